Context: an optimization exercise on an open-source flow, tuned for a short achievable clock period and few clock cycles. The choices shown serve that exercise and are no tape-out recipe. RTL that was checked went through simulation tests only; none was proved equivalent to the original. The runs stand in the order in which they began. Some may have run side by side, so a run need not build on the results above it, and the first need not be the original design. Not every run is shown, and edits may drop behaviour that the tests do not exercise. The RTL of runs 3, 5 and 6 was laid out without a check of its function.

### design/flow/config.mk
export PLATFORM = sky130hd
export DESIGN_NAME = risc_cpu
export DESIGN_NICKNAME = risc_cpu
export VERILOG_FILES = /design/flow/design.v
export SDC_FILE = /design/flow/constraint.sdc
export NUM_CORES = 4
export LEC_CHECK = 0
export CAP_MARGIN = 20
export CORE_MARGIN = 2
export CORE_UTILIZATION = 40
export SLEW_MARGIN = 20
### design/flow/constraint.sdc
create_clock -name core_clock -period 5.0 [get_ports {clk}]
set_input_delay 1.0000 -clock core_clock [delete_from_list [all_inputs] [get_ports {clk}]]
set_output_delay 1.0000 -clock core_clock [all_outputs]
set_load 0.01 [all_outputs]
### design/flow/design.v
module register (
	input clk,     
	input rst,   
	input [7:0] data,
	input 		ena ,
	output reg [15:0] opc_iraddr
);
	reg state ;
	always @(posedge clk) begin : proc_opc_iraddr
		if(rst) begin
			opc_iraddr <= 16'b 0000_0000_0000_0000;
			state      <= 1'b0 ;
		end else if (ena) begin
			case (state)
				1'b0 : begin
					opc_iraddr[15:8] <= data ;
					state			 <= 1'b1 	 ;
				end
				1'b1 : begin
					opc_iraddr[7:0] <= data ;
					state			<= 1'b0 	;
				end
			endcase
		end else begin
			state <= 1'b0 ;
		end
	end
endmodule
module accum (
	input clk,     
	input rst,     
	input ena,
	input [7:0] data,
	output reg [7:0] accum
);
	always @(posedge clk) begin
		if(rst) begin
			accum <= 8'b0000_0000;
		end else if (ena) begin
			accum <= data;
		end
	end
endmodule
module alu (
	input [2:0] opcode  ,  
	input [7:0] data    ,  
	input [7:0] accum   ,  
	output reg [7:0] alu_out, 
	output zero
);
	parameter HLT = 3'b000 ;
	parameter SKZ = 3'b001 ;
	parameter ADD = 3'b010 ;
	parameter ANDD = 3'b011 ;
	parameter XORR = 3'b100 ;
	parameter LDA = 3'b101 ;
	parameter STO = 3'b110 ;
	parameter JMP = 3'b111 ;
	always @(*) begin
		casex(opcode)
			HLT : alu_out = accum ;
			SKZ : alu_out = accum ;
			ADD : alu_out = data + accum ;
			ANDD: alu_out = data & accum ;
			XORR: alu_out = data ^ accum ;
			LDA : alu_out = data ;
			STO : alu_out = accum;
			JMP : alu_out = accum;
			default : alu_out = accum ;
		endcase
	end
	assign zero = !accum ;
endmodule
module machin (
	input clk,     
	input rst,     
	input zero,    
	input [2:0] opcode,
	output reg fetch	,   
	output reg inc_pc 	,
	output reg load_acc ,
	output reg load_pc  ,
	output reg rd 	    ,
	output reg wr	    ,
	output reg load_ir  ,
	output reg datactl_ena,
	output reg halt	    
);
	parameter HLT = 3'b000 ;
	parameter SKZ = 3'b001 ;
	parameter ADD = 3'b010 ;
	parameter ANDD = 3'b011 ;
	parameter XORR = 3'b100 ;
	parameter LDA = 3'b101 ;
	parameter STO = 3'b110 ;
	parameter JMP = 3'b111 ;
	reg [2 : 0] state ;
	always @(posedge clk) begin
		if (rst) begin
			state <= 3'b000 ;
			fetch <= 1'b0 ;
			{inc_pc, load_acc, load_pc, rd} <= 4'b0000;
			{wr, load_ir, datactl_ena, halt} <= 4'b0000;
		end else if (!halt) begin
			fetch <= (state == 3'b111) || (state == 3'b000) || (state == 3'b001) || (state == 3'b010) ;
			ctl_cycle;
		end
	end
	task ctl_cycle;
		begin
			case(state)
				3'b000:  
					begin
						{inc_pc, load_acc, load_pc, rd} <= 4'b1001 ;
						{wr, load_ir, datactl_ena, halt} <= 4'b0100;
						state <= 3'b001 ;
					end
				3'b001:  
					begin
						{inc_pc, load_acc, load_pc, rd} <= 4'b0001 ;
						{wr, load_ir, datactl_ena, halt} <= 4'b0100;
						state <= 3'b010 ;
					end
				3'b010:  
					begin
						{inc_pc, load_acc, load_pc, rd} <= 4'b1000 ;
						{wr, load_ir, datactl_ena, halt} <= 4'b0000;
						state <= 3'b011 ;
					end
				3'b011:  
					begin
						if (opcode == HLT) begin
							{inc_pc, load_acc, load_pc, rd} <= 4'b0000 ;
							{wr, load_ir, datactl_ena, halt} <= 4'b0001;
						end else begin
							{inc_pc, load_acc, load_pc, rd} <= 4'b0000 ;
							{wr, load_ir, datactl_ena, halt} <= 4'b0000;
						end
						state <= 3'b100 ;
					end
				3'b100:  
					begin
						if (opcode == JMP) begin
							{inc_pc, load_acc, load_pc, rd} <= 4'b0010 ;
							{wr, load_ir, datactl_ena, halt} <= 4'b0000;
						end 
						else if (opcode == ADD || opcode == ANDD || opcode == XORR || opcode == LDA) begin
							{inc_pc, load_acc, load_pc, rd} <= 4'b0001 ;
							{wr, load_ir, datactl_ena, halt} <= 4'b0000;
						end
						else if (opcode == STO) begin
							{inc_pc, load_acc, load_pc, rd} <= 4'b0000 ;
							{wr, load_ir, datactl_ena, halt} <= 4'b0010;
						end
						else begin
							{inc_pc, load_acc, load_pc, rd} <= 4'b0000 ;
							{wr, load_ir, datactl_ena, halt} <= 4'b0000;
						end
						state <= 3'b101 ;
					end
				3'b101:  
					begin
						if (opcode == ADD || opcode == ANDD || opcode == XORR || opcode == LDA) begin
							{inc_pc, load_acc, load_pc, rd} <= 4'b0101 ;
							{wr, load_ir, datactl_ena, halt} <= 4'b0000;
						end
						else if (opcode == SKZ && zero == 1) begin
							{inc_pc, load_acc, load_pc, rd} <= 4'b1000 ;
							{wr, load_ir, datactl_ena, halt} <= 4'b0000;
						end
						else if (opcode == JMP) begin
							{inc_pc, load_acc, load_pc, rd} <= 4'b1010 ;
							{wr, load_ir, datactl_ena, halt} <= 4'b0000;
						end
						else if (opcode == STO) begin
							{inc_pc, load_acc, load_pc, rd} <= 4'b0000 ;
							{wr, load_ir, datactl_ena, halt} <= 4'b1010;
						end
						else begin
							{inc_pc, load_acc, load_pc, rd} <= 4'b0000 ;
							{wr, load_ir, datactl_ena, halt} <= 4'b0000;
						end
						state <= 3'b110 ;
					end
				3'b110 : 
					begin
						if (opcode == STO) begin
							{inc_pc, load_acc, load_pc, rd} <= 4'b0000 ;
							{wr, load_ir, datactl_ena, halt} <= 4'b0010;
						end else if (opcode == ADD || opcode == ANDD || opcode == XORR || opcode == LDA) begin
							{inc_pc, load_acc, load_pc, rd} <= 4'b0001 ;
							{wr, load_ir, datactl_ena, halt} <= 4'b0000;
						end else begin
							{inc_pc, load_acc, load_pc, rd} <= 4'b0000 ;
							{wr, load_ir, datactl_ena, halt} <= 4'b0000;
						end
						state <= 3'b111 ;
					end 
				3'b111 : 
					begin
						if (opcode == SKZ && zero == 1) begin
							{inc_pc, load_acc, load_pc, rd} <= 4'b1000 ;
							{wr, load_ir, datactl_ena, halt} <= 4'b0000;
						end else begin
							{inc_pc, load_acc, load_pc, rd} <= 4'b0000 ;
							{wr, load_ir, datactl_ena, halt} <= 4'b0000;
						end
						state <= 3'b000 ;
					end
				default: 
					begin
						{inc_pc, load_acc, load_pc, rd} <= 4'b0000 ;
						{wr, load_ir, datactl_ena, halt} <= 4'b0000;
						state <= 3'b000 ;
					end
			endcase
		end	
	endtask
endmodule
module datactl (
	input [7:0] in 		,  
	input 	 	data_ena,  
	output wire [7:0] data  
);
	assign data = (data_ena) ? in : 8'b0000_0000;
endmodule
module adr (
    	input fetch ,  
    	input [12:0] ir_addr ,
    	input [12:0] pc_addr ,
    	output wire [12:0] addr
    );
	assign addr = fetch ? pc_addr : ir_addr ;
endmodule    
module counter (
	input 	  		  clk    ,  
	input 	  		  rst    ,  
	input 	  		  inc    ,  
	input 	  [12:0]  ir_addr,  
	input 	  		  load	 ,  
	output reg [12:0] pc_addr   
);
	always @(posedge clk) begin
		if (rst) begin
			pc_addr <= 13'b0_0000_0000_0000 ;
		end
		else if (inc && load) begin
			pc_addr <= ir_addr ;
		end else if (inc) begin
			pc_addr <= pc_addr + 1'b1 ;
		end
	end
endmodule
module risc_cpu (
	input 				clk    , 
	input 				rst    , 
	output wire 		rd     ,
	output wire 		wr     ,
	output wire 		halt   ,
	output wire [12:0] 	addr   ,
	input  wire [7:0] 	data_in ,
	output wire [7:0] 	data_out
);
	wire [7:0] alu_out ;
	wire [7:0] accum   ;
	wire [2:0] opcode  ;
	wire [12:0] ir_addr;
	wire [12:0] pc_addr;
	wire zero ;
	wire fetch;
	wire inc_pc;
	wire load_acc;
	wire load_pc;
	wire load_ir;
	wire data_ena;
	register inst_register (
		.clk(clk), 
		.rst(rst), 
		.data(data_in), 
		.ena(load_ir), 
		.opc_iraddr({opcode, ir_addr})
		);
	accum inst_accum (
		.clk(clk), 
		.rst(rst), 
		.ena(load_acc), 
		.data(alu_out), 
		.accum(accum)
		);
	alu inst_alu (
		.opcode  (opcode),
		.data    (data_in),
		.accum   (accum),
		.alu_out (alu_out),
		.zero    (zero)
		);
	machin inst_machin (
		.clk         (clk),
		.rst         (rst),
		.zero        (zero),
		.opcode      (opcode),
		.fetch       (fetch),
		.inc_pc      (inc_pc),
		.load_acc    (load_acc),
		.load_pc     (load_pc),
		.rd          (rd),
		.wr          (wr),
		.load_ir     (load_ir),
		.datactl_ena (data_ena),
		.halt        (halt)
		);
	datactl inst_datactl (
		.in(alu_out), 
		.data_ena(data_ena), 
		.data(data_out)
		);
	adr inst_adr (
		.fetch(fetch), 
		.ir_addr(ir_addr), 
		.pc_addr(pc_addr), 
		.addr(addr)
		);
	counter inst_counter (
		.clk(clk), 
		.rst(rst), 
		.inc(inc_pc), 
		.ir_addr(ir_addr), 
		.load(load_pc), 
		.pc_addr(pc_addr)
		);
endmodule
### design/flow/run.sh
#!/bin/bash
# synth_recipe.tcl (not shown) runs the flow's synth.tcl, then flattens the netlist and writes it again
# the make line also repeats each setting of config.mk as NAME=value (left out here)
make -C /OpenROAD-flow-scripts/flow DESIGN_CONFIG=/design/flow/config.mk WORK_HOME=/design/flow/orfs CLKGATE_MAP_FILE= SYNTH_SCRIPT=/design/flow/synth_recipe.tcl finish
==> results.sh, run 1 <==
export IMPL_critical_path_most_common_cell="clkdlybuf4s50_1"
export IMPL_dpl_hpwl_um=6205
export IMPL_clock_sinks=50
export IMPL_insertion_delay_ns=0.31
export IMPL_ys_types=57
export IMPL_routedWlPerCell_um=16.31
export IMPL_cts_root_buf="clkbuf_8"
export IMPL_gr_total_overflow=0
export IMPL_grt_pass1_vias=2909
export IMPL_setup_viol=0
export IMPL_worstPathCellList="clkdlybuf4s50_1 -> ha_1 -> fa_1 -> a211oi_2 -> nor3_1 -> or2_2 -> nor3b_1 -> clkdlybuf4s50_1"
export IMPL_synth_most_common_cell="dfxtp_1"
export IMPL_path_depth=8
export IMPL_avgSynthCellArea_um2=7.779
export IMPL_timing_final_crit_share_pct=95.76
export IMPL_hold_class="reg -> reg"
export IMPL_cap_viol_max_count=0
export IMPL_synthCells=442
export IMPL_drtIter0Drc=141
export IMPL_fmax_mhz=208.9
export IMPL_grt_start_max_net_pins=54
export IMPL_worstHoldPathCells=2
export IMPL_nets=471
export IMPL_cpMaxStageDelayCell="clkdlybuf4s50_1"
export IMPL_ys_top_cells_by_area="dfxtp_1 (29%), a21oi_1 (6.4%), nand2_1 (5.2%), ha_1 (4.7%), mux2_2 (4.6%)"
export IMPL_numCtsBuffers=5
export IMPL_boundaryPins=34
export IMPL_std_cell_rows=33
export IMPL_antenna_found_initial=0
export IMPL_slew_headroom_pct=30.72
export IMPL_grt_usage_pct=19.08
export IMPL_critical_path_top_delay_family="buffers and inverters"
export IMPL_synth_edf_count=0
export IMPL_reg2reg_depth=4
export IMPL_critPathKind="in -> out"
export IMPL_first_pass_iters=7
export IMPL_slowest_delay_ns=0.58
export IMPL_hold_violations=0
export IMPL_num_vias=3247
export IMPL_grt_pass1_wl_um=15010
export IMPL_place_gp_congestion=0.8651
export IMPL_n_fill_cell=858
export IMPL_drive_gt1_share_pct=7.366
export IMPL_htreeDepth=2
export IMPL_synth_fp_nets=466
export IMPL_cp_start_kind="input pin"
export IMPL_ctsHoldBuffers=0
export IMPL_required_ns=4.00
export IMPL_grt_setup_unrepaired="no"
export IMPL_cts_tree="built"
export IMPL_ys_seq_elements=50
export IMPL_core_um2=8258
export IMPL_synth_async_sr_flop_share_pct=0
export IMPL_worstPathMaxFanout=5
export IMPL_cp_arrival_ns=3.79
export IMPL_crit_buf_inv=2
export IMPL_drtAntennaViolNets=0
export IMPL_cts_path_max_buffers=2
export IMPL_post_route_drc_count=0
export IMPL_period_needed_ns=4.788
export IMPL_die_y_um=96.72
export IMPL_synth_top_cell_area_share_pct=29.11
export IMPL_outcome="timing/DRC/antenna clean"
export IMPL_final_area_um2=3876
export IMPL_skew_ns=0.003667
export IMPL_fp_dieW_um=96.72
export IMPL_synth_largest_area_cell="dfxtp_1"
export IMPL_ys_seq_area_share_pct=29.11
export IMPL_tns_ns=0
export IMPL_routed_wl_um=9022
export IMPL_initial_utilization_pct=41.64
export IMPL_slew_violations=0
export IMPL_ys_warn_count=5
export IMPL_ys_flop_type="dfxtp_1"
export IMPL_endpoint_kind="output port"
export IMPL_diodes=0
export IMPL_fin_ws_ns=0.2122
export IMPL_pre_cts_ws_ns=0.1156
export IMPL_clk_pin_slew_ns=0.10
export IMPL_vias_per_cell=5.872
export IMPL_synth_common_cells="dfxtp_1 (50), nand2_1 (48), a21oi_1 (44)"
export IMPL_max_slew_worst_pin_slew_ns=1.038
export IMPL_placed_area_um2=3750
export IMPL_area_delta_synth_final_pct=12.74
export IMPL_port_buffer_count=33
export IMPL_die_area_um2=9354
export IMPL_syn_cell_area_um2=3438
-- path summary, 6_finish.rpt --
| kind | start | end | slack (ns) |
|---|---|---|---|
| setup / recovery | data_in[0] | data_out[4] | 0.21 |
| hold / removal | inst_register.opc_iraddr[12]$_SDFFE_PP0P_ | inst_register.opc_iraddr[12]$_SDFFE_PP0P_ | 0.48 |
| setup reg to reg | inst_register.opc_iraddr[13]$_SDFFE_PP0P_ | inst_accum.accum[4]$_SDFFE_PP0P_ | 2.75 |
| hold reg to reg | inst_register.opc_iraddr[12]$_SDFFE_PP0P_ | inst_register.opc_iraddr[12]$_SDFFE_PP0P_ | 0.48 |
-- stage by stage --
step	util, %	cells	hold WS, ns
floorplan	-	442	0.4417
global placement	45.41	545	0.4566
global route	46.94	553	0.5022
CTS	46.88	553	0.4809
finish	46.94	553	0.4760
detailed placement	45.41	545	0.4657
-- sequential cells by signal (all words and copies together) (netlist names) --
register                  count
inst_machin.fetch             1
inst_machin.datactl_ena       1
inst_machin.load_pc           1
inst_accum.accum              8
inst_machin.wr                1
inst_counter.pc_addr         13
inst_machin.load_acc          1
inst_machin.halt              1
inst_machin.load_ir           1
inst_machin.inc_pc            1
inst_register.opc_iraddr     16
inst_machin.rd                1
inst_machin.state             3
inst_register.state           1
-- tightest hold or removal path, delay by kind of cell, from the launching register on --
| family | cells | cell delay [ns] |
|---|---|---|
| and+or+nand+nor | 1 | 0.05 |
| DFF | 1 | 0.33 |
| AOI/OAI and AO/OA | 1 | 0.05 |
-- logic make-up (layout without fill, tap and decap cells) --
kind of cell    Yosys count  count (layout)  synth area share (%)
simple gates            163             163                 24.27
mux                      25              25                 7.788
compound gates          142             142                 27.37
fa+ha+maj                14              14                 5.313
flops                    50              50                 29.11
buf+inv                  46              52                 5.640
xor+xnor                  2               2                0.5096
-- routing by layer --
layer  up-vias  routed length [um]  track usage, %
met5         -                   0               0
met4         0                  75           3.684
met3         9                 399           3.974
met2        67                4184           30.02
met1      1519                4363           27.19
li1       1652                   -               -
-- layout by cell type (no fill, tap or decap), types with 3 or more instances in the layout --
master / count
o211ai_1: 7
a31oi_1: 4
a21o_1: 3
nand2b_1: 12
inv_1: 9
nor2_1: 22
nand2_1: 48
o21a_1: 3
or3_1: 6
nor2b_1: 8
nor3_1: 9
ha_1: 13
mux2_2: 14
a211oi_1: 15
o22ai_1: 3
o21ai_0: 26
nand3_1: 23
and3_1: 3
a22oi_1: 3
nor4_1: 6
a21boi_0: 3
a211o_1: 4
mux2i_1: 11
dfxtp_1: 50
a311oi_1: 4
nor3b_1: 8
nand4_1: 5
clkbuf_8: 6
nand3b_1: 4
a21oi_1: 44
clkdlybuf4s50_1: 32
-- area by class of cell --
cell class | instances | area, um^2 | area share, %
multi-input cells | 346 | 2248 | 58.01
repair buffers | 35 | 340.3 | 8.780
clock inverters | 2 | 38.79 | 1.001
well taps | 105 | 131.4 | 3.389
clock buffers | 6 | 82.58 | 2.130
flip-flops and latches | 50 | 1001 | 25.82
inverters | 9 | 33.78 | 0.8715
-- timing repair --
item                       in CTS  in global routing
setup buffers                   0                  0
setup endpoints to repair       0                  1
resized for setup               0                  1
Testbench counts, summed over its fixed seeds: cycles 64,424.
Power of run 1 is not shown: the default activity estimate is doubtful for this run.
==> run 2: changes to the inputs <==
==> design/flow/design.v (replaced) <==
module risc_cpu (
	input 				clk    ,
	input 				rst    ,
	output wire 		rd     ,
	output wire 		wr     ,
	output wire 		halt   ,
	output wire [12:0] 	addr   ,
	input  wire [7:0] 	data_in ,
	output wire [7:0] 	data_out
);
	localparam [2:0] HLT = 3'b000, SKZ = 3'b001, ADD = 3'b010, ANDD = 3'b011,
	                 XORR = 3'b100, LDA = 3'b101, STO = 3'b110, JMP = 3'b111;
	localparam [1:0] S_F0 = 2'd0, S_F1 = 2'd1, S_D = 2'd2, S_W = 2'd3;
	reg [1:0]  state;
	reg [12:0] addr_r;
	reg [12:0] pc_r;       
	reg [2:0]  op_r;
	reg [4:0]  hi_r;
	reg [7:0]  acc;
	reg        rd_r, wr_r, halt_r;
	reg [7:0]  dout_r;
	assign addr     = addr_r;
	assign rd       = rd_r;
	assign wr       = wr_r;
	assign halt     = halt_r;
	assign data_out = dout_r;
	wire [2:0]  op_in = data_in[7:5];
	wire        zero  = (acc == 8'd0);
	wire [12:0] target = {hi_r, data_in};
	reg [7:0] alu;
	always @(*) begin
		case (op_r)
			ADD:     alu = acc + data_in;
			ANDD:    alu = acc & data_in;
			XORR:    alu = acc ^ data_in;
			default: alu = data_in;      
		endcase
	end
	always @(posedge clk) begin
		if (rst) begin
			state  <= S_F0;
			addr_r <= 13'd0;
			pc_r   <= 13'd0;
			op_r   <= 3'd0;
			hi_r   <= 5'd0;
			acc    <= 8'd0;
			rd_r   <= 1'b1;
			wr_r   <= 1'b0;
			halt_r <= 1'b0;
			dout_r <= 8'd0;
		end else if (!halt_r) begin
			case (state)
				S_F0: begin
					op_r <= op_in;
					hi_r <= data_in[4:0];
					if (op_in == HLT) begin
						halt_r <= 1'b1;
						rd_r   <= 1'b0;
					end else if (op_in == SKZ) begin
						addr_r <= addr_r + (zero ? 13'd4 : 13'd2);
					end else begin
						addr_r <= addr_r + 13'd1;
						state  <= S_F1;
					end
				end
				S_F1: begin
					addr_r <= target;
					pc_r   <= addr_r + 13'd1;
					if (op_r == JMP) begin
						state <= S_F0;
					end else if (op_r == STO) begin
						state  <= S_W;
						rd_r   <= 1'b0;
						wr_r   <= 1'b1;
						dout_r <= acc;
					end else begin
						state <= S_D;
					end
				end
				S_D: begin
					acc    <= alu;
					addr_r <= pc_r;
					state  <= S_F0;
				end
				S_W: begin
					addr_r <= pc_r;
					rd_r   <= 1'b1;
					wr_r   <= 1'b0;
					dout_r <= 8'd0;
					state  <= S_F0;
				end
			endcase
		end
	end
endmodule
==> run 2 against run 1 <==
Compared with the run above: highest routed layer unchanged; sequential share of layout area grew 2.8 points; maximum frequency rose by 52%; still clean; worst hold slack worse by 0.0059 ns; synthesized cell count fell by 1.8%; register-to-register slack lost 0.40 ns; final cell count grew 1.1%; global-route usage grew 2.3 points.
==> results.sh, run 2 <==
export IMPL_outcome="timing/DRC/antenna clean"
export IMPL_hp_start="rd_r$_SDFFE_PP1P_"
export IMPL_cts_resized=0
export IMPL_max_slew_worst_pin_slew_ns=1.058
export IMPL_route_met2_wl_um=4363
export IMPL_grt_usage_pct=21.42
export IMPL_grt_start_max_net_pins=57
export IMPL_dpl_hpwl_um=6567
export IMPL_synth_async_sr_flop_share_pct=0
export IMPL_ys_types=61
export IMPL_ys_warn_count=1
export IMPL_r2r_end="addr_r[11]$_SDFFE_PP0P_"
export IMPL_slew_violations=0
export IMPL_tns_ns=0
export IMPL_cts_path_max_buffers=2
export IMPL_hold_violations=0
export IMPL_reg_top3="addr_r (13), pc_r (13)"
export IMPL_synth_common_cells="nor2_1 (69), dfxtp_1 (55), nand2_1 (41)"
export IMPL_synth_fp_nets=457
export IMPL_drive_gt1_share_pct=5.947
export IMPL_post_route_drc_count=0
export IMPL_routedWlPerCell_um=16.70
export IMPL_core_um2=8175
export IMPL_final_common_cell="nor2_1"
export IMPL_ys_flop_type="dfxtp_1"
export IMPL_routed_wl_um=9334
export IMPL_synth_largest_area_cell="dfxtp_1"
export IMPL_place_gp_congestion=0.9636
export IMPL_worstHoldPathCells=2
export IMPL_grt_pass1_vias=3023
export IMPL_hold_slack_ns=0.4701
export IMPL_required_ns=5.17
export IMPL_reg2reg_depth=9
export IMPL_holdPathEnd="rd_r$_SDFFE_PP1P_"
export IMPL_avgSynthCellArea_um2=7.755
export IMPL_cp_arrival_ns=3.31
export IMPL_timing_final_crit_share_pct=62.92
export IMPL_synth_most_common_cell="nor2_1"
export IMPL_cp_start_kind="input pin"
export IMPL_syn_cell_area_um2=3366
export IMPL_first_pass_iters=4
export IMPL_die_area_um2=9164
export IMPL_met1_length_um=4392
export IMPL_ys_seq_elements=55
export IMPL_grt_setup_unrepaired="no"
export IMPL_initial_utilization_pct=41.17
export IMPL_synth_edf_count=0
export IMPL_pre_cts_ws_ns=1.527
export IMPL_cts_tree="built"
export IMPL_fmax_mhz=317.9
export IMPL_slowest_delay_ns=0.68
export IMPL_area_delta_synth_final_pct=14.13
export IMPL_die_y_um=95.73
export IMPL_ctsHoldBuffers=0
export IMPL_cap_viol_max_count=0
export IMPL_ys_seq_area_share_pct=32.71
export IMPL_cts_root_buf="clkbuf_8"
export IMPL_period_needed_ns=3.146
export IMPL_gr_total_overflow=0
export IMPL_ys_top_cells_by_area="dfxtp_1 (33%), nor2_1 (7.7%), a211oi_1 (4.7%), nand2_1 (4.6%), a21oi_1 (4.5%)"
export IMPL_clock_sinks=55
export IMPL_worstPathCellList="clkdlybuf4s50_1 -> nor3b_2 -> mux2i_1 -> mux2_2 -> a21oi_1 -> nor3_1"
export IMPL_worstPathMaxFanout=8
export IMPL_fin_ws_ns=1.854
export IMPL_slew_headroom_pct=29.48
export IMPL_drtIter0Drc=159
export IMPL_critPathKind="in -> reg"
export IMPL_num_vias=3237
export IMPL_final_core_util_pct=46.99
export IMPL_diodes=0
export IMPL_timing_rr_start="acc[1]$_SDFFE_PP0P_"
export IMPL_cts_setup_buffers=0
export IMPL_hold_class="reg -> reg"
export IMPL_numCtsBuffers=5
export IMPL_cpMaxStageDelayCell="clkdlybuf4s50_1"
export IMPL_vias_per_cell=5.791
export IMPL_insertion_delay_ns=0.31
export IMPL_boundaryPins=34
export IMPL_synthCells=434
export IMPL_synth_top_cell_area_share_pct=32.71
export IMPL_skew_ns=0.01266
export IMPL_grt_pass1_wl_um=15430
export IMPL_setup_viol=0
export IMPL_nets=476
export IMPL_antenna_found_initial=0
export IMPL_rrSetupSlack_ns=2.35
export IMPL_clk_pin_slew_ns=0.11
export IMPL_endpoint_kind="flip-flop"
export IMPL_port_buffer_count=33
export IMPL_htreeDepth=2
export IMPL_std_cell_rows=33
export IMPL_routed_top_layer="met4"
export IMPL_fp_dieW_um=95.73
export IMPL_drtAntennaViolNets=0
export IMPL_wl_met3_um=506
export IMPL_final_cell_mix="nor2_1 (69), dfxtp_1 (55), nand2_1 (41), clkdlybuf4s50_1 (32), a21oi_1 (30)"
[run 2: cell type report]
class | count | area, um^2
tap | 105 | 131.4
timing repair buffer | 37 | 355.3
clock inverter | 2 | 12.51
fill | 833 | 4334
inverter | 12 | 45.04
multi-input combinational | 342 | 2123
clock buffer | 6 | 72.57
sequential | 55 | 1101
[run 2: worst max-delay path, delay by kind of cell]
kind                   cells  cell delay [ns]
multiplexers               2             1.03
buffers and inverters      1             0.68
AND/OR/NAND/NOR            2             0.46
AO/OA/AOI/OAI              1             0.14
[run 2: worst max-delay path by stage]
stage	start	endpoint	slack [ns]	cells past startpoint
final	data_in[5]	addr_r[4]$_SDFFE_PP0P_	1.85	6
after global routing	data_in[5]	addr_r[4]$_SDFFE_PP0P_	1.67	6
after CTS	data_in[5]	addr_r[4]$_SDFFE_PP0P_	1.88	6
after detailed placement	data_in[5]	addr_r[4]$_SDFFE_PP0P_	1.53	6
after global placement	data_in[5]	addr_r[4]$_SDFFE_PP0P_	1.62	6
after floorplan	data_in[0]	acc[6]$_SDFFE_PP0P_	2.46	7
[run 2: layer usage]
metal	vias up	GRT usage (%)
met3	4	4.150
met4	0	6.071
li1	1611	-
met1	1540	30.38
met2	82	33.10
met5	-	0
[run 2: cells by family after synthesis]
logic type                 Yosys count  synth area share, %
muxes                               13                3.903
xor gates and xnor gates            13                3.383
and+or+nand+nor                    171                24.31
DFF                                 55                32.71
buffers and inverters               37                4.201
AOI/OAI and AO/OA                  132                26.21
adders and majority gates           13                5.279
[run 2: stage by stage]
| stage | cell area, um^2 | cells |
|---|---|---|
| 2_1_floorplan | 3366 | 434 |
| 5_1_grt | 3841 | 559 |
| 3_5_place_dp | 3756 | 551 |
| 4_1_cts | 3841 | 559 |
| 6_report | 3841 | 559 |
| 3_3_place_gp | 3756 | 551 |
Testbench counts for the RTL of run 2, summed over its fixed seeds: cycles 21,235.
Power of run 2 is not shown: the default activity estimate is doubtful for this run.
==> run 3: changes to the inputs <==
==> design/flow/design.v (replaced) <==
module risc_cpu (
	input 				clk    ,
	input 				rst    ,
	output wire 		rd     ,
	output wire 		wr     ,
	output wire 		halt   ,
	output wire [12:0] 	addr   ,
	input  wire [7:0] 	data_in ,
	output wire [7:0] 	data_out
);
	localparam [2:0] HLT = 3'b000, SKZ = 3'b001, ADD = 3'b010, ANDD = 3'b011,
	                 XORR = 3'b100, LDA = 3'b101, STO = 3'b110, JMP = 3'b111;
	localparam [1:0] M_FETCH = 2'd0, M_F1 = 2'd1, M_DATA = 2'd2;
	localparam integer NIDX = 5;                
	localparam integer NENT = 1 << NIDX;
	localparam integer TAGW = 13 - NIDX;        
	reg [1:0]  mode;
	reg [12:0] addr_r;
	reg [12:0] pc;         
	reg [2:0]  cur_op;     
	reg [7:0]  b0_r;
	reg [7:0]  acc;
	reg        rd_r, wr_r, halt_r;
	reg [NENT-1:0] c_val;
	reg [TAGW-1:0] c_tag [0:NENT-1];
	reg [7:0]      c_b0  [0:NENT-1];
	reg [7:0]      c_b1  [0:NENT-1];
	assign addr     = addr_r;
	assign rd       = rd_r;
	assign wr       = wr_r;
	assign halt     = halt_r;
	assign data_out = wr_r ? acc : 8'd0;
	wire            zero   = (acc == 8'd0);
	wire [NIDX-1:0] idx    = pc[NIDX:1];
	wire [TAGW-1:0] tag    = {pc[12:NIDX+1], pc[0]};
	wire            hit    = c_val[idx] && (c_tag[idx] == tag);
	wire [7:0]      h_b0   = c_b0[idx];
	wire [7:0]      h_b1   = c_b1[idx];
	wire [2:0]      h_op   = h_b0[7:5];
	wire [12:0]     h_a    = {h_b0[4:0], h_b1};
	wire [2:0]      in_op  = data_in[7:5];
	wire [12:0]     f1_a   = {b0_r[4:0], data_in};
	wire [2:0]      f1_op  = b0_r[7:5];
	wire [12:0]     pc_1   = pc + 13'd1;
	wire [12:0]     pc_2   = pc + 13'd2;
	wire [12:0]     pc_skz = pc + (zero ? 13'd4 : 13'd2);
	wire            d_read = (mode == M_DATA) && !wr_r;    
	reg [7:0] alu;
	always @(*) begin
		case (cur_op)
			ADD:     alu = acc + data_in;
			ANDD:    alu = acc & data_in;
			XORR:    alu = acc ^ data_in;
			default: alu = data_in;      
		endcase
	end
	wire c_we = (mode == M_F1) || ((mode == M_FETCH) && (in_op == SKZ));
	wire [7:0] c_wb0 = (mode == M_F1) ? b0_r : data_in;
	integer i;
	always @(posedge clk) begin
		if (rst) begin
			c_val <= {NENT{1'b0}};
		end else if (c_we && !halt_r) begin
			c_val[idx] <= 1'b1;
		end
	end
	always @(posedge clk) begin
		if (c_we && !halt_r) begin
			c_tag[idx] <= tag;
			c_b0[idx]  <= c_wb0;
			c_b1[idx]  <= data_in;
		end
	end
	always @(posedge clk) begin
		if (rst) begin
			mode   <= M_FETCH;
			addr_r <= 13'd0;
			pc     <= 13'd0;
			cur_op <= 3'd0;
			b0_r   <= 8'd0;
			acc    <= 8'd0;
			rd_r   <= 1'b1;
			wr_r   <= 1'b0;
			halt_r <= 1'b0;
		end else if (!halt_r) begin
			if (d_read) acc <= alu;
			rd_r <= 1'b1;
			wr_r <= 1'b0;
			if ((mode != M_F1) && hit) begin
				case (h_op)
					HLT: begin
						halt_r <= 1'b1;
						rd_r   <= 1'b0;
					end
					SKZ: begin
						mode <= M_FETCH;
						if (d_read) begin
							addr_r <= pc;
						end else begin
							addr_r <= pc_skz;
							pc     <= pc_skz;
						end
					end
					JMP: begin
						mode   <= M_FETCH;
						addr_r <= h_a;
						pc     <= h_a;
					end
					default: begin
						mode   <= M_DATA;
						addr_r <= h_a;
						pc     <= pc_2;
						cur_op <= h_op;
						if (h_op == STO) begin
							rd_r <= 1'b0;
							wr_r <= 1'b1;
						end
					end
				endcase
			end else if (mode == M_DATA) begin
				mode   <= M_FETCH;
				addr_r <= pc;
			end else if (mode == M_FETCH) begin
				case (in_op)
					HLT: begin
						halt_r <= 1'b1;
						rd_r   <= 1'b0;
					end
					SKZ: begin
						addr_r <= pc_skz;
						pc     <= pc_skz;
					end
					default: begin
						mode   <= M_F1;
						b0_r   <= data_in;
						addr_r <= pc_1;
					end
				endcase
			end else begin
				if (f1_op == JMP) begin
					mode   <= M_FETCH;
					addr_r <= f1_a;
					pc     <= f1_a;
				end else begin
					mode   <= M_DATA;
					addr_r <= f1_a;
					pc     <= pc_2;
					cur_op <= f1_op;
					if (f1_op == STO) begin
						rd_r <= 1'b0;
						wr_r <= 1'b1;
					end
				end
			end
		end
	end
endmodule
--- a/design/flow/config.mk
+++ b/design/flow/config.mk
@@ -5,7 +5,10 @@
 export SDC_FILE = /design/flow/constraint.sdc
 export NUM_CORES = 4
 export LEC_CHECK = 0
+export ABC_CLOCK_PERIOD_IN_PS = 1500
 export CAP_MARGIN = 20
 export CORE_MARGIN = 2
 export CORE_UTILIZATION = 40
+export SETUP_SLACK_MARGIN = 3.5
 export SLEW_MARGIN = 20
+export TNS_END_PERCENT = 100
==> run 3 against run 2 <==
Compared with the run above: critical endpoint is now pc[4]$_SDFFE_PP0P_; first-iteration DRC count increased to 21 times the previous value; global-route usage increased by 6.0 points; largest cell class is now registers; highest routed layer is now met5; count of clock-buffer cells in the layout up 106; clock skew grew 0.019 ns; wire length grew to 15 times the previous value; synthesized area grew to 11 times the previous value.
==> results.sh, run 3 <==
export IMPL_synth_xor_xnor_area_share_pct=1.072
export IMPL_hold_slack_ns=0.4634
export IMPL_vias_per_cell=6.399
export IMPL_core_um2=88780
export IMPL_dpl_cell_count=3273
export IMPL_synth_edf_count=768
export IMPL_post_route_drc_count=0
export IMPL_grt_setup_unrepaired="yes"
export IMPL_cp_start_kind="flip-flop"
export IMPL_synth_common_cells="edfxtp_1 (768), mux4_2 (213), nor2_1 (151)"
export IMPL_ys_flop_type="edfxtp_1"
export IMPL_initial_utilization_pct=40.49
export IMPL_nets=2593
export IMPL_synth_fp_nets=2126
export IMPL_die_y_um=303.8
export IMPL_insertion_delay_ns=0.66
export IMPL_avgSynthCellArea_um2=17.13
export IMPL_synth_compound_area_share_pct=5.594
export IMPL_gr_total_overflow=0
export IMPL_period_needed_ns=3.566
export IMPL_synth_top_family_by_area="multiplexers"
export IMPL_num_vias=24350
export IMPL_clk_pin_slew_ns=0.06
export IMPL_hold_violations=0
export IMPL_grt_usage_pct=27.39
export IMPL_std_cell_rows=109
export IMPL_synth_top_cell_area_share_pct=64.16
export IMPL_setup_viol=0
export IMPL_synth_async_sr_flop_share_pct=0
export IMPL_numCtsBuffers=88
export IMPL_routed_wl_um=139200
export IMPL_die_area_um2=92280
export IMPL_synth_simple_area_share_pct=5.308
export IMPL_skew_ns=0.03130
export IMPL_ys_top_cells_by_area="edfxtp_1 (64%), mux4_2 (13%), dfxtp_1 (4.8%), mux2i_1 (2.0%), nor2_1 (1.6%)"
export IMPL_fin_cells=3805
export IMPL_synth_most_common_cell="edfxtp_1"
export IMPL_final_cell_mix="edfxtp_1 (768), mux4_2 (213), buf_4 (139), clkbuf_16 (123), buf_12 (116)"
export IMPL_place_gp_congestion=0.9322
export IMPL_port_buffer_count=33
export IMPL_grt_pass1_wl_um=177600
export IMPL_outcome="timing/DRC/antenna clean"
export IMPL_cts_tree="built"
export IMPL_grt_pass1_vias=22750
export IMPL_dpl_hpwl_um=61550
export IMPL_ys_seq_elements=855
export IMPL_slew_headroom_pct=40.75
export IMPL_cp_arrival_ns=4.04
export IMPL_critPathKind="reg -> reg"
export IMPL_cts_path_max_buffers=3
export IMPL_ctsHoldBuffers=0
export IMPL_drtAntennaViolNets=0
export IMPL_antenna_found_initial=4
export IMPL_ys_seq_area_share_pct=69.01
export IMPL_endpoint_kind="flip-flop"
export IMPL_tns_ns=0
export IMPL_grt_start_max_net_pins=70
export IMPL_worstPathMaxFanout=7
export IMPL_synthCells=2098
export IMPL_max_slew_worst_pin_slew_ns=0.8888
export IMPL_required_ns=5.48
export IMPL_syn_cell_area_um2=35940
export IMPL_synthMuxAreaShare_pct=16.30
export IMPL_drive_gt1_share_pct=43.33
export IMPL_cts_root_buf="clkbuf_16"
export IMPL_routedWlPerCell_um=36.58
export IMPL_first_pass_iters=7
export IMPL_drtIter0Drc=3339
export IMPL_synth_largest_area_cell="edfxtp_1"
export IMPL_fp_dieW_um=303.8
export IMPL_final_common_cell="edfxtp_1"
export IMPL_fmax_mhz=280.4
export IMPL_boundaryPins=34
export IMPL_clock_sinks=855
export IMPL_ys_types=71
export IMPL_slew_violations=0
export IMPL_cap_viol_max_count=0
export IMPL_timing_final_crit_share_pct=71.32
export IMPL_hold_class="reg -> reg"
export IMPL_htreeDepth=3
export IMPL_synthAdderAreaFrac_pct=0.6683
export IMPL_ys_warn_count=1
export IMPL_area_delta_synth_final_pct=37.14
export IMPL_reg_top3="c_b0 (256), c_b1 (256), c_tag (256)"
-- run 3: changes by cell type in the layout (fill, tap and decap cells not counted), sizes merged, moves of 34 or more --
| cell | change |
|---|---|
| a21oi | +58 |
| buf | +448 |
| clkbuf | +140 |
| clkinv | +36 |
| edfxtp | +768 |
| mux2 | +46 |
| mux2i | +61 |
| mux4 | +213 |
| nand2 | +46 |
| nor2 | +82 |
| o22ai | +34 |
-- run 3: routing by layer --
layer / GRT usage, % / vias up / part of all wire [%]
met5: 0 / - / 0.032
met4: 12.25 / 6 / 7.0
met3: 7.062 / 425 / 14
met2: 41.01 / 1835 / 43
met1: 37.86 / 12600 / 36
li1: - / 9488 / -
-- run 3: area by class of cell --
type                            count  area (um^2)
Fill cell                        6548        39490
Inverter                           14        63.81
Timing Repair Buffer              495         7779
Clock buffer                      112         2323
Sequential cell                   855        24880
Antenna cell                        2        5.005
Clock inverter                     51        457.9
Tap cell                         1165         1458
Multi-Input combinational cell   1111        12330
-- run 3: worst paths after layout --
path | cells past startpoint | startpoint | endpoint | slack [ns]
worst max register to register | 14 | flip-flop | pc[4]$_SDFFE_PP0P_ | 1.43
worst min-delay path | 2 | addr_r[1]$_SDFFE_PP0P_ | addr_r[1]$_SDFFE_PP0P_ | 0.46
worst min register to register | 2 | addr_r[1]$_SDFFE_PP0P_ | addr_r[1]$_SDFFE_PP0P_ | 0.46
worst max-delay path | 14 | flip-flop | pc[4]$_SDFFE_PP0P_ | 1.43
-- run 3: metrics by stage --
stage	util, %	cell area (um^2)	setup WS, ns
after detailed placement	43.61	38710	0.6076
final	55.52	49290	1.434
after floorplan	-	36780	1.939
after global routing	55.52	49290	1.377
after global placement	43.61	38710	0.5645
after CTS	52.88	46950	1.535
-- run 3: logic make-up after synthesis --
family | Yosys count
flip-flops | 855
AND/OR/NAND/NOR | 400
multiplexers | 315
AO/OA/AOI/OAI | 311
buffers and inverters | 155
XOR/XNOR | 44
adder cells (fa/ha/maj) | 18
-- run 3: what timing repair did --
| item | in CTS | in global routing |
|---|---|---|
| pin swaps | 76 | 51 |
| resized for setup | 619 | 144 |
| setup buffers | 176 | 73 |
| gates cloned | 75 | 43 |
| setup endpoints to repair | 1263 | 1165 |
-- run 3: worst max-delay path, cell delays in order, from the launching register on --
cell and delay, ns:
dfxtp_4 0.45, buf_12 0.15, buf_12 0.13, mux4_2 0.51, mux4_2 0.52, mux2i_4 0.18, buf_12 0.16, buf_4 0.15
nand2_8 0.08, a21oi_4 0.23, nor2_4 0.12, and3_4 0.23, buf_4 0.14, o221ai_2 0.22, a21oi_1 0.10
Power of run 3 is not shown: the default activity estimate is doubtful for this run.
==> run 4: changes to the inputs <==
==> design/flow/design.v (replaced) <==
module risc_cpu (
	input 				clk    ,
	input 				rst    ,
	output wire 		rd     ,
	output wire 		wr     ,
	output wire 		halt   ,
	output wire [12:0] 	addr   ,
	input  wire [7:0] 	data_in ,
	output wire [7:0] 	data_out
);
	localparam [2:0] HLT = 3'b000, SKZ = 3'b001, ADD = 3'b010, ANDD = 3'b011,
	                 XORR = 3'b100, LDA = 3'b101, STO = 3'b110, JMP = 3'b111;
	localparam [1:0] S_F0 = 2'd0, S_F1 = 2'd1, S_D = 2'd2, S_W = 2'd3;
	reg [1:0]  state;
	reg [12:0] addr_r;
	reg [12:0] pc_r;       
	reg [2:0]  op_r;
	reg [4:0]  hi_r;
	reg [7:0]  acc;
	reg        rd_r, wr_r, halt_r;
	reg [7:0]  dout_r;
	assign addr     = addr_r;
	assign rd       = rd_r;
	assign wr       = wr_r;
	assign halt     = halt_r;
	assign data_out = dout_r;
	wire [2:0]  op_in = data_in[7:5];
	wire        zero  = (acc == 8'd0);
	wire [12:0] target = {hi_r, data_in};
	reg [7:0] alu;
	always @(*) begin
		case (op_r)
			ADD:     alu = acc + data_in;
			ANDD:    alu = acc & data_in;
			XORR:    alu = acc ^ data_in;
			default: alu = data_in;      
		endcase
	end
	always @(posedge clk) begin
		if (rst) begin
			state  <= S_F0;
			addr_r <= 13'd0;
			pc_r   <= 13'd0;
			op_r   <= 3'd0;
			hi_r   <= 5'd0;
			acc    <= 8'd0;
			rd_r   <= 1'b1;
			wr_r   <= 1'b0;
			halt_r <= 1'b0;
			dout_r <= 8'd0;
		end else if (!halt_r) begin
			case (state)
				S_F0: begin
					op_r <= op_in;
					hi_r <= data_in[4:0];
					if (op_in == HLT) begin
						halt_r <= 1'b1;
						rd_r   <= 1'b0;
					end else if (op_in == SKZ) begin
						addr_r <= addr_r + (zero ? 13'd4 : 13'd2);
					end else begin
						addr_r <= addr_r + 13'd1;
						state  <= S_F1;
					end
				end
				S_F1: begin
					addr_r <= target;
					pc_r   <= addr_r + 13'd1;
					if (op_r == JMP) begin
						state <= S_F0;
					end else if (op_r == STO) begin
						state  <= S_W;
						rd_r   <= 1'b0;
						wr_r   <= 1'b1;
						dout_r <= acc;
					end else begin
						state <= S_D;
					end
				end
				S_D: begin
					acc    <= alu;
					addr_r <= pc_r;
					state  <= S_F0;
				end
				S_W: begin
					addr_r <= pc_r;
					rd_r   <= 1'b1;
					wr_r   <= 1'b0;
					dout_r <= 8'd0;
					state  <= S_F0;
				end
			endcase
		end
	end
endmodule
==> run 4 against run 3 <==
Compared with the run above: die area is 90% lower; synthesized area down 91%; worst hold slack improved by 0.0011 ns.
==> results.sh, run 4 <==
export IMPL_first_pass_iters=7
export IMPL_cp_arrival_ns=2.62
export IMPL_die_y_um=95.73
export IMPL_setup_viol=0
export IMPL_outcome="timing/DRC/antenna clean"
export IMPL_core_um2=8175
export IMPL_boundaryPins=34
export IMPL_dpl_hpwl_um=6764
export IMPL_tns_ns=0
export IMPL_reg_top3="addr_r (13), pc_r (13)"
export IMPL_final_core_util_pct=59.72
export IMPL_hold_violations=0
export IMPL_grt_usage_pct=26.19
export IMPL_insertion_delay_ns=0.31
export IMPL_timing_final_crit_share_pct=48.19
export IMPL_place_gp_congestion=0.8776
export IMPL_ys_warn_count=1
export IMPL_antenna_found_initial=0
export IMPL_avgSynthCellArea_um2=7.755
export IMPL_hold_class="reg -> reg"
export IMPL_die_area_um2=9164
export IMPL_ys_top_cells_by_area="dfxtp_1 (33%), nor2_1 (7.7%), a211oi_1 (4.7%), nand2_1 (4.6%), a21oi_1 (4.5%)"
export IMPL_syn_cell_area_um2=3366
export IMPL_diodes=0
export IMPL_routed_wl_um=11550
export IMPL_synth_edf_count=0
export IMPL_vias_per_cell=5.851
export IMPL_port_buffer_count=33
export IMPL_final_cell_mix="nor2_1 (62), buf_4 (39), nand2_1 (38), buf_6 (32), a21oi_1 (25)"
export IMPL_period_needed_ns=2.410
export IMPL_max_slew_worst_pin_slew_ns=0.5443
export IMPL_reg2reg_depth=7
export IMPL_synth_most_common_cell="nor2_1"
export IMPL_fp_dieW_um=95.73
export IMPL_worstPathMaxFanout=7
export IMPL_slew_headroom_pct=63.58
export IMPL_critPathKind="in -> reg"
export IMPL_numCtsBuffers=5
export IMPL_drtAntennaViolNets=0
export IMPL_grt_start_max_net_pins=57
export IMPL_fin_cells=610
export IMPL_num_vias=3569
export IMPL_synth_largest_area_cell="dfxtp_1"
export IMPL_post_route_drc_count=0
export IMPL_clk_pin_slew_ns=0.10
export IMPL_ys_seq_area_share_pct=32.71
export IMPL_grt_setup_unrepaired="yes"
export IMPL_clock_sinks=55
export IMPL_n_fill_cell=739
export IMPL_htreeDepth=2
export IMPL_final_common_cell="nor2_1"
export IMPL_cp_start_kind="input pin"
export IMPL_ys_seq_elements=55
export IMPL_synth_async_sr_flop_share_pct=0
export IMPL_grt_pass1_vias=3461
export IMPL_synth_common_cells="nor2_1 (69), dfxtp_1 (55), nand2_1 (41)"
export IMPL_initial_utilization_pct=41.17
export IMPL_ys_types=61
export IMPL_ys_flop_type="dfxtp_1"
export IMPL_grt_pass1_wl_um=18330
export IMPL_cts_tree="built"
export IMPL_synth_fp_nets=457
export IMPL_routedWlPerCell_um=18.93
export IMPL_ctsHoldBuffers=0
export IMPL_dpl_cell_count=550
export IMPL_drive_gt1_share_pct=39.01
export IMPL_skew_ns=0.005961
export IMPL_required_ns=5.21
export IMPL_cts_root_buf="clkbuf_8"
export IMPL_seq_area_um2=1187
export IMPL_cts_path_max_buffers=2
export IMPL_std_cell_rows=33
export IMPL_worstHoldPathCells=2
export IMPL_slew_violations=0
export IMPL_drtIter0Drc=191
export IMPL_gr_total_overflow=0
export IMPL_fmax_mhz=415.0
export IMPL_synth_top_cell_area_share_pct=32.71
export IMPL_nets=527
export IMPL_multi_input_area_um2=2535
export IMPL_area_delta_synth_final_pct=45.06
export IMPL_endpoint_kind="flip-flop"
export IMPL_synthCells=434
export IMPL_cap_viol_max_count=0
==> run 4: final cells by class <==
type / count / share of cell area, %
clock buffers: 6 / 1.691
clock inverters: 2 / 0.7176
inverters: 12 / 0.9226
multi-input cells: 344 / 51.92
flip-flops and latches: 55 / 24.32
well taps: 105 / 2.691
repair buffers: 86 / 17.73
==> run 4: path summary, 6_finish.rpt <==
check / from / endpoint / slack [ns]
setup / recovery: data_in[6] / addr_r[5]$_SDFFE_PP0P_ / 2.59
hold / removal: pc_r[1]$_SDFFE_PP0P_ / pc_r[1]$_SDFFE_PP0P_ / 0.46
setup reg to reg: acc[1]$_SDFFE_PP0P_ / addr_r[5]$_SDFFE_PP0P_ / 2.64
hold reg to reg: pc_r[1]$_SDFFE_PP0P_ / pc_r[1]$_SDFFE_PP0P_ / 0.46
==> run 4: cell families (layout without fill, tap and decap cells) <==
group,Yosys count,after routing,share of synthesized area (%)
AND/OR/NAND/NOR,171,173,24.31
adder cells (fa/ha/maj),13,13,5.279
AO/OA/AOI/OAI,132,132,26.21
multiplexers,13,13,3.903
XOR/XNOR,13,13,3.383
buffers and inverters,37,106,4.201
flip-flops,55,55,32.71
==> run 4: worst max-delay path, cell delays in order <==
cell and delay, ns:
buf_12 0.11, or3b_4 0.39, or3_4 0.43, and2_4 0.17, a2111o_1 0.40, o311a_1 0.12
==> run 4: through the flow <==
| stage | hold slack [ns] | setup WS, ns | instance area, um^2 |
|---|---|---|---|
| after floorplan | 0.4360 | 2.487 | 3581 |
| after global placement | 0.4423 | 1.694 | 3905 |
| after detailed placement | 0.4466 | 1.674 | 3905 |
| after CTS | 0.4649 | 2.640 | 4695 |
| after global routing | 0.4961 | 2.576 | 4882 |
| final | 0.4645 | 2.590 | 4882 |
==> run 4: timing repair <==
| item | in CTS | in global routing |
|---|---|---|
| pin swaps | 37 | 19 |
| setup buffers | 37 | 11 |
| gates cloned | 4 | 0 |
| resized for setup | 251 | 27 |
| endpoints found under the setup margin | 79 | 77 |
==> run 4: routing by layer <==
metal | vias to the layer above | GRT usage (%) | routed length, um
met2 | 96 | 48.43 | 5992
li1 | 1716 | - | -
met1 | 1733 | 30.93 | 4776
met3 | 24 | 3.837 | 479
met5 | - | 0 | 0
met4 | 0 | 8.333 | 298
Testbench counts for the RTL of run 4, summed over its fixed seeds: cycles 21,235.
Power of run 4 is not shown: the default activity estimate is doubtful for this run.
==> run 5: changes to the inputs <==
==> design/flow/design.v (replaced) <==
module risc_cpu (
	input 				clk    ,
	input 				rst    ,
	output wire 		rd     ,
	output wire 		wr     ,
	output wire 		halt   ,
	output wire [12:0] 	addr   ,
	input  wire [7:0] 	data_in ,
	output wire [7:0] 	data_out
);
	localparam [2:0] HLT = 3'b000, SKZ = 3'b001, ADD = 3'b010, ANDD = 3'b011,
	                 XORR = 3'b100, LDA = 3'b101, STO = 3'b110, JMP = 3'b111;
	reg        s_f0, s_f1, s_d, s_w;
	reg [12:0] addr_r;
	reg [12:0] pc_r;       
	reg [4:0]  hi_r;
	reg        o_add, o_and, o_xor, o_jmp, o_sto;
	reg [7:0]  acc;
	reg        rd_r, wr_r, halt_r;
	reg [7:0]  dout_r;
	assign addr     = addr_r;
	assign rd       = rd_r;
	assign wr       = wr_r;
	assign halt     = halt_r;
	assign data_out = dout_r;
	wire [2:0]  op_in  = data_in[7:5];
	wire        in_hlt = (op_in == HLT);
	wire        in_skz = (op_in == SKZ);
	wire        zero   = (acc == 8'd0);
	wire        run    = !halt_r;
	wire [12:0] addr_p1 = addr_r + 13'd1;
	wire [12:0] pc_skz  = addr_r + (zero ? 13'd4 : 13'd2);
	wire [12:0] base    = s_f0 ? addr_p1 : pc_r;
	wire        f0_skz  = s_f0 && in_skz;
	reg [12:0] addr_n;
	always @(*) begin
		addr_n = f0_skz ? pc_skz : base;
		if (s_f1) addr_n = {hi_r, data_in};
	end
	reg [7:0] alu;
	always @(*) begin
		if (o_add)      alu = acc + data_in;
		else if (o_and) alu = acc & data_in;
		else if (o_xor) alu = acc ^ data_in;
		else            alu = data_in;      
	end
	always @(posedge clk) begin
		if (rst) begin
			s_f0   <= 1'b1;
			s_f1   <= 1'b0;
			s_d    <= 1'b0;
			s_w    <= 1'b0;
			addr_r <= 13'd0;
			acc    <= 8'd0;
			rd_r   <= 1'b1;
			wr_r   <= 1'b0;
			halt_r <= 1'b0;
			dout_r <= 8'd0;
		end else begin
			addr_r <= addr_n;
			if (s_d) acc <= alu;
			if (run) begin
				s_f0   <= (s_f0 && (in_skz || in_hlt)) || s_d || s_w || (s_f1 && o_jmp);
				s_f1   <= s_f0 && !in_skz && !in_hlt;
				s_d    <= s_f1 && !o_jmp && !o_sto;
				s_w    <= s_f1 && o_sto;
				halt_r <= s_f0 && in_hlt;
				rd_r   <= !(s_f0 && in_hlt) && !(s_f1 && o_sto);
				wr_r   <= s_f1 && o_sto;
				dout_r <= (s_f1 && o_sto) ? acc : 8'd0;
			end
		end
	end
	always @(posedge clk) begin
		if (s_f0) begin
			hi_r  <= data_in[4:0];
			o_add <= (op_in == ADD);
			o_and <= (op_in == ANDD);
			o_xor <= (op_in == XORR);
			o_jmp <= (op_in == JMP);
			o_sto <= (op_in == STO);
		end
		if (s_f1) pc_r <= addr_p1;
	end
endmodule
--- a/design/flow/config.mk
+++ b/design/flow/config.mk
@@ -9,6 +9,6 @@
 export CAP_MARGIN = 20
 export CORE_MARGIN = 2
 export CORE_UTILIZATION = 40
-export SETUP_SLACK_MARGIN = 3.5
+export SETUP_SLACK_MARGIN = 3.3
 export SLEW_MARGIN = 20
 export TNS_END_PERCENT = 100
==> run 5 against run 4 <==
Compared with the run above: largest cell class unchanged; flip-flop and latch count increased by 3; clock skew increased by 0.0048 ns; worst hold slack improved by 0.027 ns; utilization increased by 1.7 points; still clean on timing, DRC and antenna; synthesized area decreased by 3.7%.
==> results.sh, run 5 <==
export IMPL_outcome="timing/DRC/antenna clean"
export IMPL_synth_fp_nets=366
export IMPL_drtIter0Drc=143
export IMPL_synthCells=343
export IMPL_antenna_found_initial=0
export IMPL_vias_per_cell=5.589
export IMPL_max_slew_worst_pin_slew_ns=0.5898
export IMPL_period_needed_ns=2.193
export IMPL_final_common_cell="buf_4"
export IMPL_cp_arrival_ns=2.41
export IMPL_seq_area_um2=1481
export IMPL_cts_root_buf="clkbuf_8"
export IMPL_timing_final_crit_share_pct=43.87
export IMPL_cp_start_kind="input pin"
export IMPL_avgSynthCellArea_um2=9.448
export IMPL_slew_violations=0
export IMPL_diodes=0
export IMPL_r2r_end="addr_r[4]$_SDFF_PP0_"
export IMPL_routed_top_layer="met4"
export IMPL_area_delta_synth_final_pct=47.95
export IMPL_synth_top_cell_area_share_pct=21.62
export IMPL_holdPathEnd="rd_r$_SDFFE_PP1N_"
export IMPL_worstHoldPathCells=2
export IMPL_cts_path_max_buffers=2
export IMPL_std_cell_rows=32
export IMPL_cap_viol_max_count=0
export IMPL_htreeDepth=3
export IMPL_boundaryPins=34
export IMPL_ctsHoldBuffers=0
export IMPL_worstPathMaxFanout=2
export IMPL_synth_common_cells="dfxtp_1 (35), nand2_1 (31), nor2_1 (25)"
export IMPL_insertion_delay_ns=0.34
export IMPL_hold_violations=0
export IMPL_dpl_cell_count=459
export IMPL_setup_viol=0
export IMPL_die_area_um2=8838
export IMPL_drive_gt1_share_pct=46.70
export IMPL_synth_largest_area_cell="dfxtp_1"
export IMPL_required_ns=5.22
export IMPL_reg2reg_depth=10
export IMPL_timing_rr_start="acc[0]$_SDFFE_PP0P_"
export IMPL_place_gp_congestion=0.7755
export IMPL_reg_top3="addr_r (13), pc_r (13)"
export IMPL_drtAntennaViolNets=0
export IMPL_nets=442
export IMPL_fin_cells=526
export IMPL_clock_sinks=58
export IMPL_initial_utilization_pct=41.51
export IMPL_post_route_drc_count=0
export IMPL_cts_tree="built"
export IMPL_core_um2=7807
export IMPL_num_vias=2940
export IMPL_grt_setup_unrepaired="yes"
export IMPL_tns_ns=0
export IMPL_routedWlPerCell_um=17.69
export IMPL_port_buffer_count=33
export IMPL_ys_seq_area_share_pct=42.93
export IMPL_hold_class="reg -> reg"
export IMPL_first_pass_iters=4
export IMPL_gr_total_overflow=0
export IMPL_grt_pass1_wl_um=15070
export IMPL_rrSetupSlack_ns=2.86
export IMPL_grt_pass1_vias=2866
export IMPL_syn_cell_area_um2=3241
export IMPL_skew_ns=0.01073
export IMPL_grt_start_max_net_pins=44
export IMPL_fp_dieW_um=94.01
export IMPL_final_cell_mix="buf_4 (45), buf_6 (33), nand2_1 (27), edfxtp_1 (23), nor2_1 (22)"
export IMPL_slew_headroom_pct=60.62
export IMPL_ys_top_cells_by_area="dfxtp_1 (22%), edfxtp_1 (21%), a221oi_1 (4.3%), ha_1 (4.2%), nand2_1 (3.6%)"
export IMPL_clk_pin_slew_ns=0.07
export IMPL_dpl_hpwl_um=5585
export IMPL_synth_most_common_cell="dfxtp_1"
export IMPL_hp_start="rd_r$_SDFFE_PP1N_"
export IMPL_ys_flop_type="dfxtp_1"
export IMPL_route_met2_wl_um=4595
export IMPL_routed_wl_um=9306
export IMPL_ys_types=55
export IMPL_ys_seq_elements=58
export IMPL_multi_input_area_um2=2027
export IMPL_endpoint_kind="flip-flop"
export IMPL_wl_met3_um=374
export IMPL_grt_usage_pct=22.62
export IMPL_ys_warn_count=1
export IMPL_n_fill_cell=660
export IMPL_die_y_um=94.01
export IMPL_critPathKind="in -> reg"
export IMPL_fmax_mhz=455.9
export IMPL_met1_length_um=4073
export IMPL_synth_edf_count=23
export IMPL_numCtsBuffers=9
export IMPL_synth_async_sr_flop_share_pct=0
[run 5: changes by cell type after synthesis, moves of 10 or more]
cell / change
nor2_1: -44
edfxtp_1: +23
dfxtp_1: -20
a211oi_1: -18
a221oi_1: +13
clkbuf_1: -12
o21ai_0: -12
inv_1: +11
nand2_1: -10
[run 5: area by class of cell]
type / count / share of cell area (%)
Clock buffer: 11 / 2.949
Multi-Input combinational cell: 239 / 42.28
Tap cell: 102 / 2.662
Clock inverter: 5 / 1.618
Inverter: 24 / 2.009
Sequential cell: 58 / 30.90
Timing Repair Buffer: 87 / 17.59
[run 5: worst max-delay path by stage]
stage,to,startpoint,slack (ns),cells past startpoint
finish,acc[6]$_SDFFE_PP0P_,data_in[0],2.81,9
CTS,acc[6]$_SDFFE_PP0P_,data_in[0],2.73,9
global route,acc[6]$_SDFFE_PP0P_,data_in[0],2.74,9
floorplan,acc[6]$_SDFFE_PP0P_,data_in[0],2.69,8
global placement,addr_r[4]$_SDFF_PP0_,data_in[7],1.79,6
detailed placement,addr_r[4]$_SDFF_PP0_,data_in[7],1.76,6
[run 5: metrics by stage]
stage	worst slack [ns]	hold slack, ns	instance area, um^2	util (%)
floorplan	2.687	0.4711	3379	-
global placement	1.791	0.4561	3745	47.96
detailed placement	1.764	0.4740	3745	47.96
CTS	2.729	0.4903	4563	58.45
global route	2.737	0.5345	4795	61.41
finish	2.807	0.4913	4795	61.41
[run 5: kinds of logic (layout without fill, tap and decap cells)]
group	Yosys count	in the layout	synth area share [%]
XOR/XNOR	22	22	6.178
multiplexers	12	12	3.745
adder cells (fa/ha/maj)	13	13	5.483
flip-flops	58	58	42.93
AND/OR/NAND/NOR	108	108	17.38
buffers and inverters	46	127	6.216
AO/OA/AOI/OAI	84	84	18.07
[run 5: per-layer routing]
layer | GRT usage (%) | up-vias
met5 | 0 | -
met2 | 36.61 | 71
met4 | 8.454 | 0
met3 | 5.457 | 14
li1 | - | 1408
met1 | 29.23 | 1447
[run 5: what timing repair did]
action                     4_1_cts  5_1_grt
setup endpoints to repair       65       50
buffers inserted                40       11
gates resized for setup        247       35
hold endpoints to repair         0        0
pin swaps                       36       25
[run 5: worst max-delay path, stage by stage]
cell and delay (ns):
buf_8 0.08, ha_4 0.13, inv_2 0.03, fa_2 0.33, and2b_1 0.23, o211ai_1 0.09
a21boi_1 0.17, mux2i_1 0.25, o41ai_2 0.08
Power of run 5 is not shown: the default activity estimate is doubtful for this run.
==> run 6: changes to the inputs <==
==> design/flow/config.mk (replaced) <==
export PLATFORM = sky130hd
export DESIGN_NAME = risc_cpu
export DESIGN_NICKNAME = risc_cpu
export VERILOG_FILES = /design/flow/design.v
export SDC_FILE = /design/flow/constraint.sdc
export NUM_CORES = 4
export LEC_CHECK = 0
export ABC_CLOCK_PERIOD_IN_PS = 1000
export CAP_MARGIN = 20
export CORE_MARGIN = 2
export CORE_UTILIZATION = 60
export SETUP_SLACK_MARGIN = 3.5
export SLEW_MARGIN = 20
export TNS_END_PERCENT = 100
==> run 6 against run 5 <==
Compared with the run above: sequential share of layout area is 0.17 points lower; still clean; highest routed layer unchanged; clock skew hardly changed; critical path depth is 1 lower; maximum frequency is 5.7% lower; via count is 18% higher.
==> results.sh, run 6 <==
export IMPL_outcome="timing/DRC/antenna clean"
export IMPL_antenna_found_initial=0
export IMPL_clock_sinks=58
export IMPL_ys_seq_area_share_pct=42.93
export IMPL_synthCells=343
export IMPL_port_buffer_count=33
export IMPL_ys_types=55
export IMPL_clk_pin_slew_ns=0.08
export IMPL_core_um2=5172
export IMPL_nets=448
export IMPL_setup_viol=0
export IMPL_std_cell_rows=26
export IMPL_diodes=0
export IMPL_initial_utilization_pct=62.65
export IMPL_ctsHoldBuffers=0
export IMPL_period_needed_ns=2.326
export IMPL_critPathKind="in -> reg"
export IMPL_worstPathMaxFanout=5
export IMPL_synth_top_cell_area_share_pct=21.62
export IMPL_gr_total_overflow=0
export IMPL_fin_cells=500
export IMPL_timing_final_crit_share_pct=46.53
export IMPL_reg_top3="addr_r (13), pc_r (13)"
export IMPL_first_pass_iters=6
export IMPL_hold_violations=0
export IMPL_final_common_cell="buf_4"
export IMPL_grt_pass1_vias=2932
export IMPL_endpoint="acc[6]$_SDFFE_PP0P_"
export IMPL_drtIter0Drc=583
export IMPL_die_y_um=77.49
export IMPL_tns_ns=0
export IMPL_place_gp_congestion=0.9107
export IMPL_dpl_hpwl_um=5252
export IMPL_cts_tree="built"
export IMPL_routed_wl_um=12590
export IMPL_drtAntennaViolNets=0
export IMPL_cap_viol_max_count=0
export IMPL_routedWlPerCell_um=25.17
export IMPL_avgSynthCellArea_um2=9.448
export IMPL_fmax_mhz=429.8
export IMPL_timing_rr_start="acc[4]$_SDFFE_PP0P_"
export IMPL_boundaryPins=34
export IMPL_cp_startpoint="data_in[1]"
export IMPL_grt_setup_unrepaired="yes"
export IMPL_synth_common_cells="dfxtp_1 (35), nand2_1 (31), nor2_1 (25)"
export IMPL_fp_dieW_um=77.49
export IMPL_synth_edf_count=23
export IMPL_syn_cell_area_um2=3241
export IMPL_slew_violations=0
export IMPL_ys_warn_count=1
export IMPL_post_route_drc_count=0
export IMPL_slew_headroom_pct=58.29
export IMPL_grt_usage_pct=32.15
export IMPL_hold_class="reg -> reg"
export IMPL_synth_async_sr_flop_share_pct=0
export IMPL_skew_ns=0.01090
export IMPL_reg2reg_depth=8
export IMPL_ys_top_cells_by_area="dfxtp_1 (22%), edfxtp_1 (21%), a221oi_1 (4.3%), ha_1 (4.2%), nand2_1 (3.6%)"
export IMPL_required_ns=5.23
export IMPL_numCtsBuffers=9
export IMPL_synth_most_common_cell="dfxtp_1"
export IMPL_max_slew_worst_pin_slew_ns=0.6256
export IMPL_endpoint_kind="flip-flop"
export IMPL_drive_gt1_share_pct=51.16
export IMPL_grt_start_max_net_pins=44
export IMPL_rrSetupSlack_ns=2.77
export IMPL_ys_flop_type="dfxtp_1"
export IMPL_area_delta_synth_final_pct=49.38
export IMPL_htreeDepth=3
export IMPL_r2r_end="addr_r[11]$_SDFF_PP0_"
export IMPL_num_vias=3480
export IMPL_synth_fp_nets=366
export IMPL_dpl_cell_count=426
export IMPL_cp_start_kind="input pin"
export IMPL_synth_largest_area_cell="dfxtp_1"
export IMPL_insertion_delay_ns=0.37
export IMPL_cts_path_max_buffers=2
export IMPL_vias_per_cell=6.960
export IMPL_die_area_um2=6005
export IMPL_cts_root_buf="clkbuf_8"
export IMPL_cp_arrival_ns=2.56
export IMPL_grt_pass1_wl_um=14900
export IMPL_hold_slack_ns=0.5184
export IMPL_final_cell_mix="buf_4 (55), buf_6 (30), nand2_1 (26), edfxtp_1 (23)"
export IMPL_ys_seq_elements=58
==> run 6: cell counts after synthesis <==
Identical to the previous run, type by type.
==> run 6: what timing repair did <==
action	in CTS	in global routing
pin swaps	32	39
setup endpoints to repair	68	58
gates resized for setup	236	65
setup buffers	38	20
==> run 6: how the worst min path moves through the flow <==
stage / endpoint / from / depth (start not counted)
2_1_floorplan: acc[0]$_SDFFE_PP0P_ / acc[0]$_SDFFE_PP0P_ / 2
3_3_place_gp: rd_r$_SDFFE_PP1N_ / rd_r$_SDFFE_PP1N_ / 2
3_5_place_dp: rd_r$_SDFFE_PP1N_ / rd_r$_SDFFE_PP1N_ / 2
4_1_cts: rd_r$_SDFFE_PP1N_ / rd_r$_SDFFE_PP1N_ / 2
5_1_grt: rd_r$_SDFFE_PP1N_ / rd_r$_SDFFE_PP1N_ / 2
6_report: rd_r$_SDFFE_PP1N_ / rd_r$_SDFFE_PP1N_ / 2
==> run 6: final cells by class <==
cell class | count | area [um^2]
Sequential cell | 58 | 1488
Multi-Input combinational cell | 239 | 2093
Fill cell | 150 | 331.6
Clock buffer | 13 | 191.4
Timing Repair Buffer | 93 | 870.8
Clock inverter | 3 | 16.27
Inverter | 24 | 93.84
Tap cell | 70 | 87.58
==> run 6: routing by layer <==
| layer | GRT usage [%] | wire length (um) |
|---|---|---|
| met1 | 43.29 | 4614 |
| met2 | 50.00 | 5849 |
| met3 | 8.256 | 1442 |
| met4 | 11.96 | 679 |
| met5 | 0 | 0 |
==> run 6: stage by stage <==
| step | area, um^2 | worst slack, ns | util [%] |
|---|---|---|---|
| after global placement | 3705 | 2.019 | 71.63 |
| final | 4841 | 2.674 | 93.59 |
| after global routing | 4841 | 2.602 | 93.59 |
| after floorplan | 3405 | 2.687 | - |
| after detailed placement | 3705 | 1.953 | 71.63 |
| after CTS | 4417 | 2.874 | 85.39 |
==> run 6: kinds of logic after synthesis <==
logic type | synth area share [%]
AO/OA/AOI/OAI | 18.07
XOR/XNOR | 6.178
adder cells (fa/ha/maj) | 5.483
buffers and inverters | 6.216
flip-flops | 42.93
multiplexers | 3.745
AND/OR/NAND/NOR | 17.38
==> run 6: worst max-delay path, cell delays in order <==
cell	delay [ns]
buf_4	0.13
inv_2	0.05
fa_2	0.38
and2b_2	0.26
o211ai_1	0.11
a21boi_1	0.21
mux2i_1	0.12
o41ai_1	0.30
Power of run 6 is not shown: the default activity estimate is doubtful for this run.
==> run 7: changes to the inputs <==
--- a/design/flow/design.v
+++ b/design/flow/design.v
@@ -11,11 +11,14 @@
 	localparam [2:0] HLT = 3'b000, SKZ = 3'b001, ADD = 3'b010, ANDD = 3'b011,
 	                 XORR = 3'b100, LDA = 3'b101, STO = 3'b110, JMP = 3'b111;
 	reg        s_f0, s_f1, s_d, s_w;
+	reg        s_p;        
 	reg [12:0] addr_r;
 	reg [12:0] pc_r;       
 	reg [4:0]  hi_r;
 	reg        o_add, o_and, o_xor, o_jmp, o_sto;
 	reg [7:0]  acc;
+	reg [7:0]  mdr;
+	reg        zflag;      
 	reg        rd_r, wr_r, halt_r;
 	reg [7:0]  dout_r;
 	assign addr     = addr_r;
@@ -26,10 +29,11 @@
 	wire [2:0]  op_in  = data_in[7:5];
 	wire        in_hlt = (op_in == HLT);
 	wire        in_skz = (op_in == SKZ);
-	wire        zero   = (acc == 8'd0);
 	wire        run    = !halt_r;
 	wire [12:0] addr_p1 = addr_r + 13'd1;
-	wire [12:0] pc_skz  = addr_r + (zero ? 13'd4 : 13'd2);
+	wire [12:0] addr_p2 = addr_r + 13'd2;
+	wire [12:0] addr_p4 = addr_r + 13'd4;
+	wire [12:0] pc_skz  = zflag ? addr_p4 : addr_p2;
 	wire [12:0] base    = s_f0 ? addr_p1 : pc_r;
 	wire        f0_skz  = s_f0 && in_skz;
 	reg [12:0] addr_n;
@@ -37,12 +41,17 @@
 		addr_n = f0_skz ? pc_skz : base;
 		if (s_f1) addr_n = {hi_r, data_in};
 	end
+	wire z_add = ((acc ^ data_in) == {acc[6:0] | data_in[6:0], 1'b0});
+	wire z_and = ((acc & data_in) == 8'd0);
+	wire z_xor = (acc == data_in);
+	wire z_lda = (data_in == 8'd0);
+	wire z_new = o_add ? z_add : o_and ? z_and : o_xor ? z_xor : z_lda;
 	reg [7:0] alu;
 	always @(*) begin
-		if (o_add)      alu = acc + data_in;
-		else if (o_and) alu = acc & data_in;
-		else if (o_xor) alu = acc ^ data_in;
-		else            alu = data_in;      
+		if (o_add)      alu = acc + mdr;
+		else if (o_and) alu = acc & mdr;
+		else if (o_xor) alu = acc ^ mdr;
+		else            alu = mdr;      
 	end
 	always @(posedge clk) begin
 		if (rst) begin
@@ -50,20 +59,24 @@
 			s_f1   <= 1'b0;
 			s_d    <= 1'b0;
 			s_w    <= 1'b0;
+			s_p    <= 1'b0;
 			addr_r <= 13'd0;
 			acc    <= 8'd0;
+			zflag  <= 1'b1;
 			rd_r   <= 1'b1;
 			wr_r   <= 1'b0;
 			halt_r <= 1'b0;
 			dout_r <= 8'd0;
 		end else begin
 			addr_r <= addr_n;
-			if (s_d) acc <= alu;
+			if (s_p) acc <= alu;
+			if (s_d) zflag <= z_new;
 			if (run) begin
 				s_f0   <= (s_f0 && (in_skz || in_hlt)) || s_d || s_w || (s_f1 && o_jmp);
 				s_f1   <= s_f0 && !in_skz && !in_hlt;
 				s_d    <= s_f1 && !o_jmp && !o_sto;
 				s_w    <= s_f1 && o_sto;
+				s_p    <= s_d;
 				halt_r <= s_f0 && in_hlt;
 				rd_r   <= !(s_f0 && in_hlt) && !(s_f1 && o_sto);
 				wr_r   <= s_f1 && o_sto;
@@ -81,5 +94,6 @@
 			o_sto <= (op_in == STO);
 		end
 		if (s_f1) pc_r <= addr_p1;
+		if (s_d)  mdr  <= data_in;
 	end
 endmodule
==> design/flow/config.mk (replaced) <==
export PLATFORM = sky130hd
export DESIGN_NAME = risc_cpu
export DESIGN_NICKNAME = risc_cpu
export VERILOG_FILES = /design/flow/design.v
export SDC_FILE = /design/flow/constraint.sdc
export NUM_CORES = 4
export LEC_CHECK = 0
export ABC_CLOCK_PERIOD_IN_PS = 1500
export CAP_MARGIN = 20
export CORE_MARGIN = 2
export CORE_UTILIZATION = 40
export SETUP_SLACK_MARGIN = 3.3
export SLEW_MARGIN = 20
export TNS_END_PERCENT = 100
==> run 7 against run 6 <==
Compared with the run above: die area rose by 76%; utilization fell by 36 points; wire length fell by 9.7%; maximum frequency rose by 17%; non-clock buffer count fell by 3; final area rose by 14%; global-route usage fell by 9.1 points; sequential share of layout area rose by 0.82 points; via count fell by 0.83%; critical path type unchanged.
==> results.sh, run 7 <==
export IMPL_numCtsBuffers=9
export IMPL_fin_cells=621
export IMPL_cp_arrival_ns=2.25
export IMPL_synth_largest_area_cell="edfxtp_1"
export IMPL_grt_usage_pct=23.01
export IMPL_synth_most_common_cell="dfxtp_1"
export IMPL_std_cell_rows=36
export IMPL_max_slew_worst_pin_slew_ns=0.6829
export IMPL_cts_root_buf="clkbuf_8"
export IMPL_core_um2=9639
export IMPL_drive_gt1_share_pct=39.34
export IMPL_critPathKind="in -> reg"
export IMPL_final_common_cell="buf_4"
export IMPL_period_needed_ns=1.986
export IMPL_insertion_delay_ns=0.35
export IMPL_final_cell_mix="buf_4 (52), nor2_1 (34), edfxtp_1 (31), buf_6 (29), nand2_1 (27)"
export IMPL_outcome="timing/DRC/antenna clean"
export IMPL_synth_common_cells="dfxtp_1 (37), nor2_1 (35), edfxtp_1 (31)"
export IMPL_synth_top_cell_area_share_pct=23.86
export IMPL_grt_start_max_net_pins=36
export IMPL_cts_tree="built"
export IMPL_synthCells=407
export IMPL_placed_area_um2=4400
export IMPL_first_pass_iters=4
export IMPL_skew_ns=0.01174
export IMPL_synth_fp_nets=445
export IMPL_fp_dieW_um=102.8
export IMPL_post_route_drc_count=0
export IMPL_hold_violations=0
export IMPL_area_delta_synth_final_pct=41.89
export IMPL_tns_ns=0
export IMPL_synth_async_sr_flop_share_pct=0
export IMPL_grt_setup_unrepaired="yes"
export IMPL_syn_cell_area_um2=3901
export IMPL_ys_flop_type="dfxtp_1"
export IMPL_boundaryPins=34
export IMPL_num_vias=3451
export IMPL_nets=521
export IMPL_clk_pin_slew_ns=0.09
export IMPL_port_buffer_count=33
export IMPL_die_area_um2=10560
export IMPL_diodes=0
export IMPL_cts_path_max_buffers=2
export IMPL_seq_area_um2=1747
export IMPL_fmax_mhz=503.6
export IMPL_timing_final_crit_share_pct=39.71
export IMPL_vias_per_cell=5.557
export IMPL_die_y_um=102.8
export IMPL_final_area_um2=5535
export IMPL_ys_seq_elements=68
export IMPL_dpl_hpwl_um=6934
export IMPL_cp_start_kind="input pin"
export IMPL_synth_edf_count=31
export IMPL_ys_top_cells_by_area="edfxtp_1 (24%), dfxtp_1 (19%), ha_1 (8.7%), xor2_1 (3.6%), nor2_1 (3.4%)"
export IMPL_slew_headroom_pct=54.41
export IMPL_n_fill_cell=849
export IMPL_grt_pass1_wl_um=18390
export IMPL_routedWlPerCell_um=18.30
export IMPL_slew_violations=0
export IMPL_gr_total_overflow=0
export IMPL_drtIter0Drc=168
export IMPL_hold_class="reg -> reg"
export IMPL_setup_viol=0
export IMPL_worstPathMaxFanout=7
export IMPL_clock_sinks=68
export IMPL_avgSynthCellArea_um2=9.585
export IMPL_dpl_cell_count=551
export IMPL_initial_utilization_pct=40.47
export IMPL_antenna_found_initial=0
export IMPL_ys_seq_area_share_pct=42.85
export IMPL_drtAntennaViolNets=0
export IMPL_reg_top3="addr_r (13), pc_r (13)"
export IMPL_cap_viol_max_count=0
export IMPL_required_ns=5.27
export IMPL_routed_wl_um=11370
export IMPL_multi_input_area_um2=2407
export IMPL_ys_warn_count=1
export IMPL_ys_types=51
export IMPL_htreeDepth=3
export IMPL_endpoint_kind="flip-flop"
export IMPL_grt_pass1_vias=3423
export IMPL_place_gp_congestion=0.8585
[run 7: worst paths after layout]
check	startpoint	endpoint	slack [ns]	depth (start not counted)
setup / recovery	data_in[7]	addr_r[12]$_SDFF_PP0_	3.01	6
setup reg to reg	mdr[0]$_DFFE_PP_	acc[4]$_SDFFE_PP0P_	3.10	8
hold / removal	rd_r$_SDFFE_PP1N_	rd_r$_SDFFE_PP1N_	0.48	2
hold reg to reg	rd_r$_SDFFE_PP1N_	rd_r$_SDFFE_PP1N_	0.48	2
[run 7: worst max-delay path, stage by stage]
cell	delay (ns)
buf_12	0.12
or3b_4	0.46
a221oi_4	0.29
a2111oi_4	0.06
xnor2_1	0.15
o31ai_2	0.17
[run 7: cell families after synthesis]
logic type      synth area share [%]
flops                          42.85
xor+xnor                       5.613
buf+inv                        5.164
compound gates                 18.38
fa+ha+maj                      9.172
mux                            3.079
simple gates                   15.75
[run 7: what timing repair did]
action | 4_1_cts | 5_1_grt
resized for setup | 267 | 21
pin swaps | 26 | 21
setup endpoints to repair | 61 | 49
cloned | 1 | 0
hold buffers | 0 | 0
buffers inserted | 40 | 13
[run 7: per-layer routing]
metal / share of wire, % / vias up / GRT usage, %
li1: - / 1643 / -
met1: 44 / 1682 / 29.89
met2: 48 / 90 / 37.00
met3: 4.7 / 36 / 4.136
met4: 3.9 / 0 / 11.44
met5: 0 / - / 0
[run 7: per-stage QoR]
stage	util (%)	hold WS, ns	setup WS, ns
after floorplan	-	0.4472	2.674
after global placement	45.65	0.4605	1.894
after detailed placement	45.65	0.4720	1.840
after CTS	55.21	0.4885	3.020
after global routing	57.42	0.5302	2.970
final	57.42	0.4847	3.014
[run 7: final cells by class]
class                   instances  share of cell area, %
clock inverters                 7                  1.469
multi-input cells             290                  43.49
clock buffers                   9                  2.238
well taps                     133                  3.006
inverters                      24                  2.012
repair buffers                 90                  16.23
flip-flops and latches         68                  31.56
Testbench counts for the RTL of run 7, summed over its fixed seeds: cycles 21,235.
Power of run 7 is not shown: the default activity estimate is doubtful for this run.
==> run 8: changes to the inputs <==
==> design/flow/design.v (replaced) <==
module risc_cpu (
	input 				clk    ,
	input 				rst    ,
	output wire 		rd     ,
	output wire 		wr     ,
	output wire 		halt   ,
	output wire [12:0] 	addr   ,
	input  wire [7:0] 	data_in ,
	output wire [7:0] 	data_out
);
	localparam [2:0] HLT = 3'b000, SKZ = 3'b001, ADD = 3'b010, ANDD = 3'b011,
	                 XORR = 3'b100, LDA = 3'b101, STO = 3'b110, JMP = 3'b111;
	localparam integer NIDX = 5;
	localparam integer NENT = 1 << NIDX;
	localparam integer TAGW = 13 - NIDX;        
	reg        m_fetch, m_f1, m_data;
	reg [12:0] addr_r;
	reg [12:0] pc;
	reg [NENT-1:0] q;                           
	reg        e_hit;
	reg [7:0]  e_b0, e_b1;
	reg        zflag;
	reg [7:0]  b0_r;
	reg        c_add, c_and, c_xor;             
	reg [7:0]  acc;
	reg        rd_r, wr_r, halt_r;
	reg [7:0]  dout_r;
	reg [NENT-1:0] c_val;
	reg [TAGW-1:0] c_tag [0:NENT-1];
	reg [7:0]      c_b0  [0:NENT-1];
	reg [7:0]      c_b1  [0:NENT-1];
	assign addr     = addr_r;
	assign rd       = rd_r;
	assign wr       = wr_r;
	assign halt     = halt_r;
	assign data_out = dout_r;
	function [TAGW-1:0] tag_of(input [12:0] a);
		tag_of = {a[12:NIDX+1], a[0]};
	endfunction
	function [NENT-1:0] onehot(input [NIDX-1:0] i);
		onehot = {{(NENT-1){1'b0}}, 1'b1} << i;
	endfunction
	function [NENT-1:0] rotl(input [NENT-1:0] v, input integer n);
		rotl = (v << n) | (v >> (NENT - n));
	endfunction
	function [16:0] lookup(input [NENT-1:0] sel, input [NENT-1:0] match);
		integer k;
		reg [15:0] d;
		reg v;
		begin
			d = 0; v = 0;
			for (k = 0; k < NENT; k = k + 1) begin
				if (sel[k]) begin
					d = d | {c_b0[k], c_b1[k]};
					v = v | match[k];
				end
			end
			lookup = {v, d};
		end
	endfunction
	wire        zero    = zflag;
	wire        d_read  = m_data && !wr_r;        
	wire [2:0]  e_op    = e_b0[7:5];
	wire [12:0] e_a     = {e_b0[4:0], e_b1};
	wire [2:0]  in_op   = data_in[7:5];
	wire [2:0]  f1_op   = b0_r[7:5];
	wire [12:0] f1_a    = {b0_r[4:0], data_in};
	reg  [12:0] pc_1, pc_2, pc_4;
	reg  [12-NIDX-1:0] tn_r;
	wire [NENT-1:0] q_2 = rotl(q, 1);
	wire [NENT-1:0] q_4 = rotl(q, 2);
	wire [NENT-1:0] q_j = onehot(e_a[NIDX:1]);
	wire [NENT-1:0] q_f = onehot(f1_a[NIDX:1]);
	wire [TAGW-1:0] t_cur = tag_of(pc);
	wire [TAGW-1:0] t_nxt = {tn_r, pc[0]};
	reg  [NENT-1:0] m_cur, m_nxt;
	integer k;
	always @(*) begin
		for (k = 0; k < NENT; k = k + 1) begin
			m_cur[k] = c_val[k] && (c_tag[k] == t_cur);
			m_nxt[k] = c_val[k] && (c_tag[k] == t_nxt);
		end
	end
	wire [NENT-1:0] m_2 = {m_cur[NENT-1:1], m_nxt[0]};
	wire [NENT-1:0] m_4 = {m_cur[NENT-1:2], m_nxt[1:0]};
	wire [16:0] r_2 = lookup(q_2, m_2);
	wire [16:0] r_4 = lookup(q_4, m_4);
	reg [7:0] alu;
	always @(*) begin
		if (c_add)      alu = acc + data_in;
		else if (c_and) alu = acc & data_in;
		else if (c_xor) alu = acc ^ data_in;
		else            alu = data_in;      
	end
	wire z_add = ((acc ^ data_in) == {acc[6:0] | data_in[6:0], 1'b0});
	wire z_and = ((acc & data_in) == 8'd0);
	wire z_xor = (acc == data_in);
	wire z_lda = (data_in == 8'd0);
	wire z_new = c_add ? z_add : c_and ? z_and : c_xor ? z_xor : z_lda;
	wire zero_now = d_read ? z_new : zflag;
	wire c_we = !halt_r && (m_f1 || (m_fetch && (in_op == SKZ)));
	reg            w_en;
	reg [NENT-1:0] w_sel;
	reg [TAGW-1:0] w_tag;
	reg [7:0]      w_b0, w_b1;
	always @(posedge clk) begin
		if (rst) w_en <= 1'b0;
		else     w_en <= c_we;
		w_sel <= q;
		w_tag <= tag_of(pc);
		w_b0  <= m_f1 ? b0_r : data_in;
		w_b1  <= data_in;
	end
	integer i;
	always @(posedge clk) begin
		for (i = 0; i < NENT; i = i + 1) begin
			if (rst) c_val[i] <= 1'b0;
			else if (w_en && w_sel[i]) c_val[i] <= 1'b1;
			if (w_en && w_sel[i]) begin
				c_tag[i] <= w_tag;
				c_b0[i]  <= w_b0;
				c_b1[i]  <= w_b1;
			end
		end
	end
	function [52+TAGW-2:0] derive(input [12:0] x);
		derive = {x, x + 13'd1, x + 13'd2, x + 13'd4, x[12:NIDX+1] + 1'b1};
	endfunction
	wire [52+TAGW-2:0] d_2 = derive(pc_2);
	wire [52+TAGW-2:0] d_4 = derive(pc_4);
	wire [52+TAGW-2:0] d_j = derive(e_a);
	wire [52+TAGW-2:0] d_f = derive(f1_a);
	task set_pc(input [52+TAGW-2:0] d);
		begin
			{pc, pc_1, pc_2, pc_4, tn_r} <= d;
		end
	endtask
	task go_next(input sel);
		begin
			if (sel) begin
				set_pc(d_4); q <= q_4; {e_hit, e_b0, e_b1} <= r_4;
			end else begin
				set_pc(d_2); q <= q_2; {e_hit, e_b0, e_b1} <= r_2;
			end
		end
	endtask
	task start_mem(input [2:0] op, input [12:0] a);
		begin
			m_fetch <= 1'b0;
			m_f1    <= 1'b0;
			m_data  <= 1'b1;
			addr_r  <= a;
			c_add   <= (op == ADD);
			c_and   <= (op == ANDD);
			c_xor   <= (op == XORR);
			if (op == STO) begin
				rd_r   <= 1'b0;
				wr_r   <= 1'b1;
				dout_r <= d_read ? alu : acc;
			end
		end
	endtask
	task to_fetch(input [12:0] a);
		begin
			m_fetch <= 1'b1;
			m_f1    <= 1'b0;
			m_data  <= 1'b0;
			addr_r  <= a;
		end
	endtask
	always @(posedge clk) begin
		if (rst) begin
			m_fetch <= 1'b1;
			m_f1    <= 1'b0;
			m_data  <= 1'b0;
			addr_r  <= 13'd0;
			set_pc(derive(13'd0));
			q       <= onehot(0);
			e_hit   <= 1'b0;
			zflag   <= 1'b1;
			acc     <= 8'd0;
			rd_r    <= 1'b1;
			wr_r    <= 1'b0;
			halt_r  <= 1'b0;
			dout_r  <= 8'd0;
		end else if (!halt_r) begin
			if (d_read) begin
				acc   <= alu;
				zflag <= z_new;
			end
			rd_r   <= 1'b1;
			wr_r   <= 1'b0;
			dout_r <= 8'd0;
			if (!m_f1 && e_hit) begin
				case (e_op)
					HLT: begin
						halt_r <= 1'b1;
						rd_r   <= 1'b0;
					end
					SKZ: begin
						to_fetch(zero_now ? pc_4 : pc_2);
						go_next(zero_now);
					end
					JMP: begin
						to_fetch(e_a);
						set_pc(d_j);
						q     <= q_j;
						e_hit <= 1'b0;
					end
					default: begin
						start_mem(e_op, e_a);
						go_next(1'b0);
					end
				endcase
			end else if (m_data) begin
				to_fetch(pc);                     
			end else if (m_fetch) begin
				case (in_op)
					HLT: begin
						halt_r <= 1'b1;
						rd_r   <= 1'b0;
					end
					SKZ: begin
						to_fetch(zero ? pc_4 : pc_2);
						go_next(zero);
					end
					default: begin
						m_fetch <= 1'b0;
						m_f1    <= 1'b1;
						b0_r    <= data_in;
						addr_r  <= pc_1;
					end
				endcase
			end else begin
				if (f1_op == JMP) begin
					to_fetch(f1_a);
					set_pc(d_f);
					q     <= q_f;
					e_hit <= 1'b0;
				end else begin
					start_mem(f1_op, f1_a);
					go_next(1'b0);
				end
			end
		end
	end
endmodule
--- a/design/flow/config.mk
+++ b/design/flow/config.mk
@@ -8,7 +8,7 @@
 export ABC_CLOCK_PERIOD_IN_PS = 1500
 export CAP_MARGIN = 20
 export CORE_MARGIN = 2
-export CORE_UTILIZATION = 40
-export SETUP_SLACK_MARGIN = 3.3
+export CORE_UTILIZATION = 25
+export SETUP_SLACK_MARGIN = 3.0
 export SLEW_MARGIN = 20
 export TNS_END_PERCENT = 100
==> run 8 against run 7 <==
Compared with the run above: worst setup slack worse by 0.90 ns; via count grew to 11 times the previous value; final cell count increased to 11 times the previous value; flip-flop and latch count is 944 higher; synthesized cell count grew to 9.6 times the previous value; clock skew grew 0.071 ns; non-clock buffer count increased by 315; critical path depth is 9 higher; critical path type unchanged; largest cell class is now registers; highest routed layer is now met5.
==> results.sh, run 8 <==
export IMPL_ctsHoldBuffers=0
export IMPL_worstHoldPathCells=2
export IMPL_hold_class="reg -> reg"
export IMPL_htreeDepth=3
export IMPL_nets=4125
export IMPL_synth_top_cell_area_share_pct=50.64
export IMPL_area_delta_synth_final_pct=25.35
export IMPL_critical_path_top_delay_family="buffers and inverters"
export IMPL_grt_usage_pct=20.09
export IMPL_grt_pass1_vias=37350
export IMPL_drtIter0Drc=5954
export IMPL_slew_headroom_pct=16.85
export IMPL_final_common_cell="edfxtp_1"
export IMPL_synth_largest_area_cell="edfxtp_1"
export IMPL_diodes=0
export IMPL_cts_tree="built"
export IMPL_slew_violations=0
export IMPL_placed_area_um2=51100
export IMPL_worstPathMaxFanout=4
export IMPL_fp_dieW_um=438.2
export IMPL_tns_ns=0
export IMPL_synthCells=3892
export IMPL_die_y_um=438.2
export IMPL_antenna_found_initial=7
export IMPL_fmax_mhz=346.6
export IMPL_reg2reg_depth=6
export IMPL_critPathKind="in -> reg"
export IMPL_skew_ns=0.08309
export IMPL_syn_cell_area_um2=47140
export IMPL_max_slew_worst_pin_slew_ns=1.247
export IMPL_clock_sinks=1012
export IMPL_synth_common_cells="edfxtp_1 (795), xnor2_1 (292), a22oi_1 (272)"
export IMPL_avgSynthCellArea_um2=12.11
export IMPL_reg_top3="c_b0 (256), c_b1 (256), c_tag (256)"
export IMPL_holdPathEnd="pc[3]$_SDFFE_PP0P_"
export IMPL_drtAntennaViolNets=0
export IMPL_ys_seq_area_share_pct=59.86
export IMPL_required_ns=5.64
export IMPL_dpl_hpwl_um=115100
export IMPL_num_vias=38990
export IMPL_hold_violations=0
export IMPL_rrSetupSlack_ns=2.19
export IMPL_worstPathCellList="buf_6 -> buf_12 -> ha_2 -> nor4_2 -> nand4b_1 -> o211ai_1 -> buf_4 -> o211ai_1 -> buf_4 -> buf_12 -> buf_6 -> buf_12 -> buf_4 -> o221ai_1 -> a32o_1"
export IMPL_insertion_delay_ns=0.77
export IMPL_n_fill_cell=18530
export IMPL_hp_start="pc[3]$_SDFFE_PP0P_"
export IMPL_std_cell_rows=159
export IMPL_post_route_drc_count=0
export IMPL_drive_gt1_share_pct=23.20
export IMPL_routedWlPerCell_um=30.45
export IMPL_ys_top_cells_by_area="edfxtp_1 (51%), dfxtp_1 (9.2%), xnor2_1 (5.4%), a22oi_1 (4.3%), a221oi_1 (3.2%)"
export IMPL_numCtsBuffers=106
export IMPL_cpMaxStageDelayCell="nor4_2"
export IMPL_cp_startpoint="data_in[3]"
export IMPL_timing_rr_start="e_b0[5]$_DFFE_PP_"
export IMPL_cts_path_max_buffers=3
export IMPL_grt_start_max_net_pins=51
export IMPL_boundaryPins=34
export IMPL_outcome="timing/DRC/antenna clean"
export IMPL_core_um2=187600
export IMPL_port_buffer_count=33
export IMPL_cap_viol_max_count=0
export IMPL_cts_root_buf="clkbuf_16"
export IMPL_ys_warn_count=4
export IMPL_ys_flop_type="edfxtp_1"
export IMPL_timing_final_crit_share_pct=57.71
export IMPL_place_gp_congestion=0.9643
export IMPL_synth_fp_nets=3947
export IMPL_cp_start_kind="input pin"
export IMPL_synth_edf_count=795
export IMPL_crit_buf_inv=8
export IMPL_r2r_end="q[4]$_SDFFE_PP0P_"
export IMPL_grt_setup_unrepaired="yes"
export IMPL_synth_most_common_cell="edfxtp_1"
export IMPL_ys_types=78
export IMPL_cp_arrival_ns=3.53
export IMPL_vias_per_cell=5.855
export IMPL_routed_wl_um=202800
export IMPL_clk_pin_slew_ns=0.06
export IMPL_final_area_um2=59090
export IMPL_first_pass_iters=10
export IMPL_die_area_um2=192100
export IMPL_setup_viol=0
export IMPL_final_cell_mix="edfxtp_1 (795), xnor2_1 (291), a22oi_1 (268), buf_4 (248), nand2_1 (189)"
export IMPL_period_needed_ns=2.886
export IMPL_gr_total_overflow=0
export IMPL_initial_utilization_pct=25.13
export IMPL_slowest_delay_ns=0.27
export IMPL_synth_async_sr_flop_share_pct=0
export IMPL_endpoint_kind="flip-flop"
export IMPL_ys_seq_elements=1012
export IMPL_grt_pass1_wl_um=281300
==> run 8: kinds of logic (layout without fill, tap and decap cells) <==
logic type / Yosys count / count (layout) / share of synthesized area, %
simple gates: 844 / 845 / 8.870
mux: 64 / 64 / 1.409
xor+xnor: 407 / 407 / 7.562
flops: 1012 / 1012 / 59.86
buf+inv: 378 / 649 / 3.214
fa+ha+maj: 45 / 45 / 1.210
compound gates: 1142 / 1142 / 17.88
==> run 8: worst max path at each step <==
stage | to | slack (ns) | depth (start not counted)
after CTS | pc_1[6]$_SDFFE_PP0P_ | 2.27 | 16
after global placement | pc_4[2]$_SDFFE_PP1P_ | 0.78 | 11
final | pc_4[5]$_SDFFE_PP0P_ | 2.11 | 15
after floorplan | e_b0[4]$_DFFE_PP_ | 1.71 | 12
after detailed placement | pc_4[2]$_SDFFE_PP1P_ | 0.74 | 11
after global routing | pc_1[6]$_SDFFE_PP0P_ | 2.10 | 14
==> run 8: stage by stage <==
| step | instances | util, % | hold slack, ns | worst slack (ns) |
|---|---|---|---|---|
| 6_report | 6659 | 31.50 | 0.4540 | 2.114 |
| 2_1_floorplan | 3892 | - | 0.3258 | 1.713 |
| 5_1_grt | 6659 | 31.50 | 0.4468 | 2.098 |
| 3_5_place_dp | 6237 | 27.24 | 0.4501 | 0.7370 |
| 4_1_cts | 6609 | 30.86 | 0.4336 | 2.270 |
| 3_3_place_gp | 6235 | 27.21 | 0.4399 | 0.7780 |
==> run 8: routing by layer <==
metal,wire length (um),track usage [%],up-vias
met3,27650,6.089,853
met1,76130,26.26,19280
li1,-,-,15620
met5,142,0,-
met2,84990,29.73,3224
met4,13850,10.57,10
==> run 8: layout make-up <==
class	instances	area, um^2	share of cell area, %
flip-flops and latches	1012	28370	48.02
multi-input cells	2503	19340	32.72
inverters	42	220.2	0.3727
clock buffers	154	3105	5.255
repair buffers	405	4378	7.409
clock inverters	48	555.5	0.9401
well taps	2495	3122	5.283
==> run 8: worst min-delay path: cells and delay by family (launching register included) <==
kind            cells  cell delay, ns
compound gates      1            0.05
flops               1            0.31
simple gates        1            0.05
==> run 8: timing repair <==
action / CTS / global route
buffers inserted: 154 / 45
gates cloned: 16 / 5
resized for setup: 531 / 118
pin swaps: 126 / 76
endpoints found under the setup margin: 961 / 262
Testbench counts for the RTL of run 8, summed over its fixed seeds: cycles 15,320.
Power of run 8 is not shown: the default activity estimate is doubtful for this run.
==> run 9: changes to the inputs <==
--- a/design/flow/design.v
+++ b/design/flow/design.v
@@ -65,14 +65,15 @@
 	wire [2:0]  in_op   = data_in[7:5];
 	wire [2:0]  f1_op   = b0_r[7:5];
 	wire [12:0] f1_a    = {b0_r[4:0], data_in};
-	reg  [12:0] pc_1, pc_2, pc_4;
-	reg  [12-NIDX-1:0] tn_r;
+	wire [12:0] pc_1    = pc + 13'd1;
+	wire [12:0] pc_2    = pc + 13'd2;
+	wire [12:0] pc_4    = pc + 13'd4;
 	wire [NENT-1:0] q_2 = rotl(q, 1);
 	wire [NENT-1:0] q_4 = rotl(q, 2);
 	wire [NENT-1:0] q_j = onehot(e_a[NIDX:1]);
 	wire [NENT-1:0] q_f = onehot(f1_a[NIDX:1]);
 	wire [TAGW-1:0] t_cur = tag_of(pc);
-	wire [TAGW-1:0] t_nxt = {tn_r, pc[0]};
+	wire [TAGW-1:0] t_nxt = {pc[12:NIDX+1] + 1'b1, pc[0]};
 	reg  [NENT-1:0] m_cur, m_nxt;
 	integer k;
 	always @(*) begin
@@ -97,7 +98,6 @@
 	wire z_xor = (acc == data_in);
 	wire z_lda = (data_in == 8'd0);
 	wire z_new = c_add ? z_add : c_and ? z_and : c_xor ? z_xor : z_lda;
-	wire zero_now = d_read ? z_new : zflag;
 	wire c_we = !halt_r && (m_f1 || (m_fetch && (in_op == SKZ)));
 	reg            w_en;
 	reg [NENT-1:0] w_sel;
@@ -123,24 +123,12 @@
 			end
 		end
 	end
-	function [52+TAGW-2:0] derive(input [12:0] x);
-		derive = {x, x + 13'd1, x + 13'd2, x + 13'd4, x[12:NIDX+1] + 1'b1};
-	endfunction
-	wire [52+TAGW-2:0] d_2 = derive(pc_2);
-	wire [52+TAGW-2:0] d_4 = derive(pc_4);
-	wire [52+TAGW-2:0] d_j = derive(e_a);
-	wire [52+TAGW-2:0] d_f = derive(f1_a);
-	task set_pc(input [52+TAGW-2:0] d);
-		begin
-			{pc, pc_1, pc_2, pc_4, tn_r} <= d;
-		end
-	endtask
 	task go_next(input sel);
 		begin
 			if (sel) begin
-				set_pc(d_4); q <= q_4; {e_hit, e_b0, e_b1} <= r_4;
+				pc <= pc_4; q <= q_4; {e_hit, e_b0, e_b1} <= r_4;
 			end else begin
-				set_pc(d_2); q <= q_2; {e_hit, e_b0, e_b1} <= r_2;
+				pc <= pc_2; q <= q_2; {e_hit, e_b0, e_b1} <= r_2;
 			end
 		end
 	endtask
@@ -174,7 +162,7 @@
 			m_f1    <= 1'b0;
 			m_data  <= 1'b0;
 			addr_r  <= 13'd0;
-			set_pc(derive(13'd0));
+			pc      <= 13'd0;
 			q       <= onehot(0);
 			e_hit   <= 1'b0;
 			zflag   <= 1'b1;
@@ -198,12 +186,16 @@
 						rd_r   <= 1'b0;
 					end
 					SKZ: begin
-						to_fetch(zero_now ? pc_4 : pc_2);
-						go_next(zero_now);
+						if (d_read) begin
+							to_fetch(pc);             
+						end else begin
+							to_fetch(zero ? pc_4 : pc_2);
+							go_next(zero);
+						end
 					end
 					JMP: begin
 						to_fetch(e_a);
-						set_pc(d_j);
+						pc    <= e_a;
 						q     <= q_j;
 						e_hit <= 1'b0;
 					end
@@ -234,7 +226,7 @@
 			end else begin
 				if (f1_op == JMP) begin
 					to_fetch(f1_a);
-					set_pc(d_f);
+					pc    <= f1_a;
 					q     <= q_f;
 					e_hit <= 1'b0;
 				end else begin
==> run 9 against run 8 <==
Compared with the run above: register-to-register slack better by 0.46 ns; synthesized cell count decreased by 18%; non-clock buffer count shrank 11; highest routed layer unchanged.
==> results.sh, run 9 <==
export IMPL_ys_top_cells_by_area="edfxtp_1 (57%), dfxtp_1 (8.2%), a22oi_1 (5.9%), xnor2_1 (3.5%), xor2_1 (2.9%)"
export IMPL_tns_ns=0
export IMPL_core_um2=166700
export IMPL_ys_warn_count=4
export IMPL_synth_edf_count=795
export IMPL_std_cell_rows=150
export IMPL_initial_utilization_pct=25.09
export IMPL_cp_start_kind="flip-flop"
export IMPL_skew_ns=0.1020
export IMPL_synth_fp_nets=3230
export IMPL_dpl_hpwl_um=88450
export IMPL_grt_start_max_net_pins=71
export IMPL_syn_cell_area_um2=41810
export IMPL_cap_viol_max_count=0
export IMPL_nets=3468
export IMPL_critPathKind="reg -> reg"
export IMPL_cts_tree="built"
export IMPL_clock_sinks=966
export IMPL_htreeDepth=3
export IMPL_setup_viol=0
export IMPL_synthCells=3200
export IMPL_n_fill_cell=16250
export IMPL_fmax_mhz=425.9
export IMPL_grt_setup_unrepaired="yes"
export IMPL_synth_top_cell_area_share_pct=57.10
export IMPL_grt_pass1_wl_um=231900
export IMPL_outcome="timing/DRC/antenna clean"
export IMPL_vias_per_cell=5.810
export IMPL_grt_usage_pct=18.77
export IMPL_routed_wl_um=171700
export IMPL_port_buffer_count=33
export IMPL_reg_top3="c_b0 (256), c_b1 (256), c_tag (256)"
export IMPL_synth_async_sr_flop_share_pct=0
export IMPL_ys_types=69
export IMPL_final_common_cell="edfxtp_1"
export IMPL_cp_arrival_ns=2.93
export IMPL_synth_common_cells="edfxtp_1 (795), a22oi_1 (329), nor2_1 (212)"
export IMPL_cts_path_max_buffers=3
export IMPL_avgSynthCellArea_um2=13.07
export IMPL_synth_largest_area_cell="edfxtp_1"
export IMPL_worstPathMaxFanout=6
export IMPL_ys_seq_elements=966
export IMPL_ys_seq_area_share_pct=65.29
export IMPL_hold_class="reg -> reg"
export IMPL_endpoint_kind="flip-flop"
export IMPL_die_area_um2=170500
export IMPL_drive_gt1_share_pct=26.06
export IMPL_insertion_delay_ns=0.75
export IMPL_drtIter0Drc=6208
export IMPL_boundaryPins=34
export IMPL_synth_most_common_cell="edfxtp_1"
export IMPL_drtAntennaViolNets=0
export IMPL_hold_violations=0
export IMPL_cts_root_buf="clkbuf_16"
export IMPL_routedWlPerCell_um=29.98
export IMPL_final_cell_mix="edfxtp_1 (795), a22oi_1 (329), buf_4 (210), nor2_1 (198), xnor2_1 (167)"
export IMPL_first_pass_iters=10
export IMPL_ctsHoldBuffers=0
export IMPL_period_needed_ns=2.348
export IMPL_slew_headroom_pct=20.29
export IMPL_timing_final_crit_share_pct=46.96
export IMPL_antenna_found_initial=9
export IMPL_place_gp_congestion=0.9374
export IMPL_gr_total_overflow=0
export IMPL_fp_dieW_um=412.9
export IMPL_grt_pass1_vias=30960
export IMPL_required_ns=5.58
export IMPL_numCtsBuffers=97
export IMPL_die_y_um=412.9
export IMPL_max_slew_worst_pin_slew_ns=1.194
export IMPL_clk_pin_slew_ns=0.06
export IMPL_slew_violations=0
export IMPL_post_route_drc_count=0
export IMPL_area_delta_synth_final_pct=28.61
export IMPL_num_vias=33290
export IMPL_ys_flop_type="edfxtp_1"
[run 9: critical path: stages (launching register included)]
cell      delay [ns]
dfxtp_2         0.32
buf_6           0.12
nor2b_4         0.06
buf_6           0.11
buf_6           0.12
nand2_8         0.07
nand2_8         0.06
and2_4          0.19
buf_12          0.14
buf_12          0.13
buf_8           0.13
a222oi_1        0.57
a211oi_1        0.17
[run 9: layout make-up]
type	count	area, um^2	share of cell area (%)
Clock buffer	131	2698	5.017
Multi-Input combinational cell	1945	15250	28.36
Timing Repair Buffer	394	4771	8.872
Sequential cell	966	27520	51.17
Tap cell	2204	2758	5.128
Clock inverter	53	618.1	1.149
Antenna cell	2	5.005	0.009308
Inverter	34	155.1	0.2885
[run 9: logic make-up after synthesis]
logic type | after synthesis | synth area share (%)
and+or+nand+nor | 741 | 8.945
muxes | 18 | 0.4399
DFF | 966 | 65.29
buffers and inverters | 293 | 2.894
xor gates and xnor gates | 308 | 6.452
adders and majority gates | 20 | 0.6165
AOI/OAI and AO/OA | 854 | 15.36
[run 9: path summary, 6_finish.rpt]
kind	cells past startpoint	endpoint	startpoint	slack [ns]
min reg2reg	0	c_tag[3][6]$_DFFE_PP_	w_tag[6]$_DFF_P_	0.45
min	0	c_tag[3][6]$_DFFE_PP_	w_tag[6]$_DFF_P_	0.45
max	12	q[4]$_SDFFE_PP0P_	m_f1$_SDFFE_PP0P_	2.65
max reg2reg	12	q[4]$_SDFFE_PP0P_	m_f1$_SDFFE_PP0P_	2.65
[run 9: metrics by stage]
stage | utilization, % | std cells | cell area, um^2 | worst slack, ns | hold WS (ns)
3_3_place_gp | 27.01 | 5288 | 45020 | 1.068 | 0.4212
3_5_place_dp | 27.01 | 5288 | 45020 | 1.016 | 0.4204
5_1_grt | 32.26 | 5728 | 53770 | 2.597 | 0.4662
4_1_cts | 31.08 | 5636 | 51790 | 2.699 | 0.4480
6_report | 32.26 | 5729 | 53770 | 2.652 | 0.4482
2_1_floorplan | - | 3200 | 42220 | 2.209 | 0.3258
[run 9: per-layer routing]
metal / up-vias / global-route usage, % / wire (um) / share of wire [%]
li1: 13160 / - / - / -
met1: 16350 / 24.40 / 62480 / 36
met2: 3013 / 28.66 / 73420 / 43
met3: 750 / 5.652 / 25550 / 15
met4: 12 / 8.445 / 10180 / 5.9
met5: - / 0 / 93 / 0.054
[run 9: timing repair]
| action | CTS | global route |
|---|---|---|
| buffers inserted | 147 | 85 |
| endpoints found under the setup margin | 925 | 247 |
| pin swaps | 64 | 83 |
| gates cloned | 17 | 6 |
| resized for setup | 575 | 195 |
Testbench counts for the RTL of run 9, summed over its fixed seeds: cycles 15,463.
Power of run 9 is not shown: the default activity estimate is doubtful for this run.
==> run 10: changes to the inputs <==
--- a/design/flow/design.v
+++ b/design/flow/design.v
@@ -83,9 +83,7 @@
 		end
 	end
 	wire [NENT-1:0] m_2 = {m_cur[NENT-1:1], m_nxt[0]};
-	wire [NENT-1:0] m_4 = {m_cur[NENT-1:2], m_nxt[1:0]};
 	wire [16:0] r_2 = lookup(q_2, m_2);
-	wire [16:0] r_4 = lookup(q_4, m_4);
 	reg [7:0] alu;
 	always @(*) begin
 		if (c_add)      alu = acc + data_in;
@@ -126,7 +124,7 @@
 	task go_next(input sel);
 		begin
 			if (sel) begin
-				pc <= pc_4; q <= q_4; {e_hit, e_b0, e_b1} <= r_4;
+				pc <= pc_4; q <= q_4; e_hit <= 1'b0;
 			end else begin
 				pc <= pc_2; q <= q_2; {e_hit, e_b0, e_b1} <= r_2;
 			end
==> run 10 against run 9 <==
Compared with the run above: still clean; maximum frequency down 0.52%; non-clock buffer count up 55; clock skew down 0.034 ns; first-iteration DRC count down 26%; synthesized cell count down 13%; largest cell class unchanged; highest routed layer unchanged.
==> results.sh, run 10 <==
export IMPL_max_slew_worst_pin_slew_ns=1.110
export IMPL_slew_violations=0
export IMPL_cts_tree="built"
export IMPL_drive_gt1_share_pct=31.70
export IMPL_n_fill_cell=14850
export IMPL_slew_headroom_pct=25.90
export IMPL_fp_dieW_um=399.5
export IMPL_clock_sinks=966
export IMPL_final_cell_mix="edfxtp_1 (795), buf_4 (273), xnor2_1 (185), a22oi_1 (177), nor2_1 (132)"
export IMPL_routedWlPerCell_um=26.18
export IMPL_std_cell_rows=145
export IMPL_core_um2=155800
export IMPL_ys_seq_elements=966
export IMPL_cp_arrival_ns=2.88
export IMPL_synth_edf_count=795
export IMPL_timing_final_crit_share_pct=47.21
export IMPL_antenna_found_initial=5
export IMPL_reg2reg_depth=9
export IMPL_critPathKind="reg -> reg"
export IMPL_synth_top_cell_area_share_pct=61.04
export IMPL_htreeDepth=3
export IMPL_initial_utilization_pct=25.10
export IMPL_ys_seq_area_share_pct=69.79
export IMPL_required_ns=5.52
export IMPL_synthCells=2784
export IMPL_grt_setup_unrepaired="yes"
export IMPL_endpoint_kind="flip-flop"
export IMPL_final_core_util_pct=33.06
export IMPL_skew_ns=0.06849
export IMPL_cp_start_kind="flip-flop"
export IMPL_routed_wl_um=138300
export IMPL_first_pass_iters=9
export IMPL_hold_class="reg -> reg"
export IMPL_synth_fp_nets=2814
export IMPL_outcome="timing/DRC/antenna clean"
export IMPL_placed_area_um2=42290
export IMPL_cts_root_buf="clkbuf_16"
export IMPL_synth_common_cells="edfxtp_1 (795), xnor2_1 (188), a22oi_1 (182)"
export IMPL_insertion_delay_ns=0.70
export IMPL_numCtsBuffers=96
export IMPL_grt_usage_pct=16.18
export IMPL_gr_total_overflow=0
export IMPL_drtIter0Drc=4581
export IMPL_clk_pin_slew_ns=0.07
export IMPL_dpl_hpwl_um=74770
export IMPL_boundaryPins=34
export IMPL_die_y_um=399.5
export IMPL_worstHoldPathCells=0
export IMPL_avgSynthCellArea_um2=14.05
export IMPL_post_route_drc_count=0
export IMPL_tns_ns=0
export IMPL_nets=3170
export IMPL_final_area_um2=51520
export IMPL_reg_top3="c_b0 (256), c_b1 (256), c_tag (256)"
export IMPL_num_vias=28110
export IMPL_hold_slack_ns=0.4340
export IMPL_grt_pass1_vias=25440
export IMPL_synth_most_common_cell="edfxtp_1"
export IMPL_port_buffer_count=33
export IMPL_period_needed_ns=2.360
export IMPL_synth_largest_area_cell="edfxtp_1"
export IMPL_grt_pass1_wl_um=188600
export IMPL_die_area_um2=159600
export IMPL_vias_per_cell=5.319
export IMPL_setup_viol=0
export IMPL_ys_flop_type="edfxtp_1"
export IMPL_grt_start_max_net_pins=59
export IMPL_place_gp_congestion=0.9100
export IMPL_drtAntennaViolNets=0
export IMPL_hold_violations=0
export IMPL_final_common_cell="edfxtp_1"
export IMPL_area_delta_synth_final_pct=31.72
export IMPL_cap_viol_max_count=0
export IMPL_syn_cell_area_um2=39110
export IMPL_worstPathMaxFanout=5
export IMPL_fmax_mhz=423.7
export IMPL_synth_async_sr_flop_share_pct=0
export IMPL_ys_warn_count=4
export IMPL_cts_path_max_buffers=3
export IMPL_ys_types=68
export IMPL_ys_top_cells_by_area="edfxtp_1 (61%), dfxtp_1 (8.8%), xnor2_1 (4.2%), a22oi_1 (3.5%), xor2_1 (2.5%)"
[run 10: cell count changes after synthesis, sizes merged, moves of 28 or more]
cell    before  now
clkbuf     161  113
a22o       101   44
a221oi     125   65
o21a         2   36
nand4      129   85
a22oi      329  182
nor2       212  159
xor2       140  112
[run 10: cell type report]
| class | instances | area (um^2) | share of cell area [%] |
|---|---|---|---|
| clock buffer | 135 | 2791 | 5.418 |
| sequential | 966 | 27500 | 53.37 |
| multi-input combinational | 1593 | 12990 | 25.21 |
| clock inverter | 47 | 624.3 | 1.212 |
| timing repair buffer | 449 | 4882 | 9.477 |
| tap | 2058 | 2575 | 4.998 |
| antenna | 3 | 7.507 | 0.01457 |
| inverter | 34 | 152.6 | 0.2963 |
[run 10: per-layer routing]
| metal | vias up | GRT usage (%) | routed length (um) |
|---|---|---|---|
| li1 | 11550 | - | - |
| met1 | 14200 | 22.51 | 54550 |
| met2 | 1941 | 25.30 | 62680 |
| met3 | 423 | 3.148 | 15920 |
| met4 | 2 | 5.129 | 5183 |
| met5 | - | 0 | 13 |
[run 10: stage by stage]
| stage | std cells | setup slack, ns |
|---|---|---|
| global placement | 4798 | 1.074 |
| floorplan | 2784 | 2.296 |
| global route | 5283 | 2.583 |
| detailed placement | 4798 | 1.022 |
| finish | 5285 | 2.640 |
| CTS | 5131 | 2.692 |
[run 10: critical path, cell delays in order (launching register included)]
cell      delay [ns]
dfxtp_4         0.38
buf_12          0.14
buf_16          0.14
xor2_2          0.15
nor4_1          0.07
nand4_1         0.14
o22ai_1         0.11
or4_4           0.57
nor4_4          0.41
o21bai_1        0.11
[run 10: final timing paths]
path	from	end	slack, ns
max	pc[6]$_SDFFE_PP0P_	e_hit$_SDFFE_PP0P_	2.64
min reg2reg	q[12]$_SDFFE_PP0P_	w_sel[12]$_DFF_P_	0.43
max reg2reg	pc[6]$_SDFFE_PP0P_	e_hit$_SDFFE_PP0P_	2.64
min	q[12]$_SDFFE_PP0P_	w_sel[12]$_DFF_P_	0.43
[run 10: logic make-up (layout without fill, tap and decap cells)]
group | count (synthesis) | count (layout) | synth area share [%]
DFF | 966 | 966 | 69.79
muxes | 24 | 24 | 0.6238
other | 0 | 3 | 0
and+or+nand+nor | 607 | 607 | 7.777
buffers and inverters | 230 | 665 | 2.658
adders and majority gates | 20 | 20 | 0.6590
AOI/OAI and AO/OA | 637 | 642 | 11.78
xor gates and xnor gates | 300 | 300 | 6.718
[run 10: timing repair]
item / in CTS / in global routing
gates resized for setup: 503 / 314
cloned: 11 / 10
endpoints found under the setup margin: 581 / 226
buffers inserted: 140 / 141
hold buffers: 0 / 0
endpoints found under the hold margin: 0 / 0
pin swaps: 83 / 150
Testbench counts for the RTL of run 10, summed over its fixed seeds: cycles 15,475.
Power of run 10 is not shown: the default activity estimate is doubtful for this run.
==> run 11: changes to the inputs <==
--- a/design/flow/design.v
+++ b/design/flow/design.v
@@ -65,15 +65,14 @@
 	wire [2:0]  in_op   = data_in[7:5];
 	wire [2:0]  f1_op   = b0_r[7:5];
 	wire [12:0] f1_a    = {b0_r[4:0], data_in};
-	wire [12:0] pc_1    = pc + 13'd1;
-	wire [12:0] pc_2    = pc + 13'd2;
-	wire [12:0] pc_4    = pc + 13'd4;
+	reg  [12:0] pc_1, pc_2, pc_4;
+	reg  [12-NIDX-1:0] tn_r;
 	wire [NENT-1:0] q_2 = rotl(q, 1);
 	wire [NENT-1:0] q_4 = rotl(q, 2);
 	wire [NENT-1:0] q_j = onehot(e_a[NIDX:1]);
 	wire [NENT-1:0] q_f = onehot(f1_a[NIDX:1]);
 	wire [TAGW-1:0] t_cur = tag_of(pc);
-	wire [TAGW-1:0] t_nxt = {pc[12:NIDX+1] + 1'b1, pc[0]};
+	wire [TAGW-1:0] t_nxt = {tn_r, pc[0]};
 	reg  [NENT-1:0] m_cur, m_nxt;
 	integer k;
 	always @(*) begin
@@ -121,12 +120,25 @@
 			end
 		end
 	end
+	localparam integer DW = 52 + TAGW - 1;
+	function [DW-1:0] derive(input [12:0] x);
+		derive = {x, x + 13'd1, x + 13'd2, x + 13'd4, x[12:NIDX+1] + 1'b1};
+	endfunction
+	wire [DW-1:0] d_2 = derive(pc_2);
+	wire [DW-1:0] d_4 = derive(pc_4);
+	wire [DW-1:0] d_j = derive(e_a);
+	wire [DW-1:0] d_f = derive(f1_a);
+	task set_pc(input [DW-1:0] d);
+		begin
+			{pc, pc_1, pc_2, pc_4, tn_r} <= d;
+		end
+	endtask
 	task go_next(input sel);
 		begin
 			if (sel) begin
-				pc <= pc_4; q <= q_4; e_hit <= 1'b0;
+				set_pc(d_4); q <= q_4; e_hit <= 1'b0;
 			end else begin
-				pc <= pc_2; q <= q_2; {e_hit, e_b0, e_b1} <= r_2;
+				set_pc(d_2); q <= q_2; {e_hit, e_b0, e_b1} <= r_2;
 			end
 		end
 	endtask
@@ -160,7 +172,7 @@
 			m_f1    <= 1'b0;
 			m_data  <= 1'b0;
 			addr_r  <= 13'd0;
-			pc      <= 13'd0;
+			set_pc(derive(13'd0));
 			q       <= onehot(0);
 			e_hit   <= 1'b0;
 			zflag   <= 1'b1;
@@ -193,7 +205,7 @@
 					end
 					JMP: begin
 						to_fetch(e_a);
-						pc    <= e_a;
+						set_pc(d_j);
 						q     <= q_j;
 						e_hit <= 1'b0;
 					end
@@ -224,7 +236,7 @@
 			end else begin
 				if (f1_op == JMP) begin
 					to_fetch(f1_a);
-					pc    <= f1_a;
+					set_pc(d_f);
 					q     <= q_f;
 					e_hit <= 1'b0;
 				end else begin
==> run 11 against run 10 <==
Compared with the run above: final area up 11%; worst hold slack better by 0.026 ns; count of clock-buffer cells in the layout up 6; global-route usage up 1.5 points; wire length up 22%; utilization down 0.23 points; clock skew down 0.020 ns; first-iteration DRC count up 23%; still clean on timing, DRC and antenna.
==> results.sh, run 11 <==
export IMPL_critical_path_most_common_cell="buf_6"
export IMPL_first_pass_iters=11
export IMPL_dpl_hpwl_um=93710
export IMPL_hold_class="reg -> reg"
export IMPL_cp_arrival_ns=3.17
export IMPL_grt_start_max_net_pins=118
export IMPL_synth_top_cell_area_share_pct=54.50
export IMPL_outcome="timing/DRC/antenna clean"
export IMPL_synth_edf_count=795
export IMPL_r2r_end="pc_2[10]$_SDFFE_PP0P_"
export IMPL_drtIter0Drc=5619
export IMPL_ys_types=80
export IMPL_die_area_um2=178600
export IMPL_final_common_cell="edfxtp_1"
export IMPL_reg_top3="c_b0 (256), c_b1 (256), c_tag (256)"
export IMPL_synth_async_sr_flop_share_pct=0
export IMPL_ys_warn_count=4
export IMPL_initial_utilization_pct=25.17
export IMPL_core_um2=174000
export IMPL_synth_largest_area_cell="edfxtp_1"
export IMPL_post_route_drc_count=0
export IMPL_final_cell_mix="edfxtp_1 (795), buf_4 (284), xnor2_1 (280), nor2_1 (225), a22oi_1 (178)"
export IMPL_synthCells=3405
export IMPL_routedWlPerCell_um=27.33
export IMPL_port_buffer_count=33
export IMPL_worstPathCellList="nor3b_4 -> mux2i_1 -> buf_6 -> buf_4 -> buf_6 -> a211oi_4 -> nor4_4 -> a21oi_1 -> nor2_1 -> a211oi_1"
export IMPL_max_slew_worst_pin_slew_ns=1.175
export IMPL_gr_total_overflow=0
export IMPL_insertion_delay_ns=0.73
export IMPL_boundaryPins=34
export IMPL_syn_cell_area_um2=43810
export IMPL_vias_per_cell=5.406
export IMPL_required_ns=5.58
export IMPL_slowest_delay_ns=0.55
export IMPL_cp_startpoint="e_b0[7]$_DFFE_PP_"
export IMPL_grt_pass1_wl_um=232000
export IMPL_cap_viol_max_count=0
export IMPL_ys_flop_type="edfxtp_1"
export IMPL_skew_ns=0.04824
export IMPL_die_y_um=422.6
export IMPL_cpMaxStageDelayCell="nor3b_4"
export IMPL_timing_rr_start="e_b0[7]$_DFFE_PP_"
export IMPL_critPathKind="reg -> reg"
export IMPL_avgSynthCellArea_um2=12.87
export IMPL_hold_violations=0
export IMPL_std_cell_rows=153
export IMPL_endpoint="pc_2[10]$_SDFFE_PP0P_"
export IMPL_ctsHoldBuffers=0
export IMPL_reg2reg_depth=10
export IMPL_diodes=0
export IMPL_clock_sinks=1012
export IMPL_routed_wl_um=168700
export IMPL_grt_pass1_vias=31350
export IMPL_tns_ns=0
export IMPL_place_gp_congestion=0.9283
export IMPL_drtAntennaViolNets=0
export IMPL_grt_setup_unrepaired="yes"
export IMPL_ys_top_cells_by_area="edfxtp_1 (54%), dfxtp_1 (9.9%), xnor2_1 (5.7%), a22oi_1 (3.2%), xor2_1 (2.3%)"
export IMPL_n_fill_cell=16820
export IMPL_antenna_found_initial=8
export IMPL_cp_start_kind="flip-flop"
export IMPL_worstPathMaxFanout=7
export IMPL_setup_viol=0
export IMPL_fp_dieW_um=422.6
export IMPL_period_needed_ns=2.591
export IMPL_synth_most_common_cell="edfxtp_1"
export IMPL_area_delta_synth_final_pct=30.41
export IMPL_timing_final_crit_share_pct=51.82
export IMPL_numCtsBuffers=103
export IMPL_drive_gt1_share_pct=29.23
export IMPL_cts_root_buf="clkbuf_16"
export IMPL_num_vias=33380
export IMPL_synth_common_cells="edfxtp_1 (795), xnor2_1 (283), nor2_1 (261)"
export IMPL_ys_seq_area_share_pct=64.41
export IMPL_slew_headroom_pct=21.67
export IMPL_synth_fp_nets=3461
export IMPL_fmax_mhz=385.9
export IMPL_slew_violations=0
export IMPL_ys_seq_elements=1012
export IMPL_rrSetupSlack_ns=2.41
export IMPL_cts_path_max_buffers=3
export IMPL_nets=3816
export IMPL_clk_pin_slew_ns=0.06
export IMPL_cts_tree="built"
export IMPL_grt_usage_pct=17.66
export IMPL_endpoint_kind="flip-flop"
export IMPL_htreeDepth=3
==> run 11: cell type report <==
type                            count  area, um^2  area share, %
Clock inverter                     53       450.4         0.7885
Multi-Input combinational cell   2096       16520          28.91
Inverter                           36       166.4         0.2913
Sequential cell                  1012       28410          49.73
Clock buffer                      141        2843          4.976
Timing Repair Buffer              511        5834          10.21
Tap cell                         2325        2909          5.092
==> run 11: layer usage <==
metal  part of all wire, %  GRT usage, %  vias to the layer above
li1                      -             -                    13710
met1                    38         23.90                    16640
met2                    44         27.63                     2404
met3                    12         3.467                      612
met4                   5.4         7.060                        6
met5                 0.021             0                        -
==> run 11: critical path, delay by kind of cell, from the launching register on <==
kind / cells / cell delay [ns]
buf+inv: 3 / 0.47
compound gates: 3 / 0.61
simple gates: 3 / 0.70
mux: 1 / 0.19
flops: 1 / 0.50
==> run 11: worst min path at each step <==
stage	start	endpoint	slack [ns]	depth (start not counted)
finish	pc_1[0]$_SDFFE_PP1P_	pc_1[0]$_SDFFE_PP1P_	0.46	2
global route	pc_1[0]$_SDFFE_PP1P_	pc_1[0]$_SDFFE_PP1P_	0.49	2
CTS	pc_1[0]$_SDFFE_PP1P_	pc_1[0]$_SDFFE_PP1P_	0.46	2
detailed placement	pc_1[0]$_SDFFE_PP1P_	pc_1[0]$_SDFFE_PP1P_	0.45	2
global placement	pc_1[0]$_SDFFE_PP1P_	pc_1[0]$_SDFFE_PP1P_	0.44	2
floorplan	pc[6]$_SDFFE_PP0P_	w_tag[1]$_DFF_P_	0.33	0
==> run 11: stage by stage <==
stage                     cells  instance area (um^2)  util [%]  worst slack [ns]  hold slack, ns
after CTS                  6034                 54480     31.31             2.711          0.4582
after detailed placement   5636                 47240     27.15             1.239          0.4464
final                      6174                 57130     32.83             2.409          0.4596
after floorplan            3405                 44370         -             2.416          0.3319
after global routing       6174                 57130     32.83             2.360          0.4889
after global placement     5633                 47190     27.12             1.255          0.4436
==> run 11: repair_timing <==
| item | 4_1_cts | 5_1_grt |
|---|---|---|
| cloned | 24 | 15 |
| setup buffers | 180 | 125 |
| endpoints found under the setup margin | 992 | 212 |
| pin swaps | 104 | 151 |
| resized for setup | 629 | 295 |
==> run 11: kinds of logic after synthesis <==
logic type	count (synthesis)	share of synthesized area [%]
DFF	1012	64.41
and+or+nand+nor	862	9.580
AOI/OAI and AO/OA	754	12.54
xor gates and xnor gates	398	7.957
buffers and inverters	304	3.513
adders and majority gates	46	1.331
muxes	29	0.6712
Testbench counts for the RTL of run 11, summed over its fixed seeds: cycles 15,475.
Power of run 11 is not shown: the default activity estimate is doubtful for this run.
==> run 12: changes to the inputs <==
--- a/design/flow/design.v
+++ b/design/flow/design.v
@@ -65,14 +65,15 @@
 	wire [2:0]  in_op   = data_in[7:5];
 	wire [2:0]  f1_op   = b0_r[7:5];
 	wire [12:0] f1_a    = {b0_r[4:0], data_in};
-	reg  [12:0] pc_1, pc_2, pc_4;
-	reg  [12-NIDX-1:0] tn_r;
+	wire [12:0] pc_1    = pc + 13'd1;
+	wire [12:0] pc_2    = pc + 13'd2;
+	wire [12:0] pc_4    = pc + 13'd4;
 	wire [NENT-1:0] q_2 = rotl(q, 1);
 	wire [NENT-1:0] q_4 = rotl(q, 2);
 	wire [NENT-1:0] q_j = onehot(e_a[NIDX:1]);
 	wire [NENT-1:0] q_f = onehot(f1_a[NIDX:1]);
 	wire [TAGW-1:0] t_cur = tag_of(pc);
-	wire [TAGW-1:0] t_nxt = {tn_r, pc[0]};
+	wire [TAGW-1:0] t_nxt = {pc[12:NIDX+1] + 1'b1, pc[0]};
 	reg  [NENT-1:0] m_cur, m_nxt;
 	integer k;
 	always @(*) begin
@@ -120,25 +121,12 @@
 			end
 		end
 	end
-	localparam integer DW = 52 + TAGW - 1;
-	function [DW-1:0] derive(input [12:0] x);
-		derive = {x, x + 13'd1, x + 13'd2, x + 13'd4, x[12:NIDX+1] + 1'b1};
-	endfunction
-	wire [DW-1:0] d_2 = derive(pc_2);
-	wire [DW-1:0] d_4 = derive(pc_4);
-	wire [DW-1:0] d_j = derive(e_a);
-	wire [DW-1:0] d_f = derive(f1_a);
-	task set_pc(input [DW-1:0] d);
-		begin
-			{pc, pc_1, pc_2, pc_4, tn_r} <= d;
-		end
-	endtask
 	task go_next(input sel);
 		begin
 			if (sel) begin
-				set_pc(d_4); q <= q_4; e_hit <= 1'b0;
+				pc <= pc_4; q <= q_4; e_hit <= 1'b0;
 			end else begin
-				set_pc(d_2); q <= q_2; {e_hit, e_b0, e_b1} <= r_2;
+				pc <= pc_2; q <= q_2; {e_hit, e_b0, e_b1} <= r_2;
 			end
 		end
 	endtask
@@ -172,7 +160,7 @@
 			m_f1    <= 1'b0;
 			m_data  <= 1'b0;
 			addr_r  <= 13'd0;
-			set_pc(derive(13'd0));
+			pc      <= 13'd0;
 			q       <= onehot(0);
 			e_hit   <= 1'b0;
 			zflag   <= 1'b1;
@@ -205,7 +193,7 @@
 					end
 					JMP: begin
 						to_fetch(e_a);
-						set_pc(d_j);
+						pc    <= e_a;
 						q     <= q_j;
 						e_hit <= 1'b0;
 					end
@@ -236,7 +224,7 @@
 			end else begin
 				if (f1_op == JMP) begin
 					to_fetch(f1_a);
-					set_pc(d_f);
+					pc    <= f1_a;
 					q     <= q_f;
 					e_hit <= 1'b0;
 				end else begin
==> design/flow/config.mk (replaced) <==
export PLATFORM = sky130hd
export DESIGN_NAME = risc_cpu
export DESIGN_NICKNAME = risc_cpu
export VERILOG_FILES = /design/flow/design.v
export SDC_FILE = /design/flow/constraint.sdc
export NUM_CORES = 4
export LEC_CHECK = 0
export ABC_CLOCK_PERIOD_IN_PS = 1200
export CAP_MARGIN = 20
export CORE_MARGIN = 2
export CORE_UTILIZATION = 35
export SETUP_SLACK_MARGIN = 3.3
export SLEW_MARGIN = 20
export TNS_END_PERCENT = 100
==> run 12 against run 11 <==
Compared with the run above: wire length is 15% lower; final area is 9.1% lower; final cell count is 23% lower; critical path depth is 5 lower.
==> results.sh, run 12 <==
export IMPL_outcome="timing/DRC/antenna clean"
export IMPL_crit_buf_inv=1
export IMPL_port_buffer_count=33
export IMPL_fmax_mhz=411.8
export IMPL_hp_start="q[31]$_SDFFE_PP0P_"
export IMPL_drtIter0Drc=4558
export IMPL_synth_top_family_by_area="compound AO/OA/AOI/OAI gates"
export IMPL_syn_cell_area_um2=39110
export IMPL_cpMaxStageDelayCell="o32ai_1"
export IMPL_boundaryPins=34
export IMPL_die_y_um=338.3
export IMPL_clock_sinks=966
export IMPL_cp_startpoint="e_b1[2]$_DFFE_PP_"
export IMPL_first_pass_iters=9
export IMPL_synthAdderAreaFrac_pct=0.6590
export IMPL_period_needed_ns=2.428
export IMPL_ctsHoldBuffers=0
export IMPL_routedWlPerCell_um=30.09
export IMPL_grt_setup_unrepaired="yes"
export IMPL_synth_common_cells="edfxtp_1 (795), xnor2_1 (188), a22oi_1 (182)"
export IMPL_grt_pass1_wl_um=195500
export IMPL_nets=3239
export IMPL_grt_start_max_net_pins=71
export IMPL_synth_async_sr_flop_share_pct=0
export IMPL_synth_simple_area_share_pct=7.777
export IMPL_slew_headroom_pct=27.26
export IMPL_synth_top_cell_area_share_pct=61.04
export IMPL_area_delta_synth_final_pct=32.81
export IMPL_synth_fp_nets=2814
export IMPL_grt_pass1_vias=26710
export IMPL_final_common_cell="edfxtp_1"
export IMPL_drive_gt1_share_pct=34.12
export IMPL_ys_seq_elements=966
export IMPL_clk_pin_slew_ns=0.06
export IMPL_insertion_delay_ns=0.73
export IMPL_diodes=0
export IMPL_ys_flop_type="edfxtp_1"
export IMPL_critPathKind="reg -> reg"
export IMPL_cts_path_max_buffers=3
export IMPL_drtAntennaViolNets=0
export IMPL_cp_start_kind="flip-flop"
export IMPL_synthMuxAreaShare_pct=0.6238
export IMPL_endpoint_kind="flip-flop"
export IMPL_dpl_hpwl_um=72580
export IMPL_numCtsBuffers=99
export IMPL_post_route_drc_count=0
export IMPL_setup_viol=0
export IMPL_slew_violations=0
export IMPL_critical_path_top_delay_family="compound AO/OA/AOI/OAI gates"
export IMPL_place_gp_congestion=0.9277
export IMPL_timing_final_crit_share_pct=48.57
export IMPL_hold_slack_ns=0.4533
export IMPL_antenna_found_initial=5
export IMPL_n_fill_cell=9296
export IMPL_worstPathMaxFanout=7
export IMPL_routed_wl_um=143900
export IMPL_ys_seq_area_share_pct=69.79
export IMPL_avgSynthCellArea_um2=14.05
export IMPL_synth_xor_xnor_area_share_pct=6.718
export IMPL_cts_root_buf="clkbuf_16"
export IMPL_ys_types=68
export IMPL_fp_dieW_um=338.3
export IMPL_synth_compound_area_share_pct=11.78
export IMPL_die_area_um2=114400
export IMPL_max_slew_worst_pin_slew_ns=1.080
export IMPL_reg_top3="c_b0 (256), c_b1 (256), c_tag (256)"
export IMPL_num_vias=28870
export IMPL_cp_arrival_ns=3.03
export IMPL_hold_violations=0
export IMPL_timing_rr_start="e_b1[2]$_DFFE_PP_"
export IMPL_ys_warn_count=4
export IMPL_synth_most_common_cell="edfxtp_1"
export IMPL_core_um2=110800
export IMPL_ys_top_cells_by_area="edfxtp_1 (61%), dfxtp_1 (8.8%), xnor2_1 (4.2%), a22oi_1 (3.5%), xor2_1 (2.5%)"
export IMPL_vias_per_cell=6.038
export IMPL_initial_utilization_pct=35.29
export IMPL_synthCells=2784
export IMPL_gr_total_overflow=0
export IMPL_cts_tree="built"
export IMPL_final_cell_mix="edfxtp_1 (795), buf_4 (267), xnor2_1 (183), a22oi_1 (177), buf_6 (133)"
export IMPL_std_cell_rows=122
export IMPL_hold_class="reg -> reg"
export IMPL_skew_ns=0.06669
export IMPL_synth_edf_count=795
export IMPL_required_ns=5.61
export IMPL_grt_usage_pct=23.36
export IMPL_worstPathCellList="inv_1 -> nand4_1 -> o32ai_1 -> a221oi_4 -> a211oi_2"
export IMPL_htreeDepth=3
export IMPL_cap_viol_max_count=0
export IMPL_synth_largest_area_cell="edfxtp_1"
export IMPL_tns_ns=0
export IMPL_slowest_delay_ns=0.75
run 12: changes by cell type in the layout (fill, tap and decap cells not counted), sizes merged, moves of 29 or more:
cell,previous run,this run
nor2,268,159
xnor2,283,188
nand2,177,101
dfxtp,217,171
nand3,125,84
o211ai,38,9
o21a,7,36
run 12: worst paths after layout:
path,slack (ns),cells after the start,end
setup / recovery,2.57,5,q[28]$_SDFFE_PP0P_
hold / removal,0.45,0,w_sel[31]$_DFF_P_
setup reg to reg,2.57,5,q[28]$_SDFFE_PP0P_
hold reg to reg,0.45,0,w_sel[31]$_DFF_P_
run 12: per-stage QoR:
stage / area [um^2] / setup slack (ns) / instances / util [%]
after floorplan: 39570 / 2.296 / 2784 / -
after global placement: 41600 / 1.155 / 4221 / 37.53
after detailed placement: 41600 / 1.094 / 4221 / 37.54
after CTS: 49790 / 2.653 / 4664 / 44.93
after global routing: 51940 / 2.545 / 4782 / 46.87
final: 51940 / 2.572 / 4782 / 46.87
run 12: routing by layer:
layer | routed length [um] | track usage [%] | up-vias | part of all wire [%]
met4 | 7959 | 9.694 | 6 | 5.5
met2 | 63940 | 36.37 | 2138 | 44
met5 | 37 | 0 | - | 0.026
met3 | 17300 | 5.402 | 621 | 12
met1 | 54630 | 31.39 | 14440 | 38
li1 | - | - | 11670 | -
run 12: final cells by class:
cell class	instances	area, um^2	area share, %
Clock buffer	139	2749	5.292
Clock inverter	47	610.6	1.175
Inverter	34	157.7	0.3035
Multi-Input combinational cell	1600	13460	25.91
Sequential cell	966	27490	52.93
Tap cell	1488	1862	3.584
Timing Repair Buffer	508	5617	10.81
run 12: repair_timing:
item,4_1_cts,5_1_grt
setup endpoints to repair,954,363
pin swaps,167,134
gates cloned,25,6
hold endpoints to repair,0,0
gates resized for setup,733,240
buffers inserted,232,111
run 12: cells by family (layout without fill, tap and decap cells):
logic type,Yosys count,count (layout)
compound gates,637,639
buf+inv,230,728
flops,966,966
xor+xnor,300,300
simple gates,607,617
fa+ha+maj,20,20
mux,24,24
Testbench counts for the RTL of run 12, summed over its fixed seeds: cycles 15,475.
Power of run 12 is not shown: the default activity estimate is doubtful for this run.
==> run 13: changes to the inputs <==
==> design/flow/config.mk (replaced) <==
export PLATFORM = sky130hd
export DESIGN_NAME = risc_cpu
export DESIGN_NICKNAME = risc_cpu
export VERILOG_FILES = /design/flow/design.v
export SDC_FILE = /design/flow/constraint.sdc
export NUM_CORES = 4
export LEC_CHECK = 0
export ABC_CLOCK_PERIOD_IN_PS = 1500
export CAP_MARGIN = 20
export CORE_MARGIN = 2
export CORE_UTILIZATION = 45
export SETUP_SLACK_MARGIN = 2.8
export SLEW_MARGIN = 20
export TNS_END_PERCENT = 100
==> run 13 against run 12 <==
Compared with the run above: still clean; clock skew fell by 0.032 ns; worst hold slack lost 0.0063 ns; die area decreased by 22%; utilization up 7.5 points; non-clock buffer count is 221 lower; critical path type unchanged; highest routed layer unchanged.
==> results.sh, run 13 <==
export IMPL_clk_pin_slew_ns=0.06
export IMPL_grt_pass1_vias=25740
export IMPL_routed_wl_um=133800
export IMPL_setup_viol=0
export IMPL_worstHoldPathCells=2
export IMPL_worstPathMaxFanout=17
export IMPL_grt_start_max_net_pins=58
export IMPL_ys_top_cells_by_area="edfxtp_1 (61%), dfxtp_1 (8.8%), xnor2_1 (4.2%), a22oi_1 (3.5%), xor2_1 (2.5%)"
export IMPL_numCtsBuffers=97
export IMPL_synth_compound_area_share_pct=11.78
export IMPL_final_cell_mix="edfxtp_1 (795), buf_4 (188), xnor2_1 (187), a22oi_1 (182), nor2_1 (147)"
export IMPL_synth_common_cells="edfxtp_1 (795), xnor2_1 (188), a22oi_1 (182)"
export IMPL_synth_edf_count=795
export IMPL_synthCells=2784
export IMPL_antenna_found_initial=2
export IMPL_final_common_cell="edfxtp_1"
export IMPL_synthAdderAreaFrac_pct=0.6590
export IMPL_num_vias=26770
export IMPL_drtAntennaViolNets=0
export IMPL_initial_utilization_pct=45.23
export IMPL_final_area_um2=47030
export IMPL_fmax_mhz=413.8
export IMPL_outcome="timing/DRC/antenna clean"
export IMPL_hold_slack_ns=0.4470
export IMPL_gr_total_overflow=0
export IMPL_endpoint_kind="flip-flop"
export IMPL_synth_largest_area_cell="edfxtp_1"
export IMPL_cp_start_kind="flip-flop"
export IMPL_drive_gt1_share_pct=22.46
export IMPL_timing_rr_start="pc[6]$_SDFFE_PP0P_"
export IMPL_reg2reg_depth=9
export IMPL_hold_violations=0
export IMPL_avgSynthCellArea_um2=14.05
export IMPL_core_um2=86480
export IMPL_vias_per_cell=6.345
export IMPL_critPathKind="reg -> reg"
export IMPL_placed_area_um2=41100
export IMPL_final_core_util_pct=54.38
export IMPL_insertion_delay_ns=0.67
export IMPL_boundaryPins=34
export IMPL_hp_start="dout_r[7]$_SDFFE_PP0N_"
export IMPL_fp_dieW_um=298.8
export IMPL_cts_root_buf="clkbuf_16"
export IMPL_synth_simple_area_share_pct=7.777
export IMPL_synthMuxAreaShare_pct=0.6238
export IMPL_slew_violations=0
export IMPL_required_ns=5.54
export IMPL_die_y_um=298.8
export IMPL_diodes=0
export IMPL_area_delta_synth_final_pct=20.25
export IMPL_timing_final_crit_share_pct=48.33
export IMPL_synth_xor_xnor_area_share_pct=6.718
export IMPL_cts_path_max_buffers=3
export IMPL_ys_types=68
export IMPL_synth_top_cell_area_share_pct=61.04
export IMPL_period_needed_ns=2.416
export IMPL_max_slew_worst_pin_slew_ns=1.158
export IMPL_ys_seq_elements=966
export IMPL_std_cell_rows=108
export IMPL_slew_headroom_pct=21.95
export IMPL_tns_ns=0
export IMPL_grt_usage_pct=29.27
export IMPL_routedWlPerCell_um=31.71
export IMPL_skew_ns=0.03477
export IMPL_place_gp_congestion=0.9263
export IMPL_synth_async_sr_flop_share_pct=0
export IMPL_hold_class="reg -> reg"
export IMPL_clock_sinks=966
export IMPL_syn_cell_area_um2=39110
export IMPL_grt_setup_unrepaired="yes"
export IMPL_dpl_hpwl_um=75420
export IMPL_synth_most_common_cell="edfxtp_1"
export IMPL_cp_arrival_ns=2.96
export IMPL_die_area_um2=89290
export IMPL_synth_fp_nets=2814
export IMPL_first_pass_iters=8
export IMPL_cts_tree="built"
export IMPL_nets=3008
export IMPL_cap_viol_max_count=0
export IMPL_port_buffer_count=33
export IMPL_post_route_drc_count=0
export IMPL_synth_top_family_by_area="compound AO/OA/AOI/OAI gates"
export IMPL_ys_seq_area_share_pct=69.79
export IMPL_grt_pass1_wl_um=188600
export IMPL_ys_flop_type="edfxtp_1"
export IMPL_reg_top3="c_b0 (256), c_b1 (256), c_tag (256)"
export IMPL_cp_startpoint="pc[6]$_SDFFE_PP0P_"
export IMPL_htreeDepth=3
export IMPL_drtIter0Drc=3683
export IMPL_ys_warn_count=4
-- run 13: cell types whose count changed in the layout (fill, tap and decap cells not counted), moves of 21 or more --
cell	before	now
buf_12	57	23
dfxtp_4	39	16
buf_4	267	188
a21oi_2	35	12
nor2_1	114	147
dfxtp_1	93	118
a221oi_1	27	52
buf_6	133	28
and2_4	25	1
nor2_4	30	4
a21oi_1	47	79
a221oi_2	34	13
-- run 13: layout make-up --
| cell class | count | area [um^2] |
|---|---|---|
| clock buffers | 139 | 2818 |
| clock inverters | 45 | 473.0 |
| fillers | 6976 | 39450 |
| inverters | 34 | 153.9 |
| multi-input cells | 1592 | 11920 |
| flip-flops and latches | 966 | 27400 |
| well taps | 1155 | 1445 |
| repair buffers | 287 | 2815 |
-- run 13: path summary, 6_finish.rpt --
kind                       endpoint  slack (ns)
max              e_hit$_SDFFE_PP0P_        2.58
min          dout_r[7]$_SDFFE_PP0N_        0.45
max reg2reg      e_hit$_SDFFE_PP0P_        2.58
min reg2reg  dout_r[7]$_SDFFE_PP0N_        0.45
-- run 13: repair_timing --
item,4_1_cts,5_1_grt
cloned,10,3
endpoints found under the setup margin,293,172
hold buffers,0,0
buffers inserted,91,42
pin swaps,52,65
gates resized for setup,347,116
-- run 13: cells by family (layout without fill, tap and decap cells) --
family          after synthesis  in the layout
fa+ha+maj                    20             20
simple gates                607            608
buf+inv                     230            505
mux                          24             24
xor+xnor                    300            300
flops                       966            966
compound gates              637            640
-- run 13: routing by layer --
metal	vias to the layer above	track usage (%)	wire length [um]
li1	11190	-	-
met1	13610	39.35	51890
met2	1624	47.86	63570
met3	334	5.082	13230
met4	4	10.85	5040
met5	-	0	23
-- run 13: critical path, cell delays in order (launching register included) --
cell and delay [ns]:
dfxtp_4 0.44, buf_12 0.13, bufbuf_16 0.34, xnor2_1 0.09, nand3_1 0.09, o22ai_1 0.09
or4_4 0.59, nor4_4 0.28, buf_4 0.19, o21bai_1 0.06
-- run 13: through the flow --
| stage | worst slack [ns] | cells |
|---|---|---|
| global route | 2.557 | 4218 |
| global placement | 1.097 | 3888 |
| floorplan | 2.296 | 2784 |
| CTS | 2.630 | 4173 |
| detailed placement | 0.9871 | 3888 |
| finish | 2.584 | 4218 |
Power of run 13 is not shown: the default activity estimate is doubtful for this run.
==> run 14: changes to the inputs <==
--- a/design/flow/design.v
+++ b/design/flow/design.v
@@ -18,6 +18,7 @@
 	reg [12:0] pc;
 	reg [NENT-1:0] q;                           
 	reg        e_hit;
+	reg        e_hlt, e_skz, e_jmp, e_sto;    
 	reg [7:0]  e_b0, e_b1;
 	reg        zflag;
 	reg [7:0]  b0_r;
@@ -43,19 +44,24 @@
 	function [NENT-1:0] rotl(input [NENT-1:0] v, input integer n);
 		rotl = (v << n) | (v >> (NENT - n));
 	endfunction
-	function [16:0] lookup(input [NENT-1:0] sel, input [NENT-1:0] match);
+	function [3:0] opclass(input [2:0] op);
+		opclass = {op == HLT, op == SKZ, op == JMP, op == STO};
+	endfunction
+	function [20:0] lookup(input [NENT-1:0] sel, input [NENT-1:0] match);
 		integer k;
 		reg [15:0] d;
+		reg [3:0] c;
 		reg v;
 		begin
-			d = 0; v = 0;
+			d = 0; c = 0; v = 0;
 			for (k = 0; k < NENT; k = k + 1) begin
 				if (sel[k]) begin
 					d = d | {c_b0[k], c_b1[k]};
+					c = c | opclass(c_b0[k][7:5]);
 					v = v | match[k];
 				end
 			end
-			lookup = {v, d};
+			lookup = {v, c, d};
 		end
 	endfunction
 	wire        zero    = zflag;
@@ -73,17 +79,16 @@
 	wire [NENT-1:0] q_j = onehot(e_a[NIDX:1]);
 	wire [NENT-1:0] q_f = onehot(f1_a[NIDX:1]);
 	wire [TAGW-1:0] t_cur = tag_of(pc);
-	wire [TAGW-1:0] t_nxt = {pc[12:NIDX+1] + 1'b1, pc[0]};
-	reg  [NENT-1:0] m_cur, m_nxt;
+	reg  [NENT-1:0] m_cur;
 	integer k;
 	always @(*) begin
-		for (k = 0; k < NENT; k = k + 1) begin
+		for (k = 0; k < NENT; k = k + 1)
 			m_cur[k] = c_val[k] && (c_tag[k] == t_cur);
-			m_nxt[k] = c_val[k] && (c_tag[k] == t_nxt);
-		end
-	end
-	wire [NENT-1:0] m_2 = {m_cur[NENT-1:1], m_nxt[0]};
-	wire [16:0] r_2 = lookup(q_2, m_2);
+	end
+	reg  [TAGW-2:0] c_t0m1;
+	wire m_nxt0 = c_val[0] && ({c_t0m1, c_tag[0][0]} == t_cur);
+	wire [NENT-1:0] m_2 = {m_cur[NENT-1:1], m_nxt0};
+	wire [20:0] r_2 = lookup(q_2, m_2);
 	reg [7:0] alu;
 	always @(*) begin
 		if (c_add)      alu = acc + data_in;
@@ -120,17 +125,18 @@
 				c_b1[i]  <= w_b1;
 			end
 		end
+		if (w_en && w_sel[0]) c_t0m1 <= w_tag[TAGW-1:1] - 1'b1;
 	end
 	task go_next(input sel);
 		begin
 			if (sel) begin
 				pc <= pc_4; q <= q_4; e_hit <= 1'b0;
 			end else begin
-				pc <= pc_2; q <= q_2; {e_hit, e_b0, e_b1} <= r_2;
+				pc <= pc_2; q <= q_2; {e_hit, e_hlt, e_skz, e_jmp, e_sto, e_b0, e_b1} <= r_2;
 			end
 		end
 	endtask
-	task start_mem(input [2:0] op, input [12:0] a);
+	task start_mem(input [2:0] op, input sto, input [12:0] a);
 		begin
 			m_fetch <= 1'b0;
 			m_f1    <= 1'b0;
@@ -139,7 +145,7 @@
 			c_add   <= (op == ADD);
 			c_and   <= (op == ANDD);
 			c_xor   <= (op == XORR);
-			if (op == STO) begin
+			if (sto) begin
 				rd_r   <= 1'b0;
 				wr_r   <= 1'b1;
 				dout_r <= d_read ? alu : acc;
@@ -178,30 +184,25 @@
 			wr_r   <= 1'b0;
 			dout_r <= 8'd0;
 			if (!m_f1 && e_hit) begin
-				case (e_op)
-					HLT: begin
-						halt_r <= 1'b1;
-						rd_r   <= 1'b0;
-					end
-					SKZ: begin
-						if (d_read) begin
-							to_fetch(pc);             
-						end else begin
-							to_fetch(zero ? pc_4 : pc_2);
-							go_next(zero);
-						end
-					end
-					JMP: begin
-						to_fetch(e_a);
-						pc    <= e_a;
-						q     <= q_j;
-						e_hit <= 1'b0;
-					end
-					default: begin
-						start_mem(e_op, e_a);
-						go_next(1'b0);
-					end
-				endcase
+				if (e_hlt) begin
+					halt_r <= 1'b1;
+					rd_r   <= 1'b0;
+				end else if (e_skz) begin
+					if (d_read) begin
+						to_fetch(pc);             
+					end else begin
+						to_fetch(zero ? pc_4 : pc_2);
+						go_next(zero);
+					end
+				end else if (e_jmp) begin
+					to_fetch(e_a);
+					pc    <= e_a;
+					q     <= q_j;
+					e_hit <= 1'b0;
+				end else begin
+					start_mem(e_op, e_sto, e_a);
+					go_next(1'b0);
+				end
 			end else if (m_data) begin
 				to_fetch(pc);                     
 			end else if (m_fetch) begin
@@ -228,7 +229,7 @@
 					q     <= q_f;
 					e_hit <= 1'b0;
 				end else begin
-					start_mem(f1_op, f1_a);
+					start_mem(f1_op, f1_op == STO, f1_a);
 					go_next(1'b0);
 				end
 			end
--- a/design/flow/config.mk
+++ b/design/flow/config.mk
@@ -8,7 +8,7 @@
 export ABC_CLOCK_PERIOD_IN_PS = 1500
 export CAP_MARGIN = 20
 export CORE_MARGIN = 2
-export CORE_UTILIZATION = 45
+export CORE_UTILIZATION = 35
 export SETUP_SLACK_MARGIN = 2.8
 export SLEW_MARGIN = 20
 export TNS_END_PERCENT = 100
==> run 14 against run 13 <==
Compared with the run above: still clean; non-clock buffer count grew 21; die area grew 33%; wire length grew 6.8%; sequential share of layout area shrank 2.2 points; register-to-register slack gained 0.04 ns; maximum frequency grew 1.8%; clock skew is essentially flat; final cell count grew 15%; largest cell class unchanged.
==> results.sh, run 14 <==
export IMPL_cts_tree="built"
export IMPL_ys_seq_area_share_pct=67.37
export IMPL_synth_most_common_cell="edfxtp_1"
export IMPL_critPathKind="reg -> reg"
export IMPL_core_um2=115700
export IMPL_drive_gt1_share_pct=20.19
export IMPL_slew_violations=0
export IMPL_drtIter0Drc=4291
export IMPL_grt_pass1_wl_um=201500
export IMPL_synth_fp_nets=3059
export IMPL_grt_pass1_vias=27440
export IMPL_fin_ws_ns=2.627
export IMPL_vias_per_cell=6.063
export IMPL_cp_startpoint="q[30]$_SDFFE_PP0P_"
export IMPL_final_cell_mix="edfxtp_1 (799), xnor2_1 (229), buf_4 (200), nand2_1 (143), dfxtp_1 (134)"
export IMPL_tns_ns=0
export IMPL_hold_slack_ns=0.4563
export IMPL_gr_total_overflow=0
export IMPL_port_buffer_count=33
export IMPL_die_y_um=345.0
export IMPL_max_slew_worst_pin_slew_ns=1.104
export IMPL_antenna_found_initial=5
export IMPL_cp_start_kind="flip-flop"
export IMPL_htreeDepth=3
export IMPL_setup_viol=0
export IMPL_grt_start_max_net_pins=38
export IMPL_final_common_cell="edfxtp_1"
export IMPL_timing_rr_start="q[30]$_SDFFE_PP0P_"
export IMPL_drtAntennaViolNets=0
export IMPL_dpl_hpwl_um=84010
export IMPL_reg2reg_depth=7
export IMPL_synth_async_sr_flop_share_pct=0
export IMPL_required_ns=5.57
export IMPL_worstHoldPathCells=2
export IMPL_hold_violations=0
export IMPL_initial_utilization_pct=35.16
export IMPL_fp_dieW_um=345.0
export IMPL_endpoint_kind="flip-flop"
export IMPL_std_cell_rows=125
export IMPL_syn_cell_area_um2=40690
export IMPL_final_area_um2=49050
export IMPL_ys_types=84
export IMPL_synth_largest_area_cell="edfxtp_1"
export IMPL_rrSetupSlack_ns=2.63
export IMPL_insertion_delay_ns=0.68
export IMPL_ctsHoldBuffers=0
export IMPL_fmax_mhz=421.5
export IMPL_first_pass_iters=9
export IMPL_ys_flop_type="edfxtp_1"
export IMPL_boundaryPins=34
export IMPL_synth_edf_count=799
export IMPL_cts_root_buf="clkbuf_16"
export IMPL_reg_top3="c_b0 (256), c_b1 (256), c_tag (249)"
export IMPL_cp_arrival_ns=2.95
export IMPL_ys_warn_count=4
export IMPL_clock_sinks=970
export IMPL_timing_final_crit_share_pct=47.45
export IMPL_grt_usage_pct=23.39
export IMPL_nets=3254
export IMPL_die_area_um2=119000
export IMPL_numCtsBuffers=98
export IMPL_ys_seq_elements=970
export IMPL_hold_class="reg -> reg"
export IMPL_num_vias=29300
export IMPL_clk_pin_slew_ns=0.07
export IMPL_routed_wl_um=142800
export IMPL_synth_common_cells="edfxtp_1 (799), xnor2_1 (231), dfxtp_1 (171)"
export IMPL_place_gp_congestion=0.9648
export IMPL_routedWlPerCell_um=29.55
export IMPL_ys_top_cells_by_area="edfxtp_1 (59%), dfxtp_1 (8.4%), xnor2_1 (5.0%), a221oi_1 (2.3%), a22oi_1 (1.9%)"
export IMPL_cap_viol_max_count=0
export IMPL_slew_headroom_pct=25.64
export IMPL_synth_top_cell_area_share_pct=58.96
export IMPL_worstPathMaxFanout=23
export IMPL_area_delta_synth_final_pct=20.55
export IMPL_post_route_drc_count=0
export IMPL_synthCells=3029
export IMPL_grt_setup_unrepaired="yes"
export IMPL_outcome="timing/DRC/antenna clean"
export IMPL_hp_start="addr_r[2]$_SDFFE_PP0P_"
export IMPL_skew_ns=0.03469
export IMPL_r2r_end="e_hit$_SDFFE_PP0P_"
export IMPL_avgSynthCellArea_um2=13.43
export IMPL_period_needed_ns=2.373
export IMPL_pre_cts_ws_ns=1.109
export IMPL_cts_path_max_buffers=3
export IMPL_placed_area_um2=43190
export IMPL_holdPathEnd="addr_r[2]$_SDFFE_PP0P_"
-- run 14: cells by family (layout without fill, tap and decap cells) --
| logic type | Yosys count | in the layout | synth area share [%] |
|---|---|---|---|
| flops | 970 | 970 | 67.37 |
| compound gates | 735 | 738 | 13.10 |
| simple gates | 719 | 720 | 9.123 |
| xor+xnor | 304 | 304 | 6.543 |
| buf+inv | 258 | 533 | 2.647 |
| mux | 23 | 23 | 0.5842 |
| fa+ha+maj | 20 | 20 | 0.6334 |
| other cells | 0 | 1 | 0 |
-- run 14: final cells by class --
type                            instances  area [um^2]
Inverter                               41        177.7
Sequential cell                       970        27500
Clock buffer                          138         2744
Timing Repair Buffer                  308         3064
Multi-Input combinational cell       1805        13250
Fill cell                           10500        66680
Antenna cell                            1        2.502
Tap cell                             1524         1907
Clock inverter                         46        402.9
-- run 14: metrics by stage --
step | instances | utilization [%]
detailed placement | 4495 | 37.32
floorplan | 3029 | -
CTS | 4771 | 41.43
global placement | 4495 | 37.31
finish | 4833 | 42.38
global route | 4832 | 42.38
-- run 14: how the worst max path moves through the flow --
stage                              end  slack [ns]
floorplan           q[10]$_SDFFE_PP0P_        2.37
global placement    q[11]$_SDFFE_PP0P_        1.16
detailed placement  q[11]$_SDFFE_PP0P_        1.11
CTS                    e_skz$_DFFE_PP_        2.67
global route        e_hit$_SDFFE_PP0P_        2.64
finish              e_hit$_SDFFE_PP0P_        2.63
-- run 14: worst max-delay path: stages (launching register included) --
cell	delay (ns)
dfxtp_1	0.37
buf_6	0.24
nand3_1	0.17
nor3_1	0.08
or4_4	0.57
nor3_2	0.16
nand4_1	0.33
a41o_1	0.32
-- run 14: per-layer routing --
| metal | global-route usage [%] | vias up | part of all wire, % |
|---|---|---|---|
| met4 | 8.586 | 6 | 4.1 |
| met1 | 32.23 | 14670 | 40 |
| met5 | 0 | - | 0.027 |
| met3 | 3.991 | 416 | 11 |
| li1 | - | 12250 | - |
| met2 | 37.10 | 1958 | 45 |
-- run 14: repair_timing --
item | CTS | global route
pin swaps | 32 | 43
cloned | 10 | 9
resized for setup | 323 | 112
buffers inserted | 82 | 52
endpoints found under the setup margin | 582 | 117
Testbench counts for the RTL of run 14, summed over its fixed seeds: cycles 15,475.
Power of run 14 is not shown: the default activity estimate is doubtful for this run.
==> run 15: changes to the inputs <==
==> design/flow/design.v: back to that of run 10 <==
==> run 15 against run 14 <==
Compared with the run above: wire length fell by 11%; flip-flop and latch count fell by 4; global-route usage fell by 2.0 points; clock skew rose by 0.0053 ns; utilization barely moved; largest cell class unchanged; final area fell by 4.2%; register-to-register slack improved by 0.07 ns; non-clock buffer count fell by 57; via count fell by 10%; synthesized area fell by 3.9%; final cell count fell by 6.6%; still clean; die area fell by 3.8%.
==> results.sh, run 15 <==
export IMPL_numCtsBuffers=99
export IMPL_multi_input_area_um2=11890
export IMPL_slew_headroom_pct=24.26
export IMPL_reg_top3="c_b0 (256), c_b1 (256), c_tag (256)"
export IMPL_avgSynthCellArea_um2=14.05
export IMPL_worstHoldPathCells=2
export IMPL_num_vias=26290
export IMPL_cts_root_buf="clkbuf_16"
export IMPL_cp_start_kind="flip-flop"
export IMPL_seq_area_um2=27420
export IMPL_diodes=0
export IMPL_synth_largest_area_cell="edfxtp_1"
export IMPL_fin_cells=4514
export IMPL_hold_class="reg -> reg"
export IMPL_synthCells=2784
export IMPL_port_buffer_count=33
export IMPL_cts_tree="built"
export IMPL_final_cell_mix="edfxtp_1 (795), xnor2_1 (188), a22oi_1 (182), buf_4 (160), nor2_1 (147)"
export IMPL_grt_pass1_wl_um=180300
export IMPL_final_common_cell="edfxtp_1"
export IMPL_nets=2973
export IMPL_synth_top_cell_area_share_pct=61.04
export IMPL_vias_per_cell=5.825
export IMPL_synth_common_cells="edfxtp_1 (795), xnor2_1 (188), a22oi_1 (182)"
export IMPL_hold_violations=0
export IMPL_ys_top_cells_by_area="edfxtp_1 (61%), dfxtp_1 (8.8%), xnor2_1 (4.2%), a22oi_1 (3.5%), xor2_1 (2.5%)"
export IMPL_post_route_drc_count=0
export IMPL_clock_sinks=966
export IMPL_grt_pass1_vias=24650
export IMPL_worstPathMaxFanout=6
export IMPL_grt_usage_pct=21.37
export IMPL_required_ns=5.61
export IMPL_drtAntennaViolNets=0
export IMPL_slew_violations=0
export IMPL_initial_utilization_pct=35.29
export IMPL_ys_seq_area_share_pct=69.79
export IMPL_timing_final_crit_share_pct=46.06
export IMPL_ys_types=68
export IMPL_first_pass_iters=8
export IMPL_htreeDepth=3
export IMPL_ys_seq_elements=966
export IMPL_routedWlPerCell_um=28.16
export IMPL_drtIter0Drc=4036
export IMPL_reg2reg_depth=7
export IMPL_fmax_mhz=434.2
export IMPL_fp_dieW_um=338.3
export IMPL_dpl_cell_count=4219
export IMPL_ctsHoldBuffers=0
export IMPL_die_y_um=338.3
export IMPL_synth_edf_count=795
export IMPL_setup_viol=0
export IMPL_critPathKind="reg -> reg"
export IMPL_antenna_found_initial=3
export IMPL_die_area_um2=114400
export IMPL_synth_async_sr_flop_share_pct=0
export IMPL_synth_fp_nets=2814
export IMPL_syn_cell_area_um2=39110
export IMPL_drive_gt1_share_pct=21.08
export IMPL_gr_total_overflow=0
export IMPL_std_cell_rows=122
export IMPL_grt_setup_unrepaired="yes"
export IMPL_clk_pin_slew_ns=0.06
export IMPL_grt_start_max_net_pins=66
export IMPL_placed_area_um2=41470
export IMPL_skew_ns=0.03999
export IMPL_area_delta_synth_final_pct=20.10
export IMPL_cap_viol_max_count=0
export IMPL_insertion_delay_ns=0.69
export IMPL_max_slew_worst_pin_slew_ns=1.136
export IMPL_tns_ns=0
export IMPL_dpl_hpwl_um=72890
export IMPL_period_needed_ns=2.303
export IMPL_routed_wl_um=127100
export IMPL_cts_path_max_buffers=3
export IMPL_ys_flop_type="edfxtp_1"
export IMPL_final_area_um2=46970
export IMPL_synth_most_common_cell="edfxtp_1"
export IMPL_n_fill_cell=10050
export IMPL_boundaryPins=34
export IMPL_place_gp_congestion=0.9018
export IMPL_ys_warn_count=4
export IMPL_core_um2=110800
export IMPL_outcome="timing/DRC/antenna clean"
export IMPL_endpoint_kind="flip-flop"
export IMPL_cp_arrival_ns=2.92
## run 15: cell count changes after synthesis, sizes merged, moves of 21 or more
cell,delta
a211oi,+21
a221oi,-44
a22o,-42
a22oi,+77
a311oi,+23
clkbuf,-28
nand2,-53
nand3,-27
nand4,-34
nor2,+33
o21ai,-35
o22ai,-22
xnor2,-43
xor2,+39
## run 15: metrics by stage
step / setup slack, ns / util [%] / hold slack, ns
floorplan: 2.296 / - / 0.3258
global placement: 0.9927 / 37.42 / 0.4416
detailed placement: 0.9312 / 37.42 / 0.4404
CTS: 2.703 / 41.66 / 0.4460
global route: 2.600 / 42.39 / 0.4614
finish: 2.697 / 42.39 / 0.4438
## run 15: area by class of cell
cell class,instances,share of cell area (%)
Sequential cell,966,58.37
Multi-Input combinational cell,1591,25.32
Inverter,34,0.3383
Tap cell,1488,3.964
Timing Repair Buffer,251,5.165
Clock inverter,42,1.034
Clock buffer,142,5.812
## run 15: per-layer routing
layer | track usage (%) | wire length [um]
met1 | 29.69 | 50820
met3 | 3.431 | 13110
met2 | 33.80 | 58590
met5 | 0 | 41
met4 | 7.815 | 4537
## run 15: logic make-up after synthesis
kind of cell               Yosys count  synth area share, %
DFF                                966                69.79
AOI/OAI and AO/OA                  637                11.78
and+or+nand+nor                    607                7.777
xor gates and xnor gates           300                6.718
buffers and inverters              230                2.658
muxes                               24               0.6238
adders and majority gates           20               0.6590
## run 15: final timing paths
kind / from / to / slack (ns)
hold / removal: dout_r[7]$_SDFFE_PP0N_ / dout_r[7]$_SDFFE_PP0N_ / 0.44
setup reg to reg: pc[6]$_SDFFE_PP0P_ / e_hit$_SDFFE_PP0P_ / 2.70
hold reg to reg: dout_r[7]$_SDFFE_PP0N_ / dout_r[7]$_SDFFE_PP0N_ / 0.44
setup / recovery: pc[6]$_SDFFE_PP0P_ / e_hit$_SDFFE_PP0P_ / 2.70
## run 15: worst max-delay path, stage by stage (launching register included)
cell and delay [ns]:
dfxtp_4 0.43, ha_4 0.22, xor2_1 0.15, or4_1 0.55, or4_4 0.44, and4_4 0.18
o21ai_1 0.13, o21bai_1 0.12
## run 15: repair_timing
action	in CTS	in global routing
cloned	6	7
buffers inserted	67	31
setup endpoints to repair	918	90
resized for setup	362	103
pin swaps	34	46
Testbench counts for the RTL of run 15, summed over its fixed seeds: cycles 15,475.
Power of run 15 is not shown: the default activity estimate is doubtful for this run.
==> run 16: changes to the inputs <==
--- a/design/flow/design.v
+++ b/design/flow/design.v
@@ -18,12 +18,14 @@
 	reg [12:0] pc;
 	reg [NENT-1:0] q;                           
 	reg        e_hit;
+	reg        e_hlt, e_skz, e_jmp, e_sto;    
 	reg [7:0]  e_b0, e_b1;
 	reg        zflag;
 	reg [7:0]  b0_r;
 	reg        c_add, c_and, c_xor;             
 	reg [7:0]  acc;
 	reg        rd_r, wr_r, halt_r;
+	reg        go_r;       
 	reg [7:0]  dout_r;
 	reg [NENT-1:0] c_val;
 	reg [TAGW-1:0] c_tag [0:NENT-1];
@@ -43,19 +45,24 @@
 	function [NENT-1:0] rotl(input [NENT-1:0] v, input integer n);
 		rotl = (v << n) | (v >> (NENT - n));
 	endfunction
-	function [16:0] lookup(input [NENT-1:0] sel, input [NENT-1:0] match);
+	function [3:0] opclass(input [2:0] op);
+		opclass = {op == HLT, op == SKZ, op == JMP, op == STO};
+	endfunction
+	function [20:0] lookup(input [NENT-1:0] sel, input [NENT-1:0] match);
 		integer k;
 		reg [15:0] d;
+		reg [3:0] c;
 		reg v;
 		begin
-			d = 0; v = 0;
+			d = 0; c = 0; v = 0;
 			for (k = 0; k < NENT; k = k + 1) begin
 				if (sel[k]) begin
 					d = d | {c_b0[k], c_b1[k]};
+					c = c | opclass(c_b0[k][7:5]);
 					v = v | match[k];
 				end
 			end
-			lookup = {v, d};
+			lookup = {v, c, d};
 		end
 	endfunction
 	wire        zero    = zflag;
@@ -73,17 +80,16 @@
 	wire [NENT-1:0] q_j = onehot(e_a[NIDX:1]);
 	wire [NENT-1:0] q_f = onehot(f1_a[NIDX:1]);
 	wire [TAGW-1:0] t_cur = tag_of(pc);
-	wire [TAGW-1:0] t_nxt = {pc[12:NIDX+1] + 1'b1, pc[0]};
-	reg  [NENT-1:0] m_cur, m_nxt;
+	reg  [NENT-1:0] m_cur;
 	integer k;
 	always @(*) begin
-		for (k = 0; k < NENT; k = k + 1) begin
+		for (k = 0; k < NENT; k = k + 1)
 			m_cur[k] = c_val[k] && (c_tag[k] == t_cur);
-			m_nxt[k] = c_val[k] && (c_tag[k] == t_nxt);
-		end
-	end
-	wire [NENT-1:0] m_2 = {m_cur[NENT-1:1], m_nxt[0]};
-	wire [16:0] r_2 = lookup(q_2, m_2);
+	end
+	reg  [TAGW-2:0] c_t0m1;
+	wire m_nxt0 = c_val[0] && ({c_t0m1, c_tag[0][0]} == t_cur);
+	wire [NENT-1:0] m_2 = {m_cur[NENT-1:1], m_nxt0};
+	wire [20:0] r_2 = lookup(q_2, m_2);
 	reg [7:0] alu;
 	always @(*) begin
 		if (c_add)      alu = acc + data_in;
@@ -96,7 +102,7 @@
 	wire z_xor = (acc == data_in);
 	wire z_lda = (data_in == 8'd0);
 	wire z_new = c_add ? z_add : c_and ? z_and : c_xor ? z_xor : z_lda;
-	wire c_we = !halt_r && (m_f1 || (m_fetch && (in_op == SKZ)));
+	wire c_we = go_r && (m_f1 || (m_fetch && (in_op == SKZ)));
 	reg            w_en;
 	reg [NENT-1:0] w_sel;
 	reg [TAGW-1:0] w_tag;
@@ -120,17 +126,18 @@
 				c_b1[i]  <= w_b1;
 			end
 		end
+		if (w_en && w_sel[0]) c_t0m1 <= w_tag[TAGW-1:1] - 1'b1;
 	end
 	task go_next(input sel);
 		begin
 			if (sel) begin
 				pc <= pc_4; q <= q_4; e_hit <= 1'b0;
 			end else begin
-				pc <= pc_2; q <= q_2; {e_hit, e_b0, e_b1} <= r_2;
+				pc <= pc_2; q <= q_2; {e_hit, e_hlt, e_skz, e_jmp, e_sto, e_b0, e_b1} <= r_2;
 			end
 		end
 	endtask
-	task start_mem(input [2:0] op, input [12:0] a);
+	task start_mem(input [2:0] op, input sto, input [12:0] a);
 		begin
 			m_fetch <= 1'b0;
 			m_f1    <= 1'b0;
@@ -139,7 +146,7 @@
 			c_add   <= (op == ADD);
 			c_and   <= (op == ANDD);
 			c_xor   <= (op == XORR);
-			if (op == STO) begin
+			if (sto) begin
 				rd_r   <= 1'b0;
 				wr_r   <= 1'b1;
 				dout_r <= d_read ? alu : acc;
@@ -168,8 +175,9 @@
 			rd_r    <= 1'b1;
 			wr_r    <= 1'b0;
 			halt_r  <= 1'b0;
+			go_r    <= 1'b1;
 			dout_r  <= 8'd0;
-		end else if (!halt_r) begin
+		end else if (go_r) begin
 			if (d_read) begin
 				acc   <= alu;
 				zflag <= z_new;
@@ -178,36 +186,33 @@
 			wr_r   <= 1'b0;
 			dout_r <= 8'd0;
 			if (!m_f1 && e_hit) begin
-				case (e_op)
-					HLT: begin
-						halt_r <= 1'b1;
-						rd_r   <= 1'b0;
-					end
-					SKZ: begin
-						if (d_read) begin
-							to_fetch(pc);             
-						end else begin
-							to_fetch(zero ? pc_4 : pc_2);
-							go_next(zero);
-						end
-					end
-					JMP: begin
-						to_fetch(e_a);
-						pc    <= e_a;
-						q     <= q_j;
-						e_hit <= 1'b0;
-					end
-					default: begin
-						start_mem(e_op, e_a);
-						go_next(1'b0);
-					end
-				endcase
+				if (e_hlt) begin
+					halt_r <= 1'b1;
+					go_r   <= 1'b0;
+					rd_r   <= 1'b0;
+				end else if (e_skz) begin
+					if (d_read) begin
+						to_fetch(pc);             
+					end else begin
+						to_fetch(zero ? pc_4 : pc_2);
+						go_next(zero);
+					end
+				end else if (e_jmp) begin
+					to_fetch(e_a);
+					pc    <= e_a;
+					q     <= q_j;
+					e_hit <= 1'b0;
+				end else begin
+					start_mem(e_op, e_sto, e_a);
+					go_next(1'b0);
+				end
 			end else if (m_data) begin
 				to_fetch(pc);                     
 			end else if (m_fetch) begin
 				case (in_op)
 					HLT: begin
 						halt_r <= 1'b1;
+						go_r   <= 1'b0;
 						rd_r   <= 1'b0;
 					end
 					SKZ: begin
@@ -228,7 +233,7 @@
 					q     <= q_f;
 					e_hit <= 1'b0;
 				end else begin
-					start_mem(f1_op, f1_a);
+					start_mem(f1_op, f1_op == STO, f1_a);
 					go_next(1'b0);
 				end
 			end
==> run 16 against run 15 <==
Compared with the run above: final area rose by 5.5%; die area rose by 4.9%; via count rose by 13%; register-to-register slack got worse by 0.13 ns; first-iteration DRC count rose by 6.0%; still clean on timing, DRC and antenna; synthesized area rose by 5.0%; worst hold slack improved by 0.0073 ns; sequential share of layout area fell by 2.8 points; largest cell class unchanged.
==> results.sh, run 16 <==
export IMPL_outcome="timing/DRC/antenna clean"
export IMPL_critPathKind="reg -> reg"
export IMPL_die_area_um2=120100
export IMPL_n_fill_cell=10440
export IMPL_slew_violations=0
export IMPL_slew_headroom_pct=22.40
export IMPL_ys_seq_area_share_pct=66.83
export IMPL_die_y_um=346.5
export IMPL_synth_fp_nets=3121
export IMPL_drive_gt1_share_pct=20.40
export IMPL_boundaryPins=34
export IMPL_synth_most_common_cell="edfxtp_1"
export IMPL_diodes=0
export IMPL_synth_edf_count=799
export IMPL_ctsHoldBuffers=0
export IMPL_numCtsBuffers=96
export IMPL_final_core_util_pct=42.66
export IMPL_cts_root_buf="clkbuf_16"
export IMPL_reg2reg_depth=9
export IMPL_cp_startpoint="pc[0]$_SDFFE_PP0P_"
export IMPL_cp_start_kind="flip-flop"
export IMPL_timing_final_crit_share_pct=48.68
export IMPL_cts_path_max_buffers=3
export IMPL_insertion_delay_ns=0.68
export IMPL_ys_seq_elements=971
export IMPL_grt_usage_pct=23.15
export IMPL_std_cell_rows=125
export IMPL_cp_arrival_ns=3.01
export IMPL_final_area_um2=49570
export IMPL_cts_tree="built"
export IMPL_tns_ns=0
export IMPL_nets=3278
export IMPL_num_vias=29600
export IMPL_ys_top_cells_by_area="edfxtp_1 (58%), dfxtp_1 (8.4%), xnor2_1 (4.2%), a22oi_1 (2.7%), a221oi_1 (2.3%)"
export IMPL_hold_violations=0
export IMPL_antenna_found_initial=2
export IMPL_core_um2=116200
export IMPL_rrSetupSlack_ns=2.57
export IMPL_fmax_mhz=410.9
export IMPL_htreeDepth=3
export IMPL_synth_largest_area_cell="edfxtp_1"
export IMPL_ys_warn_count=4
export IMPL_grt_start_max_net_pins=61
export IMPL_grt_setup_unrepaired="yes"
export IMPL_ys_types=77
export IMPL_avgSynthCellArea_um2=13.28
export IMPL_worstPathMaxFanout=8
export IMPL_final_cell_mix="edfxtp_1 (799), xnor2_1 (193), buf_4 (172), a22oi_1 (148), nand2_1 (142)"
export IMPL_post_route_drc_count=0
export IMPL_gr_total_overflow=0
export IMPL_port_buffer_count=33
export IMPL_cap_viol_max_count=0
export IMPL_reg_top3="c_b0 (256), c_b1 (256), c_tag (249)"
export IMPL_synthCells=3091
export IMPL_endpoint_kind="flip-flop"
export IMPL_synth_async_sr_flop_share_pct=0
export IMPL_dpl_hpwl_um=84270
export IMPL_timing_rr_start="pc[0]$_SDFFE_PP0P_"
export IMPL_period_needed_ns=2.434
export IMPL_grt_pass1_wl_um=203000
export IMPL_syn_cell_area_um2=41060
export IMPL_final_common_cell="edfxtp_1"
export IMPL_hold_class="reg -> reg"
export IMPL_grt_pass1_vias=27500
export IMPL_ys_flop_type="edfxtp_1"
export IMPL_first_pass_iters=7
export IMPL_r2r_end="e_hit$_SDFFE_PP0P_"
export IMPL_routedWlPerCell_um=29.61
export IMPL_max_slew_worst_pin_slew_ns=1.162
export IMPL_place_gp_congestion=0.9727
export IMPL_fp_dieW_um=346.5
export IMPL_required_ns=5.57
export IMPL_area_delta_synth_final_pct=20.74
export IMPL_drtAntennaViolNets=0
export IMPL_drtIter0Drc=4278
export IMPL_synth_top_cell_area_share_pct=58.44
export IMPL_clk_pin_slew_ns=0.06
export IMPL_synth_common_cells="edfxtp_1 (799), xnor2_1 (197), dfxtp_1 (172)"
export IMPL_initial_utilization_pct=35.33
export IMPL_worstHoldPathCells=2
export IMPL_routed_wl_um=143700
export IMPL_clock_sinks=971
export IMPL_skew_ns=0.03751
export IMPL_placed_area_um2=43520
export IMPL_endpoint="e_hit$_SDFFE_PP0P_"
export IMPL_vias_per_cell=6.099
export IMPL_setup_viol=0
==> run 16: cell types whose count changed after synthesis, moves of 21 or more <==
cell,change
clkbuf_1,+53
nand4_1,+28
nand3_1,+31
a21oi_1,+21
a31oi_1,+23
nand2_1,+55
nor3_1,+27
a221oi_1,+45
a22oi_1,-34
==> run 16: final cells by class <==
| type | count | area (um^2) | share of cell area [%] |
|---|---|---|---|
| flip-flops and latches | 971 | 27540 | 55.56 |
| multi-input cells | 1849 | 13850 | 27.93 |
| repair buffers | 288 | 2882 | 5.813 |
| clock buffers | 139 | 2789 | 5.626 |
| well taps | 1524 | 1907 | 3.847 |
| clock inverters | 40 | 419.2 | 0.8455 |
| inverters | 42 | 185.2 | 0.3735 |
==> run 16: logic make-up (layout without fill, tap and decap cells) <==
logic type	Yosys count	after routing	share of synthesized area, %
fa+ha+maj	20	20	0.6278
flops	971	971	66.83
mux	43	43	1.076
simple gates	766	766	9.521
buf+inv	274	509	2.761
xor+xnor	303	303	6.464
compound gates	714	717	12.72
==> run 16: per-layer routing <==
metal,track usage (%),routed length [um]
met5,0,16
met1,32.39,57380
met3,4.195,15930
met4,7.976,5836
met2,36.12,64550
==> run 16: repair_timing <==
item	in CTS	in global routing
setup endpoints to repair	633	113
setup buffers	79	43
resized for setup	365	144
endpoints found under the hold margin	0	0
cloned	6	4
pin swaps	48	48
==> run 16: metrics by stage <==
step | std cells | hold WS [ns] | setup slack, ns
2_1_floorplan | 3091 | 0.3258 | 2.089
3_3_place_gp | 4542 | 0.4433 | 1.099
3_5_place_dp | 4542 | 0.4479 | 1.133
4_1_cts | 4806 | 0.4533 | 2.586
5_1_grt | 4853 | 0.4644 | 2.548
6_report | 4853 | 0.4511 | 2.566
==> run 16: worst min-delay path by stage <==
stage	end	start
floorplan	w_tag[3]$_DFF_P_	pc[8]$_SDFFE_PP0P_
global placement	dout_r[7]$_SDFFE_PP0P_	dout_r[7]$_SDFFE_PP0P_
detailed placement	dout_r[7]$_SDFFE_PP0P_	dout_r[7]$_SDFFE_PP0P_
CTS	dout_r[7]$_SDFFE_PP0P_	dout_r[7]$_SDFFE_PP0P_
global route	addr_r[1]$_SDFFE_PP0P_	addr_r[1]$_SDFFE_PP0P_
finish	dout_r[7]$_SDFFE_PP0P_	dout_r[7]$_SDFFE_PP0P_
==> run 16: worst max-delay path, stage by stage (launching register included) <==
cell     delay, ns
dfxtp_4       0.47
buf_8         0.19
buf_6         0.18
xnor2_1       0.09
nand4_1       0.11
nor3_1        0.07
or4_4         0.54
nor3_1        0.15
nand4_1       0.23
a32o_1        0.29
Testbench counts for the RTL of run 16, summed over its fixed seeds: cycles 15,475.
Power of run 16 is not shown: the default activity estimate is doubtful for this run.
==> run 17: changes to the inputs <==
--- a/design/flow/config.mk
+++ b/design/flow/config.mk
@@ -8,7 +8,7 @@
 export ABC_CLOCK_PERIOD_IN_PS = 1500
 export CAP_MARGIN = 20
 export CORE_MARGIN = 2
-export CORE_UTILIZATION = 35
-export SETUP_SLACK_MARGIN = 2.8
+export CORE_UTILIZATION = 30
+export SETUP_SLACK_MARGIN = 2.9
 export SLEW_MARGIN = 20
 export TNS_END_PERCENT = 100
==> run 17 against run 16 <==
Compared with the run above: worst setup slack lost 0.14 ns; sequential share of layout area fell by 1.5 points; utilization fell by 5.0 points; critical path depth fell by 1; critical endpoint unchanged; worst hold slack improved by 0.0086 ns; register-to-register slack lost 0.14 ns; final area rose by 3.0%; flip-flop and latch count unchanged; count of clock-buffer cells in the layout increased by 7.
==> results.sh, run 17 <==
export IMPL_cap_viol_max_count=0
export IMPL_slowest_delay_ns=0.54
export IMPL_timing_rr_start="pc[6]$_SDFFE_PP0P_"
export IMPL_final_cell_mix="edfxtp_1 (799), buf_4 (206), xnor2_1 (194), a22oi_1 (148), nand2_1 (139)"
export IMPL_grt_start_max_net_pins=61
export IMPL_cts_tree="built"
export IMPL_fp_dieW_um=373.9
export IMPL_clk_pin_slew_ns=0.06
export IMPL_avgSynthCellArea_um2=13.28
export IMPL_insertion_delay_ns=0.70
export IMPL_ys_warn_count=4
export IMPL_r2r_end="e_hit$_SDFFE_PP0P_"
export IMPL_synth_most_common_cell="edfxtp_1"
export IMPL_drive_gt1_share_pct=23.91
export IMPL_initial_utilization_pct=30.27
export IMPL_reg2reg_depth=8
export IMPL_place_gp_congestion=0.9673
export IMPL_std_cell_rows=135
export IMPL_routedWlPerCell_um=28.91
export IMPL_ys_flop_type="edfxtp_1"
export IMPL_timing_final_crit_share_pct=51.46
export IMPL_drtIter0Drc=4344
export IMPL_synth_fp_nets=3121
export IMPL_post_route_drc_count=0
export IMPL_grt_usage_pct=20.53
export IMPL_worstPathMaxFanout=6
export IMPL_synth_common_cells="edfxtp_1 (799), xnor2_1 (197), dfxtp_1 (172)"
export IMPL_reg_top3="c_b0 (256), c_b1 (256), c_tag (249)"
export IMPL_fmax_mhz=388.7
export IMPL_synthCells=3091
export IMPL_final_common_cell="edfxtp_1"
export IMPL_routed_wl_um=149500
export IMPL_cp_arrival_ns=3.14
export IMPL_core_um2=135600
export IMPL_ys_types=77
export IMPL_slew_headroom_pct=26.03
export IMPL_synth_top_cell_area_share_pct=58.44
export IMPL_drtAntennaViolNets=0
export IMPL_dpl_hpwl_um=87420
export IMPL_worstPathCellList="buf_6 -> xnor2_2 -> nand4_1 -> nor3_2 -> or4_4 -> nor4_4 -> nand4_1 -> a32o_1"
export IMPL_numCtsBuffers=99
export IMPL_cpMaxStageDelayCell="or4_4"
export IMPL_outcome="timing/DRC/antenna clean"
export IMPL_ctsHoldBuffers=0
export IMPL_hp_start="addr_r[1]$_SDFFE_PP0P_"
export IMPL_die_y_um=373.9
export IMPL_hold_violations=0
export IMPL_period_needed_ns=2.573
export IMPL_boundaryPins=34
export IMPL_tns_ns=0
export IMPL_grt_pass1_vias=28200
export IMPL_ys_seq_area_share_pct=66.83
export IMPL_die_area_um2=139800
export IMPL_vias_per_cell=5.793
export IMPL_port_buffer_count=33
export IMPL_ys_top_cells_by_area="edfxtp_1 (58%), dfxtp_1 (8.4%), xnor2_1 (4.2%), a22oi_1 (2.7%), a221oi_1 (2.3%)"
export IMPL_holdPathEnd="addr_r[1]$_SDFFE_PP0P_"
export IMPL_pre_cts_ws_ns=0.9512
export IMPL_cts_path_max_buffers=3
export IMPL_endpoint_kind="flip-flop"
export IMPL_synth_largest_area_cell="edfxtp_1"
export IMPL_ys_seq_elements=971
export IMPL_clock_sinks=971
export IMPL_first_pass_iters=7
export IMPL_fin_ws_ns=2.427
export IMPL_diodes=0
export IMPL_n_fill_cell=12670
export IMPL_required_ns=5.57
export IMPL_area_delta_synth_final_pct=24.33
export IMPL_max_slew_worst_pin_slew_ns=1.108
export IMPL_critPathKind="reg -> reg"
export IMPL_skew_ns=0.02565
export IMPL_htreeDepth=3
export IMPL_rrSetupSlack_ns=2.43
export IMPL_worstHoldPathCells=2
export IMPL_nets=3336
export IMPL_grt_pass1_wl_um=210400
export IMPL_num_vias=29970
export IMPL_antenna_found_initial=2
export IMPL_synth_edf_count=799
export IMPL_syn_cell_area_um2=41060
export IMPL_gr_total_overflow=0
export IMPL_hold_class="reg -> reg"
export IMPL_cp_start_kind="flip-flop"
export IMPL_synth_async_sr_flop_share_pct=0
export IMPL_grt_setup_unrepaired="yes"
export IMPL_slew_violations=0
export IMPL_critical_path_most_common_cell="nand4_1"
export IMPL_cts_root_buf="clkbuf_16"
export IMPL_setup_viol=0
==> run 17: cell count changes in the layout (fill, tap and decap cells not counted), moves of 14 or more <==
cell | before | now
dfxtp_2 | 26 | 40
buf_2 | 24 | 1
a21oi_1 | 103 | 85
buf_4 | 172 | 206
dfxtp_1 | 126 | 105
a21oi_2 | 8 | 26
buf_6 | 37 | 74
==> run 17: final cells by class <==
class                      instances  area [um^2]  area share (%)
multi-input combinational       1847        14070           27.56
timing repair buffer             345         3735           7.317
tap                             1781         2228           4.366
sequential                       971        27590           54.05
clock buffer                     146         2795           5.476
clock inverter                    41        429.2          0.8407
inverter                          42        203.9          0.3995
==> run 17: cell families after synthesis <==
logic type | synth area share (%)
flip-flops | 66.83
AND/OR/NAND/NOR | 9.521
AO/OA/AOI/OAI | 12.72
XOR/XNOR | 6.464
buffers and inverters | 2.761
multiplexers | 1.076
adder cells (fa/ha/maj) | 0.6278
==> run 17: worst max-delay path: cells and delay by family, from the launching register on <==
kind / cells / cell delay (ns)
flops: 1 / 0.47
buf+inv: 1 / 0.16
xor+xnor: 1 / 0.07
compound gates: 1 / 0.32
simple gates: 5 / 1.43
==> run 17: timing repair <==
item                                    CTS  global route
gates cloned                             11             4
endpoints found under the setup margin  537           165
setup buffers                           110            52
pin swaps                                69            67
resized for setup                       498           150
==> run 17: metrics by stage <==
stage | utilization [%] | hold WS, ns | cell area [um^2] | std cells
5_1_grt | 37.63 | 0.4746 | 51050 | 5173
6_report | 37.63 | 0.4596 | 51050 | 5173
2_1_floorplan | - | 0.3258 | 41380 | 3091
3_3_place_gp | 32.39 | 0.4406 | 43930 | 4808
4_1_cts | 36.79 | 0.4523 | 49900 | 5116
3_5_place_dp | 32.39 | 0.4525 | 43930 | 4808
==> run 17: worst max path at each step <==
stage	cells past startpoint	from	to	slack [ns]
after floorplan	10	data_in[7]	e_jmp$_DFFE_PP_	2.09
after global placement	7	data_in[5]	e_b1[1]$_DFFE_PP_	1.03
after detailed placement	7	data_in[5]	e_b1[1]$_DFFE_PP_	0.95
after CTS	8	pc[6]$_SDFFE_PP0P_	e_hit$_SDFFE_PP0P_	2.62
after global routing	8	pc[6]$_SDFFE_PP0P_	e_hit$_SDFFE_PP0P_	2.47
final	8	pc[6]$_SDFFE_PP0P_	e_hit$_SDFFE_PP0P_	2.43
==> run 17: layer usage <==
metal | GRT usage (%) | wire length (um) | part of all wire, %
met1 | 27.95 | 59530 | 40
met2 | 32.48 | 68050 | 46
met3 | 3.848 | 16350 | 11
met4 | 7.616 | 5597 | 3.7
met5 | 0 | 0 | 0
Power of run 17 is not shown: the default activity estimate is doubtful for this run.
==> run 18: changes to the inputs <==
--- a/design/flow/design.v
+++ b/design/flow/design.v
@@ -17,15 +17,14 @@
 	reg [12:0] addr_r;
 	reg [12:0] pc;
 	reg [NENT-1:0] q;                           
-	reg        e_hit;
-	reg        e_hlt, e_skz, e_jmp, e_sto;    
+	reg        e_hit_lo, e_hit_hi;      
+	wire       e_hit = e_hit_lo | e_hit_hi;
 	reg [7:0]  e_b0, e_b1;
 	reg        zflag;
 	reg [7:0]  b0_r;
 	reg        c_add, c_and, c_xor;             
 	reg [7:0]  acc;
 	reg        rd_r, wr_r, halt_r;
-	reg        go_r;       
 	reg [7:0]  dout_r;
 	reg [NENT-1:0] c_val;
 	reg [TAGW-1:0] c_tag [0:NENT-1];
@@ -45,24 +44,19 @@
 	function [NENT-1:0] rotl(input [NENT-1:0] v, input integer n);
 		rotl = (v << n) | (v >> (NENT - n));
 	endfunction
-	function [3:0] opclass(input [2:0] op);
-		opclass = {op == HLT, op == SKZ, op == JMP, op == STO};
-	endfunction
-	function [20:0] lookup(input [NENT-1:0] sel, input [NENT-1:0] match);
+	function [16:0] lookup(input [NENT-1:0] sel, input [NENT-1:0] match);
 		integer k;
 		reg [15:0] d;
-		reg [3:0] c;
 		reg v;
 		begin
-			d = 0; c = 0; v = 0;
+			d = 0; v = 0;
 			for (k = 0; k < NENT; k = k + 1) begin
 				if (sel[k]) begin
 					d = d | {c_b0[k], c_b1[k]};
-					c = c | opclass(c_b0[k][7:5]);
 					v = v | match[k];
 				end
 			end
-			lookup = {v, c, d};
+			lookup = {v, d};
 		end
 	endfunction
 	wire        zero    = zflag;
@@ -80,16 +74,19 @@
 	wire [NENT-1:0] q_j = onehot(e_a[NIDX:1]);
 	wire [NENT-1:0] q_f = onehot(f1_a[NIDX:1]);
 	wire [TAGW-1:0] t_cur = tag_of(pc);
-	reg  [NENT-1:0] m_cur;
+	wire [TAGW-1:0] t_nxt = {pc[12:NIDX+1] + 1'b1, pc[0]};
+	reg  [NENT-1:0] m_cur, m_nxt;
 	integer k;
 	always @(*) begin
-		for (k = 0; k < NENT; k = k + 1)
+		for (k = 0; k < NENT; k = k + 1) begin
 			m_cur[k] = c_val[k] && (c_tag[k] == t_cur);
-	end
-	reg  [TAGW-2:0] c_t0m1;
-	wire m_nxt0 = c_val[0] && ({c_t0m1, c_tag[0][0]} == t_cur);
-	wire [NENT-1:0] m_2 = {m_cur[NENT-1:1], m_nxt0};
-	wire [20:0] r_2 = lookup(q_2, m_2);
+			m_nxt[k] = c_val[k] && (c_tag[k] == t_nxt);
+		end
+	end
+	wire [NENT-1:0] m_2 = {m_cur[NENT-1:1], m_nxt[0]};
+	wire [16:0] r_2 = lookup(q_2, m_2);
+	wire r_2lo = |(q_2[NENT/2-1:0] & m_2[NENT/2-1:0]);
+	wire r_2hi = |(q_2[NENT-1:NENT/2] & m_2[NENT-1:NENT/2]);
 	reg [7:0] alu;
 	always @(*) begin
 		if (c_add)      alu = acc + data_in;
@@ -102,7 +99,7 @@
 	wire z_xor = (acc == data_in);
 	wire z_lda = (data_in == 8'd0);
 	wire z_new = c_add ? z_add : c_and ? z_and : c_xor ? z_xor : z_lda;
-	wire c_we = go_r && (m_f1 || (m_fetch && (in_op == SKZ)));
+	wire c_we = !halt_r && (m_f1 || (m_fetch && (in_op == SKZ)));
 	reg            w_en;
 	reg [NENT-1:0] w_sel;
 	reg [TAGW-1:0] w_tag;
@@ -126,18 +123,17 @@
 				c_b1[i]  <= w_b1;
 			end
 		end
-		if (w_en && w_sel[0]) c_t0m1 <= w_tag[TAGW-1:1] - 1'b1;
 	end
 	task go_next(input sel);
 		begin
 			if (sel) begin
-				pc <= pc_4; q <= q_4; e_hit <= 1'b0;
+				pc <= pc_4; q <= q_4; {e_hit_lo, e_hit_hi} <= 2'b00;
 			end else begin
-				pc <= pc_2; q <= q_2; {e_hit, e_hlt, e_skz, e_jmp, e_sto, e_b0, e_b1} <= r_2;
+				pc <= pc_2; q <= q_2; {e_b0, e_b1} <= r_2[15:0]; {e_hit_lo, e_hit_hi} <= {r_2lo, r_2hi};
 			end
 		end
 	endtask
-	task start_mem(input [2:0] op, input sto, input [12:0] a);
+	task start_mem(input [2:0] op, input [12:0] a);
 		begin
 			m_fetch <= 1'b0;
 			m_f1    <= 1'b0;
@@ -146,7 +142,7 @@
 			c_add   <= (op == ADD);
 			c_and   <= (op == ANDD);
 			c_xor   <= (op == XORR);
-			if (sto) begin
+			if (op == STO) begin
 				rd_r   <= 1'b0;
 				wr_r   <= 1'b1;
 				dout_r <= d_read ? alu : acc;
@@ -169,15 +165,14 @@
 			addr_r  <= 13'd0;
 			pc      <= 13'd0;
 			q       <= onehot(0);
-			e_hit   <= 1'b0;
+			{e_hit_lo, e_hit_hi} <= 2'b00;
 			zflag   <= 1'b1;
 			acc     <= 8'd0;
 			rd_r    <= 1'b1;
 			wr_r    <= 1'b0;
 			halt_r  <= 1'b0;
-			go_r    <= 1'b1;
 			dout_r  <= 8'd0;
-		end else if (go_r) begin
+		end else if (!halt_r) begin
 			if (d_read) begin
 				acc   <= alu;
 				zflag <= z_new;
@@ -186,33 +181,36 @@
 			wr_r   <= 1'b0;
 			dout_r <= 8'd0;
 			if (!m_f1 && e_hit) begin
-				if (e_hlt) begin
-					halt_r <= 1'b1;
-					go_r   <= 1'b0;
-					rd_r   <= 1'b0;
-				end else if (e_skz) begin
-					if (d_read) begin
-						to_fetch(pc);             
-					end else begin
-						to_fetch(zero ? pc_4 : pc_2);
-						go_next(zero);
-					end
-				end else if (e_jmp) begin
-					to_fetch(e_a);
-					pc    <= e_a;
-					q     <= q_j;
-					e_hit <= 1'b0;
-				end else begin
-					start_mem(e_op, e_sto, e_a);
-					go_next(1'b0);
-				end
+				case (e_op)
+					HLT: begin
+						halt_r <= 1'b1;
+						rd_r   <= 1'b0;
+					end
+					SKZ: begin
+						if (d_read) begin
+							to_fetch(pc);             
+						end else begin
+							to_fetch(zero ? pc_4 : pc_2);
+							go_next(zero);
+						end
+					end
+					JMP: begin
+						to_fetch(e_a);
+						pc    <= e_a;
+						q     <= q_j;
+						{e_hit_lo, e_hit_hi} <= 2'b00;
+					end
+					default: begin
+						start_mem(e_op, e_a);
+						go_next(1'b0);
+					end
+				endcase
 			end else if (m_data) begin
 				to_fetch(pc);                     
 			end else if (m_fetch) begin
 				case (in_op)
 					HLT: begin
 						halt_r <= 1'b1;
-						go_r   <= 1'b0;
 						rd_r   <= 1'b0;
 					end
 					SKZ: begin
@@ -231,9 +229,9 @@
 					to_fetch(f1_a);
 					pc    <= f1_a;
 					q     <= q_f;
-					e_hit <= 1'b0;
+					{e_hit_lo, e_hit_hi} <= 2'b00;
 				end else begin
-					start_mem(f1_op, f1_op == STO, f1_a);
+					start_mem(f1_op, f1_a);
 					go_next(1'b0);
 				end
 			end
--- a/design/flow/config.mk
+++ b/design/flow/config.mk
@@ -8,7 +8,7 @@
 export ABC_CLOCK_PERIOD_IN_PS = 1500
 export CAP_MARGIN = 20
 export CORE_MARGIN = 2
-export CORE_UTILIZATION = 30
-export SETUP_SLACK_MARGIN = 2.9
+export CORE_UTILIZATION = 35
+export SETUP_SLACK_MARGIN = 2.8
 export SLEW_MARGIN = 20
 export TNS_END_PERCENT = 100
==> run 18 against run 17 <==
Compared with the run above: still clean on timing, DRC and antenna; clock skew grew 0.034 ns; register-to-register slack better by 0.18 ns; final cell count shrank 14%; wire length is 14% lower; first-iteration DRC count fell by 7.9%; critical path type unchanged.
==> results.sh, run 18 <==
export IMPL_outcome="timing/DRC/antenna clean"
export IMPL_required_ns=5.59
export IMPL_grt_start_max_net_pins=36
export IMPL_ys_warn_count=4
export IMPL_place_gp_congestion=0.9034
export IMPL_initial_utilization_pct=35.39
export IMPL_boundaryPins=34
export IMPL_clk_pin_slew_ns=0.06
export IMPL_antenna_found_initial=2
export IMPL_endpoint_kind="flip-flop"
export IMPL_synth_most_common_cell="edfxtp_1"
export IMPL_first_pass_iters=15
export IMPL_max_slew_worst_pin_slew_ns=1.206
export IMPL_insertion_delay_ns=0.70
export IMPL_area_delta_synth_final_pct=22.11
export IMPL_synth_common_cells="edfxtp_1 (795), a22oi_1 (183), xnor2_1 (179)"
export IMPL_n_fill_cell=9743
export IMPL_cp_arrival_ns=2.98
export IMPL_fmax_mhz=418.7
export IMPL_ys_flop_type="edfxtp_1"
export IMPL_tns_ns=0
export IMPL_htreeDepth=3
export IMPL_std_cell_rows=121
export IMPL_grt_pass1_wl_um=181500
export IMPL_avgSynthCellArea_um2=14.36
export IMPL_synth_largest_area_cell="edfxtp_1"
export IMPL_ys_seq_elements=967
export IMPL_cap_viol_max_count=0
export IMPL_syn_cell_area_um2=38680
export IMPL_dpl_hpwl_um=71680
export IMPL_slew_headroom_pct=19.58
export IMPL_slew_violations=0
export IMPL_skew_ns=0.05978
export IMPL_synthCells=2693
export IMPL_clock_sinks=967
export IMPL_core_um2=109300
export IMPL_cts_path_max_buffers=3
export IMPL_grt_usage_pct=22.12
export IMPL_ys_top_cells_by_area="edfxtp_1 (62%), dfxtp_1 (8.9%), xnor2_1 (4.1%), a22oi_1 (3.6%), xor2_1 (2.7%)"
export IMPL_drtIter0Drc=3999
export IMPL_final_common_cell="edfxtp_1"
export IMPL_period_needed_ns=2.388
export IMPL_synth_async_sr_flop_share_pct=0
export IMPL_routedWlPerCell_um=28.83
export IMPL_port_buffer_count=33
export IMPL_synth_edf_count=795
export IMPL_setup_viol=0
export IMPL_hold_violations=0
export IMPL_seq_area_um2=27430
export IMPL_worstPathMaxFanout=4
export IMPL_timing_final_crit_share_pct=47.77
export IMPL_ys_types=77
export IMPL_ctsHoldBuffers=0
export IMPL_grt_pass1_vias=24770
export IMPL_vias_per_cell=5.882
export IMPL_gr_total_overflow=0
export IMPL_drive_gt1_share_pct=23.95
export IMPL_numCtsBuffers=102
export IMPL_drtAntennaViolNets=0
export IMPL_grt_setup_unrepaired="yes"
export IMPL_die_y_um=336.4
export IMPL_final_cell_mix="edfxtp_1 (795), buf_4 (189), a22oi_1 (183), xnor2_1 (177), nor2_1 (120)"
export IMPL_synth_top_cell_area_share_pct=61.72
export IMPL_critPathKind="reg -> reg"
export IMPL_reg_top3="c_b0 (256), c_b1 (256), c_tag (256)"
export IMPL_hold_class="reg -> reg"
export IMPL_cp_start_kind="flip-flop"
export IMPL_synth_fp_nets=2723
export IMPL_cts_root_buf="clkbuf_16"
export IMPL_die_area_um2=113200
export IMPL_fp_dieW_um=336.4
export IMPL_multi_input_area_um2=11690
export IMPL_post_route_drc_count=0
export IMPL_nets=2927
export IMPL_routed_wl_um=128600
export IMPL_ys_seq_area_share_pct=70.62
export IMPL_cts_tree="built"
export IMPL_num_vias=26250
-- run 18: worst max-delay path, stage by stage, from the launching register on --
cell and delay (ns):
dfxtp_4 0.41, buf_6 0.17, buf_4 0.18, xor2_2 0.19
nor4_2 0.26, nand4_1 0.18, nor4_2 0.31, nor3_2 0.07
nand4_1 0.35, a32o_1 0.18
-- run 18: cells by family after synthesis --
kind of cell               after synthesis  synth area share (%)
AOI/OAI and AO/OA                      653                 12.26
muxes                                   16                0.4334
and+or+nand+nor                        521                 6.896
DFF                                    967                 70.62
adders and majority gates               20                0.6663
xor gates and xnor gates               297                 6.725
buffers and inverters                  219                 2.400
-- run 18: final timing paths --
check	from	end	slack, ns	cells after the start
max	pc[8]$_SDFFE_PP0P_	e_hit_hi$_SDFFE_PP0P_	2.61	9
min	w_tag[3]$_DFF_P_	c_tag[7][3]$_DFFE_PP_	0.45	0
max reg2reg	pc[8]$_SDFFE_PP0P_	e_hit_hi$_SDFFE_PP0P_	2.61	9
min reg2reg	w_tag[3]$_DFF_P_	c_tag[7][3]$_DFFE_PP_	0.45	0
-- run 18: per-stage QoR --
step | area [um^2] | std cells | hold slack [ns] | utilization [%] | setup WS, ns
after floorplan | 38990 | 2693 | 0.3258 | - | 2.406
after global placement | 41170 | 4118 | 0.4117 | 37.67 | 0.9433
after detailed placement | 41170 | 4118 | 0.4384 | 37.67 | 0.9342
after CTS | 46120 | 4414 | 0.4538 | 42.19 | 2.617
after global routing | 47230 | 4461 | 0.4426 | 43.21 | 2.526
final | 47230 | 4462 | 0.4493 | 43.21 | 2.612
-- run 18: layout make-up --
cell class                      instances  share of cell area, %
Sequential cell                       967                  58.08
Inverter                               27                 0.2993
Timing Repair Buffer                  288                  5.984
Clock buffer                          135                  5.968
Antenna cell                            1               0.005298
Multi-Input combinational cell       1511                  24.75
Clock inverter                         57                  1.004
Tap cell                             1476                  3.910
-- run 18: layer usage --
| metal | wire, um | track usage, % |
|---|---|---|
| met5 | 23 | 0.6383 |
| met3 | 13130 | 4.452 |
| met1 | 52070 | 30.30 |
| met2 | 58580 | 35.30 |
| met4 | 4824 | 6.924 |
-- run 18: what timing repair did --
item                       4_1_cts  5_1_grt
setup endpoints to repair      176      100
gates cloned                    11        6
pin swaps                       33       78
resized for setup              317      151
setup buffers                   93       41
Testbench counts for the RTL of run 18, summed over its fixed seeds: cycles 15,475.
Power of run 18 is not shown: the default activity estimate is doubtful for this run.
==> run 19: changes to the inputs <==
--- a/design/flow/design.v
+++ b/design/flow/design.v
@@ -17,8 +17,7 @@
 	reg [12:0] addr_r;
 	reg [12:0] pc;
 	reg [NENT-1:0] q;                           
-	reg        e_hit_lo, e_hit_hi;      
-	wire       e_hit = e_hit_lo | e_hit_hi;
+	reg        e_hit;
 	reg [7:0]  e_b0, e_b1;
 	reg        zflag;
 	reg [7:0]  b0_r;
@@ -85,8 +84,6 @@
 	end
 	wire [NENT-1:0] m_2 = {m_cur[NENT-1:1], m_nxt[0]};
 	wire [16:0] r_2 = lookup(q_2, m_2);
-	wire r_2lo = |(q_2[NENT/2-1:0] & m_2[NENT/2-1:0]);
-	wire r_2hi = |(q_2[NENT-1:NENT/2] & m_2[NENT-1:NENT/2]);
 	reg [7:0] alu;
 	always @(*) begin
 		if (c_add)      alu = acc + data_in;
@@ -127,9 +124,9 @@
 	task go_next(input sel);
 		begin
 			if (sel) begin
-				pc <= pc_4; q <= q_4; {e_hit_lo, e_hit_hi} <= 2'b00;
+				pc <= pc_4; q <= q_4; e_hit <= 1'b0;
 			end else begin
-				pc <= pc_2; q <= q_2; {e_b0, e_b1} <= r_2[15:0]; {e_hit_lo, e_hit_hi} <= {r_2lo, r_2hi};
+				pc <= pc_2; q <= q_2; {e_hit, e_b0, e_b1} <= r_2;
 			end
 		end
 	endtask
@@ -165,7 +162,7 @@
 			addr_r  <= 13'd0;
 			pc      <= 13'd0;
 			q       <= onehot(0);
-			{e_hit_lo, e_hit_hi} <= 2'b00;
+			e_hit   <= 1'b0;
 			zflag   <= 1'b1;
 			acc     <= 8'd0;
 			rd_r    <= 1'b1;
@@ -198,7 +195,7 @@
 						to_fetch(e_a);
 						pc    <= e_a;
 						q     <= q_j;
-						{e_hit_lo, e_hit_hi} <= 2'b00;
+						e_hit <= 1'b0;
 					end
 					default: begin
 						start_mem(e_op, e_a);
@@ -229,7 +226,7 @@
 					to_fetch(f1_a);
 					pc    <= f1_a;
 					q     <= q_f;
-					{e_hit_lo, e_hit_hi} <= 2'b00;
+					e_hit <= 1'b0;
 				end else begin
 					start_mem(f1_op, f1_a);
 					go_next(1'b0);
--- a/design/flow/config.mk
+++ b/design/flow/config.mk
@@ -9,6 +9,8 @@
 export CAP_MARGIN = 20
 export CORE_MARGIN = 2
 export CORE_UTILIZATION = 35
+export CTS_CLUSTER_DIAMETER = 60
+export CTS_CLUSTER_SIZE = 16
 export SETUP_SLACK_MARGIN = 2.8
 export SLEW_MARGIN = 20
 export TNS_END_PERCENT = 100
==> run 19 against run 18 <==
Compared with the run above: highest routed layer is now met4; still clean on timing, DRC and antenna; sequential share of layout area rose by 0.22 points; flip-flop and latch count fell by 1; final area fell by 0.42%; critical endpoint is now e_hit$_SDFFE_PP0P_; utilization fell by 0.77 points; via count rose by 1.6%; worst setup slack improved by 0.043 ns; largest cell class unchanged.
==> results.sh, run 19 <==
export IMPL_area_delta_synth_final_pct=20.26
export IMPL_die_y_um=338.3
export IMPL_place_gp_congestion=0.9018
export IMPL_hp_start="dout_r[7]$_SDFFE_PP0N_"
export IMPL_final_cell_mix="edfxtp_1 (795), buf_4 (208), xnor2_1 (186), a22oi_1 (182), nor2_1 (148)"
export IMPL_gr_total_overflow=0
export IMPL_core_um2=110800
export IMPL_hold_slack_ns=0.4448
export IMPL_boundaryPins=34
export IMPL_cts_tree="built"
export IMPL_synth_top_family_by_area="compound AO/OA/AOI/OAI gates"
export IMPL_tns_ns=0
export IMPL_period_needed_ns=2.345
export IMPL_cp_arrival_ns=2.94
export IMPL_pre_cts_ws_ns=0.9312
export IMPL_crit_buf_inv=1
export IMPL_grt_setup_unrepaired="yes"
export IMPL_drive_gt1_share_pct=22.47
export IMPL_drtAntennaViolNets=0
export IMPL_routedWlPerCell_um=28.28
export IMPL_cts_root_buf="clkbuf_16"
export IMPL_endpoint_kind="flip-flop"
export IMPL_grt_pass1_vias=24640
export IMPL_synth_fp_nets=2814
export IMPL_nets=3012
export IMPL_ys_types=68
export IMPL_synth_largest_area_cell="edfxtp_1"
export IMPL_num_vias=26670
export IMPL_required_ns=5.59
export IMPL_avgSynthCellArea_um2=14.05
export IMPL_routed_wl_um=128300
export IMPL_holdPathEnd="dout_r[7]$_SDFFE_PP0N_"
export IMPL_synth_most_common_cell="edfxtp_1"
export IMPL_worstPathCellList="buf_6 -> ha_4 -> xor2_1 -> or4_4 -> or4_4 -> and4_4 -> o21ai_2 -> o21bai_1"
export IMPL_reg2reg_depth=8
export IMPL_outcome="timing/DRC/antenna clean"
export IMPL_grt_pass1_wl_um=181300
export IMPL_drtIter0Drc=3821
export IMPL_ys_top_cells_by_area="edfxtp_1 (61%), dfxtp_1 (8.8%), xnor2_1 (4.2%), a22oi_1 (3.5%), xor2_1 (2.5%)"
export IMPL_timing_rr_start="pc[6]$_SDFFE_PP0P_"
export IMPL_synth_async_sr_flop_share_pct=0
export IMPL_synthMuxAreaShare_pct=0.6238
export IMPL_die_area_um2=114400
export IMPL_synth_xor_xnor_area_share_pct=6.718
export IMPL_critical_path_top_delay_family="simple AND/OR/NAND/NOR gates"
export IMPL_fmax_mhz=426.4
export IMPL_grt_usage_pct=21.48
export IMPL_final_common_cell="edfxtp_1"
export IMPL_insertion_delay_ns=0.67
export IMPL_r2r_end="e_hit$_SDFFE_PP0P_"
export IMPL_slowest_delay_ns=0.51
export IMPL_std_cell_rows=122
export IMPL_antenna_found_initial=1
export IMPL_synth_common_cells="edfxtp_1 (795), xnor2_1 (188), a22oi_1 (182)"
export IMPL_cap_viol_max_count=0
export IMPL_diodes=0
export IMPL_post_route_drc_count=0
export IMPL_hold_class="reg -> reg"
export IMPL_first_pass_iters=8
export IMPL_skew_ns=0.05338
export IMPL_ys_warn_count=4
export IMPL_cp_start_kind="flip-flop"
export IMPL_slew_headroom_pct=25.70
export IMPL_max_slew_worst_pin_slew_ns=1.113
export IMPL_grt_start_max_net_pins=66
export IMPL_ys_seq_area_share_pct=69.79
export IMPL_synth_compound_area_share_pct=11.78
export IMPL_critPathKind="reg -> reg"
export IMPL_rrSetupSlack_ns=2.65
export IMPL_synthCells=2784
export IMPL_synth_simple_area_share_pct=7.777
export IMPL_ctsHoldBuffers=0
export IMPL_clk_pin_slew_ns=0.07
export IMPL_syn_cell_area_um2=39110
export IMPL_fin_ws_ns=2.655
export IMPL_dpl_hpwl_um=72890
export IMPL_n_fill_cell=10030
export IMPL_worstPathMaxFanout=7
export IMPL_setup_viol=0
export IMPL_reg_top3="c_b0 (256), c_b1 (256), c_tag (256)"
export IMPL_synth_edf_count=795
export IMPL_htreeDepth=3
export IMPL_cpMaxStageDelayCell="or4_4"
export IMPL_port_buffer_count=33
export IMPL_numCtsBuffers=81
export IMPL_cts_path_max_buffers=3
export IMPL_clock_sinks=966
export IMPL_fp_dieW_um=338.3
export IMPL_critical_path_most_common_cell="or4_4"
export IMPL_hold_violations=0
export IMPL_timing_final_crit_share_pct=46.90
export IMPL_initial_utilization_pct=35.29
export IMPL_ys_flop_type="edfxtp_1"
export IMPL_vias_per_cell=5.878
export IMPL_ys_seq_elements=966
export IMPL_worstHoldPathCells=2
export IMPL_synthAdderAreaFrac_pct=0.6590
export IMPL_synth_top_cell_area_share_pct=61.04
export IMPL_slew_violations=0
-- run 19: changes by cell type after synthesis, sizes merged, moves of 9 or more --
cell    change
nand2      +28
nand3      +27
nor2       +24
a222oi     -23
a211oi     -17
a311oi     +17
a221oi     +15
a21oi      -11
clkbuf     +11
xnor2       +9
-- run 19: how the worst max path moves through the flow --
stage / startpoint / end / slack, ns / cells after the start
after floorplan: data_in[3] / zflag$_SDFFE_PP1P_ / 2.30 / 9
after global placement: data_in[7] / e_hit$_SDFFE_PP0P_ / 0.99 / 8
after detailed placement: data_in[7] / e_hit$_SDFFE_PP0P_ / 0.93 / 8
after CTS: pc[6]$_SDFFE_PP0P_ / e_hit$_SDFFE_PP0P_ / 2.73 / 7
after global routing: pc[6]$_SDFFE_PP0P_ / e_hit$_SDFFE_PP0P_ / 2.59 / 10
final: pc[6]$_SDFFE_PP0P_ / e_hit$_SDFFE_PP0P_ / 2.65 / 8
-- run 19: routing by layer --
layer  GRT usage (%)  vias to the layer above  share of wire [%]
met5               0                        -                  0
met4           6.898                        0                3.7
met3           3.566                      322                 10
met2           34.49                     1645                 46
met1           29.68                    13530                 40
li1                -                    11180                  -
-- run 19: cell type report --
type	count	area [um^2]	share of cell area, %
Clock buffer	121	2218	4.716
Clock inverter	29	409.1	0.8698
Inverter	34	156.4	0.3325
Multi-Input combinational cell	1591	11990	25.49
Sequential cell	966	27420	58.29
Tap cell	1488	1862	3.958
Timing Repair Buffer	308	2980	6.336
-- run 19: through the flow --
stage	instances	area, um^2	util [%]
detailed placement	4219	41470	37.42
floorplan	2784	39440	-
finish	4537	47040	42.44
global route	4537	47040	42.44
CTS	4460	45860	41.38
global placement	4219	41470	37.42
-- run 19: worst register-to-register path, delay by kind of cell (launching register included) --
kind                       cells  cell delay [ns]
DFF                            1             0.45
adders and majority gates      1             0.18
AOI/OAI and AO/OA              2             0.21
buffers and inverters          1             0.13
xor gates and xnor gates       1             0.15
and+or+nand+nor                3             1.19
-- run 19: cells by family (layout without fill, tap and decap cells) --
kind of cell	Yosys count	count (layout)
fa+ha+maj	20	20
flops	966	966
xor+xnor	300	300
compound gates	637	639
mux	24	24
simple gates	607	608
buf+inv	230	492
-- run 19: timing repair --
action	in CTS	in global routing
pin swaps	43	80
cloned	10	4
endpoints found under the setup margin	889	110
setup buffers	81	73
resized for setup	379	116
Testbench counts for the RTL of run 19, summed over its fixed seeds: cycles 15,475.
Power of run 19 is not shown: the default activity estimate is doubtful for this run.
==> run 20: changes to the inputs <==
--- a/design/flow/config.mk
+++ b/design/flow/config.mk
@@ -8,9 +8,7 @@
 export ABC_CLOCK_PERIOD_IN_PS = 1500
 export CAP_MARGIN = 20
 export CORE_MARGIN = 2
-export CORE_UTILIZATION = 35
-export CTS_CLUSTER_DIAMETER = 60
-export CTS_CLUSTER_SIZE = 16
+export CORE_UTILIZATION = 30
 export SETUP_SLACK_MARGIN = 2.8
 export SLEW_MARGIN = 20
 export TNS_END_PERCENT = 100
==> run 20 against run 19 <==
Compared with the run above: still clean; sequential share of layout area down 1.2 points; critical path depth up 1; non-clock buffer count down 12; synthesized area unchanged; worst setup slack better by 0.055 ns; critical endpoint unchanged; largest cell class unchanged.
==> results.sh, run 20 <==
export IMPL_final_common_cell="edfxtp_1"
export IMPL_ys_seq_area_share_pct=69.79
export IMPL_insertion_delay_ns=0.72
export IMPL_drive_gt1_share_pct=23.19
export IMPL_dpl_cell_count=4472
export IMPL_routed_wl_um=131400
export IMPL_placed_area_um2=41800
export IMPL_avgSynthCellArea_um2=14.05
export IMPL_slew_violations=0
export IMPL_ctsHoldBuffers=0
export IMPL_fin_cells=4817
export IMPL_fmax_mhz=436.6
export IMPL_die_y_um=365.1
export IMPL_setup_viol=0
export IMPL_num_vias=26750
export IMPL_critPathKind="reg -> reg"
export IMPL_vias_per_cell=5.553
export IMPL_synthCells=2784
export IMPL_drtIter0Drc=3928
export IMPL_synth_async_sr_flop_share_pct=0
export IMPL_grt_usage_pct=19.04
export IMPL_hold_violations=0
export IMPL_first_pass_iters=8
export IMPL_antenna_found_initial=3
export IMPL_area_delta_synth_final_pct=22.87
export IMPL_final_area_um2=48060
export IMPL_grt_pass1_vias=25030
export IMPL_port_buffer_count=33
export IMPL_clock_sinks=966
export IMPL_skew_ns=0.05503
export IMPL_worstPathMaxFanout=8
export IMPL_cts_tree="built"
export IMPL_ys_top_cells_by_area="edfxtp_1 (61%), dfxtp_1 (8.8%), xnor2_1 (4.2%), a22oi_1 (3.5%), xor2_1 (2.5%)"
export IMPL_synth_most_common_cell="edfxtp_1"
export IMPL_ys_seq_elements=966
export IMPL_final_cell_mix="edfxtp_1 (795), buf_4 (201), xnor2_1 (187), a22oi_1 (181), nor2_1 (147)"
export IMPL_cts_path_max_buffers=3
export IMPL_drtAntennaViolNets=0
export IMPL_synth_top_cell_area_share_pct=61.04
export IMPL_synth_largest_area_cell="edfxtp_1"
export IMPL_tns_ns=0
export IMPL_initial_utilization_pct=30.21
export IMPL_outcome="timing/DRC/antenna clean"
export IMPL_syn_cell_area_um2=39110
export IMPL_cts_root_buf="clkbuf_16"
export IMPL_core_um2=129500
export IMPL_ys_warn_count=4
export IMPL_ys_flop_type="edfxtp_1"
export IMPL_nets=3018
export IMPL_endpoint_kind="flip-flop"
export IMPL_cp_start_kind="flip-flop"
export IMPL_slew_headroom_pct=24.09
export IMPL_required_ns=5.58
export IMPL_fp_dieW_um=365.1
export IMPL_dpl_hpwl_um=73440
export IMPL_boundaryPins=34
export IMPL_synth_common_cells="edfxtp_1 (795), xnor2_1 (188), a22oi_1 (182)"
export IMPL_final_core_util_pct=37.12
export IMPL_die_area_um2=133300
export IMPL_reg_top3="c_b0 (256), c_b1 (256), c_tag (256)"
export IMPL_cap_viol_max_count=0
export IMPL_post_route_drc_count=0
export IMPL_cp_arrival_ns=2.87
export IMPL_place_gp_congestion=0.9116
export IMPL_max_slew_worst_pin_slew_ns=1.139
export IMPL_numCtsBuffers=99
export IMPL_synth_edf_count=795
export IMPL_grt_start_max_net_pins=51
export IMPL_hold_class="reg -> reg"
export IMPL_period_needed_ns=2.290
export IMPL_htreeDepth=3
export IMPL_clk_pin_slew_ns=0.06
export IMPL_gr_total_overflow=0
export IMPL_timing_final_crit_share_pct=45.80
export IMPL_synth_fp_nets=2814
export IMPL_routedWlPerCell_um=27.28
export IMPL_std_cell_rows=132
export IMPL_ys_types=68
export IMPL_grt_setup_unrepaired="yes"
export IMPL_grt_pass1_wl_um=184400
## run 20: area by class of cell
type	instances	area, um^2
Inverter	34	150.1
Tap cell	1742	2180
Clock inverter	57	787.0
Timing Repair Buffer	296	2818
Multi-Input combinational cell	1591	12010
Clock buffer	130	2694
Sequential cell	966	27420
Antenna cell	1	2.502
Fill cell	12210	81430
## run 20: layer usage
metal | global-route usage, % | routed length [um] | part of all wire (%)
met5 | 0 | 13 | 0.0099
met4 | 6.730 | 4967 | 3.8
met3 | 3.649 | 13700 | 10
met2 | 29.87 | 59340 | 45
met1 | 26.28 | 53370 | 41
## run 20: per-stage QoR
stage	setup slack [ns]	hold slack, ns
2_1_floorplan	2.296	0.3258
3_3_place_gp	0.9119	0.4381
3_5_place_dp	0.8303	0.4391
4_1_cts	2.697	0.4479
5_1_grt	2.640	0.4741
6_report	2.710	0.4461
## run 20: path summary, 6_finish.rpt
path | slack [ns] | start | cells after the start | endpoint
setup / recovery | 2.71 | pc[11]$_SDFFE_PP0P_ | 9 | e_hit$_SDFFE_PP0P_
hold reg to reg | 0.45 | dout_r[6]$_SDFFE_PP0N_ | 2 | dout_r[6]$_SDFFE_PP0N_
hold / removal | 0.45 | dout_r[6]$_SDFFE_PP0N_ | 2 | dout_r[6]$_SDFFE_PP0N_
setup reg to reg | 2.71 | pc[11]$_SDFFE_PP0P_ | 9 | e_hit$_SDFFE_PP0P_
## run 20: kinds of logic (layout without fill, tap and decap cells)
kind of cell | after synthesis | count (layout) | synth area share [%]
AOI/OAI and AO/OA | 637 | 639 | 11.78
xor gates and xnor gates | 300 | 300 | 6.718
adders and majority gates | 20 | 20 | 0.6590
buffers and inverters | 230 | 517 | 2.658
DFF | 966 | 966 | 69.79
muxes | 24 | 24 | 0.6238
other | 0 | 1 | 0
and+or+nand+nor | 607 | 608 | 7.777
## run 20: critical path: stages (launching register included)
cell and delay, ns:
dfxtp_4 0.48, buf_4 0.24, xor2_1 0.16, nor4_1 0.07, nand4_1 0.14, o22ai_1 0.09
or4_4 0.59, nor4_4 0.14, buf_4 0.18, o21bai_1 0.07
## run 20: what timing repair did
item / 4_1_cts / 5_1_grt
cloned: 3 / 7
buffers inserted: 84 / 63
pin swaps: 27 / 61
resized for setup: 317 / 158
setup endpoints to repair: 766 / 90
Power of run 20 is not shown: the default activity estimate is doubtful for this run.
==> run 21: changes to the inputs <==
--- a/design/flow/config.mk
+++ b/design/flow/config.mk
@@ -8,7 +8,7 @@
 export ABC_CLOCK_PERIOD_IN_PS = 1500
 export CAP_MARGIN = 20
 export CORE_MARGIN = 2
-export CORE_UTILIZATION = 30
-export SETUP_SLACK_MARGIN = 2.8
+export CORE_UTILIZATION = 35
+export SETUP_SLACK_MARGIN = 2.6
 export SLEW_MARGIN = 20
 export TNS_END_PERCENT = 100
==> run 21 against run 20 <==
Compared with the run above: worst hold slack barely moved; first-iteration DRC count fell by 9.5%; worst setup slack got worse by 0.16 ns; largest cell class unchanged; highest routed layer unchanged.
==> results.sh, run 21 <==
export IMPL_outcome="timing/DRC/antenna clean"
export IMPL_setup_viol=0
export IMPL_ys_flop_type="edfxtp_1"
export IMPL_synth_edf_count=795
export IMPL_worstPathMaxFanout=13
export IMPL_endpoint_kind="flip-flop"
export IMPL_tns_ns=0
export IMPL_synthAdderAreaFrac_pct=0.6590
export IMPL_slew_violations=0
export IMPL_ys_top_cells_by_area="edfxtp_1 (61%), dfxtp_1 (8.8%), xnor2_1 (4.2%), a22oi_1 (3.5%), xor2_1 (2.5%)"
export IMPL_timing_final_crit_share_pct=48.98
export IMPL_routedWlPerCell_um=28.09
export IMPL_final_common_cell="edfxtp_1"
export IMPL_cp_arrival_ns=3.01
export IMPL_synth_simple_area_share_pct=7.777
export IMPL_critPathKind="reg -> reg"
export IMPL_hold_violations=0
export IMPL_worstHoldPathCells=2
export IMPL_max_slew_worst_pin_slew_ns=1.124
export IMPL_cpMaxStageDelayCell="or4_1"
export IMPL_use_met1_pct=29.43
export IMPL_initial_utilization_pct=35.29
export IMPL_grt_pass1_wl_um=177500
export IMPL_port_buffer_count=33
export IMPL_first_pass_iters=8
export IMPL_ys_seq_area_share_pct=69.79
export IMPL_ys_warn_count=4
export IMPL_vias_per_cell=5.783
export IMPL_worstPathCellList="buf_12 -> xor2_1 -> nor4_1 -> nand4_1 -> o22ai_1 -> or4_1 -> nor4_2 -> buf_4 -> o21bai_1"
export IMPL_synth_async_sr_flop_share_pct=0
export IMPL_period_needed_ns=2.449
export IMPL_grt_start_max_net_pins=46
export IMPL_final_cell_mix="edfxtp_1 (795), xnor2_1 (188), a22oi_1 (182), buf_4 (161), nor2_1 (153)"
export IMPL_grt_usage_pct=21.07
export IMPL_fmax_mhz=408.3
export IMPL_fp_dieW_um=338.3
export IMPL_synth_top_family_by_area="compound AO/OA/AOI/OAI gates"
export IMPL_synth_largest_area_cell="edfxtp_1"
export IMPL_numCtsBuffers=98
export IMPL_place_gp_congestion=0.9122
export IMPL_required_ns=5.56
export IMPL_placed_area_um2=41510
export IMPL_synthCells=2784
export IMPL_synth_top_cell_area_share_pct=61.04
export IMPL_drive_gt1_share_pct=16.58
export IMPL_hold_class="reg -> reg"
export IMPL_grt_pass1_vias=24280
export IMPL_synth_most_common_cell="edfxtp_1"
export IMPL_boundaryPins=34
export IMPL_skew_ns=0.02793
export IMPL_antenna_found_initial=2
export IMPL_insertion_delay_ns=0.68
export IMPL_cp_start_kind="flip-flop"
export IMPL_n_fill_cell=10090
export IMPL_routed_wl_um=126300
export IMPL_synth_fp_nets=2814
export IMPL_avgSynthCellArea_um2=14.05
export IMPL_ys_seq_elements=966
export IMPL_post_route_drc_count=0
export IMPL_busiest_layer="met2"
export IMPL_htreeDepth=3
export IMPL_drtIter0Drc=3556
export IMPL_gr_total_overflow=0
export IMPL_core_um2=110800
export IMPL_reg2reg_depth=9
export IMPL_synth_common_cells="edfxtp_1 (795), xnor2_1 (188), a22oi_1 (182)"
export IMPL_grt_setup_unrepaired="yes"
export IMPL_slowest_delay_ns=0.61
export IMPL_cap_viol_max_count=0
export IMPL_clk_pin_slew_ns=0.06
export IMPL_clock_sinks=966
export IMPL_cts_path_max_buffers=3
export IMPL_synth_compound_area_share_pct=11.78
export IMPL_synthMuxAreaShare_pct=0.6238
export IMPL_reg_top3="c_b0 (256), c_b1 (256), c_tag (256)"
export IMPL_drtAntennaViolNets=0
export IMPL_area_delta_synth_final_pct=18.25
export IMPL_dpl_hpwl_um=73080
export IMPL_cts_tree="built"
export IMPL_synth_xor_xnor_area_share_pct=6.718
export IMPL_slew_headroom_pct=25.08
export IMPL_cts_root_buf="clkbuf_16"
export IMPL_die_area_um2=114400
export IMPL_num_vias=25990
export IMPL_ys_types=68
export IMPL_nets=2950
export IMPL_die_y_um=338.3
export IMPL_gr_usage_met3_pct=3.364
export IMPL_syn_cell_area_um2=39110
export IMPL_final_area_um2=46250
export IMPL_std_cell_rows=122
export IMPL_use_met2_pct=33.69
-- run 21: metrics by stage --
stage | util (%) | hold slack, ns | std cells | setup WS [ns]
5_1_grt | 41.73 | 0.4665 | 4492 | 2.452
3_3_place_gp | 37.46 | 0.4382 | 4227 | 1.129
2_1_floorplan | - | 0.3258 | 2784 | 2.288
3_5_place_dp | 37.46 | 0.4388 | 4227 | 1.123
4_1_cts | 41.13 | 0.4488 | 4459 | 2.351
6_report | 41.73 | 0.4457 | 4495 | 2.551
-- run 21: cell families after synthesis --
group	after synthesis
AOI/OAI and AO/OA	637
xor gates and xnor gates	300
adders and majority gates	20
buffers and inverters	230
DFF	966
muxes	24
and+or+nand+nor	607
-- run 21: worst max-delay path: cells and delay by family (launching register included) --
kind,cells,cell delay (ns)
DFF,1,0.48
buffers and inverters,2,0.41
and+or+nand+nor,4,1.07
xor gates and xnor gates,1,0.17
AOI/OAI and AO/OA,2,0.17
-- run 21: final timing paths --
| check | startpoint | endpoint | slack (ns) |
|---|---|---|---|
| worst min-delay path | dout_r[6]$_SDFFE_PP0N_ | dout_r[6]$_SDFFE_PP0N_ | 0.45 |
| worst max register to register | pc[9]$_SDFFE_PP0P_ | e_hit$_SDFFE_PP0P_ | 2.55 |
| worst min register to register | dout_r[6]$_SDFFE_PP0N_ | dout_r[6]$_SDFFE_PP0N_ | 0.45 |
| worst max-delay path | pc[9]$_SDFFE_PP0P_ | e_hit$_SDFFE_PP0P_ | 2.55 |
-- run 21: area by class of cell --
| class | instances | area (um^2) | share of cell area (%) |
|---|---|---|---|
| clock inverter | 39 | 411.6 | 0.8900 |
| sequential | 966 | 27360 | 59.15 |
| inverter | 34 | 150.1 | 0.3246 |
| multi-input combinational | 1589 | 11460 | 24.77 |
| tap | 1488 | 1862 | 4.025 |
| antenna | 3 | 7.507 | 0.01623 |
| clock buffer | 145 | 2823 | 6.103 |
| timing repair buffer | 231 | 2183 | 4.721 |
-- run 21: what timing repair did --
action | CTS | global route
resized for setup | 139 | 78
cloned | 5 | 4
pin swaps | 11 | 17
endpoints found under the setup margin | 169 | 79
setup buffers | 43 | 29
hold buffers | 0 | 0
-- run 21: per-layer routing --
| metal | wire length, um | part of all wire, % |
|---|---|---|
| met5 | 20 | 0.016 |
| met4 | 3732 | 3.0 |
| met3 | 12030 | 9.5 |
| met2 | 58540 | 46 |
| met1 | 51960 | 41 |
Power of run 21 is not shown: the default activity estimate is doubtful for this run.
==> run 22: changes to the inputs <==
--- a/design/flow/config.mk
+++ b/design/flow/config.mk
@@ -8,7 +8,8 @@
 export ABC_CLOCK_PERIOD_IN_PS = 1500
 export CAP_MARGIN = 20
 export CORE_MARGIN = 2
-export CORE_UTILIZATION = 35
-export SETUP_SLACK_MARGIN = 2.6
+export CORE_UTILIZATION = 30
+export PLACE_DENSITY = 0.65
+export SETUP_SLACK_MARGIN = 2.8
 export SLEW_MARGIN = 20
 export TNS_END_PERCENT = 100
==> run 22 against run 21 <==
Compared with the run above: flip-flop and latch count unchanged; first-iteration DRC count rose by 18%; worst hold slack improved by 0.0018 ns; final area up 3.4%; global-route usage is 2.3 points lower; non-clock buffer count increased by 83; synthesized area unchanged; synthesized cell count unchanged; die area rose by 16%; count of clock-buffer cells in the layout down 20; via count is 3.7% higher; critical path depth rose by 1.
==> results.sh, run 22 <==
export IMPL_vias_per_cell=5.588
export IMPL_fp_dieW_um=365.1
export IMPL_ys_types=68
export IMPL_place_gp_congestion=0.9212
export IMPL_antenna_found_initial=3
export IMPL_core_um2=129500
export IMPL_grt_setup_unrepaired="yes"
export IMPL_timing_rr_start="pc[6]$_SDFFE_PP0P_"
export IMPL_hold_violations=0
export IMPL_critPathKind="reg -> reg"
export IMPL_cap_viol_max_count=0
export IMPL_area_delta_synth_final_pct=22.23
export IMPL_gr_total_overflow=0
export IMPL_synth_common_cells="edfxtp_1 (795), xnor2_1 (188), a22oi_1 (182)"
export IMPL_slew_headroom_pct=13.78
export IMPL_slew_violations=0
export IMPL_tns_ns=0
export IMPL_busiest_layer="met2"
export IMPL_ys_seq_area_share_pct=69.79
export IMPL_syn_cell_area_um2=39110
export IMPL_gr_usage_met3_pct=3.942
export IMPL_use_met1_pct=26.15
export IMPL_die_y_um=365.1
export IMPL_synth_largest_area_cell="edfxtp_1"
export IMPL_ys_flop_type="edfxtp_1"
export IMPL_endpoint="e_hit$_SDFFE_PP0P_"
export IMPL_synth_async_sr_flop_share_pct=0
export IMPL_period_needed_ns=2.346
export IMPL_hold_class="reg -> reg"
export IMPL_reg_top3="c_b0 (256), c_b1 (256), c_tag (256)"
export IMPL_outcome="timing/DRC/antenna clean"
export IMPL_avgSynthCellArea_um2=14.05
export IMPL_clk_pin_slew_ns=0.06
export IMPL_htreeDepth=3
export IMPL_ys_warn_count=4
export IMPL_initial_utilization_pct=30.21
export IMPL_routedWlPerCell_um=26.81
export IMPL_dpl_hpwl_um=73430
export IMPL_port_buffer_count=33
export IMPL_r2r_end="e_hit$_SDFFE_PP0P_"
export IMPL_first_pass_iters=8
export IMPL_timing_final_crit_share_pct=46.91
export IMPL_grt_usage_pct=18.80
export IMPL_clock_sinks=966
export IMPL_drtAntennaViolNets=0
export IMPL_required_ns=5.57
export IMPL_rrSetupSlack_ns=2.65
export IMPL_synth_edf_count=795
export IMPL_fmax_mhz=426.3
export IMPL_cp_start_kind="flip-flop"
export IMPL_ys_top_cells_by_area="edfxtp_1 (61%), dfxtp_1 (8.8%), xnor2_1 (4.2%), a22oi_1 (3.5%), xor2_1 (2.5%)"
export IMPL_std_cell_rows=132
export IMPL_synth_most_common_cell="edfxtp_1"
export IMPL_routed_wl_um=129400
export IMPL_boundaryPins=34
export IMPL_die_area_um2=133300
export IMPL_drtIter0Drc=4182
export IMPL_num_vias=26970
export IMPL_final_cell_mix="edfxtp_1 (795), buf_4 (207), xnor2_1 (187), a22oi_1 (182), nor2_1 (145)"
export IMPL_synth_fp_nets=2814
export IMPL_final_common_cell="edfxtp_1"
export IMPL_cts_path_max_buffers=3
export IMPL_endpoint_kind="flip-flop"
export IMPL_cts_root_buf="clkbuf_16"
export IMPL_numCtsBuffers=95
export IMPL_setup_viol=0
export IMPL_use_met2_pct=28.97
export IMPL_max_slew_worst_pin_slew_ns=1.280
export IMPL_cts_tree="built"
export IMPL_nets=3030
export IMPL_cp_arrival_ns=2.92
export IMPL_post_route_drc_count=0
export IMPL_grt_pass1_vias=25000
export IMPL_cp_startpoint="pc[6]$_SDFFE_PP0P_"
export IMPL_skew_ns=0.05070
export IMPL_worstPathMaxFanout=8
export IMPL_synth_top_cell_area_share_pct=61.04
export IMPL_drive_gt1_share_pct=22.52
export IMPL_ys_seq_elements=966
export IMPL_grt_pass1_wl_um=182800
export IMPL_grt_start_max_net_pins=55
export IMPL_reg2reg_depth=10
export IMPL_synthCells=2784
export IMPL_insertion_delay_ns=0.68
## run 22: cell counts after synthesis
No cell type changed its count.
## run 22: logic make-up after synthesis
family          count (synthesis)  synth area share, %
mux                            24               0.6238
simple gates                  607                7.777
compound gates                637                11.78
xor+xnor                      300                6.718
flops                         966                69.79
buf+inv                       230                2.658
fa+ha+maj                      20               0.6590
## run 22: worst min path at each step
stage,startpoint,slack (ns),end,cells past startpoint
floorplan,pc[11]$_SDFFE_PP0P_,0.33,w_tag[6]$_DFF_P_,0
global placement,dout_r[7]$_SDFFE_PP0N_,0.44,dout_r[7]$_SDFFE_PP0N_,2
detailed placement,dout_r[7]$_SDFFE_PP0N_,0.44,dout_r[7]$_SDFFE_PP0N_,2
CTS,dout_r[7]$_SDFFE_PP0N_,0.45,dout_r[7]$_SDFFE_PP0N_,2
global route,dout_r[5]$_SDFFE_PP0N_,0.47,dout_r[5]$_SDFFE_PP0N_,2
finish,dout_r[5]$_SDFFE_PP0N_,0.45,dout_r[5]$_SDFFE_PP0N_,2
## run 22: metal layers
layer	up-vias	wire length, um
met5	-	23
met1	13530	50080
met4	4	5139
li1	11210	-
met2	1889	57490
met3	333	16680
## run 22: layout make-up
type	instances	area, um^2
inverters	34	152.6
clock buffers	125	2582
clock inverters	54	491.7
repair buffers	314	3075
well taps	1742	2180
flip-flops and latches	966	27440
diodes	2	5.005
multi-input cells	1589	11880
fillers	12130	81680
## run 22: metrics by stage
step                hold WS [ns]  worst slack, ns  std cells  util [%]  area (um^2)
floorplan                 0.3258            2.296       2784         -        39440
detailed placement        0.4405            1.019       4480     32.32        41850
global route              0.4687            2.621       4824     36.92        47800
global placement          0.4432            1.039       4480     32.32        41850
CTS                       0.4465            2.660       4760     36.05        46670
finish                    0.4476            2.654       4826     36.92        47810
## run 22: repair_timing
item,4_1_cts,5_1_grt
cloned,8,5
pin swaps,51,49
buffers inserted,93,59
resized for setup,336,129
endpoints found under the hold margin,0,0
hold buffers,0,0
setup endpoints to repair,447,91
## run 22: worst max-delay path, cell delays in order (launching register included)
cell	delay, ns
dfxtp_4	0.37
buf_4	0.14
buf_4	0.11
buf_4	0.16
and3_4	0.20
nand3_2	0.16
xnor2_1	0.18
or4_1	0.54
and4_4	0.19
o21ai_1	0.11
o21bai_1	0.11
Power of run 22 is not shown: the default activity estimate is doubtful for this run.
==> run 23: changes to the inputs <==
==> design/flow/config.mk (replaced) <==
export PLATFORM = sky130hd
export DESIGN_NAME = risc_cpu
export DESIGN_NICKNAME = risc_cpu
export VERILOG_FILES = /design/flow/design.v
export SDC_FILE = /design/flow/constraint.sdc
export NUM_CORES = 4
export LEC_CHECK = 0
export ABC_CLOCK_PERIOD_IN_PS = 1300
export CAP_MARGIN = 20
export CORE_MARGIN = 2
export CORE_UTILIZATION = 30
export SETUP_SLACK_MARGIN = 2.9
export SLEW_MARGIN = 20
export TNS_END_PERCENT = 100
==> run 23 against run 22 <==
Compared with the run above: wire length is 2.5% higher; highest routed layer is now met4; still clean; utilization is 1.3 points higher; clock skew is 0.016 ns higher; critical endpoint unchanged.
==> results.sh, run 23 <==
export IMPL_outcome="timing/DRC/antenna clean"
export IMPL_rrSetupSlack_ns=2.63
export IMPL_skew_ns=0.06623
export IMPL_ys_flop_type="edfxtp_1"
export IMPL_grt_pass1_vias=25340
export IMPL_synth_fp_nets=2814
export IMPL_fp_dieW_um=365.1
export IMPL_area_delta_synth_final_pct=26.52
export IMPL_avgSynthCellArea_um2=14.05
export IMPL_cts_tree="built"
export IMPL_core_um2=129500
export IMPL_hp_start="w_tag[0]$_DFF_P_"
export IMPL_worstPathMaxFanout=7
export IMPL_ctsHoldBuffers=0
export IMPL_std_cell_rows=132
export IMPL_grt_pass1_wl_um=184300
export IMPL_nets=3079
export IMPL_slew_headroom_pct=23.13
export IMPL_ys_top_cells_by_area="edfxtp_1 (61%), dfxtp_1 (8.8%), xnor2_1 (4.2%), a22oi_1 (3.5%), xor2_1 (2.5%)"
export IMPL_critPathKind="reg -> reg"
export IMPL_required_ns=5.56
export IMPL_final_common_cell="edfxtp_1"
export IMPL_routed_wl_um=132700
export IMPL_numCtsBuffers=98
export IMPL_grt_usage_pct=18.95
export IMPL_antenna_found_initial=0
export IMPL_cts_path_max_buffers=3
export IMPL_reg2reg_depth=8
export IMPL_r2r_end="e_hit$_SDFFE_PP0P_"
export IMPL_die_y_um=365.1
export IMPL_cts_root_buf="clkbuf_16"
export IMPL_routedWlPerCell_um=27.20
export IMPL_timing_final_crit_share_pct=47.46
export IMPL_ys_types=68
export IMPL_ys_seq_area_share_pct=69.79
export IMPL_first_pass_iters=8
export IMPL_setup_viol=0
export IMPL_period_needed_ns=2.373
export IMPL_syn_cell_area_um2=39110
export IMPL_port_buffer_count=33
export IMPL_endpoint_kind="flip-flop"
export IMPL_synth_edf_count=795
export IMPL_final_cell_mix="edfxtp_1 (795), buf_4 (230), xnor2_1 (185), a22oi_1 (181), nor2_1 (146)"
export IMPL_hold_class="reg -> reg"
export IMPL_synth_most_common_cell="edfxtp_1"
export IMPL_fmax_mhz=421.4
export IMPL_vias_per_cell=5.576
export IMPL_drtAntennaViolNets=0
export IMPL_ys_warn_count=4
export IMPL_num_vias=27200
export IMPL_slew_violations=0
export IMPL_clk_pin_slew_ns=0.06
export IMPL_drive_gt1_share_pct=27.27
export IMPL_holdPathEnd="c_tag[11][0]$_DFFE_PP_"
export IMPL_n_fill_cell=11950
export IMPL_initial_utilization_pct=30.21
export IMPL_post_route_drc_count=0
export IMPL_htreeDepth=3
export IMPL_clock_sinks=966
export IMPL_synth_largest_area_cell="edfxtp_1"
export IMPL_tns_ns=0
export IMPL_cp_start_kind="flip-flop"
export IMPL_grt_start_max_net_pins=61
export IMPL_place_gp_congestion=0.9188
export IMPL_cap_viol_max_count=0
export IMPL_synth_common_cells="edfxtp_1 (795), xnor2_1 (188), a22oi_1 (182)"
export IMPL_dpl_hpwl_um=74000
export IMPL_hold_violations=0
export IMPL_reg_top3="c_b0 (256), c_b1 (256), c_tag (256)"
export IMPL_synthCells=2784
export IMPL_worstHoldPathCells=0
export IMPL_die_area_um2=133300
export IMPL_max_slew_worst_pin_slew_ns=1.152
export IMPL_ys_seq_elements=966
export IMPL_synth_async_sr_flop_share_pct=0
export IMPL_synth_top_cell_area_share_pct=61.04
export IMPL_gr_total_overflow=0
export IMPL_cp_arrival_ns=2.94
export IMPL_boundaryPins=34
export IMPL_timing_rr_start="pc[7]$_SDFFE_PP0P_"
export IMPL_grt_setup_unrepaired="yes"
export IMPL_insertion_delay_ns=0.70
export IMPL_drtIter0Drc=4044
==> run 23: cell counts after synthesis <==
No cell type changed its count.
==> run 23: worst max-delay path by stage <==
stage                       start            endpoint  slack [ns]
2_1_floorplan          data_in[3]  zflag$_SDFFE_PP1P_        2.30
3_3_place_gp           data_in[7]   q[9]$_SDFFE_PP0P_        0.78
3_5_place_dp           data_in[7]  q[22]$_SDFFE_PP0P_        0.71
4_1_cts        pc[6]$_SDFFE_PP0P_  e_hit$_SDFFE_PP0P_        2.62
5_1_grt        pc[7]$_SDFFE_PP0P_  e_hit$_SDFFE_PP0P_        2.51
6_report       pc[7]$_SDFFE_PP0P_  e_hit$_SDFFE_PP0P_        2.63
==> run 23: worst max-delay path: stages (launching register included) <==
cell and delay [ns]:
dfxtp_4 0.49, buf_4 0.17, ha_4 0.19, xor2_1 0.13, or4_1 0.48, or4_1 0.43, and4_4 0.19, o21ai_2 0.10
o21bai_1 0.11
==> run 23: per-stage QoR <==
| stage | setup WS, ns | hold WS (ns) | cells | cell area (um^2) | utilization (%) |
|---|---|---|---|---|---|
| 3_3_place_gp | 0.7777 | 0.4110 | 4480 | 41890 | 32.35 |
| 3_5_place_dp | 0.7070 | 0.4153 | 4480 | 41890 | 32.35 |
| 6_report | 2.627 | 0.4327 | 4878 | 49490 | 38.22 |
| 2_1_floorplan | 2.296 | 0.3258 | 2784 | 39460 | - |
| 5_1_grt | 2.513 | 0.4454 | 4877 | 49480 | 38.22 |
| 4_1_cts | 2.623 | 0.4303 | 4798 | 47640 | 36.79 |
==> run 23: kinds of logic (layout without fill, tap and decap cells) <==
logic type,count (synthesis),after routing,share of synthesized area (%)
other cells,0,1,0
simple gates,607,608,7.777
xor+xnor,300,300,6.718
fa+ha+maj,20,20,0.6590
compound gates,637,639,11.78
flops,966,966,69.79
buf+inv,230,578,2.658
mux,24,24,0.6238
==> run 23: per-layer routing <==
metal | vias to the layer above | track usage [%] | wire length [um]
met5 | - | 0 | 0
met4 | 0 | 5.342 | 4465
met3 | 353 | 3.712 | 14650
met2 | 1760 | 29.84 | 60040
met1 | 13740 | 26.54 | 53530
li1 | 11350 | - | -
==> run 23: area by class of cell <==
type	instances	area, um^2	area share (%)
Inverter	34	151.4	0.3059
Clock inverter	47	530.5	1.072
Sequential cell	966	27430	55.44
Antenna cell	1	2.502	0.005057
Tap cell	1742	2180	4.405
Clock buffer	139	2780	5.618
Timing Repair Buffer	358	3824	7.727
Multi-Input combinational cell	1591	12580	25.43
==> run 23: timing repair <==
item,CTS,global route
gates cloned,13,7
endpoints found under the setup margin,287,165
pin swaps,77,111
gates resized for setup,448,218
buffers inserted,119,72
Power of run 23 is not shown: the default activity estimate is doubtful for this run.

==> separate check: timing with driven ports <==
The flow's constraints put no driver on any port. The routed layouts listed below were extracted and timed again, unchanged, in two steps.
Step 1 sets driving cells, clkbuf_16 on the clock port and buf_2 on the other inputs (assumed; they add their load-dependent delay and slew).
Step 2 adds t to the input delays and takes it off the output delays; t is the mean of the earliest and latest rising clock arrival at the registers after step 1. Input paths then give back, and output paths get back, about the clock's delay inside the block.
Three values: ideal, step 1, step 2; two values: the first two.
| run | t (ns) | slack for setup (ns) | worst data-port slew with drivers (ns) | cell pins on the clock port's net |
|---|---|---|---|---|
| run 1 | 0.341 | 0.212 / 0.192 / 0.192 | 0.03 | 1 |
| run 2 | 0.340 | 1.854 / 1.865 / 1.526 | 0.03 | 1 |
| run 3 | 0.716 | 1.434 / 1.434 / 1.434 | 0.08 | 1 |
| run 4 | 0.343 | 2.590 / 2.575 / 2.233 | 0.06 | 1 |
| run 5 | 0.366 | 2.807 / 2.774 / 2.408 | 0.07 | 1 |
| run 6 | 0.390 | 2.674 / 2.661 / 2.271 | 0.09 | 1 |
| run 7 | 0.383 | 3.014 / 2.994 / 2.611 | 0.07 | 1 |
| run 8 | 0.808 | 2.114 / 2.162 / 1.354 | 0.10 | 1 |
| run 9 | 0.787 | 2.652 / 2.652 / 1.926 | 0.08 | 1 |
| run 10 | 0.746 | 2.640 / 2.640 / 2.034 | 0.07 | 1 |
| run 11 | 0.776 | 2.409 / 2.409 / 1.982 | 0.09 | 1 |
| run 12 | 0.762 | 2.572 / 2.572 / 1.943 | 0.07 | 1 |
| run 13 | 0.722 | 2.584 / 2.584 / 2.073 | 0.06 | 1 |
| run 14 | 0.738 | 2.627 / 2.627 / 1.976 | 0.06 | 1 |
| run 15 | 0.742 | 2.697 / 2.668 / 2.107 | 0.07 | 1 |
| run 16 | 0.740 | 2.566 / 2.566 / 2.004 | 0.06 | 1 |
| run 17 | 0.770 | 2.427 / 2.427 / 1.936 | 0.06 | 1 |
| run 18 | 0.741 | 2.612 / 2.612 / 2.051 | 0.07 | 1 |
| run 19 | 0.714 | 2.655 / 2.655 / 2.071 | 0.07 | 1 |
| run 20 | 0.763 | 2.710 / 2.677 / 2.026 | 0.07 | 1 |
| run 21 | 0.736 | 2.551 / 2.551 / 1.949 | 0.04 | 1 |
| run 22 | 0.733 | 2.654 / 2.654 / 2.019 | 0.06 | 1 |
| run 23 | 0.733 | 2.627 / 2.627 / 2.011 | 0.06 | 1 |
After both steps every run listed still meets setup and hold. The setup slack of run 8, which loses most, moves by +0.048 ns with the drivers and by -0.760 ns with both steps.
